This design comes from an exercise in tuning for small area on the open sky130 flow, not from production work.
In this exercise RTL edits were held to simulation tests only and were not proved equivalent to the original.
The runs stand in the order in which they began. Some may have run side by side, so a run need not build on the results above it, and the first need not be the original design.
Not every run is shown, and edits may drop behaviour that the tests do not exercise.
Power figures rest on the tool's default switching activity, not on a simulated workload.

--- run.sh ---
#!/bin/bash
# synth_recipe.tcl (not shown) runs the flow's synth.tcl, then flattens the netlist and writes it again
# the make line also repeats each setting of config.mk as NAME=value (left out here)
make -C /OpenROAD-flow-scripts/flow DESIGN_CONFIG=/design/flow/config.mk WORK_HOME=/design/flow/orfs CLKGATE_MAP_FILE= SYNTH_SCRIPT=/design/flow/synth_recipe.tcl finish
--- config.mk ---
export PLATFORM = sky130hd
export DESIGN_NAME = au_top_0
export DESIGN_NICKNAME = au_top_0
export VERILOG_FILES = /design/flow/design.v
export SDC_FILE = /design/flow/constraint.sdc
export NUM_CORES = 4
export LEC_CHECK = 0
export CAP_MARGIN = 20
export CORE_MARGIN = 2
export CORE_UTILIZATION = 40
export SLEW_MARGIN = 20
--- design.v ---
module pipeline_6 (
    input clk,
    input in,
    output reg out
  );
  localparam DEPTH = 2'h2;
  reg [1:0] M_pipe_d, M_pipe_q;
  always @* begin
    M_pipe_d = M_pipe_q;
    M_pipe_d[0+0-:1] = in;
    out = M_pipe_q[1+0-:1];
    M_pipe_d[1] = M_pipe_q[0];
  end
  always @(posedge clk) begin
    M_pipe_q <= M_pipe_d;
  end
endmodule
module button_conditioner_2 (
    input clk,
    input in,
    output reg out
  );
  localparam CLK_FREQ = 26'h2faf080;
  localparam MIN_DELAY = 5'h14;
  localparam NUM_SYNC = 2'h2;
  wire [1-1:0] M_sync_out;
  reg [1-1:0] M_sync_in;
  pipeline_6 sync (
    .clk(clk),
    .in(M_sync_in),
    .out(M_sync_out)
  );
  reg [7:0] M_ctr_d, M_ctr_q;  
  always @* begin
    M_ctr_d = M_ctr_q;
    M_sync_in = in;
    out = (&M_ctr_q);
    if (!(&M_ctr_q)) begin
      M_ctr_d = M_ctr_q + 1'h1;
    end
    if (!M_sync_out) begin
      M_ctr_d = 1'h0;
    end
  end
  always @(posedge clk) begin
    M_ctr_q <= M_ctr_d;
  end
endmodule
module edge_detector_3 (
    input clk,
    input in,
    output reg out
  );
  localparam RISE = 1'h1;
  localparam FALL = 1'h0;
  reg M_last_d, M_last_q;
  always @* begin
    M_last_d = M_last_q;
    out = 1'h0;
    M_last_d = in;
    if (1'h1) begin
      if (in == 1'h1 && M_last_q == 1'h0) begin
        out = 1'h1;
      end
    end
    if (1'h0) begin
      if (in == 1'h0 && M_last_q == 1'h1) begin
        out = 1'h1;
      end
    end
  end
  always @(posedge clk) begin
    M_last_q <= M_last_d;
  end
endmodule
module reset_conditioner_1 (
    input clk,
    input in,
    output reg out
  );
  localparam STAGES = 3'h4;
  reg [3:0] M_stage_d, M_stage_q;
  always @* begin
    M_stage_d = M_stage_q;
    M_stage_d = {M_stage_q[0+2-:3], 1'h0};
    out = M_stage_q[3+0-:1];
  end
  always @(posedge clk) begin
    if (in == 1'b1) begin
      M_stage_q <= 4'hf;
    end else begin
      M_stage_q <= M_stage_d;
    end
  end
endmodule
module counter_11 (
    input clk,
    input rst,
    output reg [0:0] value
  );
  localparam SIZE = 1'h1;
  localparam DIV = 5'h0e;
  localparam TOP = 1'h0;
  localparam UP = 1'h1;
  reg [14:0] M_ctr_d, M_ctr_q;
  localparam MAX_VALUE = 15'h3fff;
  always @* begin
    M_ctr_d = M_ctr_q;
    value = M_ctr_q[14+0-:1];
    if (1'h1) begin
      M_ctr_d = M_ctr_q + 1'h1;
      if (1'h0 && M_ctr_q == 15'h3fff) begin
        M_ctr_d = 1'h0;
      end
    end else begin
      M_ctr_d = M_ctr_q - 1'h1;
      if (1'h0 && M_ctr_q == 1'h0) begin
        M_ctr_d = 15'h3fff;
      end
    end
  end
  always @(posedge clk) begin
    if (rst == 1'b1) begin
      M_ctr_q <= 1'h0;
    end else begin
      M_ctr_q <= M_ctr_d;
    end
  end
endmodule
module counter_12 (
    input clk,
    input rst,
    output reg [1:0] value
  );
  localparam SIZE = 2'h2;
  localparam DIV = 5'h10;
  localparam TOP = 4'h3;
  localparam UP = 1'h1;
  reg [17:0] M_ctr_d, M_ctr_q;
  localparam MAX_VALUE = 20'h3ffff;
  always @* begin
    M_ctr_d = M_ctr_q;
    value = M_ctr_q[16+1-:2];
    if (1'h1) begin
      M_ctr_d = M_ctr_q + 1'h1;
      if (1'h1 && M_ctr_q == 20'h3ffff) begin
        M_ctr_d = 1'h0;
      end
    end else begin
      M_ctr_d = M_ctr_q - 1'h1;
      if (1'h1 && M_ctr_q == 1'h0) begin
        M_ctr_d = 20'h3ffff;
      end
    end
  end
  always @(posedge clk) begin
    if (rst == 1'b1) begin
      M_ctr_q <= 1'h0;
    end else begin
      M_ctr_q <= M_ctr_d;
    end
  end
endmodule
module decoder_14 (
    input [1:0] in,
    output reg [3:0] out
  );
  localparam WIDTH = 2'h2;
  always @* begin
    out = 1'h0;
    out[(in)*1+0-:1] = 1'h1;
  end
endmodule
module seven_seg_13 (
    input [4:0] char,
    output reg [6:0] segs
  );
  always @* begin
    case (char)
      1'h0: begin
        segs = 7'h3f;
      end
      1'h1: begin
        segs = 7'h06;
      end
      2'h2: begin
        segs = 7'h5b;
      end
      2'h3: begin
        segs = 7'h4f;
      end
      3'h4: begin
        segs = 7'h66;
      end
      3'h5: begin
        segs = 7'h6d;
      end
      3'h6: begin
        segs = 7'h7d;
      end
      3'h7: begin
        segs = 7'h07;
      end
      4'h8: begin
        segs = 7'h7f;
      end
      4'h9: begin
        segs = 7'h67;
      end
      4'ha: begin
        segs = 7'h77;
      end
      4'hb: begin
        segs = 7'h7c;
      end
      4'hc: begin
        segs = 7'h39;
      end
      4'hd: begin
        segs = 7'h79;
      end
      4'he: begin
        segs = 7'h76;
      end
      4'hf: begin
        segs = 7'h5e;
      end
      5'h10: begin
        segs = 7'h38;
      end
      5'h11: begin
        segs = 7'h71;
      end
      5'h12: begin
        segs = 7'h6d;
      end
      5'h13: begin
        segs = 7'h73;
      end
      5'h14: begin
        segs = 7'h77;
      end
      5'h15: begin
        segs = 7'h3e;
      end
      default: begin
        segs = 7'h00;
      end
    endcase
  end
endmodule
module multi_seven_seg_5 (
    input clk,
    input rst,
    input [19:0] values,
    output reg [6:0] seg,
    output reg [3:0] sel
  );
  localparam DIGITS = 3'h4;
  localparam DIV = 5'h10;
  localparam DIGIT_BITS = 2'h2;
  wire [2-1:0] M_ctr_value;
  counter_12 ctr (
    .clk(clk),
    .rst(rst),
    .value(M_ctr_value)
  );
  wire [7-1:0] M_seg_dec_segs;
  reg [5-1:0] M_seg_dec_char;
  seven_seg_13 seg_dec (
    .char(M_seg_dec_char),
    .segs(M_seg_dec_segs)
  );
  wire [4-1:0] M_digit_dec_out;
  reg [2-1:0] M_digit_dec_in;
  decoder_14 digit_dec (
    .in(M_digit_dec_in),
    .out(M_digit_dec_out)
  );
  always @* begin
    M_seg_dec_char = values[(M_ctr_value)*5+4-:5];
    seg = M_seg_dec_segs;
    M_digit_dec_in = M_ctr_value;
    sel = M_digit_dec_out;
  end
endmodule
module adder_16 (
    input rst,
    input [15:0] a,
    input [15:0] b,
    input [5:0] alufn,
    output reg [2:0] zvn,
    output reg [15:0] out
  );
  reg [15:0] s;
  always @* begin
    s = 16'h0000;
    if (alufn[0+0-:1] == 1'h0) begin
      s = a + b;
    end
    if (alufn[0+0-:1] == 1'h1) begin
      s = a - b;
    end
    zvn[0+0-:1] = s[15+0-:1];
    zvn[1+0-:1] = (a[15+0-:1] & (b[15+0-:1] ^ alufn[0+0-:1]) & !s[15+0-:1]) | (!a[15+0-:1] & !(b[15+0-:1] ^ alufn[0+0-:1]) & s[15+0-:1]);
    zvn[2+0-:1] = 1'h0;
    if (s == 16'h0000) begin
      zvn[2+0-:1] = 1'h1;
    end
    out = s;
  end
endmodule
module boolean_18 (
    input rst,
    input [15:0] a,
    input [15:0] b,
    input [5:0] alufn_op,
    output reg [15:0] out
  );
  always @* begin
    case (alufn_op[0+3-:4])
      4'h8: begin
        out = a & b;
      end
      4'he: begin
        out = a | b;
      end
      4'h6: begin
        out = a ^ b;
      end
      4'ha: begin
        out = a;
      end
      default: begin
        out = 16'h0000;
      end
    endcase
  end
endmodule
module comparator_15 (
    input rst,
    input z,
    input v,
    input n,
    input [5:0] alufn_op,
    output reg [15:0] out
  );
  always @* begin
    case (alufn_op[1+1-:2])
      default: begin
        out[0+0-:1] = 1'h0;
      end
      2'h2: begin
        out[0+0-:1] = n ^ v;
      end
      2'h1: begin
        out[0+0-:1] = z;
      end
      2'h3: begin
        out[0+0-:1] = z | n ^ v;
      end
    endcase
    out[1+14-:15] = 1'h0;
  end
endmodule
module multiplier_19 (
    input rst,
    input [15:0] a,
    input [15:0] b,
    input [5:0] alufn_op,
    output reg [15:0] out
  );
  always @* begin
    case (alufn_op)
      default: begin
        out = 16'h0000;
      end
      6'h02: begin
        out = a * b;
      end
    endcase
  end
endmodule
module shifter_17 (
    input rst,
    input [15:0] a,
    input [3:0] b,
    input [5:0] alufn_op,
    output reg [15:0] out
  );
  always @* begin
    case (alufn_op[0+2-:3])
      default: begin
        out = a;
      end
      2'h0: begin
        out = a << b;
      end
      2'h1: begin
        out = a >> b;
      end
      2'h2: begin
        out = $signed(a) >>> b;
      end
      2'h3: begin
        out = (a << b) | (a >> (5'h10 - b));
      end
      3'h4: begin
        out = (a >> b) | (a << (5'h10 - b));
      end
    endcase
  end
endmodule
module alu_7 (
    input rst,
    input [5:0] alufn_signal,
    input [15:0] a,
    input [15:0] b,
    output reg [15:0] out,
    output reg [0:0] div_err,
    output reg [2:0] zvn,
    output reg [15:0] a_data,
    output reg [15:0] b_data,
    output reg [5:0] aluop_signal
  );
  wire [16-1:0] M_cmp_out;
  reg [1-1:0] M_cmp_z;
  reg [1-1:0] M_cmp_v;
  reg [1-1:0] M_cmp_n;
  reg [6-1:0] M_cmp_alufn_op;
  comparator_15 cmp (
    .rst(rst),
    .z(M_cmp_z),
    .v(M_cmp_v),
    .n(M_cmp_n),
    .alufn_op(M_cmp_alufn_op),
    .out(M_cmp_out)
  );
  wire [3-1:0] M_add_zvn;
  wire [16-1:0] M_add_out;
  reg [16-1:0] M_add_a;
  reg [16-1:0] M_add_b;
  reg [6-1:0] M_add_alufn;
  adder_16 add (
    .rst(rst),
    .a(M_add_a),
    .b(M_add_b),
    .alufn(M_add_alufn),
    .zvn(M_add_zvn),
    .out(M_add_out)
  );
  wire [16-1:0] M_shift_out;
  reg [16-1:0] M_shift_a;
  reg [4-1:0] M_shift_b;
  reg [6-1:0] M_shift_alufn_op;
  shifter_17 shift (
    .rst(rst),
    .a(M_shift_a),
    .b(M_shift_b),
    .alufn_op(M_shift_alufn_op),
    .out(M_shift_out)
  );
  wire [16-1:0] M_bool_out;
  reg [16-1:0] M_bool_a;
  reg [16-1:0] M_bool_b;
  reg [6-1:0] M_bool_alufn_op;
  boolean_18 bool (
    .rst(rst),
    .a(M_bool_a),
    .b(M_bool_b),
    .alufn_op(M_bool_alufn_op),
    .out(M_bool_out)
  );
  wire [16-1:0] M_mult_out;
  reg [16-1:0] M_mult_a;
  reg [16-1:0] M_mult_b;
  reg [6-1:0] M_mult_alufn_op;
  multiplier_19 mult (
    .rst(rst),
    .a(M_mult_a),
    .b(M_mult_b),
    .alufn_op(M_mult_alufn_op),
    .out(M_mult_out)
  );
  always @* begin
    zvn = 3'h0;
    M_add_a = a;
    M_add_b = b;
    M_add_alufn = alufn_signal;
    M_bool_a = a;
    M_bool_b = b;
    M_bool_alufn_op = alufn_signal;
    M_mult_a = a;
    M_mult_b = b;
    M_mult_alufn_op = alufn_signal;
    M_shift_a = a;
    M_shift_b = b;
    M_shift_alufn_op = alufn_signal;
    M_cmp_z = 1'h0;
    M_cmp_v = 1'h0;
    M_cmp_n = 1'h0;
    M_cmp_alufn_op = alufn_signal;
    div_err = 1'h0;
    out = 16'h0000;
    a_data = a;
    b_data = b;
    aluop_signal = alufn_signal;
    case (alufn_signal[4+1-:2])
      2'h0: begin
        case (alufn_signal[1+0-:1])
          1'h0: begin
            out = M_add_out;
            zvn[2+0-:1] = M_add_zvn[2+0-:1];
            zvn[1+0-:1] = M_add_zvn[1+0-:1];
            zvn[0+0-:1] = M_add_zvn[0+0-:1];
          end
          1'h1: begin
            out = M_mult_out;
          end
        endcase
      end
      2'h1: begin
        out = M_bool_out;
      end
      2'h2: begin
        out = M_shift_out;
      end
      2'h3: begin
        M_cmp_z = M_add_zvn[2+0-:1];
        M_cmp_v = M_add_zvn[1+0-:1];
        M_cmp_n = M_add_zvn[0+0-:1];
        out = M_cmp_out;
      end
    endcase
  end
endmodule
module regfile_8 (
    input clk,
    input rst,
    input [4:0] ra,
    input [4:0] rb,
    input [4:0] rc,
    input we,
    input [15:0] wr_data,
    output reg [15:0] ra_data,
    output reg [15:0] rb_data
  );
  reg [15:0] M_reg_current_position_d, M_reg_current_position_q;
  reg [15:0] M_reg_current_colour_d, M_reg_current_colour_q;
  reg [15:0] M_reg_current_guess_count_d, M_reg_current_guess_count_q;
  reg [15:0] M_reg_game_mode_d, M_reg_game_mode_q;
  reg [15:0] M_reg_code_d, M_reg_code_q;
  reg [15:0] M_reg_code_helper_d, M_reg_code_helper_q;
  reg [15:0] M_reg_guess_d, M_reg_guess_q;
  reg [15:0] M_reg_guess_helper_d, M_reg_guess_helper_q;
  reg [15:0] M_reg_hint_d, M_reg_hint_q;
  reg [15:0] M_reg_temp_code_d, M_reg_temp_code_q;
  reg [15:0] M_reg_temp_guess_d, M_reg_temp_guess_q;
  reg [15:0] M_reg_temp_counter_d, M_reg_temp_counter_q;
  reg [15:0] M_reg_xor_d, M_reg_xor_q;
  reg [15:0] M_reg_led_colour_d, M_reg_led_colour_q;
  reg [15:0] M_reg_temp_d, M_reg_temp_q;
  always @* begin
    M_reg_current_guess_count_d = M_reg_current_guess_count_q;
    M_reg_led_colour_d = M_reg_led_colour_q;
    M_reg_guess_helper_d = M_reg_guess_helper_q;
    M_reg_xor_d = M_reg_xor_q;
    M_reg_code_helper_d = M_reg_code_helper_q;
    M_reg_temp_counter_d = M_reg_temp_counter_q;
    M_reg_temp_d = M_reg_temp_q;
    M_reg_temp_code_d = M_reg_temp_code_q;
    M_reg_current_position_d = M_reg_current_position_q;
    M_reg_current_colour_d = M_reg_current_colour_q;
    M_reg_game_mode_d = M_reg_game_mode_q;
    M_reg_hint_d = M_reg_hint_q;
    M_reg_temp_guess_d = M_reg_temp_guess_q;
    M_reg_guess_d = M_reg_guess_q;
    M_reg_code_d = M_reg_code_q;
    ra_data = 16'h0000;
    rb_data = 16'h0000;
    if (we) begin
      case (rc)
        4'h1: begin
          M_reg_current_position_d = wr_data;
        end
        4'h2: begin
          M_reg_current_colour_d = wr_data;
        end
        4'h3: begin
          M_reg_current_guess_count_d = wr_data;
        end
        4'h4: begin
          M_reg_game_mode_d = wr_data;
        end
        4'h5: begin
          M_reg_code_d = wr_data;
        end
        4'h6: begin
          M_reg_code_helper_d = wr_data;
        end
        4'h7: begin
          M_reg_guess_d = wr_data;
        end
        4'h8: begin
          M_reg_guess_helper_d = wr_data;
        end
        4'h9: begin
          M_reg_hint_d = wr_data;
        end
        4'ha: begin
          M_reg_temp_code_d = wr_data;
        end
        4'hb: begin
          M_reg_temp_guess_d = wr_data;
        end
        4'hc: begin
          M_reg_temp_counter_d = wr_data;
        end
        4'hd: begin
          M_reg_xor_d = wr_data;
        end
        4'he: begin
          M_reg_led_colour_d = wr_data;
        end
        4'hf: begin
          M_reg_temp_d = wr_data;
        end
      endcase
    end
    case (ra)
      4'h1: begin
        ra_data = M_reg_current_position_q;
      end
      4'h2: begin
        ra_data = M_reg_current_colour_q;
      end
      4'h3: begin
        ra_data = M_reg_current_guess_count_q;
      end
      4'h4: begin
        ra_data = M_reg_game_mode_q;
      end
      4'h5: begin
        ra_data = M_reg_code_q;
      end
      4'h6: begin
        ra_data = M_reg_code_helper_q;
      end
      4'h7: begin
        ra_data = M_reg_guess_q;
      end
      4'h8: begin
        ra_data = M_reg_guess_helper_q;
      end
      4'h9: begin
        ra_data = M_reg_hint_q;
      end
      4'ha: begin
        ra_data = M_reg_temp_code_q;
      end
      4'hb: begin
        ra_data = M_reg_temp_guess_q;
      end
      4'hc: begin
        ra_data = M_reg_temp_counter_q;
      end
      4'hd: begin
        ra_data = M_reg_xor_q;
      end
      4'he: begin
        ra_data = M_reg_led_colour_q;
      end
      4'hf: begin
        ra_data = M_reg_temp_q;
      end
      default: begin
        ra_data = 16'h0000;
      end
    endcase
    case (rb)
      4'h1: begin
        rb_data = M_reg_current_position_q;
      end
      4'h2: begin
        rb_data = M_reg_current_colour_q;
      end
      4'h3: begin
        rb_data = M_reg_current_guess_count_q;
      end
      4'h4: begin
        rb_data = M_reg_game_mode_q;
      end
      4'h5: begin
        rb_data = M_reg_code_q;
      end
      4'h6: begin
        rb_data = M_reg_code_helper_q;
      end
      4'h7: begin
        rb_data = M_reg_guess_q;
      end
      4'h8: begin
        rb_data = M_reg_guess_helper_q;
      end
      4'h9: begin
        rb_data = M_reg_hint_q;
      end
      4'ha: begin
        rb_data = M_reg_temp_code_q;
      end
      4'hb: begin
        rb_data = M_reg_temp_guess_q;
      end
      4'hc: begin
        rb_data = M_reg_temp_counter_q;
      end
      4'hd: begin
        rb_data = M_reg_xor_q;
      end
      4'he: begin
        rb_data = M_reg_led_colour_q;
      end
      4'hf: begin
        rb_data = M_reg_temp_q;
      end
      default: begin
        rb_data = 16'h0000;
      end
    endcase
  end
  always @(posedge clk) begin
    if (rst == 1'b1) begin
      M_reg_hint_q <= 1'h0;
    end else begin
      M_reg_hint_q <= M_reg_hint_d;
    end
  end
  always @(posedge clk) begin
    if (rst == 1'b1) begin
      M_reg_temp_guess_q <= 1'h0;
    end else begin
      M_reg_temp_guess_q <= M_reg_temp_guess_d;
    end
  end
  always @(posedge clk) begin
    if (rst == 1'b1) begin
      M_reg_led_colour_q <= 16'h2222;
    end else begin
      M_reg_led_colour_q <= M_reg_led_colour_d;
    end
  end
  always @(posedge clk) begin
    if (rst == 1'b1) begin
      M_reg_game_mode_q <= 1'h0;
    end else begin
      M_reg_game_mode_q <= M_reg_game_mode_d;
    end
  end
  always @(posedge clk) begin
    if (rst == 1'b1) begin
      M_reg_temp_code_q <= 1'h0;
    end else begin
      M_reg_temp_code_q <= M_reg_temp_code_d;
    end
  end
  always @(posedge clk) begin
    if (rst == 1'b1) begin
      M_reg_temp_q <= 1'h0;
    end else begin
      M_reg_temp_q <= M_reg_temp_d;
    end
  end
  always @(posedge clk) begin
    if (rst == 1'b1) begin
      M_reg_current_guess_count_q <= 16'h8000;
    end else begin
      M_reg_current_guess_count_q <= M_reg_current_guess_count_d;
    end
  end
  always @(posedge clk) begin
    if (rst == 1'b1) begin
      M_reg_code_helper_q <= 16'hf000;
    end else begin
      M_reg_code_helper_q <= M_reg_code_helper_d;
    end
  end
  always @(posedge clk) begin
    if (rst == 1'b1) begin
      M_reg_current_position_q <= 1'h0;
    end else begin
      M_reg_current_position_q <= M_reg_current_position_d;
    end
  end
  always @(posedge clk) begin
    if (rst == 1'b1) begin
      M_reg_temp_counter_q <= 1'h1;
    end else begin
      M_reg_temp_counter_q <= M_reg_temp_counter_d;
    end
  end
  always @(posedge clk) begin
    if (rst == 1'b1) begin
      M_reg_guess_helper_q <= 16'hf000;
    end else begin
      M_reg_guess_helper_q <= M_reg_guess_helper_d;
    end
  end
  always @(posedge clk) begin
    if (rst == 1'b1) begin
      M_reg_guess_q <= 16'h2222;
    end else begin
      M_reg_guess_q <= M_reg_guess_d;
    end
  end
  always @(posedge clk) begin
    if (rst == 1'b1) begin
      M_reg_current_colour_q <= 2'h2;
    end else begin
      M_reg_current_colour_q <= M_reg_current_colour_d;
    end
  end
  always @(posedge clk) begin
    if (rst == 1'b1) begin
      M_reg_code_q <= 15'h4627;
    end else begin
      M_reg_code_q <= M_reg_code_d;
    end
  end
  always @(posedge clk) begin
    if (rst == 1'b1) begin
      M_reg_xor_q <= 16'hf000;
    end else begin
      M_reg_xor_q <= M_reg_xor_d;
    end
  end
endmodule
module sel_mux_9 (
    input [15:0] ra_data,
    input [15:0] rb_data,
    input [15:0] alu_data,
    input [2:0] asel_signal,
    input [3:0] bsel_signal,
    input [1:0] wdsel_signal,
    output reg [15:0] asel_out,
    output reg [15:0] bsel_out,
    output reg [15:0] wdsel_out
  );
  always @* begin
    asel_out = 16'h0000;
    bsel_out = 16'h0000;
    wdsel_out = 16'h0000;
    case (asel_signal)
      2'h0: begin
        asel_out = ra_data;
      end
      2'h1: begin
        asel_out = 16'h0001;
      end
      2'h2: begin
        asel_out = 16'h0000;
      end
      2'h3: begin
        asel_out = 16'h0002;
      end
      3'h4: begin
        asel_out = 16'h0008;
      end
      3'h5: begin
        asel_out = 16'h2222;
      end
      3'h6: begin
        asel_out = 16'hf000;
      end
      3'h7: begin
        asel_out = 16'h8000;
      end
      default: begin
        asel_out = ra_data;
      end
    endcase
    case (bsel_signal)
      3'h0: begin
        bsel_out = rb_data;
      end
      3'h1: begin
        bsel_out = 16'h0000;
      end
      3'h2: begin
        bsel_out = 16'h0001;
      end
      3'h3: begin
        bsel_out = 16'h0003;
      end
      3'h4: begin
        bsel_out = 16'h0004;
      end
      3'h5: begin
        bsel_out = 16'h0005;
      end
      3'h6: begin
        bsel_out = 16'h0006;
      end
      3'h7: begin
        bsel_out = 16'h0007;
      end
      4'h8: begin
        bsel_out = 16'h0008;
      end
      4'hc: begin
        bsel_out = 16'h000c;
      end
      4'he: begin
        bsel_out = 16'hffff;
      end
      default: begin
        bsel_out = rb_data;
      end
    endcase
    case (wdsel_signal)
      2'h0: begin
        wdsel_out = alu_data;
      end
      2'h1: begin
        wdsel_out = 16'h0fff;
      end
      2'h2: begin
        wdsel_out = 16'h0000;
      end
    endcase
  end
endmodule
module ws2812b_writer_20 (
    input clk,
    input rst,
    input update,
    input [23:0] color,
    output reg [1:0] pixel_address,
    output reg led,
    output reg reset
  );
  localparam PIXEL_COUNT = 3'h4;
  localparam SEND_PIXEL_state = 1'd0;
  localparam RESET_state = 1'd1;
  reg M_state_d, M_state_q;
  reg [1:0] M_pixel_address_ctr_d, M_pixel_address_ctr_q;
  reg [4:0] M_bit_ctr_d, M_bit_ctr_q;
  reg [6:0] M_ctr_d, M_ctr_q;
  reg [12:0] M_rst_ctr_d, M_rst_ctr_q;
  always @* begin
    M_state_d = M_state_q;
    M_ctr_d = M_ctr_q;
    M_bit_ctr_d = M_bit_ctr_q;
    M_pixel_address_ctr_d = M_pixel_address_ctr_q;
    M_rst_ctr_d = M_rst_ctr_q;
    led = 1'h0;
    reset = 1'h0;
    pixel_address = M_pixel_address_ctr_q;
    case (M_state_q)
      SEND_PIXEL_state: begin
        if (color[(M_bit_ctr_q)*1+0-:1]) begin
          led = M_ctr_q < 7'h50;
        end else begin
          led = M_ctr_q < 6'h28;
        end
        M_ctr_d = M_ctr_q + 1'h1;
        if (M_ctr_q == 7'h7d) begin
          M_ctr_d = 1'h0;
          M_bit_ctr_d = M_bit_ctr_q + 1'h1;
          if (M_bit_ctr_q == 5'h17) begin
            M_bit_ctr_d = 1'h0;
            M_pixel_address_ctr_d = M_pixel_address_ctr_q + 1'h1;
            if (M_pixel_address_ctr_q == 4'h3) begin
              M_pixel_address_ctr_d = 1'h0;
              M_state_d = RESET_state;
            end
          end
        end
      end
      RESET_state: begin
        reset = 1'h1;
        if ((&M_rst_ctr_q)) begin
          if (update) begin
            M_rst_ctr_d = 1'h0;
            M_state_d = SEND_PIXEL_state;
          end
        end else begin
          M_rst_ctr_d = M_rst_ctr_q + 1'h1;
        end
      end
    endcase
  end
  always @(posedge clk) begin
    if (rst == 1'b1) begin
      M_pixel_address_ctr_q <= 1'h0;
      M_bit_ctr_q <= 1'h0;
      M_ctr_q <= 1'h0;
      M_rst_ctr_q <= 1'h0;
      M_state_q <= 1'h0;
    end else begin
      M_pixel_address_ctr_q <= M_pixel_address_ctr_d;
      M_bit_ctr_q <= M_bit_ctr_d;
      M_ctr_q <= M_ctr_d;
      M_rst_ctr_q <= M_rst_ctr_d;
      M_state_q <= M_state_d;
    end
  end
endmodule
module led_out_10 (
    input clk,
    input rst,
    input update,
    input [15:0] encode,
    output reg led
  );
  localparam PIXEL_COUNT = 3'h4;
  localparam ENCODING_AMOUNT = 4'h8;
  reg [3:0] transformed_pixel_address;
  reg [3:0] current_color_encoding;
  localparam LEDCOLOR = 192'h00333366ff664c9900330000003300000033606060000000;
  reg [15:0] M_led_encoding_d, M_led_encoding_q;
  reg [15:0] M_temp_encoding_d, M_temp_encoding_q;
  wire [2-1:0] M_led_strip_pixel_address;
  wire [1-1:0] M_led_strip_led;
  wire [1-1:0] M_led_strip_reset;
  reg [1-1:0] M_led_strip_update;
  reg [24-1:0] M_led_strip_color;
  ws2812b_writer_20 led_strip (
    .clk(clk),
    .rst(rst),
    .update(M_led_strip_update),
    .color(M_led_strip_color),
    .pixel_address(M_led_strip_pixel_address),
    .led(M_led_strip_led),
    .reset(M_led_strip_reset)
  );
  localparam IDLE_state = 1'd0;
  localparam LOAD_state = 1'd1;
  reg M_state_d, M_state_q;
  always @* begin
    M_state_d = M_state_q;
    M_temp_encoding_d = M_temp_encoding_q;
    M_led_encoding_d = M_led_encoding_q;
    case (M_state_q)
      IDLE_state: begin
        if (update) begin
          M_temp_encoding_d = encode;
          M_state_d = LOAD_state;
        end
      end
      LOAD_state: begin
        if (M_led_strip_reset) begin
          M_led_encoding_d = M_temp_encoding_q;
          M_state_d = IDLE_state;
        end
      end
    endcase
    M_led_strip_update = 1'h1;
    transformed_pixel_address = M_led_strip_pixel_address * 3'h4;
    current_color_encoding[0] = M_led_encoding_q[transformed_pixel_address];
    current_color_encoding[1] = M_led_encoding_q[transformed_pixel_address + 4'h1];
    current_color_encoding[2] = M_led_encoding_q[transformed_pixel_address + 4'h2];
    current_color_encoding[3] = 1'b0;
    M_led_strip_color = LEDCOLOR[(current_color_encoding)*24+23-:24];
    led = M_led_strip_led;
  end
  always @(posedge clk) begin
    if (rst == 1'b1) begin
      M_state_q <= 1'h0;
    end else begin
      M_state_q <= M_state_d;
    end
  end
  always @(posedge clk) begin
    if (rst == 1'b1) begin
      M_temp_encoding_q <= 1'h0;
    end else begin
      M_temp_encoding_q <= M_temp_encoding_d;
    end
  end
  always @(posedge clk) begin
    if (rst == 1'b1) begin
      M_led_encoding_q <= 1'h0;
    end else begin
      M_led_encoding_q <= M_led_encoding_d;
    end
  end
endmodule
module control_fsm_4 (
    input clk,
    input rst,
    input colour_button,
    input confirm_button,
    output reg [15:0] out,
    output reg [19:0] seg_out,
    output reg [15:0] outled
  );
  wire [16-1:0] M_alu16_out;
  wire [1-1:0] M_alu16_div_err;
  wire [3-1:0] M_alu16_zvn;
  wire [16-1:0] M_alu16_a_data;
  wire [16-1:0] M_alu16_b_data;
  wire [6-1:0] M_alu16_aluop_signal;
  reg [6-1:0] M_alu16_alufn_signal;
  reg [16-1:0] M_alu16_a;
  reg [16-1:0] M_alu16_b;
  alu_7 alu16 (
    .rst(rst),
    .alufn_signal(M_alu16_alufn_signal),
    .a(M_alu16_a),
    .b(M_alu16_b),
    .out(M_alu16_out),
    .div_err(M_alu16_div_err),
    .zvn(M_alu16_zvn),
    .a_data(M_alu16_a_data),
    .b_data(M_alu16_b_data),
    .aluop_signal(M_alu16_aluop_signal)
  );
  wire [16-1:0] M_regfile_ra_data;
  wire [16-1:0] M_regfile_rb_data;
  reg [5-1:0] M_regfile_ra;
  reg [5-1:0] M_regfile_rb;
  reg [5-1:0] M_regfile_rc;
  reg [1-1:0] M_regfile_we;
  reg [16-1:0] M_regfile_wr_data;
  regfile_8 regfile (
    .clk(clk),
    .rst(rst),
    .ra(M_regfile_ra),
    .rb(M_regfile_rb),
    .rc(M_regfile_rc),
    .we(M_regfile_we),
    .wr_data(M_regfile_wr_data),
    .ra_data(M_regfile_ra_data),
    .rb_data(M_regfile_rb_data)
  );
  wire [16-1:0] M_sel_mux_asel_out;
  wire [16-1:0] M_sel_mux_bsel_out;
  wire [16-1:0] M_sel_mux_wdsel_out;
  reg [16-1:0] M_sel_mux_ra_data;
  reg [16-1:0] M_sel_mux_rb_data;
  reg [16-1:0] M_sel_mux_alu_data;
  reg [3-1:0] M_sel_mux_asel_signal;
  reg [4-1:0] M_sel_mux_bsel_signal;
  reg [2-1:0] M_sel_mux_wdsel_signal;
  sel_mux_9 sel_mux (
    .ra_data(M_sel_mux_ra_data),
    .rb_data(M_sel_mux_rb_data),
    .alu_data(M_sel_mux_alu_data),
    .asel_signal(M_sel_mux_asel_signal),
    .bsel_signal(M_sel_mux_bsel_signal),
    .wdsel_signal(M_sel_mux_wdsel_signal),
    .asel_out(M_sel_mux_asel_out),
    .bsel_out(M_sel_mux_bsel_out),
    .wdsel_out(M_sel_mux_wdsel_out)
  );
  wire [(5'h10+0)-1:0] M_led_out_led;
  reg [(5'h10+0)-1:0] M_led_out_update;
  reg [(5'h10+0)*16-1:0] M_led_out_encode;
  genvar GEN_led_out0;
  generate
  for (GEN_led_out0=0;GEN_led_out0<5'h10;GEN_led_out0=GEN_led_out0+1) begin: led_out_gen_0
    led_out_10 led_out (
      .clk(clk),
      .rst(rst),
      .update(M_led_out_update[GEN_led_out0*(1)+(1)-1-:(1)]),
      .encode(M_led_out_encode[GEN_led_out0*(5'h10)+(5'h10)-1-:(5'h10)]),
      .led(M_led_out_led[GEN_led_out0*(1)+(1)-1-:(1)])
    );
  end
  endgenerate
  wire [1-1:0] M_slow_clock_value;
  counter_11 slow_clock (
    .clk(clk),
    .rst(rst),
    .value(M_slow_clock_value)
  );
  wire [1-1:0] M_slow_edge_out;
  reg [1-1:0] M_slow_edge_in;
  edge_detector_3 slow_edge (
    .clk(clk),
    .in(M_slow_edge_in),
    .out(M_slow_edge_out)
  );
  localparam IDLE_phase = 7'd0;
  localparam NORMALMODE_phase = 7'd1;
  localparam IMPOSTERMODE_phase = 7'd2;
  localparam ADDGAMEMODE_phase = 7'd3;
  localparam SUBGAMEMODE_phase = 7'd4;
  localparam UPDATEGAMEMODEADD_phase = 7'd5;
  localparam UPDATEGAMEMODESUB_phase = 7'd6;
  localparam POSITION_phase = 7'd7;
  localparam BRANCHCOLOURINDEX_phase = 7'd8;
  localparam INCREASECOLOURINDEX_phase = 7'd9;
  localparam UPDATECOLOURINDEX_phase = 7'd10;
  localparam BACKTOFIRSTCOLOURINDEX_phase = 7'd11;
  localparam UPDATECOLOURPOS0_phase = 7'd12;
  localparam ADDTOGUESSINDEX_phase = 7'd13;
  localparam UPDATEGUESSINDEX_phase = 7'd14;
  localparam SHIFTLEFTGUESSINDEX_phase = 7'd15;
  localparam UPDATESHIFTEDGUESSINDEX_phase = 7'd16;
  localparam BRANCHCHECKPOSITIONINDEX_phase = 7'd17;
  localparam INCREASEPOSITIONINDEX_phase = 7'd18;
  localparam UPDATEPOSITIONINDEX_phase = 7'd19;
  localparam FINISH_phase = 7'd20;
  localparam ANDLEDSTRIP_phase = 7'd21;
  localparam SHIFTCOLOUR_phase = 7'd22;
  localparam UPDATELEDCOLOUR_phase = 7'd23;
  localparam UPDATEPHASETWOLED_phase = 7'd24;
  localparam SHIFTXORHELPER_phase = 7'd25;
  localparam UPDATEXORHELPER_phase = 7'd26;
  localparam XOR_phase = 7'd27;
  localparam BRANCHSHIFTCOLOURPOSITION_phase = 7'd28;
  localparam SHIFTCOLOUR0_phase = 7'd29;
  localparam SHIFTCOLOUR1_phase = 7'd30;
  localparam SHIFTCOLOUR2_phase = 7'd31;
  localparam SHIFTCOLOUR3_phase = 7'd32;
  localparam SHIFTGUESSATTEMPTCOUNT_phase = 7'd33;
  localparam UPDATEGUESSATTEMPTCOUNT_phase = 7'd34;
  localparam GETGUESS_phase = 7'd35;
  localparam GETCODE_phase = 7'd36;
  localparam CHECKGUESS_CORRCODE_phase = 7'd37;
  localparam SHIFTHINTRED_phase = 7'd38;
  localparam UPDATEHINTRED_phase = 7'd39;
  localparam SHIFTGUESSHELPERDEFAULT_phase = 7'd40;
  localparam UPDATEGUESSHELPERDEFAULT_phase = 7'd41;
  localparam SHIFTCODEHELPER_phase = 7'd42;
  localparam UPDATECODEHELPER_phase = 7'd43;
  localparam CHECKCODEHELPER_phase = 7'd44;
  localparam SHIFTNOHINT_phase = 7'd45;
  localparam UPDATENOHINT_phase = 7'd46;
  localparam GETNEXTCODE_phase = 7'd47;
  localparam SHIFTTEMPGUESS_phase = 7'd48;
  localparam UPDATETEMPGUESS_phase = 7'd49;
  localparam CHECKTEMPGUESS_TEMPCODE_phase = 7'd50;
  localparam SHIFTHINTWHITE_phase = 7'd51;
  localparam UPDATEHINTWHITE_phase = 7'd52;
  localparam SHIFTCODEHELPERDEFAULT_phase = 7'd53;
  localparam UPDATECODEHELPERDEFAULT_phase = 7'd54;
  localparam COMPARETEMPCOUNTER_phase = 7'd55;
  localparam ADDTEMPCOUNTER_phase = 7'd56;
  localparam UPDATETEMPCOUNTER_phase = 7'd57;
  localparam CHECKGAMEMODE_phase = 7'd58;
  localparam ADDIMPOSTER_phase = 7'd59;
  localparam UPDATEIMPOSTER_phase = 7'd60;
  localparam COMPARECODE_GUESS_phase = 7'd61;
  localparam SHIFTATTEMPTCOUNT_phase = 7'd62;
  localparam UPDATEATTEMPTCOUNT_phase = 7'd63;
  localparam BRANCHATTEMPTCOUNT_phase = 7'd64;
  localparam UPDATEHINTLED_phase = 7'd65;
  localparam RESETPOSITION_phase = 7'd66;
  localparam RESETCOLOUR_phase = 7'd67;
  localparam RESETHINT_phase = 7'd68;
  localparam RESETCOUNTER_phase = 7'd69;
  localparam RESETATTEMPT_phase = 7'd70;
  localparam RESETLEDCOLOUR_phase = 7'd71;
  localparam RESETXORHELPER_phase = 7'd72;
  localparam RESETALLLED_phase = 7'd73;
  localparam RESETGAMEMODE_phase = 7'd74;
  localparam RESETGUESS_phase = 7'd75;
  localparam RESETPOSITIONFINAL_phase = 7'd76;
  localparam RESETCOLOURFINAL_phase = 7'd77;
  localparam RESETHINTFINAL_phase = 7'd78;
  localparam RESETCOUNTERFINAL_phase = 7'd79;
  localparam RESETATTEMPTFINAL_phase = 7'd80;
  localparam RESETLEDCOLOURFINAL_phase = 7'd81;
  localparam RESETXORHELPERFINAL_phase = 7'd82;
  localparam RESETGUESSFINAL_phase = 7'd83;
  localparam LOSE_phase = 7'd84;
  localparam WIN_phase = 7'd85;
  localparam GAMEOVER_phase = 7'd86;
  reg [6:0] M_phase_d, M_phase_q;
  always @* begin
    M_phase_d = M_phase_q;
    M_regfile_ra = 4'h0;
    M_regfile_rb = 4'h0;
    M_regfile_rc = 4'h0;
    M_regfile_we = 1'h0;
    M_regfile_wr_data = 1'h0;
    M_alu16_alufn_signal = 6'h00;
    M_sel_mux_asel_signal = 2'h0;
    M_sel_mux_bsel_signal = 3'h0;
    M_sel_mux_wdsel_signal = 2'h0;
    M_sel_mux_ra_data = M_regfile_ra_data;
    M_sel_mux_rb_data = M_regfile_rb_data;
    M_alu16_a = M_sel_mux_asel_out;
    M_alu16_b = M_sel_mux_bsel_out;
    M_sel_mux_alu_data = M_alu16_out;
    M_regfile_wr_data = M_sel_mux_wdsel_out;
    out = 16'h0000;
    seg_out = 20'h00000;
    M_slow_edge_in = M_slow_clock_value;
    M_led_out_update = 16'h0000;
    M_led_out_encode = 256'h0000000000000000000000000000000000000000000000000000000000000000;
    outled = M_led_out_led;
    case (M_phase_q)
      IDLE_phase: begin
        seg_out = 20'h0be0d;
        if (confirm_button) begin
          M_phase_d = NORMALMODE_phase;
        end
      end
      NORMALMODE_phase: begin
        seg_out = 20'hb59c1;
        if (colour_button) begin
          M_phase_d = ADDGAMEMODE_phase;
        end else begin
          if (confirm_button) begin
            M_phase_d = POSITION_phase;
          end
        end
      end
      ADDGAMEMODE_phase: begin
        seg_out = 20'h519c0;
        M_regfile_ra = 4'h4;
        M_regfile_rb = 4'h0;
        M_sel_mux_asel_signal = 1'h0;
        M_sel_mux_bsel_signal = 2'h2;
        M_sel_mux_wdsel_signal = 2'h0;
        M_alu16_a = M_sel_mux_asel_out;
        M_alu16_b = M_sel_mux_bsel_out;
        M_alu16_alufn_signal = 6'h00;
        M_regfile_rc = 4'hf;
        M_regfile_we = 1'h1;
        M_phase_d = UPDATEGAMEMODEADD_phase;
      end
      UPDATEGAMEMODEADD_phase: begin
        seg_out = 20'h554ce;
        M_regfile_ra = 4'hf;
        M_regfile_rb = 4'h0;
        M_sel_mux_asel_signal = 1'h0;
        M_sel_mux_bsel_signal = 1'h0;
        M_sel_mux_wdsel_signal = 2'h0;
        M_alu16_a = M_sel_mux_asel_out;
        M_alu16_b = M_sel_mux_bsel_out;
        M_alu16_alufn_signal = 6'h1a;
        M_regfile_rc = 4'h4;
        M_regfile_we = 1'h1;
        out = M_sel_mux_asel_out;
        M_phase_d = IMPOSTERMODE_phase;
      end
      IMPOSTERMODE_phase: begin
        seg_out = 20'hb59c2;
        if (colour_button) begin
          M_phase_d = SUBGAMEMODE_phase;
        end else begin
          if (confirm_button) begin
            M_phase_d = POSITION_phase;
          end
        end
      end
      SUBGAMEMODE_phase: begin
        seg_out = 20'h519c0;
        M_regfile_ra = 4'h4;
        M_regfile_rb = 4'h0;
        M_sel_mux_asel_signal = 1'h0;
        M_sel_mux_bsel_signal = 2'h2;
        M_sel_mux_wdsel_signal = 2'h0;
        M_alu16_a = M_sel_mux_asel_out;
        M_alu16_b = M_sel_mux_bsel_out;
        M_alu16_alufn_signal = 6'h01;
        M_regfile_rc = 4'hf;
        M_regfile_we = 1'h1;
        M_phase_d = UPDATEGAMEMODESUB_phase;
      end
      UPDATEGAMEMODESUB_phase: begin
        seg_out = 20'h954ce;
        M_regfile_ra = 4'hf;
        M_regfile_rb = 4'h0;
        M_sel_mux_asel_signal = 1'h0;
        M_sel_mux_bsel_signal = 1'h0;
        M_sel_mux_wdsel_signal = 2'h0;
        M_alu16_a = M_sel_mux_asel_out;
        M_alu16_b = M_sel_mux_bsel_out;
        M_alu16_alufn_signal = 6'h1a;
        M_regfile_rc = 4'h4;
        M_regfile_we = 1'h1;
        out = M_sel_mux_asel_out;
        M_phase_d = NORMALMODE_phase;
      end
      POSITION_phase: begin
        seg_out = 20'h055d0;
        M_regfile_ra = 4'he;
        M_regfile_rb = 4'h3;
        M_sel_mux_asel_signal = 2'h0;
        M_sel_mux_bsel_signal = 3'h0;
        M_sel_mux_wdsel_signal = 2'h0;
        M_alu16_alufn_signal = 6'h1a;
        M_regfile_rc = 4'h0;
        M_regfile_we = 1'h0;
        M_led_out_encode = {5'h10{{M_sel_mux_asel_out}}};
        out = M_sel_mux_asel_out;
        M_led_out_update = M_sel_mux_bsel_out;
        M_phase_d = BACKTOFIRSTCOLOURINDEX_phase;
      end
      BRANCHCOLOURINDEX_phase: begin
        seg_out = 20'h02d81;
        M_regfile_ra = 4'h2;
        M_sel_mux_asel_signal = 1'h0;
        M_sel_mux_bsel_signal = 3'h7;
        M_sel_mux_wdsel_signal = 2'h0;
        M_alu16_a = M_sel_mux_asel_out;
        M_alu16_b = M_sel_mux_bsel_out;
        M_alu16_alufn_signal = 6'h35;
        if (M_sel_mux_wdsel_out) begin
          M_phase_d = INCREASECOLOURINDEX_phase;
        end else begin
          M_phase_d = BACKTOFIRSTCOLOURINDEX_phase;
        end
      end
      INCREASECOLOURINDEX_phase: begin
        seg_out = 20'h00581;
        M_regfile_ra = 4'h2;
        M_regfile_rb = 4'h0;
        M_sel_mux_asel_signal = 1'h0;
        M_sel_mux_bsel_signal = 3'h2;
        M_sel_mux_wdsel_signal = 2'h0;
        M_alu16_a = M_sel_mux_asel_out;
        M_alu16_b = M_sel_mux_bsel_out;
        M_alu16_alufn_signal = 6'h00;
        M_regfile_rc = 4'hf;
        M_regfile_we = 1'h1;
        M_phase_d = UPDATECOLOURINDEX_phase;
      end
      UPDATECOLOURINDEX_phase: begin
        seg_out = 20'h05581;
        M_regfile_ra = 4'hf;
        M_regfile_rb = 4'h0;
        M_sel_mux_asel_signal = 1'h0;
        M_sel_mux_bsel_signal = 1'h0;
        M_sel_mux_wdsel_signal = 2'h0;
        M_alu16_a = M_sel_mux_asel_out;
        M_alu16_b = M_sel_mux_bsel_out;
        M_alu16_alufn_signal = 6'h1a;
        M_regfile_rc = 4'h2;
        M_regfile_we = 1'h1;
        out = M_sel_mux_asel_out;
        M_phase_d = XOR_phase;
      end
      XOR_phase: begin
        seg_out = 20'h05014;
        M_regfile_ra = 4'hd;
        M_regfile_rb = 4'h0;
        M_sel_mux_asel_signal = 1'h0;
        M_sel_mux_bsel_signal = 4'he;
        M_sel_mux_wdsel_signal = 2'h0;
        M_alu16_a = M_sel_mux_asel_out;
        M_alu16_b = M_sel_mux_bsel_out;
        M_alu16_alufn_signal = 6'h16;
        M_regfile_rc = 4'hf;
        M_regfile_we = 1'h1;
        out = M_sel_mux_wdsel_out;
        M_phase_d = ANDLEDSTRIP_phase;
      end
      ANDLEDSTRIP_phase: begin
        seg_out = 20'h02a12;
        M_regfile_ra = 4'h7;
        M_regfile_rb = 4'hf;
        M_sel_mux_asel_signal = 1'h0;
        M_sel_mux_bsel_signal = 1'h0;
        M_sel_mux_wdsel_signal = 2'h0;
        M_alu16_a = M_sel_mux_asel_out;
        M_alu16_b = M_sel_mux_bsel_out;
        M_alu16_alufn_signal = 6'h18;
        M_regfile_rc = 4'he;
        M_regfile_we = 1'h1;
        out = M_sel_mux_wdsel_out;
        M_phase_d = BRANCHSHIFTCOLOURPOSITION_phase;
      end
      BRANCHSHIFTCOLOURPOSITION_phase: begin
        seg_out = 20'h5c993;
        M_regfile_ra = 4'h1;
        M_regfile_rb = 4'h0;
        M_sel_mux_asel_signal = 1'h0;
        M_sel_mux_bsel_signal = 1'h0;
        M_sel_mux_wdsel_signal = 2'h0;
        M_alu16_a = M_sel_mux_asel_out;
        M_alu16_b = M_sel_mux_bsel_out;
        M_alu16_alufn_signal = 6'h1a;
        M_regfile_rc = 4'hf;
        M_regfile_we = 1'h0;
        out = M_sel_mux_wdsel_out;
        if (M_sel_mux_wdsel_out == 1'h0) begin
          M_phase_d = SHIFTCOLOUR0_phase;
        end else begin
          if (M_sel_mux_wdsel_out == 1'h1) begin
            M_phase_d = SHIFTCOLOUR1_phase;
          end else begin
            if (M_sel_mux_wdsel_out == 2'h2) begin
              M_phase_d = SHIFTCOLOUR2_phase;
            end else begin
              if (M_sel_mux_wdsel_out == 2'h3) begin
                M_phase_d = SHIFTCOLOUR3_phase;
              end
            end
          end
        end
      end
      SHIFTCOLOUR0_phase: begin
        seg_out = 20'h93a00;
        M_regfile_ra = 4'h2;
        M_regfile_rb = 4'h0;
        M_sel_mux_asel_signal = 1'h0;
        M_sel_mux_bsel_signal = 4'hc;
        M_sel_mux_wdsel_signal = 2'h0;
        M_alu16_a = M_sel_mux_asel_out;
        M_alu16_b = M_sel_mux_bsel_out;
        M_alu16_alufn_signal = 6'h20;
        M_regfile_rc = 4'hf;
        M_regfile_we = 1'h1;
        out = M_sel_mux_wdsel_out;
        M_phase_d = UPDATELEDCOLOUR_phase;
      end
      SHIFTCOLOUR1_phase: begin
        seg_out = 20'h93a01;
        M_regfile_ra = 4'h2;
        M_regfile_rb = 4'h0;
        M_sel_mux_asel_signal = 1'h0;
        M_sel_mux_bsel_signal = 4'h8;
        M_sel_mux_wdsel_signal = 2'h0;
        M_alu16_a = M_sel_mux_asel_out;
        M_alu16_b = M_sel_mux_bsel_out;
        M_alu16_alufn_signal = 6'h20;
        M_regfile_rc = 4'hf;
        M_regfile_we = 1'h1;
        out = M_sel_mux_wdsel_out;
        M_phase_d = UPDATELEDCOLOUR_phase;
      end
      SHIFTCOLOUR2_phase: begin
        seg_out = 20'h93a02;
        M_regfile_ra = 4'h2;
        M_regfile_rb = 4'h0;
        M_sel_mux_asel_signal = 1'h0;
        M_sel_mux_bsel_signal = 3'h4;
        M_sel_mux_wdsel_signal = 2'h0;
        M_alu16_a = M_sel_mux_asel_out;
        M_alu16_b = M_sel_mux_bsel_out;
        M_alu16_alufn_signal = 6'h20;
        M_regfile_rc = 4'hf;
        M_regfile_we = 1'h1;
        out = M_sel_mux_wdsel_out;
        M_phase_d = UPDATELEDCOLOUR_phase;
      end
      SHIFTCOLOUR3_phase: begin
        seg_out = 20'h93a03;
        M_regfile_ra = 4'h2;
        M_regfile_rb = 4'h0;
        M_sel_mux_asel_signal = 1'h0;
        M_sel_mux_bsel_signal = 1'h0;
        M_sel_mux_wdsel_signal = 2'h0;
        M_alu16_a = M_sel_mux_asel_out;
        M_alu16_b = M_sel_mux_bsel_out;
        M_alu16_alufn_signal = 6'h1a;
        M_regfile_rc = 4'hf;
        M_regfile_we = 1'h1;
        out = M_sel_mux_wdsel_out;
        M_phase_d = UPDATELEDCOLOUR_phase;
      end
      UPDATELEDCOLOUR_phase: begin
        seg_out = 20'hac260;
        M_regfile_ra = 4'hf;
        M_regfile_rb = 4'he;
        M_sel_mux_asel_signal = 2'h0;
        M_sel_mux_bsel_signal = 3'h0;
        M_sel_mux_wdsel_signal = 2'h0;
        M_alu16_alufn_signal = 6'h00;
        M_regfile_rc = 4'h7;
        M_regfile_we = 1'h1;
        M_phase_d = UPDATEPHASETWOLED_phase;
      end
      UPDATEPHASETWOLED_phase: begin
        seg_out = 20'h05590;
        M_regfile_ra = 4'h7;
        M_regfile_rb = 4'h3;
        M_sel_mux_asel_signal = 2'h0;
        M_sel_mux_bsel_signal = 3'h0;
        M_sel_mux_wdsel_signal = 2'h0;
        M_alu16_alufn_signal = 6'h00;
        M_regfile_rc = 4'h0;
        M_regfile_we = 1'h0;
        M_led_out_encode = {5'h10{{M_sel_mux_asel_out}}};
        out = M_sel_mux_asel_out;
        M_led_out_update = M_sel_mux_bsel_out;
        if (confirm_button) begin
          M_phase_d = BRANCHCHECKPOSITIONINDEX_phase;
        end else begin
          if (colour_button) begin
            M_phase_d = BRANCHCOLOURINDEX_phase;
          end
        end
      end
      BACKTOFIRSTCOLOURINDEX_phase: begin
        seg_out = 20'h5c581;
        M_regfile_ra = 4'h0;
        M_regfile_rb = 4'h0;
        M_sel_mux_asel_signal = 2'h3;
        M_sel_mux_bsel_signal = 1'h0;
        M_sel_mux_wdsel_signal = 2'h0;
        M_alu16_a = M_sel_mux_asel_out;
        M_alu16_b = M_sel_mux_bsel_out;
        M_alu16_alufn_signal = 6'h1a;
        M_regfile_rc = 4'hf;
        M_regfile_we = 1'h1;
        M_phase_d = UPDATECOLOURINDEX_phase;
      end
      BRANCHCHECKPOSITIONINDEX_phase: begin
        seg_out = 20'h5b261;
        M_regfile_ra = 4'h1;
        M_regfile_rb = 4'h0;
        M_sel_mux_asel_signal = 1'h0;
        M_sel_mux_bsel_signal = 3'h3;
        M_sel_mux_wdsel_signal = 2'h0;
        M_alu16_a = M_sel_mux_asel_out;
        M_alu16_b = M_sel_mux_bsel_out;
        M_alu16_alufn_signal = 6'h35;
        M_regfile_rc = 4'h0;
        M_regfile_we = 1'h0;
        if (M_sel_mux_wdsel_out) begin
          M_phase_d = INCREASEPOSITIONINDEX_phase;
        end else begin
          M_phase_d = SHIFTGUESSATTEMPTCOUNT_phase;
        end
      end
      INCREASEPOSITIONINDEX_phase: begin
        seg_out = 20'h00661;
        M_regfile_ra = 4'h1;
        M_regfile_rb = 4'h0;
        M_sel_mux_asel_signal = 1'h0;
        M_sel_mux_bsel_signal = 3'h2;
        M_sel_mux_wdsel_signal = 2'h0;
        M_alu16_a = M_sel_mux_asel_out;
        M_alu16_b = M_sel_mux_bsel_out;
        M_alu16_alufn_signal = 6'h00;
        M_regfile_rc = 4'hf;
        M_regfile_we = 1'h1;
        M_phase_d = UPDATEPOSITIONINDEX_phase;
      end
      UPDATEPOSITIONINDEX_phase: begin
        seg_out = 20'h05661;
        M_regfile_ra = 4'hf;
        M_regfile_rb = 4'h0;
        M_sel_mux_asel_signal = 1'h0;
        M_sel_mux_bsel_signal = 1'h0;
        M_sel_mux_wdsel_signal = 2'h0;
        M_alu16_a = M_sel_mux_asel_out;
        M_alu16_b = M_sel_mux_bsel_out;
        M_alu16_alufn_signal = 6'h1a;
        M_regfile_rc = 4'h1;
        M_regfile_we = 1'h1;
        M_phase_d = SHIFTXORHELPER_phase;
      end
      SHIFTXORHELPER_phase: begin
        seg_out = 20'h049d4;
        M_regfile_ra = 4'hd;
        M_regfile_rb = 4'h0;
        M_sel_mux_asel_signal = 1'h0;
        M_sel_mux_bsel_signal = 3'h4;
        M_sel_mux_wdsel_signal = 2'h0;
        M_alu16_a = M_sel_mux_asel_out;
        M_alu16_b = M_sel_mux_bsel_out;
        M_alu16_alufn_signal = 6'h21;
        M_regfile_rc = 4'hf;
        M_regfile_we = 1'h1;
        out = M_sel_mux_wdsel_out;
        M_phase_d = UPDATEXORHELPER_phase;
      end
      UPDATEXORHELPER_phase: begin
        seg_out = 20'hac9d4;
        M_regfile_ra = 4'hf;
        M_regfile_rb = 4'h0;
        M_sel_mux_asel_signal = 1'h0;
        M_sel_mux_bsel_signal = 3'h4;
        M_sel_mux_wdsel_signal = 2'h0;
        M_alu16_a = M_sel_mux_asel_out;
        M_alu16_b = M_sel_mux_bsel_out;
        M_alu16_alufn_signal = 6'h1a;
        M_regfile_rc = 4'hd;
        M_regfile_we = 1'h1;
        out = M_sel_mux_wdsel_out;
        M_phase_d = BACKTOFIRSTCOLOURINDEX_phase;
      end
      SHIFTGUESSATTEMPTCOUNT_phase: begin
        seg_out = 20'h9194c;
        M_regfile_ra = 4'h3;
        M_regfile_rb = 4'h0;
        M_sel_mux_asel_signal = 2'h0;
        M_sel_mux_bsel_signal = 4'h2;
        M_sel_mux_wdsel_signal = 2'h0;
        M_alu16_alufn_signal = 6'h21;
        M_regfile_rc = 4'hf;
        M_regfile_we = 1'h1;
        out = M_sel_mux_wdsel_out;
        M_phase_d = UPDATEGUESSATTEMPTCOUNT_phase;
      end
      UPDATEGUESSATTEMPTCOUNT_phase: begin
        seg_out = 20'ha994c;
        M_regfile_ra = 4'hf;
        M_regfile_rb = 4'h0;
        M_sel_mux_asel_signal = 2'h0;
        M_sel_mux_bsel_signal = 4'h0;
        M_sel_mux_wdsel_signal = 2'h0;
        M_alu16_alufn_signal = 6'h1a;
        M_regfile_rc = 4'h3;
        M_regfile_we = 1'h1;
        out = M_sel_mux_wdsel_out;
        M_phase_d = FINISH_phase;
      end
      FINISH_phase: begin
        seg_out = 20'h8864e;
        M_regfile_ra = 4'h7;
        M_regfile_rb = 4'h0;
        M_sel_mux_asel_signal = 1'h0;
        M_sel_mux_bsel_signal = 3'h4;
        M_sel_mux_wdsel_signal = 2'h0;
        M_alu16_a = M_sel_mux_asel_out;
        M_alu16_b = M_sel_mux_bsel_out;
        M_alu16_alufn_signal = 6'h1a;
        M_regfile_rc = 4'h0;
        M_regfile_we = 1'h0;
        out = M_sel_mux_wdsel_out;
        M_phase_d = GETGUESS_phase;
      end
      GETGUESS_phase: begin
        seg_out = 20'h00001;
        M_regfile_ra = 4'h7;
        M_regfile_rb = 4'h8;
        M_sel_mux_asel_signal = 2'h0;
        M_sel_mux_bsel_signal = 4'h0;
        M_sel_mux_wdsel_signal = 2'h0;
        M_alu16_alufn_signal = 6'h18;
        M_regfile_rc = 4'hb;
        M_regfile_we = 1'h1;
        out = M_sel_mux_asel_out;
        M_phase_d = GETCODE_phase;
      end
      GETCODE_phase: begin
        seg_out = 20'h00002;
        M_regfile_ra = 4'h5;
        M_regfile_rb = 4'h6;
        M_sel_mux_asel_signal = 2'h0;
        M_sel_mux_bsel_signal = 4'h0;
        M_sel_mux_wdsel_signal = 2'h0;
        M_alu16_alufn_signal = 6'h18;
        M_regfile_rc = 4'ha;
        M_regfile_we = 1'h1;
        M_phase_d = CHECKGUESS_CORRCODE_phase;
      end
      CHECKGUESS_CORRCODE_phase: begin
        seg_out = 20'h6318c;
        M_regfile_ra = 4'ha;
        M_regfile_rb = 4'hb;
        M_sel_mux_asel_signal = 2'h0;
        M_sel_mux_bsel_signal = 4'h0;
        M_sel_mux_wdsel_signal = 2'h0;
        M_alu16_alufn_signal = 6'h33;
        M_regfile_rc = 4'h0;
        M_regfile_we = 1'h0;
        if (M_sel_mux_wdsel_out == 16'h0001) begin
          M_phase_d = SHIFTHINTRED_phase;
        end else begin
          M_phase_d = SHIFTCODEHELPER_phase;
        end
      end
      SHIFTHINTRED_phase: begin
        seg_out = 20'h049d4;
        M_regfile_ra = 4'h9;
        M_regfile_rb = 4'h0;
        M_sel_mux_asel_signal = 2'h0;
        M_sel_mux_bsel_signal = 4'h4;
        M_sel_mux_wdsel_signal = 2'h0;
        M_alu16_alufn_signal = 6'h23;
        M_regfile_rc = 4'hf;
        M_regfile_we = 1'h1;
        M_phase_d = UPDATEHINTRED_phase;
      end
      UPDATEHINTRED_phase: begin
        seg_out = 20'h049d4;
        M_regfile_ra = 4'hf;
        M_regfile_rb = 4'h0;
        M_sel_mux_asel_signal = 2'h0;
        M_sel_mux_bsel_signal = 4'h3;
        M_sel_mux_wdsel_signal = 2'h0;
        M_alu16_alufn_signal = 6'h00;
        M_regfile_rc = 4'h9;
        M_regfile_we = 1'h1;
        M_phase_d = SHIFTGUESSHELPERDEFAULT_phase;
      end
      SHIFTCODEHELPER_phase: begin
        seg_out = 20'h0498e;
        M_regfile_ra = 4'h6;
        M_regfile_rb = 4'h0;
        M_sel_mux_asel_signal = 2'h0;
        M_sel_mux_bsel_signal = 4'h4;
        M_sel_mux_wdsel_signal = 2'h0;
        M_alu16_alufn_signal = 6'h23;
        M_regfile_rc = 4'hf;
        M_regfile_we = 1'h1;
        M_phase_d = UPDATECODEHELPER_phase;
      end
      UPDATECODEHELPER_phase: begin
        seg_out = 20'h0558e;
        M_regfile_ra = 4'hf;
        M_regfile_rb = 4'h0;
        M_sel_mux_asel_signal = 2'h0;
        M_sel_mux_bsel_signal = 4'h0;
        M_sel_mux_wdsel_signal = 2'h0;
        M_alu16_alufn_signal = 6'h1a;
        M_regfile_rc = 4'h6;
        M_regfile_we = 1'h1;
        M_phase_d = CHECKCODEHELPER_phase;
      end
      CHECKCODEHELPER_phase: begin
        seg_out = 20'h0318e;
        M_regfile_ra = 4'h6;
        M_regfile_rb = 4'h8;
        M_sel_mux_asel_signal = 2'h0;
        M_sel_mux_bsel_signal = 4'h0;
        M_sel_mux_wdsel_signal = 2'h0;
        M_alu16_alufn_signal = 6'h33;
        M_regfile_rc = 4'h0;
        M_regfile_we = 1'h0;
        if (M_sel_mux_wdsel_out == 16'h0001) begin
          M_phase_d = SHIFTNOHINT_phase;
        end else begin
          M_phase_d = GETNEXTCODE_phase;
        end
      end
      SHIFTNOHINT_phase: begin
        seg_out = 20'h0000e;
        M_regfile_ra = 4'h9;
        M_regfile_rb = 4'h0;
        M_sel_mux_asel_signal = 2'h0;
        M_sel_mux_bsel_signal = 4'h4;
        M_sel_mux_wdsel_signal = 2'h0;
        M_alu16_alufn_signal = 6'h23;
        M_regfile_rc = 4'hf;
        M_regfile_we = 1'h1;
        M_phase_d = UPDATENOHINT_phase;
      end
      UPDATENOHINT_phase: begin
        seg_out = 20'ha800e;
        M_regfile_ra = 4'hf;
        M_regfile_rb = 4'h0;
        M_sel_mux_asel_signal = 2'h0;
        M_sel_mux_bsel_signal = 4'h0;
        M_sel_mux_wdsel_signal = 2'h0;
        M_alu16_alufn_signal = 6'h1a;
        M_regfile_rc = 4'h9;
        M_regfile_we = 1'h1;
        M_phase_d = SHIFTGUESSHELPERDEFAULT_phase;
      end
      GETNEXTCODE_phase: begin
        seg_out = 20'h00003;
        M_regfile_ra = 4'h5;
        M_regfile_rb = 4'h6;
        M_sel_mux_asel_signal = 2'h0;
        M_sel_mux_bsel_signal = 4'h0;
        M_sel_mux_wdsel_signal = 2'h0;
        M_alu16_alufn_signal = 6'h18;
        M_regfile_rc = 4'ha;
        M_regfile_we = 1'h1;
        M_phase_d = SHIFTTEMPGUESS_phase;
      end
      SHIFTTEMPGUESS_phase: begin
        seg_out = 20'h00012;
        M_regfile_ra = 4'hb;
        M_regfile_rb = 4'h0;
        M_sel_mux_asel_signal = 2'h0;
        M_sel_mux_bsel_signal = 4'h4;
        M_sel_mux_wdsel_signal = 2'h0;
        M_alu16_alufn_signal = 6'h23;
        M_regfile_rc = 4'hf;
        M_regfile_we = 1'h1;
        M_phase_d = UPDATETEMPGUESS_phase;
      end
      UPDATETEMPGUESS_phase: begin
        seg_out = 20'h0540c;
        M_regfile_ra = 4'hf;
        M_regfile_rb = 4'h0;
        M_sel_mux_asel_signal = 2'h0;
        M_sel_mux_bsel_signal = 4'h0;
        M_sel_mux_wdsel_signal = 2'h0;
        M_alu16_alufn_signal = 16'h001a;
        M_regfile_rc = 4'hb;
        M_regfile_we = 1'h1;
        M_phase_d = CHECKTEMPGUESS_TEMPCODE_phase;
      end
      CHECKTEMPGUESS_TEMPCODE_phase: begin
        seg_out = 20'h0300c;
        M_regfile_ra = 4'ha;
        M_regfile_rb = 4'hb;
        M_sel_mux_asel_signal = 2'h0;
        M_sel_mux_bsel_signal = 4'h0;
        M_sel_mux_wdsel_signal = 2'h0;
        M_alu16_alufn_signal = 6'h33;
        M_regfile_rc = 4'h0;
        M_regfile_we = 1'h0;
        if (M_sel_mux_wdsel_out == 16'h0001) begin
          M_phase_d = SHIFTHINTWHITE_phase;
        end else begin
          M_phase_d = SHIFTCODEHELPER_phase;
        end
      end
      SHIFTHINTWHITE_phase: begin
        seg_out = 20'h049ce;
        M_regfile_ra = 4'h9;
        M_regfile_rb = 4'h0;
        M_sel_mux_asel_signal = 2'h0;
        M_sel_mux_bsel_signal = 4'h4;
        M_sel_mux_wdsel_signal = 2'h0;
        M_alu16_alufn_signal = 6'h23;
        M_regfile_rc = 4'hf;
        M_regfile_we = 1'h1;
        M_phase_d = UPDATEHINTWHITE_phase;
      end
      UPDATEHINTWHITE_phase: begin
        seg_out = 20'h029ce;
        M_regfile_ra = 4'hf;
        M_regfile_rb = 4'h0;
        M_sel_mux_asel_signal = 2'h0;
        M_sel_mux_bsel_signal = 4'h2;
        M_sel_mux_wdsel_signal = 2'h0;
        M_alu16_alufn_signal = 6'h00;
        M_regfile_rc = 4'h9;
        M_regfile_we = 1'h1;
        M_phase_d = SHIFTGUESSHELPERDEFAULT_phase;
      end
      SHIFTGUESSHELPERDEFAULT_phase: begin
        seg_out = 20'h031cf;
        M_regfile_ra = 4'h8;
        M_regfile_rb = 4'h0;
        M_sel_mux_asel_signal = 2'h0;
        M_sel_mux_bsel_signal = 4'h4;
        M_sel_mux_wdsel_signal = 2'h0;
        M_alu16_alufn_signal = 6'h24;
        M_regfile_rc = 4'hf;
        M_regfile_we = 1'h1;
        M_phase_d = UPDATEGUESSHELPERDEFAULT_phase;
      end
      UPDATEGUESSHELPERDEFAULT_phase: begin
        seg_out = 20'h055cf;
        M_regfile_ra = 4'hf;
        M_regfile_rb = 4'h0;
        M_sel_mux_asel_signal = 2'h0;
        M_sel_mux_bsel_signal = 4'h0;
        M_sel_mux_wdsel_signal = 2'h0;
        M_alu16_alufn_signal = 6'h1a;
        M_regfile_rc = 4'h8;
        M_regfile_we = 1'h1;
        M_phase_d = UPDATECODEHELPERDEFAULT_phase;
      end
      UPDATECODEHELPERDEFAULT_phase: begin
        seg_out = 20'h0318f;
        M_regfile_ra = 4'h8;
        M_regfile_rb = 4'h0;
        M_sel_mux_asel_signal = 2'h0;
        M_sel_mux_bsel_signal = 4'h0;
        M_sel_mux_wdsel_signal = 2'h0;
        M_alu16_alufn_signal = 6'h1a;
        M_regfile_rc = 4'h6;
        M_regfile_we = 1'h1;
        M_phase_d = COMPARETEMPCOUNTER_phase;
      end
      COMPARETEMPCOUNTER_phase: begin
        seg_out = 20'h6302c;
        M_regfile_ra = 4'hc;
        M_regfile_rb = 4'h0;
        M_sel_mux_asel_signal = 2'h0;
        M_sel_mux_bsel_signal = 4'h4;
        M_sel_mux_wdsel_signal = 2'h0;
        M_alu16_alufn_signal = 6'h33;
        M_regfile_rc = 4'h0;
        M_regfile_we = 1'h0;
        if (M_sel_mux_wdsel_out == 16'h0001) begin
          M_phase_d = CHECKGAMEMODE_phase;
        end else begin
          M_phase_d = ADDTEMPCOUNTER_phase;
        end
      end
      ADDTEMPCOUNTER_phase: begin
        seg_out = 20'h53180;
        M_regfile_ra = 4'hc;
        M_regfile_rb = 4'h0;
        M_sel_mux_asel_signal = 2'h0;
        M_sel_mux_bsel_signal = 4'h2;
        M_sel_mux_wdsel_signal = 2'h0;
        M_alu16_alufn_signal = 6'h00;
        M_regfile_rc = 4'hf;
        M_regfile_we = 1'h1;
        M_phase_d = UPDATETEMPCOUNTER_phase;
      end
      UPDATETEMPCOUNTER_phase: begin
        seg_out = 20'hab18c;
        M_regfile_ra = 4'hf;
        M_regfile_rb = 4'h0;
        M_sel_mux_asel_signal = 2'h0;
        M_sel_mux_bsel_signal = 4'h0;
        M_sel_mux_wdsel_signal = 2'h0;
        M_alu16_alufn_signal = 6'h1a;
        M_regfile_rc = 4'hc;
        M_regfile_we = 1'h1;
        M_phase_d = GETGUESS_phase;
      end
      CHECKGAMEMODE_phase: begin
        seg_out = 20'h630ce;
        M_regfile_ra = 4'h4;
        M_regfile_rb = 4'h0;
        M_sel_mux_asel_signal = 2'h0;
        M_sel_mux_bsel_signal = 4'h2;
        M_sel_mux_wdsel_signal = 2'h0;
        M_alu16_alufn_signal = 6'h33;
        M_regfile_rc = 4'h0;
        M_regfile_we = 1'h0;
        if (M_sel_mux_wdsel_out == 16'h0001) begin
          M_phase_d = ADDIMPOSTER_phase;
        end else begin
          M_phase_d = UPDATEHINTLED_phase;
        end
      end
      ADDIMPOSTER_phase: begin
        seg_out = 20'h52821;
        M_regfile_ra = 4'h9;
        M_regfile_rb = 4'h0;
        M_sel_mux_asel_signal = 2'h0;
        M_sel_mux_bsel_signal = 4'h3;
        M_sel_mux_wdsel_signal = 2'h0;
        M_alu16_alufn_signal = 6'h1e;
        M_regfile_rc = 4'hf;
        M_regfile_we = 1'h1;
        out = M_sel_mux_asel_out;
        M_phase_d = UPDATEIMPOSTER_phase;
      end
      UPDATEIMPOSTER_phase: begin
        seg_out = 20'ha8421;
        M_regfile_ra = 4'hf;
        M_regfile_rb = 4'h0;
        M_sel_mux_asel_signal = 2'h0;
        M_sel_mux_bsel_signal = 4'h0;
        M_sel_mux_wdsel_signal = 2'h0;
        M_alu16_alufn_signal = 6'h1a;
        M_regfile_rc = 4'h9;
        M_regfile_we = 1'h1;
        out = M_sel_mux_asel_out;
        M_phase_d = UPDATEHINTLED_phase;
      end
      UPDATEHINTLED_phase: begin
        seg_out = 20'hab82d;
        M_regfile_ra = 4'h9;
        M_regfile_rb = 4'h3;
        M_sel_mux_asel_signal = 2'h0;
        M_sel_mux_bsel_signal = 4'h0;
        M_sel_mux_wdsel_signal = 2'h0;
        M_alu16_alufn_signal = 6'h1a;
        M_regfile_rc = 4'h0;
        M_regfile_we = 1'h0;
        M_led_out_encode = {5'h10{{M_sel_mux_asel_out}}};
        out = M_sel_mux_asel_out;
        M_led_out_update = M_sel_mux_bsel_out;
        M_phase_d = COMPARECODE_GUESS_phase;
      end
      COMPARECODE_GUESS_phase: begin
        seg_out = 20'h6318c;
        M_regfile_ra = 4'h5;
        M_regfile_rb = 4'h7;
        M_sel_mux_asel_signal = 2'h0;
        M_sel_mux_bsel_signal = 4'h0;
        M_sel_mux_wdsel_signal = 2'h0;
        M_alu16_alufn_signal = 6'h33;
        M_regfile_rc = 4'h0;
        M_regfile_we = 1'h0;
        if (M_sel_mux_wdsel_out == 16'h0001) begin
          M_phase_d = WIN_phase;
        end else begin
          M_phase_d = SHIFTATTEMPTCOUNT_phase;
        end
      end
      SHIFTATTEMPTCOUNT_phase: begin
        seg_out = 20'h5298c;
        M_regfile_ra = 4'h3;
        M_regfile_rb = 4'h0;
        M_sel_mux_asel_signal = 2'h0;
        M_sel_mux_bsel_signal = 4'h2;
        M_sel_mux_wdsel_signal = 2'h0;
        M_alu16_alufn_signal = 6'h21;
        M_regfile_rc = 4'hf;
        M_regfile_we = 1'h1;
        out = M_sel_mux_wdsel_out;
        M_phase_d = UPDATEATTEMPTCOUNT_phase;
      end
      UPDATEATTEMPTCOUNT_phase: begin
        seg_out = 20'haa98c;
        M_regfile_ra = 4'hf;
        M_regfile_rb = 4'h0;
        M_sel_mux_asel_signal = 2'h0;
        M_sel_mux_bsel_signal = 4'h0;
        M_sel_mux_wdsel_signal = 2'h0;
        M_alu16_alufn_signal = 6'h1a;
        M_regfile_rc = 4'h3;
        M_regfile_we = 1'h1;
        out = M_sel_mux_wdsel_out;
        M_phase_d = BRANCHATTEMPTCOUNT_phase;
      end
      BRANCHATTEMPTCOUNT_phase: begin
        seg_out = 20'h5314c;
        M_regfile_ra = 4'h3;
        M_regfile_rb = 4'h0;
        M_sel_mux_asel_signal = 2'h0;
        M_sel_mux_bsel_signal = 4'h1;
        M_sel_mux_wdsel_signal = 2'h0;
        M_alu16_alufn_signal = 6'h33;
        M_regfile_rc = 4'h0;
        M_regfile_we = 1'h0;
        if (M_sel_mux_wdsel_out == 16'h0001) begin
          M_phase_d = LOSE_phase;
        end else begin
          M_phase_d = RESETPOSITION_phase;
        end
      end
      RESETPOSITION_phase: begin
        seg_out = 20'ha5281;
        M_regfile_ra = 4'h0;
        M_regfile_rb = 4'h0;
        M_sel_mux_asel_signal = 2'h2;
        M_sel_mux_bsel_signal = 4'h0;
        M_sel_mux_wdsel_signal = 2'h0;
        M_alu16_alufn_signal = 6'h1a;
        M_regfile_rc = 4'h1;
        M_regfile_we = 1'h1;
        out = M_sel_mux_wdsel_out;
        M_phase_d = RESETCOLOUR_phase;
      end
      RESETCOLOUR_phase: begin
        seg_out = 20'ha5282;
        M_regfile_ra = 4'h0;
        M_regfile_rb = 4'h0;
        M_sel_mux_asel_signal = 2'h3;
        M_sel_mux_bsel_signal = 4'h0;
        M_sel_mux_wdsel_signal = 2'h0;
        M_alu16_alufn_signal = 6'h1a;
        M_regfile_rc = 4'h2;
        M_regfile_we = 1'h1;
        out = M_sel_mux_wdsel_out;
        M_phase_d = RESETHINT_phase;
      end
      RESETHINT_phase: begin
        seg_out = 20'ha5283;
        M_regfile_ra = 4'h0;
        M_regfile_rb = 4'h0;
        M_sel_mux_asel_signal = 2'h2;
        M_sel_mux_bsel_signal = 4'h0;
        M_sel_mux_wdsel_signal = 2'h0;
        M_alu16_alufn_signal = 6'h1a;
        M_regfile_rc = 4'h9;
        M_regfile_we = 1'h1;
        out = M_sel_mux_wdsel_out;
        M_phase_d = RESETCOUNTER_phase;
      end
      RESETCOUNTER_phase: begin
        seg_out = 20'ha5281;
        M_regfile_ra = 4'h0;
        M_regfile_rb = 4'h0;
        M_sel_mux_asel_signal = 2'h1;
        M_sel_mux_bsel_signal = 4'h0;
        M_sel_mux_wdsel_signal = 2'h0;
        M_alu16_alufn_signal = 6'h1a;
        M_regfile_rc = 4'hc;
        M_regfile_we = 1'h1;
        out = M_sel_mux_wdsel_out;
        M_phase_d = RESETLEDCOLOUR_phase;
      end
      RESETLEDCOLOUR_phase: begin
        seg_out = 20'h0520c;
        M_regfile_ra = 4'h0;
        M_regfile_rb = 4'h0;
        M_sel_mux_asel_signal = 3'h5;
        M_sel_mux_bsel_signal = 4'h0;
        M_sel_mux_wdsel_signal = 2'h0;
        M_alu16_alufn_signal = 6'h1a;
        M_regfile_rc = 4'he;
        M_regfile_we = 1'h1;
        out = M_sel_mux_wdsel_out;
        M_phase_d = RESETXORHELPER_phase;
      end
      RESETXORHELPER_phase: begin
        seg_out = 20'h5294e;
        M_regfile_ra = 4'h0;
        M_regfile_rb = 4'h0;
        M_sel_mux_asel_signal = 3'h6;
        M_sel_mux_bsel_signal = 4'h0;
        M_sel_mux_wdsel_signal = 2'h0;
        M_alu16_alufn_signal = 6'h1a;
        M_regfile_rc = 4'hd;
        M_regfile_we = 1'h1;
        out = M_sel_mux_wdsel_out;
        M_phase_d = RESETGUESS_phase;
      end
      RESETGUESS_phase: begin
        seg_out = 20'h52946;
        M_regfile_ra = 4'h0;
        M_regfile_rb = 4'h0;
        M_sel_mux_asel_signal = 3'h5;
        M_sel_mux_bsel_signal = 4'h0;
        M_sel_mux_wdsel_signal = 2'h0;
        M_alu16_alufn_signal = 6'h1a;
        M_regfile_rc = 4'h7;
        M_regfile_we = 1'h1;
        out = M_sel_mux_wdsel_out;
        M_phase_d = POSITION_phase;
      end
      LOSE_phase: begin
        seg_out = 20'h8024d;
        if (M_slow_edge_out) begin
          M_phase_d = GAMEOVER_phase;
        end
      end
      WIN_phase: begin
        seg_out = 20'h9aa52;
        if (M_slow_edge_out) begin
          M_phase_d = GAMEOVER_phase;
        end
      end
      GAMEOVER_phase: begin
        seg_out = 20'h8864e;
        if (M_slow_edge_out) begin
          M_phase_d = RESETATTEMPT_phase;
        end
      end
      RESETATTEMPT_phase: begin
        seg_out = 20'h5294a;
        M_regfile_ra = 4'h0;
        M_regfile_rb = 4'h0;
        M_sel_mux_asel_signal = 3'h7;
        M_sel_mux_bsel_signal = 3'h0;
        M_sel_mux_wdsel_signal = 2'h0;
        M_alu16_alufn_signal = 6'h1a;
        M_regfile_rc = 4'h3;
        M_regfile_we = 1'h1;
        out = M_sel_mux_wdsel_out;
        M_phase_d = RESETALLLED_phase;
      end
      RESETALLLED_phase: begin
        seg_out = 20'h52950;
        M_regfile_ra = 4'h0;
        M_regfile_rb = 4'h0;
        M_sel_mux_asel_signal = 3'h2;
        M_sel_mux_bsel_signal = 4'he;
        M_sel_mux_wdsel_signal = 2'h0;
        M_alu16_alufn_signal = 6'h1a;
        M_regfile_rc = 4'h0;
        M_regfile_we = 1'h0;
        M_led_out_encode = {5'h10{{M_sel_mux_asel_out}}};
        out = M_sel_mux_wdsel_out;
        M_led_out_update = M_sel_mux_bsel_out;
        M_phase_d = RESETGAMEMODE_phase;
      end
      RESETGAMEMODE_phase: begin
        seg_out = 20'h528ce;
        M_regfile_ra = 4'h0;
        M_regfile_rb = 4'h0;
        M_sel_mux_asel_signal = 3'h2;
        M_sel_mux_bsel_signal = 4'he;
        M_sel_mux_wdsel_signal = 2'h0;
        M_alu16_alufn_signal = 6'h1a;
        M_regfile_rc = 4'h4;
        M_regfile_we = 1'h1;
        M_led_out_encode = {5'h10{{M_sel_mux_asel_out}}};
        out = M_sel_mux_wdsel_out;
        M_led_out_update = M_sel_mux_bsel_out;
        M_phase_d = RESETPOSITIONFINAL_phase;
      end
      RESETPOSITIONFINAL_phase: begin
        seg_out = 20'ha5281;
        M_regfile_ra = 4'h0;
        M_regfile_rb = 4'h0;
        M_sel_mux_asel_signal = 2'h2;
        M_sel_mux_bsel_signal = 4'h0;
        M_sel_mux_wdsel_signal = 2'h0;
        M_alu16_alufn_signal = 6'h1a;
        M_regfile_rc = 4'h1;
        M_regfile_we = 1'h1;
        out = M_sel_mux_wdsel_out;
        M_phase_d = RESETCOLOURFINAL_phase;
      end
      RESETCOLOURFINAL_phase: begin
        seg_out = 20'ha5282;
        M_regfile_ra = 4'h0;
        M_regfile_rb = 4'h0;
        M_sel_mux_asel_signal = 2'h3;
        M_sel_mux_bsel_signal = 4'h0;
        M_sel_mux_wdsel_signal = 2'h0;
        M_alu16_alufn_signal = 6'h1a;
        M_regfile_rc = 4'h2;
        M_regfile_we = 1'h1;
        out = M_sel_mux_wdsel_out;
        M_phase_d = RESETHINTFINAL_phase;
      end
      RESETHINTFINAL_phase: begin
        seg_out = 20'ha5283;
        M_regfile_ra = 4'h0;
        M_regfile_rb = 4'h0;
        M_sel_mux_asel_signal = 2'h2;
        M_sel_mux_bsel_signal = 4'h0;
        M_sel_mux_wdsel_signal = 2'h0;
        M_alu16_alufn_signal = 6'h1a;
        M_regfile_rc = 4'h9;
        M_regfile_we = 1'h1;
        out = M_sel_mux_wdsel_out;
        M_phase_d = RESETCOUNTERFINAL_phase;
      end
      RESETCOUNTERFINAL_phase: begin
        seg_out = 20'ha5281;
        M_regfile_ra = 4'h0;
        M_regfile_rb = 4'h0;
        M_sel_mux_asel_signal = 2'h1;
        M_sel_mux_bsel_signal = 4'h0;
        M_sel_mux_wdsel_signal = 2'h0;
        M_alu16_alufn_signal = 6'h1a;
        M_regfile_rc = 4'hc;
        M_regfile_we = 1'h1;
        out = M_sel_mux_wdsel_out;
        M_phase_d = RESETLEDCOLOURFINAL_phase;
      end
      RESETLEDCOLOURFINAL_phase: begin
        seg_out = 20'h0520c;
        M_regfile_ra = 4'h0;
        M_regfile_rb = 4'h0;
        M_sel_mux_asel_signal = 3'h5;
        M_sel_mux_bsel_signal = 4'h0;
        M_sel_mux_wdsel_signal = 2'h0;
        M_alu16_alufn_signal = 6'h1a;
        M_regfile_rc = 4'he;
        M_regfile_we = 1'h1;
        out = M_sel_mux_wdsel_out;
        M_phase_d = RESETXORHELPERFINAL_phase;
      end
      RESETXORHELPERFINAL_phase: begin
        seg_out = 20'h5294e;
        M_regfile_ra = 4'h0;
        M_regfile_rb = 4'h0;
        M_sel_mux_asel_signal = 3'h6;
        M_sel_mux_bsel_signal = 4'h0;
        M_sel_mux_wdsel_signal = 2'h0;
        M_alu16_alufn_signal = 6'h1a;
        M_regfile_rc = 4'hd;
        M_regfile_we = 1'h1;
        out = M_sel_mux_wdsel_out;
        M_phase_d = RESETGUESSFINAL_phase;
      end
      RESETGUESSFINAL_phase: begin
        seg_out = 20'h52946;
        M_regfile_ra = 4'h0;
        M_regfile_rb = 4'h0;
        M_sel_mux_asel_signal = 3'h5;
        M_sel_mux_bsel_signal = 4'h0;
        M_sel_mux_wdsel_signal = 2'h0;
        M_alu16_alufn_signal = 6'h1a;
        M_regfile_rc = 4'h7;
        M_regfile_we = 1'h1;
        out = M_sel_mux_wdsel_out;
        M_phase_d = IDLE_phase;
      end
    endcase
  end
  always @(posedge clk) begin
    if (rst == 1'b1) begin
      M_phase_q <= 1'h0;
    end else begin
      M_phase_q <= M_phase_d;
    end
  end
endmodule
module au_top_0 (
    input clk,
    input rst_n,
    output reg [7:0] led,
    input usb_rx,
    output reg usb_tx,
    output reg [7:0] io_seg,
    output reg [3:0] io_sel,
    input [1:0] inbutton,
    output reg [15:0] outled,
    output reg [7:0] outseg,
    output reg [3:0] outsel
  );
  reg rst;
  wire [1-1:0] M_reset_cond_out;
  reg [1-1:0] M_reset_cond_in;
  reset_conditioner_1 reset_cond (
    .clk(clk),
    .in(M_reset_cond_in),
    .out(M_reset_cond_out)
  );
  wire [(2'h2+0)-1:0] M_buttoncond_out;
  reg [(2'h2+0)-1:0] M_buttoncond_in;
  genvar GEN_buttoncond0;
  generate
  for (GEN_buttoncond0=0;GEN_buttoncond0<2'h2;GEN_buttoncond0=GEN_buttoncond0+1) begin: buttoncond_gen_0
    button_conditioner_2 buttoncond (
      .clk(clk),
      .in(M_buttoncond_in[GEN_buttoncond0*(1)+(1)-1-:(1)]),
      .out(M_buttoncond_out[GEN_buttoncond0*(1)+(1)-1-:(1)])
    );
  end
  endgenerate
  wire [(2'h2+0)-1:0] M_buttondetector_out;
  reg [(2'h2+0)-1:0] M_buttondetector_in;
  genvar GEN_buttondetector0;
  generate
  for (GEN_buttondetector0=0;GEN_buttondetector0<2'h2;GEN_buttondetector0=GEN_buttondetector0+1) begin: buttondetector_gen_0
    edge_detector_3 buttondetector (
      .clk(clk),
      .in(M_buttondetector_in[GEN_buttondetector0*(1)+(1)-1-:(1)]),
      .out(M_buttondetector_out[GEN_buttondetector0*(1)+(1)-1-:(1)])
    );
  end
  endgenerate
  wire [16-1:0] M_man_out;
  wire [20-1:0] M_man_seg_out;
  wire [16-1:0] M_man_outled;
  reg [1-1:0] M_man_colour_button;
  reg [1-1:0] M_man_confirm_button;
  control_fsm_4 man (
    .clk(clk),
    .rst(rst),
    .colour_button(M_man_colour_button),
    .confirm_button(M_man_confirm_button),
    .out(M_man_out),
    .seg_out(M_man_seg_out),
    .outled(M_man_outled)
  );
  wire [7-1:0] M_seg_seg;
  wire [4-1:0] M_seg_sel;
  reg [20-1:0] M_seg_values;
  multi_seven_seg_5 seg (
    .clk(clk),
    .rst(rst),
    .values(M_seg_values),
    .seg(M_seg_seg),
    .sel(M_seg_sel)
  );
  always @* begin
    M_reset_cond_in = ~rst_n;
    rst = M_reset_cond_out;
    usb_tx = usb_rx;
    led = 8'h00;
    io_seg = 8'hff;
    io_sel = 4'hf;
    M_buttoncond_in = inbutton;
    M_buttondetector_in = M_buttoncond_out;
    outseg = M_seg_seg;
    outsel = M_seg_sel;
    M_man_confirm_button = 1'h0;
    M_man_colour_button = 1'h0;
    M_man_confirm_button = M_buttondetector_out[0+0-:1];
    M_man_colour_button = M_buttondetector_out[1+0-:1];
    outled = M_man_outled;
    M_seg_values = M_man_seg_out;
    io_seg = ~M_seg_seg;
    io_sel = ~M_seg_sel;
  end
endmodule
--- constraint.sdc ---
create_clock -name core_clock -period 12.0 [get_ports {clk}]
set_input_delay 2.4000 -clock core_clock [delete_from_list [all_inputs] [get_ports {clk}]]
set_output_delay 2.4000 -clock core_clock [all_outputs]
set_load 0.01 [all_outputs]
==> results.yml, run 1 <==
outcome:
  status: "timing/DRC/antenna clean"
die:
  die_y_um: 425
  initial_utilization: 0.402
  coreArea_sq_mm: 0.176
  die-area_sq_mm: 0.180
  die_x_um: 425
  io_pins: 54
  rows: 154
critical_path:
  crit_top_cell: "nor2_1"
  critPathLaunchType: "flip-flop"
  path_class: "flip-flop to flip-flop"
  required_ps: 12700
  critPathSlowestCell: "a211oi_4"
  cp-end-kind: "flip-flop"
  worst_path_largest_cell_delay_ps: 860
  r2r_cells: 29
  cp_top_family: "simple AND/OR/NAND/NOR gates"
  startpoint: "man.M_phase_q[2]"
  reg2reg_slack_ps: 2420
  timing.rr.end: "man.M_phase_q[6]"
  path_buf_inv: 2
  worstSetupPathDepth: 29
  cp_max_fo: 48
  worstPathArrival_ps: 10280
  cp-endpoint: "man.M_phase_q[6]"
  worstReg2RegStart: "man.M_phase_q[2]"
placement:
  place.gp.congestion: 1.05
  dpl.hpwl_um: 174000
  io_buffers: 41
sta:
  setup_viol: 0
  drv_slew: 0
  relSlewSlack: 0.152
  finalCriticalPeriod_ps: 9580
  fin_tns_setup_ps: 0
  finalCritPeriodShare: 0.798
  finalHoldViolations: 0
  rsz0062_at_grt: "no"
  fin_skew_ps: 51.9
  timing.fmax_mhz: 104
  worst_pin_slew_ps: 1260
synthesis:
  syn_area_sq_mm: 0.0707
  synth_ff_type: "dfxtp_1"
  synth_async_sr_flop_share: 0
  synthSimpleGateAreaFrac: 0.237
  syn_area_per_cell_sq_um: 7.75
  postSynthCellCount: 9132
  synth.top_cell.area_share: 0.327
  ys_top_cells_by_area: "dfxtp_1 (33%), nor2_1 (7.1%), nand2_1 (6.5%), ha_1 (5.6%), a21oi_1 (5.2%)"
  synth_seq_cells: 1155
  synthAdderAreaFrac: 0.0605
  yosysWarnings: 21
  synth_compound_area_frac: 0.216
  synth_cell_type_count: 126
  synth_area_leader_cell: "dfxtp_1"
  seq_area_frac_synth: 0.327
  synthMuxAreaShare: 0.0499
  synth-edff-count: 0
  synthXorXnorAreaFrac: 0.0553
  synth_top_family_by_area: "simple AND/OR/NAND/NOR gates"
clock_network:
  worstSkewPairLatency_ps: 820
  post_cts_buffers: 0
  ctsHoldBuffers: 0
  clockRootBuffer: "clkbuf_16"
  cts.sinks: 1155
  numCtsBuffers: 136
  htree_levels: 4
  cts-resized-gates: 0
  cts_tree: "yes"
  cts_max_path_buffers: 3
  clk_pin_slew_ps: 70
cells_and_area:
  fillers: 17400
  area_delta_synth_final_pct: 9.51
  final_nets: 9148
  drive_above_1_share: 0.0715
route:
  wl_per_cell_um: 22.2
  routed_wl_um: 251000
  firstDrtPassIters: 8
  vias: 67600
  drc_errors: 0
  ant_nets: 0
  via_per_inst: 6.00
  first_iter_violations: 7662
flow_run:
  cap_viol_max_count: 0
global_routing:
  grt_pass1_wl_um: 381000
  grt_pass1_vias: 62300
  grt_max_degree: 162
  grt_util_all_layers: 0.268
  grt_antenna_before_repair: 9
  grt_overflow_total: 0
hold_path:
  min_path_type: "flip-flop to flip-flop"
  worstHoldStart: "buttoncond_gen_0[0].buttoncond.sync.M_pipe_q[0]"
## per-layer routing
| metal | global-route usage | up-vias | part of all wire |
|---|---|---|---|
| met5 | 0 | - | 0.00030 |
| li1 | - | 31800 | - |
| met4 | 0.139 | 10 | 0.056 |
| met1 | 0.353 | 31900 | 0.42 |
| met3 | 0.0685 | 789 | 0.094 |
| met2 | 0.402 | 3099 | 0.42 |
## metrics by stage
stage	cell area, sq um	hold slack, ps	utilization	setup slack, ps	instances
floorplan	70800	310	-	4300	9140
global placement	72600	313	0.413	2890	11000
detailed placement	72600	315	0.413	2910	11000
CTS	77400	328	0.440	2580	11300
global route	77400	330	0.440	2000	11300
finish	77500	326	0.440	2420	11300
## layout make-up
cell class,instances,area [sq um],area share
multi-input cells,7078,44000,0.568
flip-flops and latches,1155,23100,0.299
clock buffers,182,3830,0.0494
well taps,2340,2930,0.0378
repair buffers,207,1690,0.0218
clock inverters,66,935,0.0121
inverters,233,881,0.0114
diodes,7,17.5,0.000226
## cell usage in the layout, fill, tap and decap left out, types with 138 or more instances in the layout
master / instances
nand3_1: 270
buf_4: 163
nor3_1: 157
xnor2_1: 205
mux2i_1: 188
a21oi_1: 728
inv_1: 207
nand2_1: 1229
a211oi_1: 331
nor2_1: 1333
dfxtp_1: 1147
ha_1: 315
xor2_1: 239
clkbuf_16: 138
o21ai_0: 384
## synthesized netlist by cell type, types with 31 or more instances
library cell,n
nor2_1,1336
nor3b_1,40
nand2b_1,45
a31oi_1,97
inv_1,208
o21ai_0,384
a21oi_1,732
nand3_1,270
buf_4,51
a211oi_1,331
nand4_1,113
xnor2_1,206
xor2_1,239
clkbuf_1,490
dfxtp_1,1155
buf_2,62
mux2i_1,188
a221oi_1,37
or3_1,49
nor3_1,177
and3_1,101
nor4_1,39
a22o_1,33
nand2_1,1229
ha_1,315
a22oi_1,97
and2_1,39
mux4_2,68
a21o_1,34
o2111ai_1,31
o211ai_1,72
a32oi_1,42
nor2b_1,66
o21ai_1,32
o22ai_1,84
buf_1,43
## worst min-delay path by stage
stage                     cells past startpoint                                               to
final                                         0  buttoncond_gen_0[0].buttoncond.sync.M_pipe_q[1]
after global routing                          0  buttoncond_gen_0[0].buttoncond.sync.M_pipe_q[1]
after CTS                                     0  buttoncond_gen_0[0].buttoncond.sync.M_pipe_q[1]
after detailed placement                      0  buttoncond_gen_0[0].buttoncond.sync.M_pipe_q[1]
after global placement                        0  buttoncond_gen_0[0].buttoncond.sync.M_pipe_q[1]
after floorplan                               0  buttoncond_gen_0[0].buttoncond.sync.M_pipe_q[1]
## worst reg2reg max path: cells and delay by family (launching register included)
kind | cells | cell delay [ps]
buffers and inverters | 2 | 670
and+or+nand+nor | 15 | 4700
AOI/OAI and AO/OA | 8 | 1990
adders and majority gates | 2 | 1010
DFF | 1 | 730
xor gates and xnor gates | 2 | 380
## sequential cells by signal (all words and copies together) (netlist names), 18 cells and up
register                                                   flops
man.led_out_gen_0.led_out.led_strip.M_rst_ctr_q              208
man.led_out_gen_0.led_out.M_led_encoding_q                   192
man.led_out_gen_0.led_out.M_temp_encoding_q                  192
man.led_out_gen_0.led_out.led_strip.M_ctr_q                  112
man.led_out_gen_0.led_out.led_strip.M_bit_ctr_q               80
man.led_out_gen_0.led_out.led_strip.M_pixel_address_ctr_q     32
seg.ctr.M_ctr_q                                               18
## logic make-up after synthesis
family,count (synthesis)
AOI/OAI and AO/OA,2329
xor gates and xnor gates,446
adders and majority gates,332
buffers and inverters,907
DFF,1155
muxes,265
other,2
and+or+nand+nor,3696
Power of run 1 is not shown: the default activity estimate is doubtful for this run.
==> run 2, diff against run 1 <==
==> design.v (replaced) <==
module button_conditioner_2 (
    input clk,
    input in,
    output press
  );
  reg [1:0] sync;
  reg [7:0] ctr;
  reg last;
  wire full = &ctr;
  always @(posedge clk) begin
    sync <= {sync[0], in};
    if (!sync[1])
      ctr <= 8'h00;
    else if (!full)
      ctr <= ctr + 8'h01;
    last <= full;
  end
  assign press = full & ~last;
endmodule
module reset_conditioner_1 (
    input clk,
    input in,
    output out
  );
  reg [3:0] stage;
  always @(posedge clk) begin
    if (in)
      stage <= 4'hf;
    else
      stage <= {stage[2:0], 1'b0};
  end
  assign out = stage[3];
endmodule
module multi_seven_seg_5 (
    input clk,
    input rst,
    input [19:0] values,
    output reg [6:0] seg,
    output [3:0] sel,
    output slow_edge
  );
  reg [17:0] ctr;
  always @(posedge clk) begin
    if (rst)
      ctr <= 18'h00000;
    else
      ctr <= ctr + 18'h00001;
  end
  assign slow_edge = ctr[14] & ~|ctr[13:0];
  wire [1:0] digit = ctr[17:16];
  assign sel = 4'b0001 << digit;
  wire [4:0] ch = values[digit*5 +: 5];
  always @* begin
    case (ch)
      5'h00: seg = 7'h3f;
      5'h01: seg = 7'h06;
      5'h02: seg = 7'h5b;
      5'h03: seg = 7'h4f;
      5'h04: seg = 7'h66;
      5'h05: seg = 7'h6d;
      5'h06: seg = 7'h7d;
      5'h07: seg = 7'h07;
      5'h08: seg = 7'h7f;
      5'h09: seg = 7'h67;
      5'h0a: seg = 7'h77;
      5'h0b: seg = 7'h7c;
      5'h0c: seg = 7'h39;
      5'h0d: seg = 7'h79;
      5'h0e: seg = 7'h76;
      5'h0f: seg = 7'h5e;
      5'h10: seg = 7'h38;
      5'h11: seg = 7'h71;
      5'h12: seg = 7'h6d;
      5'h13: seg = 7'h73;
      5'h14: seg = 7'h77;
      5'h15: seg = 7'h3e;
      default: seg = 7'h00;
    endcase
  end
endmodule
module ws2812b_writer_20 (
    input clk,
    input rst,
    output reg in_reset,
    output reg [1:0] pixel,
    output [7:0] wave
  );
  localparam LEDCOLOR = 192'h00333366ff664c9900330000003300000033606060000000;
  reg [6:0] ctr;
  reg [4:0] bit_ctr;
  wire c1 = in_reset ? &ctr : (ctr == 7'd125);
  wire c2 = c1 & (in_reset ? &bit_ctr : (bit_ctr == 5'd23));
  wire c3 = c2 & (in_reset ? pixel[0] : &pixel);
  always @(posedge clk) begin
    if (rst) begin
      in_reset <= 1'b0;
      pixel <= 2'd0;
      bit_ctr <= 5'd0;
      ctr <= 7'd0;
    end else begin
      ctr <= c1 ? 7'd0 : ctr + 7'd1;
      if (c2)
        bit_ctr <= 5'd0;
      else if (c1)
        bit_ctr <= bit_ctr + 5'd1;
      if (c3)
        pixel <= 2'd0;
      else if (c2)
        pixel <= pixel + 2'd1;
      if (c3)
        in_reset <= ~in_reset;
    end
  end
  wire lt40 = ctr < 7'd40;
  wire lt80 = ctr < 7'd80;
  genvar c;
  generate
    for (c = 0; c < 8; c = c + 1) begin : wv
      assign wave[c] = ~in_reset & (LEDCOLOR[c*24 + bit_ctr] ? lt80 : lt40);
    end
  endgenerate
endmodule
module led_out_10 (
    input clk,
    input rst,
    input upd_guess,           
    input upd_hint,            
    input upd_all,             
    input [3:0] attempt,
    input [11:0] guess,
    input [7:0] hint,
    output [15:0] outled
  );
  wire in_reset;
  wire [1:0] pixel;
  wire [7:0] wave;
  ws2812b_writer_20 writer (.clk(clk), .rst(rst), .in_reset(in_reset), .pixel(pixel), .wave(wave));
  wire [11:0] genc = upd_all ? 12'h000 : guess;
  wire [7:0] henc = upd_all ? 8'h00 : hint;
  genvar k;
  generate
    for (k = 0; k < 8; k = k + 1) begin : line
      reg gst;
      reg [11:0] gpend, gdisp;
      wire gupd = upd_all | (upd_guess & (attempt == k));
      always @(posedge clk) begin
        if (rst) begin
          gst <= 1'b0;
          gdisp <= 12'h000;
        end else if (gst) begin
          if (in_reset) begin
            gst <= 1'b0;
            gdisp <= gpend;
          end
        end else if (gupd) begin
          gst <= 1'b1;
        end
        if (!gst && gupd)
          gpend <= genc;
      end
      wire [2:0] gcol = gdisp[pixel*3 +: 3];
      assign outled[15-2*k] = wave[gcol];
      reg hst;
      reg [7:0] hpend, hdisp;
      wire hupd = upd_all | (upd_hint & (attempt == k));
      always @(posedge clk) begin
        if (rst) begin
          hst <= 1'b0;
          hdisp <= 8'h00;
        end else if (hst) begin
          if (in_reset) begin
            hst <= 1'b0;
            hdisp <= hpend;
          end
        end else if (hupd) begin
          hst <= 1'b1;
        end
        if (!hst && hupd)
          hpend <= henc;
      end
      wire [1:0] hcol = hdisp[pixel*2 +: 2];
      assign outled[14-2*k] = hcol[1] ? wave[3] : hcol[0] ? wave[1] : wave[0];
    end
  endgenerate
endmodule
module control_fsm_4 (
    input clk,
    input rst,
    input colour_button,
    input confirm_button,
    input slow_edge,
    output reg [19:0] seg_out,
    output upd_guess,
    output upd_hint,
    output upd_all,
    output [3:0] attempt,
    output [11:0] guess,
    output [7:0] hint
  );
  localparam IDLE = 7'd0;
  localparam NORMALMODE = 7'd1;
  localparam IMPOSTERMODE = 7'd2;
  localparam ADDGAMEMODE = 7'd3;
  localparam SUBGAMEMODE = 7'd4;
  localparam UPDATEGAMEMODEADD = 7'd5;
  localparam UPDATEGAMEMODESUB = 7'd6;
  localparam POSITION = 7'd7;
  localparam BRANCHCOLOURINDEX = 7'd8;
  localparam INCREASECOLOURINDEX = 7'd9;
  localparam UPDATECOLOURINDEX = 7'd10;
  localparam BACKTOFIRSTCOLOURINDEX = 7'd11;
  localparam BRANCHCHECKPOSITIONINDEX = 7'd17;
  localparam INCREASEPOSITIONINDEX = 7'd18;
  localparam UPDATEPOSITIONINDEX = 7'd19;
  localparam FINISH = 7'd20;
  localparam ANDLEDSTRIP = 7'd21;
  localparam UPDATELEDCOLOUR = 7'd23;
  localparam UPDATEPHASETWOLED = 7'd24;
  localparam SHIFTXORHELPER = 7'd25;
  localparam UPDATEXORHELPER = 7'd26;
  localparam XOR = 7'd27;
  localparam BRANCHSHIFTCOLOURPOSITION = 7'd28;
  localparam SHIFTCOLOUR0 = 7'd29;
  localparam SHIFTCOLOUR1 = 7'd30;
  localparam SHIFTCOLOUR2 = 7'd31;
  localparam SHIFTCOLOUR3 = 7'd32;
  localparam SHIFTGUESSATTEMPTCOUNT = 7'd33;
  localparam UPDATEGUESSATTEMPTCOUNT = 7'd34;
  localparam GETGUESS = 7'd35;
  localparam GETCODE = 7'd36;
  localparam CHECKGUESS_CORRCODE = 7'd37;
  localparam SHIFTHINTRED = 7'd38;
  localparam UPDATEHINTRED = 7'd39;
  localparam SHIFTGUESSHELPERDEFAULT = 7'd40;
  localparam UPDATEGUESSHELPERDEFAULT = 7'd41;
  localparam SHIFTCODEHELPER = 7'd42;
  localparam UPDATECODEHELPER = 7'd43;
  localparam CHECKCODEHELPER = 7'd44;
  localparam SHIFTNOHINT = 7'd45;
  localparam UPDATENOHINT = 7'd46;
  localparam GETNEXTCODE = 7'd47;
  localparam SHIFTTEMPGUESS = 7'd48;
  localparam UPDATETEMPGUESS = 7'd49;
  localparam CHECKTEMPGUESS_TEMPCODE = 7'd50;
  localparam SHIFTHINTWHITE = 7'd51;
  localparam UPDATEHINTWHITE = 7'd52;
  localparam UPDATECODEHELPERDEFAULT = 7'd54;
  localparam COMPARETEMPCOUNTER = 7'd55;
  localparam ADDTEMPCOUNTER = 7'd56;
  localparam UPDATETEMPCOUNTER = 7'd57;
  localparam CHECKGAMEMODE = 7'd58;
  localparam ADDIMPOSTER = 7'd59;
  localparam UPDATEIMPOSTER = 7'd60;
  localparam COMPARECODE_GUESS = 7'd61;
  localparam SHIFTATTEMPTCOUNT = 7'd62;
  localparam UPDATEATTEMPTCOUNT = 7'd63;
  localparam BRANCHATTEMPTCOUNT = 7'd64;
  localparam UPDATEHINTLED = 7'd65;
  localparam RESETPOSITION = 7'd66;
  localparam RESETCOLOUR = 7'd67;
  localparam RESETHINT = 7'd68;
  localparam RESETCOUNTER = 7'd69;
  localparam RESETATTEMPT = 7'd70;
  localparam RESETLEDCOLOUR = 7'd71;
  localparam RESETXORHELPER = 7'd72;
  localparam RESETALLLED = 7'd73;
  localparam RESETGAMEMODE = 7'd74;
  localparam RESETGUESS = 7'd75;
  localparam LOSE = 7'd84;
  localparam WIN = 7'd85;
  localparam GAMEOVER = 7'd86;
  localparam [11:0] CODE = {3'd4, 3'd6, 3'd2, 3'd7};
  reg [6:0] ph, ph_d;
  reg [1:0] pos;
  reg [2:0] col;
  reg [3:0] att;
  reg mode;
  reg [11:0] g;
  reg [7:0] h;
  reg [1:0] tc, j;
  assign attempt = att;
  assign guess = g;
  assign hint = h;
  assign upd_guess = (ph == POSITION) | (ph == UPDATEPHASETWOLED);
  assign upd_hint = (ph == UPDATEHINTLED);
  assign upd_all = (ph == RESETALLLED) | (ph == RESETGAMEMODE);
  wire [1:0] q0 = ~tc;                
  wire [1:0] q1 = q0 + j;             
  wire [2:0] gq = g[q0*3 +: 3];
  wire red = gq == CODE[q0*3 +: 3];
  wire white = gq == CODE[q1*3 +: 3];
  always @* begin
    ph_d = ph;
    seg_out = 20'h00000;
    case (ph)
      IDLE: begin
        seg_out = 20'h0be0d;
        if (confirm_button) ph_d = NORMALMODE;
      end
      NORMALMODE: begin
        seg_out = 20'hb59c1;
        if (colour_button) ph_d = ADDGAMEMODE;
        else if (confirm_button) ph_d = POSITION;
      end
      ADDGAMEMODE: begin
        seg_out = 20'h519c0;
        ph_d = UPDATEGAMEMODEADD;
      end
      UPDATEGAMEMODEADD: begin
        seg_out = 20'h554ce;
        ph_d = IMPOSTERMODE;
      end
      IMPOSTERMODE: begin
        seg_out = 20'hb59c2;
        if (colour_button) ph_d = SUBGAMEMODE;
        else if (confirm_button) ph_d = POSITION;
      end
      SUBGAMEMODE: begin
        seg_out = 20'h519c0;
        ph_d = UPDATEGAMEMODESUB;
      end
      UPDATEGAMEMODESUB: begin
        seg_out = 20'h954ce;
        ph_d = NORMALMODE;
      end
      POSITION: begin
        seg_out = 20'h055d0;
        ph_d = BACKTOFIRSTCOLOURINDEX;
      end
      BRANCHCOLOURINDEX: begin
        seg_out = 20'h02d81;
        ph_d = (col != 3'd7) ? INCREASECOLOURINDEX : BACKTOFIRSTCOLOURINDEX;
      end
      INCREASECOLOURINDEX: begin
        seg_out = 20'h00581;
        ph_d = UPDATECOLOURINDEX;
      end
      UPDATECOLOURINDEX: begin
        seg_out = 20'h05581;
        ph_d = XOR;
      end
      XOR: begin
        seg_out = 20'h05014;
        ph_d = ANDLEDSTRIP;
      end
      ANDLEDSTRIP: begin
        seg_out = 20'h02a12;
        ph_d = BRANCHSHIFTCOLOURPOSITION;
      end
      BRANCHSHIFTCOLOURPOSITION: begin
        seg_out = 20'h5c993;
        case (pos)
          2'd0: ph_d = SHIFTCOLOUR0;
          2'd1: ph_d = SHIFTCOLOUR1;
          2'd2: ph_d = SHIFTCOLOUR2;
          default: ph_d = SHIFTCOLOUR3;
        endcase
      end
      SHIFTCOLOUR0: begin
        seg_out = 20'h93a00;
        ph_d = UPDATELEDCOLOUR;
      end
      SHIFTCOLOUR1: begin
        seg_out = 20'h93a01;
        ph_d = UPDATELEDCOLOUR;
      end
      SHIFTCOLOUR2: begin
        seg_out = 20'h93a02;
        ph_d = UPDATELEDCOLOUR;
      end
      SHIFTCOLOUR3: begin
        seg_out = 20'h93a03;
        ph_d = UPDATELEDCOLOUR;
      end
      UPDATELEDCOLOUR: begin
        seg_out = 20'hac260;
        ph_d = UPDATEPHASETWOLED;
      end
      UPDATEPHASETWOLED: begin
        seg_out = 20'h05590;
        if (confirm_button) ph_d = BRANCHCHECKPOSITIONINDEX;
        else if (colour_button) ph_d = BRANCHCOLOURINDEX;
      end
      BACKTOFIRSTCOLOURINDEX: begin
        seg_out = 20'h5c581;
        ph_d = UPDATECOLOURINDEX;
      end
      BRANCHCHECKPOSITIONINDEX: begin
        seg_out = 20'h5b261;
        ph_d = (pos != 2'd3) ? INCREASEPOSITIONINDEX : SHIFTGUESSATTEMPTCOUNT;
      end
      INCREASEPOSITIONINDEX: begin
        seg_out = 20'h00661;
        ph_d = UPDATEPOSITIONINDEX;
      end
      UPDATEPOSITIONINDEX: begin
        seg_out = 20'h05661;
        ph_d = SHIFTXORHELPER;
      end
      SHIFTXORHELPER: begin
        seg_out = 20'h049d4;
        ph_d = UPDATEXORHELPER;
      end
      UPDATEXORHELPER: begin
        seg_out = 20'hac9d4;
        ph_d = BACKTOFIRSTCOLOURINDEX;
      end
      SHIFTGUESSATTEMPTCOUNT: begin
        seg_out = 20'h9194c;
        ph_d = UPDATEGUESSATTEMPTCOUNT;
      end
      UPDATEGUESSATTEMPTCOUNT: begin
        seg_out = 20'ha994c;
        ph_d = FINISH;
      end
      FINISH: begin
        seg_out = 20'h8864e;
        ph_d = GETGUESS;
      end
      GETGUESS: begin
        seg_out = 20'h00001;
        ph_d = GETCODE;
      end
      GETCODE: begin
        seg_out = 20'h00002;
        ph_d = CHECKGUESS_CORRCODE;
      end
      CHECKGUESS_CORRCODE: begin
        seg_out = 20'h6318c;
        ph_d = red ? SHIFTHINTRED : SHIFTCODEHELPER;
      end
      SHIFTHINTRED: begin
        seg_out = 20'h049d4;
        ph_d = UPDATEHINTRED;
      end
      UPDATEHINTRED: begin
        seg_out = 20'h049d4;
        ph_d = SHIFTGUESSHELPERDEFAULT;
      end
      SHIFTCODEHELPER: begin
        seg_out = 20'h0498e;
        ph_d = UPDATECODEHELPER;
      end
      UPDATECODEHELPER: begin
        seg_out = 20'h0558e;
        ph_d = CHECKCODEHELPER;
      end
      CHECKCODEHELPER: begin
        seg_out = 20'h0318e;
        ph_d = (j == 2'd0) ? SHIFTNOHINT : GETNEXTCODE;
      end
      SHIFTNOHINT: begin
        seg_out = 20'h0000e;
        ph_d = UPDATENOHINT;
      end
      UPDATENOHINT: begin
        seg_out = 20'ha800e;
        ph_d = SHIFTGUESSHELPERDEFAULT;
      end
      GETNEXTCODE: begin
        seg_out = 20'h00003;
        ph_d = SHIFTTEMPGUESS;
      end
      SHIFTTEMPGUESS: begin
        seg_out = 20'h00012;
        ph_d = UPDATETEMPGUESS;
      end
      UPDATETEMPGUESS: begin
        seg_out = 20'h0540c;
        ph_d = CHECKTEMPGUESS_TEMPCODE;
      end
      CHECKTEMPGUESS_TEMPCODE: begin
        seg_out = 20'h0300c;
        ph_d = white ? SHIFTHINTWHITE : SHIFTCODEHELPER;
      end
      SHIFTHINTWHITE: begin
        seg_out = 20'h049ce;
        ph_d = UPDATEHINTWHITE;
      end
      UPDATEHINTWHITE: begin
        seg_out = 20'h029ce;
        ph_d = SHIFTGUESSHELPERDEFAULT;
      end
      SHIFTGUESSHELPERDEFAULT: begin
        seg_out = 20'h031cf;
        ph_d = UPDATEGUESSHELPERDEFAULT;
      end
      UPDATEGUESSHELPERDEFAULT: begin
        seg_out = 20'h055cf;
        ph_d = UPDATECODEHELPERDEFAULT;
      end
      UPDATECODEHELPERDEFAULT: begin
        seg_out = 20'h0318f;
        ph_d = COMPARETEMPCOUNTER;
      end
      COMPARETEMPCOUNTER: begin
        seg_out = 20'h6302c;
        ph_d = (tc == 2'd3) ? CHECKGAMEMODE : ADDTEMPCOUNTER;
      end
      ADDTEMPCOUNTER: begin
        seg_out = 20'h53180;
        ph_d = UPDATETEMPCOUNTER;
      end
      UPDATETEMPCOUNTER: begin
        seg_out = 20'hab18c;
        ph_d = GETGUESS;
      end
      CHECKGAMEMODE: begin
        seg_out = 20'h630ce;
        ph_d = mode ? ADDIMPOSTER : UPDATEHINTLED;
      end
      ADDIMPOSTER: begin
        seg_out = 20'h52821;
        ph_d = UPDATEIMPOSTER;
      end
      UPDATEIMPOSTER: begin
        seg_out = 20'ha8421;
        ph_d = UPDATEHINTLED;
      end
      UPDATEHINTLED: begin
        seg_out = 20'hab82d;
        ph_d = COMPARECODE_GUESS;
      end
      COMPARECODE_GUESS: begin
        seg_out = 20'h6318c;
        ph_d = (g == CODE) ? WIN : SHIFTATTEMPTCOUNT;
      end
      SHIFTATTEMPTCOUNT: begin
        seg_out = 20'h5298c;
        ph_d = UPDATEATTEMPTCOUNT;
      end
      UPDATEATTEMPTCOUNT: begin
        seg_out = 20'haa98c;
        ph_d = BRANCHATTEMPTCOUNT;
      end
      BRANCHATTEMPTCOUNT: begin
        seg_out = 20'h5314c;
        ph_d = att[3] ? LOSE : RESETPOSITION;
      end
      RESETPOSITION: begin
        seg_out = 20'ha5281;
        ph_d = RESETCOLOUR;
      end
      RESETCOLOUR: begin
        seg_out = 20'ha5282;
        ph_d = RESETHINT;
      end
      RESETHINT: begin
        seg_out = 20'ha5283;
        ph_d = RESETCOUNTER;
      end
      RESETCOUNTER: begin
        seg_out = 20'ha5281;
        ph_d = RESETLEDCOLOUR;
      end
      RESETLEDCOLOUR: begin
        seg_out = 20'h0520c;
        ph_d = RESETXORHELPER;
      end
      RESETXORHELPER: begin
        seg_out = 20'h5294e;
        ph_d = RESETGUESS;
      end
      RESETGUESS: begin
        seg_out = 20'h52946;
        ph_d = (att == 4'd0) ? IDLE : POSITION;
      end
      LOSE: begin
        seg_out = 20'h8024d;
        if (slow_edge) ph_d = GAMEOVER;
      end
      WIN: begin
        seg_out = 20'h9aa52;
        if (slow_edge) ph_d = GAMEOVER;
      end
      GAMEOVER: begin
        seg_out = 20'h8864e;
        if (slow_edge) ph_d = RESETATTEMPT;
      end
      RESETATTEMPT: begin
        seg_out = 20'h5294a;
        ph_d = RESETALLLED;
      end
      RESETALLLED: begin
        seg_out = 20'h52950;
        ph_d = RESETGAMEMODE;
      end
      RESETGAMEMODE: begin
        seg_out = 20'h528ce;
        ph_d = RESETPOSITION;
      end
      default: begin
        seg_out = 20'h00000;
        ph_d = ph;
      end
    endcase
  end
  always @(posedge clk) begin
    if (rst)
      ph <= IDLE;
    else
      ph <= ph_d;
    if (ph == BACKTOFIRSTCOLOURINDEX)
      col <= 3'd2;
    else if (ph == INCREASECOLOURINDEX)
      col <= col + 3'd1;
    if (ph == POSITION)
      pos <= 2'd0;
    else if (ph == INCREASEPOSITIONINDEX)
      pos <= pos + 2'd1;
    if (rst || ph == RESETATTEMPT)
      att <= 4'd0;
    else if (ph == SHIFTATTEMPTCOUNT)
      att <= att + 4'd1;
    if (ph == IDLE)
      mode <= 1'b0;
    else if (ph == ADDGAMEMODE)
      mode <= 1'b1;
    else if (ph == SUBGAMEMODE)
      mode <= 1'b0;
    if (rst || ph == RESETGUESS)
      g <= {4{3'd2}};
    else if (ph == UPDATELEDCOLOUR)
      case (pos)
        2'd0: g[11:9] <= col;
        2'd1: g[8:6] <= col;
        2'd2: g[5:3] <= col;
        default: g[2:0] <= col;
      endcase
    if (ph == UPDATEHINTRED)
      h <= {h[5:0], 2'b11};
    else if (ph == UPDATEHINTWHITE)
      h <= {h[5:0], 2'b01};
    else if (ph == UPDATENOHINT)
      h <= {h[5:0], 2'b00};
    else if (ph == UPDATEIMPOSTER)
      h[1:0] <= 2'b11;
    if (ph == POSITION)
      tc <= 2'd0;
    else if (ph == ADDTEMPCOUNTER)
      tc <= tc + 2'd1;
    if (ph == GETGUESS)
      j <= 2'd0;
    else if (ph == SHIFTCODEHELPER)
      j <= j + 2'd1;
  end
endmodule
module au_top_0 (
    input clk,
    input rst_n,
    output [7:0] led,
    input usb_rx,
    output usb_tx,
    output [7:0] io_seg,
    output [3:0] io_sel,
    input [1:0] inbutton,
    output [15:0] outled,
    output [7:0] outseg,
    output [3:0] outsel
  );
  wire rst;
  reset_conditioner_1 reset_cond (.clk(clk), .in(~rst_n), .out(rst));
  wire confirm_button, colour_button;
  button_conditioner_2 confirm_cond (.clk(clk), .in(inbutton[0]), .press(confirm_button));
  button_conditioner_2 colour_cond  (.clk(clk), .in(inbutton[1]), .press(colour_button));
  wire [19:0] seg_values;
  wire slow_edge;
  wire [6:0] seg;
  wire [3:0] sel;
  multi_seven_seg_5 display (.clk(clk), .rst(rst), .values(seg_values), .seg(seg), .sel(sel),
                             .slow_edge(slow_edge));
  wire upd_guess, upd_hint, upd_all;
  wire [3:0] attempt;
  wire [11:0] guess;
  wire [7:0] hint;
  control_fsm_4 man (
    .clk(clk), .rst(rst),
    .colour_button(colour_button), .confirm_button(confirm_button),
    .slow_edge(slow_edge),
    .seg_out(seg_values),
    .upd_guess(upd_guess), .upd_hint(upd_hint), .upd_all(upd_all),
    .attempt(attempt), .guess(guess), .hint(hint)
  );
  led_out_10 leds (
    .clk(clk), .rst(rst),
    .upd_guess(upd_guess), .upd_hint(upd_hint), .upd_all(upd_all),
    .attempt(attempt), .guess(guess), .hint(hint),
    .outled(outled)
  );
  assign usb_tx = usb_rx;
  assign led = 8'h00;
  assign outseg = {1'b0, seg};
  assign outsel = sel;
  assign io_seg = ~{1'b0, seg};
  assign io_sel = ~sel;
endmodule
==> run 2 against run 1 <==
Register-to-register slack better by 5300 ps. Maximum frequency increased by 18%. Clock skew shrank 30 ps. Area after synthesis shrank 70%. Count of clock-buffer cells in the layout down 119. Design area decreased by 70%. Core utilization is 0.51 points higher. Routed wire length decreased by 74%. Critical path type is now flip-flop to output pin. Largest cell class is now sequential cells. Highest routed layer is now met4.
==> results.yml, run 2 <==
critical_path:
  startpoint: "man.ph[6]"
  path_class: "flip-flop to output pin"
  worstReg2RegStart: "man.ph[3]"
  cp-end-kind: "output pin"
  required_ps: 9600
  cp_max_fo: 46
  critPathSlowestCell: "nand3b_1"
  path_buf_inv: 2
  cp_top_family: "simple AND/OR/NAND/NOR gates"
  critPathLaunchType: "flip-flop"
  worstPathArrival_ps: 5740
  worst_path_largest_cell_delay_ps: 720
  crit_chain: "buf_4 > nand3b_1 > nor2_1 > a211oi_1 > o2111ai_1 > nor4_1 > or3_1 > mux2_2 > o22ai_1 > o21bai_1 > clkdlybuf4s50_1"
clock_network:
  cts_tree: "yes"
  clockRootBuffer: "clkbuf_16"
  ctsHoldBuffers: 0
  htree_levels: 2
  worstSkewPairLatency_ps: 570
  cts.sinks: 436
  cts_max_path_buffers: 3
  clk_pin_slew_ps: 60
  cts-resized-gates: 0
  numCtsBuffers: 45
  post_cts_buffers: 0
cells_and_area:
  design_area_sq_mm: 0.0235
  fillers: 5036
  antenna_cells: 0
  multi_input_area_sq_mm: 0.0101
  final_cell_mix: "nand2_1 (380), dfxtp_1 (262), a21oi_1 (250), edfxtp_1 (166), nor2_1 (141)"
  regArea_sq_mm: 0.0104
  top_regs: "leds.line.gdisp (96), leds.line.gpend (96)"
  drive_above_1_share: 0.0965
  final_nets: 2231
  final_common_cell: "nand2_1"
  area_delta_synth_final_pct: 9.84
global_routing:
  grt_util_all_layers: 0.234
  grt_overflow_total: 0
  grt_antenna_before_repair: 0
  grt_pass1_wl_um: 100000
  grt_pass1_vias: 16300
  grt_max_degree: 90
route:
  wl_per_cell_um: 22.7
  firstDrtPassIters: 6
  routed_wl_um: 66100
  drc_errors: 0
  via_per_inst: 5.87
  vias: 17100
  ant_nets: 0
  first_iter_violations: 1638
sta:
  rsz0062_at_grt: "no"
  drv_slew: 0
  whs_ps: 330
  finalCriticalPeriod_ps: 8140
  timing.fmax_mhz: 123
  relSlewSlack: 0.231
  finalHoldViolations: 0
  fin_tns_setup_ps: 0
  fin_skew_ps: 22.4
  setup_viol: 0
  finalCritPeriodShare: 0.679
  worst_pin_slew_ps: 1150
synthesis:
  synth-edff-count: 166
  yosysWarnings: 6
  synth.top_cell.area_share: 0.253
  yosysMostFrequentCell: "nand2_1"
  postSynthCellCount: 2238
  synth_cell_type_count: 95
  ys_top_cells_by_area: "dfxtp_1 (25%), edfxtp_1 (23%), nand2_1 (6.7%), mux4_2 (6.2%), a21oi_1 (5.9%)"
  synth_seq_cells: 436
  seq_area_frac_synth: 0.486
  synth_area_leader_cell: "dfxtp_1"
  synth_ff_type: "dfxtp_1"
  syn_area_sq_mm: 0.0214
  synth_async_sr_flop_share: 0
  synth_common_cells: "nand2_1 (380), dfxtp_1 (270), a21oi_1 (251)"
  syn_area_per_cell_sq_um: 9.56
hold_path:
  min_path_type: "flip-flop to flip-flop"
  worstHoldStart: "confirm_cond.sync[0]"
die:
  coreArea_sq_mm: 0.0528
  io_pins: 54
  initial_utilization: 0.405
  die_x_um: 235
  rows: 84
  die-area_sq_mm: 0.0553
  die_y_um: 235
flow_run:
  cap_viol_max_count: 0
placement:
  io_buffers: 41
  dpl.hpwl_um: 44400
  place_area_sq_mm: 0.0221
  place.gp.congestion: 1.05
outcome:
  status: "timing/DRC/antenna clean"
## run 2: changes by cell type after synthesis, sizes merged, moves of 172 or more
cell	previous run	this run
xor2	239	34
clkbuf	493	90
xnor2	207	18
nand2	1229	380
a211oi	335	31
a21oi	735	251
inv	217	43
ha	315	34
o21ai	418	69
dfxtp	1155	270
mux2i	189	17
nor2	1336	144
## run 2: path summary, 6_finish.rpt
path / cells after the start / end / slack (ps)
worst max-delay path: 11 / io_seg[4] / 3860
worst min-delay path: 0 / confirm_cond.sync[1] / 330
worst max register to register: 9 / man.ph[0] / 7680
worst min register to register: 0 / confirm_cond.sync[1] / 330
## run 2: cell families (layout without fill, tap and decap cells)
group | count (synthesis) | after routing | share of synthesized area
AND/OR/NAND/NOR | 929 | 929 | 0.211
AO/OA/AOI/OAI | 487 | 487 | 0.139
flip-flops | 436 | 436 | 0.486
buffers and inverters | 209 | 191 | 0.0457
multiplexers | 89 | 89 | 0.0769
XOR/XNOR | 52 | 52 | 0.0213
adder cells (fa/ha/maj) | 34 | 34 | 0.0199
other | 2 | 10 | 0.000351
## run 2: layout make-up
cell class                      count  area share
Tap cell                          688      0.0366
Multi-Input combinational cell   1601       0.429
Sequential cell                   436       0.443
Inverter                           43     0.00687
Clock buffer                       63      0.0538
Clock inverter                     20     0.00591
Timing Repair Buffer               65      0.0253
## run 2: through the flow
step | util | setup slack (ps) | std cells
global route | 0.445 | 3530 | 2916
floorplan | - | 6340 | 2246
CTS | 0.445 | 3960 | 2915
detailed placement | 0.419 | 4590 | 2832
global placement | 0.418 | 4580 | 2831
finish | 0.445 | 3860 | 2916
## run 2: metal layers
layer	vias up	GRT usage	part of all wire
li1	7996	-	-
met1	8270	0.315	0.43
met2	683	0.374	0.45
met3	168	0.0331	0.063
met4	0	0.108	0.048
met5	-	0	0
Power of run 2 is not shown: the default activity estimate is doubtful for this run.
==> run 3, diff against run 2 <==
==> design.v (replaced) <==
module button_conditioner_2 (
    input clk,
    input in,
    output press
  );
  reg [1:0] sync;
  reg [7:0] ctr;
  reg last;
  wire full = &ctr;
  always @(posedge clk) begin
    sync <= {sync[0], in};
    if (!sync[1])
      ctr <= 8'h00;
    else if (!full)
      ctr <= ctr + 8'h01;
    last <= full;
  end
  assign press = full & ~last;
endmodule
module reset_conditioner_1 (
    input clk,
    input in,
    output out
  );
  reg [3:0] stage;
  always @(posedge clk) begin
    if (in)
      stage <= 4'hf;
    else
      stage <= {stage[2:0], 1'b0};
  end
  assign out = stage[3];
endmodule
module multi_seven_seg_5 (
    input clk,
    input rst,
    input [19:0] values,
    output reg [6:0] seg,
    output [3:0] sel,
    output slow_edge,
    output [1:0] phase
  );
  reg [17:0] ctr;
  always @(posedge clk) begin
    if (rst)
      ctr <= 18'h00000;
    else
      ctr <= ctr + 18'h00001;
  end
  assign slow_edge = ctr[14] & ~|ctr[13:0];
  assign phase = ctr[1:0];
  wire [1:0] digit = ctr[17:16];
  assign sel = 4'b0001 << digit;
  wire [4:0] ch = values[digit*5 +: 5];
  always @* begin
    case (ch)
      5'h00: seg = 7'h3f;
      5'h01: seg = 7'h06;
      5'h02: seg = 7'h5b;
      5'h03: seg = 7'h4f;
      5'h04: seg = 7'h66;
      5'h05: seg = 7'h6d;
      5'h06: seg = 7'h7d;
      5'h07: seg = 7'h07;
      5'h08: seg = 7'h7f;
      5'h09: seg = 7'h67;
      5'h0a: seg = 7'h77;
      5'h0b: seg = 7'h7c;
      5'h0c: seg = 7'h39;
      5'h0d: seg = 7'h79;
      5'h0e: seg = 7'h76;
      5'h0f: seg = 7'h5e;
      5'h10: seg = 7'h38;
      5'h11: seg = 7'h71;
      5'h12: seg = 7'h6d;
      5'h13: seg = 7'h73;
      5'h14: seg = 7'h77;
      5'h15: seg = 7'h3e;
      default: seg = 7'h00;
    endcase
  end
endmodule
module ws2812b_writer_20 (
    input clk,
    input rst,
    output reg in_reset,       
    output reg [1:0] pixel,    
    output [7:0] colbit,       
    output hi_all,             
    output hi_one,             
    output sample,             
    output gap_start           
  );
  localparam LEDCOLOR = 192'h00333366ff664c9900330000003300000033606060000000;
  reg [6:0] ctr;
  reg [4:0] bit_ctr;
  wire c1 = in_reset ? &ctr : (ctr == 7'd125);
  wire c2 = c1 & (in_reset ? &bit_ctr : (bit_ctr == 5'd23));
  wire c3 = c2 & (in_reset ? pixel[0] : &pixel);
  always @(posedge clk) begin
    if (rst) begin
      in_reset <= 1'b0;
      pixel <= 2'd0;
      bit_ctr <= 5'd0;
      ctr <= 7'd0;
    end else begin
      ctr <= c1 ? 7'd0 : ctr + 7'd1;
      if (c2)
        bit_ctr <= 5'd0;
      else if (c1)
        bit_ctr <= bit_ctr + 5'd1;
      if (c3)
        pixel <= 2'd0;
      else if (c2)
        pixel <= pixel + 2'd1;
      if (c3)
        in_reset <= ~in_reset;
    end
  end
  assign hi_all = ~in_reset & (ctr < 7'd40);
  assign hi_one = ~in_reset & (ctr < 7'd80);
  assign sample = ~in_reset & (ctr[6:2] == 5'd9);
  assign gap_start = in_reset & (ctr[6:2] == 5'd0) & (bit_ctr == 5'd0) & ~pixel[0];
  genvar c;
  generate
    for (c = 0; c < 8; c = c + 1) begin : cb
      assign colbit[c] = LEDCOLOR[c*24 + bit_ctr];
    end
  endgenerate
endmodule
module led_out_10 (
    input clk,
    input rst,
    input upd_guess,           
    input upd_hint,            
    input upd_all,             
    input [3:0] attempt,
    input [11:0] guess,
    input [7:0] hint,
    input [1:0] phase,
    output [15:0] outled
  );
  wire in_reset, hi_all, hi_one, sample, gap_start;
  wire [1:0] pixel;
  wire [7:0] colbit;
  ws2812b_writer_20 writer (.clk(clk), .rst(rst), .in_reset(in_reset), .pixel(pixel),
                            .colbit(colbit), .hi_all(hi_all), .hi_one(hi_one),
                            .sample(sample), .gap_start(gap_start));
  wire [1:0] lpix = ~phase;
  wire take = sample & (lpix == pixel);
  wire [7:0] gcap, hcap;       
  wire ev = |{gcap, hcap};
  reg ev1, ev2, ev3, cev1, cev2, cev3;
  reg tg, th, tz;              
  wire cev = ev1 & in_reset;
  wire lwin = ev1 | ev2 | ev3;
  wire cwin = cev | cev1 | cev2 | cev3;
  wire zero = rst | (ev ? upd_all : tz);
  wire lall = rst | lwin;
  wire zall = rst | tz;
  wire call = rst | gap_start;
  always @(posedge clk) begin
    if (rst) begin
      {ev1, ev2, ev3, cev1, cev2, cev3} <= 6'b0;
      {tg, th, tz} <= 3'b0;
    end else begin
      ev1 <= ev; ev2 <= ev1; ev3 <= ev2;
      cev1 <= cev; cev2 <= cev1; cev3 <= cev2;
      if (ev) begin
        tg <= upd_guess;
        th <= upd_hint;
        tz <= upd_all;
      end
    end
  end
  wire [2:0] gsrc = zero ? 3'b000 : guess[lpix*3 +: 3];
  wire [1:0] hsrc = zero ? 2'b00 : hint[lpix*2 +: 2];
  genvar k, b;
  generate
    for (k = 0; k < 8; k = k + 1) begin : line
      wire mine = (attempt == k);
      reg gst, gcur;
      wire gupd = upd_all | (upd_guess & mine);
      assign gcap[k] = ~gst & gupd;
      wire gsel = zall | (tg & mine);
      wire gload = gcap[k] | (lall & gsel);
      wire gcopy = call | (cwin & gsel);
      wire [2:0] gtap;
      always @(posedge clk) begin
        if (rst)
          gst <= 1'b0;
        else if (gst)
          gst <= ~in_reset;
        else
          gst <= gupd;
      end
      for (b = 0; b < 3; b = b + 1) begin : gbit
        reg [3:0] pend, disp;
        wire pin = gload ? gsrc[b] : pend[3];
        wire din = gcopy ? pin : disp[3];
        always @(posedge clk) begin
          pend <= {pend[2:0], pin};
          disp <= {disp[2:0], din};
        end
        assign gtap[b] = disp[3];
      end
      always @(posedge clk)
        if (take) gcur <= colbit[gtap];
      assign outled[15-2*k] = hi_all | (hi_one & gcur);
      reg hst, hcur;
      wire hupd = upd_all | (upd_hint & mine);
      assign hcap[k] = ~hst & hupd;
      wire hsel = zall | (th & mine);
      wire hload = hcap[k] | (lall & hsel);
      wire hcopy = call | (cwin & hsel);
      wire [1:0] htap;
      always @(posedge clk) begin
        if (rst)
          hst <= 1'b0;
        else if (hst)
          hst <= ~in_reset;
        else
          hst <= hupd;
      end
      for (b = 0; b < 2; b = b + 1) begin : hbit
        reg [3:0] pend, disp;
        wire pin = hload ? hsrc[b] : pend[3];
        wire din = hcopy ? pin : disp[3];
        always @(posedge clk) begin
          pend <= {pend[2:0], pin};
          disp <= {disp[2:0], din};
        end
        assign htap[b] = disp[3];
      end
      always @(posedge clk)
        if (take) hcur <= htap[1] ? colbit[3] : htap[0] ? colbit[1] : colbit[0];
      assign outled[14-2*k] = hi_all | (hi_one & hcur);
    end
  endgenerate
endmodule
module control_fsm_4 (
    input clk,
    input rst,
    input colour_button,
    input confirm_button,
    input slow_edge,
    output reg [20-1:0] seg_out,
    output upd_guess,
    output upd_hint,
    output upd_all,
    output [3:0] attempt,
    output [11:0] guess,
    output [7:0] hint
  );
  localparam [6:0] IDLE = 7'd0;
  localparam [6:0] NORMALMODE = 7'd1;
  localparam [6:0] ADDGAMEMODE = 7'd2;
  localparam [6:0] UPDATEGAMEMODEADD = 7'd3;
  localparam [6:0] IMPOSTERMODE = 7'd4;
  localparam [6:0] SUBGAMEMODE = 7'd5;
  localparam [6:0] UPDATEGAMEMODESUB = 7'd6;
  localparam [6:0] RESETGUESS = 7'd7;
  localparam [6:0] POSITION = 7'd8;
  localparam [6:0] BACKTOFIRSTCOLOURINDEX = 7'd9;
  localparam [6:0] UPDATECOLOURINDEX = 7'd10;
  localparam [6:0] XOR = 7'd11;
  localparam [6:0] ANDLEDSTRIP = 7'd12;
  localparam [6:0] BRANCHSHIFTCOLOURPOSITION = 7'd13;
  localparam [6:0] UPDATELEDCOLOUR = 7'd14;
  localparam [6:0] UPDATEPHASETWOLED = 7'd15;
  localparam [6:0] BRANCHCOLOURINDEX = 7'd16;
  localparam [6:0] INCREASECOLOURINDEX = 7'd17;
  localparam [6:0] BRANCHCHECKPOSITIONINDEX = 7'd18;
  localparam [6:0] INCREASEPOSITIONINDEX = 7'd19;
  localparam [6:0] UPDATEPOSITIONINDEX = 7'd20;
  localparam [6:0] SHIFTXORHELPER = 7'd21;
  localparam [6:0] UPDATEXORHELPER = 7'd22;
  localparam [6:0] SHIFTCOLOUR0 = 7'd23;
  localparam [6:0] SHIFTCOLOUR1 = 7'd24;
  localparam [6:0] SHIFTCOLOUR2 = 7'd25;
  localparam [6:0] SHIFTCOLOUR3 = 7'd26;
  localparam [6:0] SHIFTGUESSATTEMPTCOUNT = 7'd27;
  localparam [6:0] UPDATEGUESSATTEMPTCOUNT = 7'd28;
  localparam [6:0] FINISH = 7'd29;
  localparam [6:0] GETGUESS = 7'd30;
  localparam [6:0] GETCODE = 7'd31;
  localparam [6:0] CHECKGUESS_CORRCODE = 7'd32;
  localparam [6:0] SHIFTCODEHELPER = 7'd33;
  localparam [6:0] UPDATECODEHELPER = 7'd34;
  localparam [6:0] CHECKCODEHELPER = 7'd35;
  localparam [6:0] GETNEXTCODE = 7'd36;
  localparam [6:0] SHIFTTEMPGUESS = 7'd37;
  localparam [6:0] UPDATETEMPGUESS = 7'd38;
  localparam [6:0] CHECKTEMPGUESS_TEMPCODE = 7'd39;
  localparam [6:0] SHIFTHINTWHITE = 7'd40;
  localparam [6:0] UPDATEHINTWHITE = 7'd41;
  localparam [6:0] SHIFTNOHINT = 7'd42;
  localparam [6:0] UPDATENOHINT = 7'd43;
  localparam [6:0] SHIFTHINTRED = 7'd44;
  localparam [6:0] UPDATEHINTRED = 7'd45;
  localparam [6:0] SHIFTGUESSHELPERDEFAULT = 7'd46;
  localparam [6:0] UPDATEGUESSHELPERDEFAULT = 7'd47;
  localparam [6:0] UPDATECODEHELPERDEFAULT = 7'd48;
  localparam [6:0] COMPARETEMPCOUNTER = 7'd49;
  localparam [6:0] ADDTEMPCOUNTER = 7'd50;
  localparam [6:0] UPDATETEMPCOUNTER = 7'd51;
  localparam [6:0] CHECKGAMEMODE = 7'd52;
  localparam [6:0] ADDIMPOSTER = 7'd53;
  localparam [6:0] UPDATEIMPOSTER = 7'd54;
  localparam [6:0] UPDATEHINTLED = 7'd55;
  localparam [6:0] COMPARECODE_GUESS = 7'd56;
  localparam [6:0] SHIFTATTEMPTCOUNT = 7'd57;
  localparam [6:0] UPDATEATTEMPTCOUNT = 7'd58;
  localparam [6:0] BRANCHATTEMPTCOUNT = 7'd59;
  localparam [6:0] RESETPOSITION = 7'd60;
  localparam [6:0] RESETCOLOUR = 7'd61;
  localparam [6:0] RESETHINT = 7'd62;
  localparam [6:0] RESETCOUNTER = 7'd63;
  localparam [6:0] RESETLEDCOLOUR = 7'd64;
  localparam [6:0] RESETXORHELPER = 7'd65;
  localparam [6:0] WIN = 7'd66;
  localparam [6:0] LOSE = 7'd67;
  localparam [6:0] GAMEOVER = 7'd68;
  localparam [6:0] RESETATTEMPT = 7'd69;
  localparam [6:0] RESETALLLED = 7'd70;
  localparam [6:0] RESETGAMEMODE = 7'd71;
  localparam [11:0] CODE = {3'd4, 3'd6, 3'd2, 3'd7};
  reg [7-1:0] ph, ph_d;
  reg [1:0] pos;
  reg [2:0] col;
  reg [3:0] att;
  reg mode;
  reg [11:0] g;
  reg [7:0] h;
  reg [1:0] tc, j;
  assign attempt = att;
  assign guess = g;
  assign hint = h;
  assign upd_guess = (ph == POSITION) | (ph == UPDATEPHASETWOLED);
  assign upd_hint = (ph == UPDATEHINTLED);
  assign upd_all = (ph == RESETALLLED) | (ph == RESETGAMEMODE);
  wire [1:0] q0 = ~tc;                
  wire [1:0] q1 = q0 + j;             
  wire [2:0] gq = g[q0*3 +: 3];
  wire red = gq == CODE[q0*3 +: 3];
  wire white = gq == CODE[q1*3 +: 3];
  always @* begin
    ph_d = ph + 1'b1;
    seg_out = 0;
    case (ph)
      IDLE: begin seg_out = 20'h0be0d; if (confirm_button) ph_d = NORMALMODE; else ph_d = IDLE; end
      NORMALMODE: begin seg_out = 20'hb59c1; if (colour_button) ph_d = ADDGAMEMODE; else if (confirm_button) ph_d = POSITION; else ph_d = NORMALMODE; end
      ADDGAMEMODE: begin seg_out = 20'h519c0; end
      UPDATEGAMEMODEADD: begin seg_out = 20'h554ce; end
      IMPOSTERMODE: begin seg_out = 20'hb59c2; if (colour_button) ph_d = SUBGAMEMODE; else if (confirm_button) ph_d = POSITION; else ph_d = IMPOSTERMODE; end
      SUBGAMEMODE: begin seg_out = 20'h519c0; end
      UPDATEGAMEMODESUB: begin seg_out = 20'h954ce; ph_d = NORMALMODE; end
      RESETGUESS: begin seg_out = 20'h52946; if (att == 4'd0) ph_d = IDLE; else ph_d = ph + 1'b1; end
      POSITION: begin seg_out = 20'h055d0; end
      BACKTOFIRSTCOLOURINDEX: begin seg_out = 20'h5c581; end
      UPDATECOLOURINDEX: begin seg_out = 20'h05581; end
      XOR: begin seg_out = 20'h05014; end
      ANDLEDSTRIP: begin seg_out = 20'h02a12; end
      BRANCHSHIFTCOLOURPOSITION: begin seg_out = 20'h5c993; if (pos == 2'd0) ph_d = SHIFTCOLOUR0; else if (pos == 2'd1) ph_d = SHIFTCOLOUR1; else if (pos == 2'd2) ph_d = SHIFTCOLOUR2; else ph_d = SHIFTCOLOUR3; end
      UPDATELEDCOLOUR: begin seg_out = 20'hac260; end
      UPDATEPHASETWOLED: begin seg_out = 20'h05590; if (confirm_button) ph_d = BRANCHCHECKPOSITIONINDEX; else if (colour_button) ph_d = BRANCHCOLOURINDEX; else ph_d = UPDATEPHASETWOLED; end
      BRANCHCOLOURINDEX: begin seg_out = 20'h02d81; if (col == 3'd7) ph_d = BACKTOFIRSTCOLOURINDEX; else ph_d = ph + 1'b1; end
      INCREASECOLOURINDEX: begin seg_out = 20'h00581; ph_d = UPDATECOLOURINDEX; end
      BRANCHCHECKPOSITIONINDEX: begin seg_out = 20'h5b261; if (pos == 2'd3) ph_d = SHIFTGUESSATTEMPTCOUNT; else ph_d = ph + 1'b1; end
      INCREASEPOSITIONINDEX: begin seg_out = 20'h00661; end
      UPDATEPOSITIONINDEX: begin seg_out = 20'h05661; end
      SHIFTXORHELPER: begin seg_out = 20'h049d4; end
      UPDATEXORHELPER: begin seg_out = 20'hac9d4; ph_d = BACKTOFIRSTCOLOURINDEX; end
      SHIFTCOLOUR0: begin seg_out = 20'h93a00; ph_d = UPDATELEDCOLOUR; end
      SHIFTCOLOUR1: begin seg_out = 20'h93a01; ph_d = UPDATELEDCOLOUR; end
      SHIFTCOLOUR2: begin seg_out = 20'h93a02; ph_d = UPDATELEDCOLOUR; end
      SHIFTCOLOUR3: begin seg_out = 20'h93a03; ph_d = UPDATELEDCOLOUR; end
      SHIFTGUESSATTEMPTCOUNT: begin seg_out = 20'h9194c; end
      UPDATEGUESSATTEMPTCOUNT: begin seg_out = 20'ha994c; end
      FINISH: begin seg_out = 20'h8864e; end
      GETGUESS: begin seg_out = 20'h00001; end
      GETCODE: begin seg_out = 20'h00002; end
      CHECKGUESS_CORRCODE: begin seg_out = 20'h6318c; if (red) ph_d = SHIFTHINTRED; else ph_d = ph + 1'b1; end
      SHIFTCODEHELPER: begin seg_out = 20'h0498e; end
      UPDATECODEHELPER: begin seg_out = 20'h0558e; end
      CHECKCODEHELPER: begin seg_out = 20'h0318e; if (j == 2'd0) ph_d = SHIFTNOHINT; else ph_d = ph + 1'b1; end
      GETNEXTCODE: begin seg_out = 20'h00003; end
      SHIFTTEMPGUESS: begin seg_out = 20'h00012; end
      UPDATETEMPGUESS: begin seg_out = 20'h0540c; end
      CHECKTEMPGUESS_TEMPCODE: begin seg_out = 20'h0300c; if (white) ph_d = SHIFTHINTWHITE; else ph_d = SHIFTCODEHELPER; end
      SHIFTHINTWHITE: begin seg_out = 20'h049ce; end
      UPDATEHINTWHITE: begin seg_out = 20'h029ce; ph_d = SHIFTGUESSHELPERDEFAULT; end
      SHIFTNOHINT: begin seg_out = 20'h0000e; end
      UPDATENOHINT: begin seg_out = 20'ha800e; ph_d = SHIFTGUESSHELPERDEFAULT; end
      SHIFTHINTRED: begin seg_out = 20'h049d4; end
      UPDATEHINTRED: begin seg_out = 20'h049d4; end
      SHIFTGUESSHELPERDEFAULT: begin seg_out = 20'h031cf; end
      UPDATEGUESSHELPERDEFAULT: begin seg_out = 20'h055cf; end
      UPDATECODEHELPERDEFAULT: begin seg_out = 20'h0318f; end
      COMPARETEMPCOUNTER: begin seg_out = 20'h6302c; if (tc == 2'd3) ph_d = CHECKGAMEMODE; else ph_d = ph + 1'b1; end
      ADDTEMPCOUNTER: begin seg_out = 20'h53180; end
      UPDATETEMPCOUNTER: begin seg_out = 20'hab18c; ph_d = GETGUESS; end
      CHECKGAMEMODE: begin seg_out = 20'h630ce; if (mode) ph_d = ADDIMPOSTER; else ph_d = UPDATEHINTLED; end
      ADDIMPOSTER: begin seg_out = 20'h52821; end
      UPDATEIMPOSTER: begin seg_out = 20'ha8421; end
      UPDATEHINTLED: begin seg_out = 20'hab82d; end
      COMPARECODE_GUESS: begin seg_out = 20'h6318c; if (g == CODE) ph_d = WIN; else ph_d = ph + 1'b1; end
      SHIFTATTEMPTCOUNT: begin seg_out = 20'h5298c; end
      UPDATEATTEMPTCOUNT: begin seg_out = 20'haa98c; end
      BRANCHATTEMPTCOUNT: begin seg_out = 20'h5314c; if (att == 4'd7) ph_d = LOSE; else ph_d = ph + 1'b1; end
      RESETPOSITION: begin seg_out = 20'ha5281; end
      RESETCOLOUR: begin seg_out = 20'ha5282; end
      RESETHINT: begin seg_out = 20'ha5283; end
      RESETCOUNTER: begin seg_out = 20'ha5281; end
      RESETLEDCOLOUR: begin seg_out = 20'h0520c; end
      RESETXORHELPER: begin seg_out = 20'h5294e; ph_d = RESETGUESS; end
      WIN: begin seg_out = 20'h9aa52; if (slow_edge) ph_d = GAMEOVER; else ph_d = WIN; end
      LOSE: begin seg_out = 20'h8024d; if (slow_edge) ph_d = GAMEOVER; else ph_d = LOSE; end
      GAMEOVER: begin seg_out = 20'h8864e; if (slow_edge) ph_d = RESETATTEMPT; else ph_d = GAMEOVER; end
      RESETATTEMPT: begin seg_out = 20'h5294a; end
      RESETALLLED: begin seg_out = 20'h52950; end
      RESETGAMEMODE: begin seg_out = 20'h528ce; ph_d = RESETPOSITION; end
      default: ;
    endcase
  end
  always @(posedge clk) begin
    if (rst)
      ph <= IDLE;
    else
      ph <= ph_d;
    if (ph == BACKTOFIRSTCOLOURINDEX)
      col <= 3'd2;
    else if (ph == INCREASECOLOURINDEX)
      col <= col + 3'd1;
    if (ph == POSITION)
      pos <= 2'd0;
    else if (ph == INCREASEPOSITIONINDEX)
      pos <= pos + 2'd1;
    if (rst || ph == RESETATTEMPT)
      att <= 4'd0;
    else if (ph == BRANCHATTEMPTCOUNT)
      att <= att + 4'd1;
    if (ph == IDLE)
      mode <= 1'b0;
    else if (ph == ADDGAMEMODE)
      mode <= 1'b1;
    else if (ph == SUBGAMEMODE)
      mode <= 1'b0;
    if (rst || ph == RESETGUESS)
      g <= {4{3'd2}};
    else if (ph == UPDATELEDCOLOUR)
      case (pos)
        2'd0: g[11:9] <= col;
        2'd1: g[8:6] <= col;
        2'd2: g[5:3] <= col;
        default: g[2:0] <= col;
      endcase
    if (ph == UPDATEHINTRED)
      h <= {h[5:0], 2'b11};
    else if (ph == UPDATEHINTWHITE)
      h <= {h[5:0], 2'b01};
    else if (ph == UPDATENOHINT)
      h <= {h[5:0], 2'b00};
    else if (ph == UPDATEIMPOSTER)
      h[1:0] <= 2'b11;
    if (ph == POSITION)
      tc <= 2'd0;
    else if (ph == ADDTEMPCOUNTER)
      tc <= tc + 2'd1;
    if (ph == GETGUESS)
      j <= 2'd0;
    else if (ph == SHIFTCODEHELPER)
      j <= j + 2'd1;
  end
endmodule
module au_top_0 (
    input clk,
    input rst_n,
    output [7:0] led,
    input usb_rx,
    output usb_tx,
    output [7:0] io_seg,
    output [3:0] io_sel,
    input [1:0] inbutton,
    output [15:0] outled,
    output [7:0] outseg,
    output [3:0] outsel
  );
  wire rst;
  reset_conditioner_1 reset_cond (.clk(clk), .in(~rst_n), .out(rst));
  wire confirm_button, colour_button;
  button_conditioner_2 confirm_cond (.clk(clk), .in(inbutton[0]), .press(confirm_button));
  button_conditioner_2 colour_cond  (.clk(clk), .in(inbutton[1]), .press(colour_button));
  wire [19:0] seg_values;
  wire slow_edge;
  wire [1:0] phase;
  wire [6:0] seg;
  wire [3:0] sel;
  multi_seven_seg_5 display (.clk(clk), .rst(rst), .values(seg_values), .seg(seg), .sel(sel),
                             .slow_edge(slow_edge), .phase(phase));
  wire upd_guess, upd_hint, upd_all;
  wire [3:0] attempt;
  wire [11:0] guess;
  wire [7:0] hint;
  control_fsm_4 man (
    .clk(clk), .rst(rst),
    .colour_button(colour_button), .confirm_button(confirm_button),
    .slow_edge(slow_edge),
    .seg_out(seg_values),
    .upd_guess(upd_guess), .upd_hint(upd_hint), .upd_all(upd_all),
    .attempt(attempt), .guess(guess), .hint(hint)
  );
  led_out_10 leds (
    .clk(clk), .rst(rst),
    .upd_guess(upd_guess), .upd_hint(upd_hint), .upd_all(upd_all),
    .attempt(attempt), .guess(guess), .hint(hint), .phase(phase),
    .outled(outled)
  );
  assign usb_tx = usb_rx;
  assign led = 8'h00;
  assign outseg = {1'b0, seg};
  assign outsel = sel;
  assign io_seg = ~{1'b0, seg};
  assign io_sel = ~sel;
endmodule
==> run 3 against run 2 <==
Critical path depth is 2 higher. Die area is 13% lower. Design area is 11% lower. Global-route usage is 3.2 points lower. Clock skew is 21 ps higher. Via count is 17% lower. Sequential cell count is 25 higher. Setup slack better by 390 ps. First-iteration DRC count is 35% lower. Cell count is 12% lower. Register-to-register slack hardly changed. Sequential share of layout area is 0.94 points higher. Critical endpoint is now outseg[3].
==> results.yml, run 3 <==
sta:
  finalCriticalPeriod_ps: 7750
  drv_slew: 0
  finalHoldViolations: 0
  rsz0062_at_grt: "no"
  setup_viol: 0
  whs_ps: 286
  fin_tns_setup_ps: 0
  fin_skew_ps: 43.2
  finalCritPeriodShare: 0.646
  worst_pin_slew_ps: 1120
  relSlewSlack: 0.254
  timing.fmax_mhz: 129
route:
  ant_nets: 0
  drc_errors: 0
  routed_wl_um: 48900
  firstDrtPassIters: 5
  via_per_inst: 5.52
  first_iter_violations: 1057
  vias: 14100
  wl_per_cell_um: 19.1
power_and_ir_drop:
  p_leak_nw: 7.97
  peakVddDrop_uv: 108
  internal_power_w: 0.00242
  switchingPower_w: 0.000626
  p_per_area_mw_per_mm2: 146
  swShare: 0.206
  pwr-share-clk: 0.470
  power_frac_comb: 0.014
  finalPower_w: 0.00304
  seqPwrFrac: 0.516
die:
  io_pins: 54
  rows: 79
  die_x_um: 220
  die_y_um: 220
  coreArea_sq_mm: 0.0463
  die-area_sq_mm: 0.0483
  initial_utilization: 0.403
flow_run:
  cap_viol_max_count: 0
clock_network:
  cts.sinks: 461
  numCtsBuffers: 46
  post_cts_buffers: 0
  cts_max_path_buffers: 3
  htree_levels: 2
  clk_pin_slew_ps: 60
  worstSkewPairLatency_ps: 580
  ctsHoldBuffers: 0
  cts_tree: "yes"
  cts-resized-gates: 0
  clockRootBuffer: "clkbuf_16"
critical_path:
  path_class: "flip-flop to output pin"
  worstPathArrival_ps: 5350
  required_ps: 9600
  critPathLaunchType: "flip-flop"
  cp-end-kind: "output pin"
  cp_max_fo: 29
  critPathSlowestCell: "nor3_1"
  worst_path_largest_cell_delay_ps: 700
  crit_chain: "inv_1 > ha_1 > buf_4 > or2_2 > o21ai_0 > a21oi_1 > nor3_1 > a41o_1 > and2_1 > nand2_1 > a31o_2 > o31a_1 > clkdlybuf4s50_1"
placement:
  dp_cells: 2475
  dpl.hpwl_um: 33900
  io_buffers: 41
  place.gp.congestion: 0.983
synthesis:
  syn_area_per_cell_sq_um: 9.65
  yosysWarnings: 6
  synth-edff-count: 22
  syn_area_sq_mm: 0.0186
  synth_seq_cells: 461
  seq_area_frac_synth: 0.507
  synth_cell_type_count: 86
  synth.top_cell.area_share: 0.472
  synth_area_leader_cell: "dfxtp_1"
  yosysMostFrequentCell: "dfxtp_1"
  postSynthCellCount: 1930
  synth_common_cells: "dfxtp_1 (439), nand2_1 (182), a21oi_1 (163)"
  synth_ff_type: "dfxtp_1"
  ys_top_cells_by_area: "dfxtp_1 (47%), a21oi_1 (4.4%), nand2_1 (3.7%), edfxtp_1 (3.5%), nor2_1 (3.2%)"
  synth_async_sr_flop_share: 0
cells_and_area:
  area_delta_synth_final_pct: 12.1
  antenna_cells: 0
  finalNonFillerCells: 2558
  fin_util: 0.452
  top_regs: "leds.line.gbit.disp (96), leds.line.gbit.pend (96)"
  drive_above_1_share: 0.0912
  final_common_cell: "dfxtp_1"
  final_nets: 1961
  fillers: 4367
  final_cell_mix: "dfxtp_1 (438), nand2_1 (182), a21oi_1 (163), nor2_1 (160), nand3_1 (65)"
global_routing:
  grt_antenna_before_repair: 0
  grt_overflow_total: 0
  grt_util_all_layers: 0.202
  grt_pass1_wl_um: 76300
  grt_max_degree: 82
  grt_pass1_vias: 13400
outcome:
  status: "timing/DRC/antenna clean"
hold_path:
  min_path_type: "flip-flop to flip-flop"
## run 3: cell types whose count changed after synthesis, moves of 26 or more
cell      before  now
dfxtp_1      270  439
nand3_1      126   65
mux4_2        59   22
clkbuf_1      90   64
o31ai_2        0   27
o31ai_1        7   64
a21oi_1      251  163
nand2_1      380  182
and3_1        16   55
edfxtp_1     166   22
## run 3: worst paths after layout
path	start	to	slack, ps	cells past startpoint
max	man.ph[0]	outseg[3]	4250	13
min	leds.line[4].hbit[0].pend[2]	leds.line[4].hbit[0].pend[3]	290	0
max reg2reg	man.ph[6]	leds.line[0].hbit[0].disp[0]	7670	9
min reg2reg	leds.line[4].hbit[0].pend[2]	leds.line[4].hbit[0].pend[3]	290	0
## run 3: area by class of cell
class / count / area (sq um) / area share
Sequential cell: 461 / 9450 / 0.452
Multi-Input combinational cell: 1313 / 8450 / 0.405
Clock buffer: 63 / 1320 / 0.0629
Tap cell: 607 / 759 / 0.0363
Timing Repair Buffer: 59 / 546 / 0.0261
Clock inverter: 19 / 236 / 0.0113
Inverter: 36 / 135 / 0.00647
## run 3: critical path, delay by kind of cell, from the launching register on
kind            cells  cell delay [ps]
compound gates      5             1520
fa+ha+maj           1              220
simple gates        4             1710
buf+inv             3              850
flops               1              460
## run 3: kinds of logic (layout without fill, tap and decap cells)
kind of cell | after synthesis | in the layout | synth area share
adders and majority gates | 39 | 39 | 0.0262
AOI/OAI and AO/OA | 477 | 477 | 0.173
DFF | 461 | 461 | 0.507
other | 2 | 10 | 0.000403
buffers and inverters | 164 | 177 | 0.0424
muxes | 40 | 40 | 0.0366
and+or+nand+nor | 692 | 692 | 0.188
xor gates and xnor gates | 55 | 55 | 0.0259
## run 3: metrics by stage
stage	worst slack, ps	area, sq um
2_1_floorplan	6110	18700
3_3_place_gp	4950	19300
3_5_place_dp	5020	19300
4_1_cts	4370	20900
5_1_grt	4070	20900
6_report	4250	20900
## run 3: metal layers
layer	track usage	wire, um	up-vias
met5	0	0	-
met3	0.0346	2680	110
met1	0.262	21500	6700
met4	0.0796	1750	0
li1	-	-	6868
met2	0.335	23000	444
## run 3: power by group through the flow
stage | logic (W) | clock network [W] | registers, W
finish | 0.0000435 | 0.00143 | 0.00157
detailed placement | 0.0000439 | 0 | 0.00160
global route | 0.0000490 | 0.00153 | 0.00157
global placement | 0.0000431 | 0 | 0.00160
floorplan | 0.0000358 | 0 | 0.00160
CTS | 0.0000441 | 0.00147 | 0.00157
==> run 4, diff against run 3 <==
--- a/config.mk
+++ b/config.mk
@@ -8,4 +8,5 @@
 export CAP_MARGIN = 20
 export CORE_MARGIN = 2
-export CORE_UTILIZATION = 40
+export CORE_UTILIZATION = 70
+export PLACE_DENSITY = 0.8
 export SLEW_MARGIN = 20
==> run 4 against run 3 <==
Die area down 42%. Cell count down 11%. Hold slack better by 27 ps. Total power up 0.53%. Routed wire length up 28%. Combinational power up 14%. Largest power group unchanged. Maximum frequency up 0.21%.
==> results.yml, run 4 <==
clock_network:
  ctsHoldBuffers: 0
  numCtsBuffers: 43
  post_cts_buffers: 0
  cts.sinks: 461
  cts_max_path_buffers: 3
  cts-resized-gates: 0
  worstSkewPairLatency_ps: 560
  cts_tree: "yes"
  clk_pin_slew_ps: 70
  clockRootBuffer: "clkbuf_16"
  htree_levels: 2
route:
  routed_wl_um: 62400
  drc_errors: 0
  wl_per_cell_um: 27.3
  vias: 16400
  first_iter_violations: 2765
  ant_nets: 0
  firstDrtPassIters: 31
  via_per_inst: 7.20
synthesis:
  synth_area_leader_cell: "dfxtp_1"
  synth_ff_type: "dfxtp_1"
  synthXorXnorAreaFrac: 0.0259
  yosysMostFrequentCell: "dfxtp_1"
  postSynthCellCount: 1930
  yosysWarnings: 6
  synth_compound_area_frac: 0.173
  synthSimpleGateAreaFrac: 0.188
  synth_cell_type_count: 86
  synth_seq_cells: 461
  synthAdderAreaFrac: 0.0262
  syn_area_per_cell_sq_um: 9.65
  seq_area_frac_synth: 0.507
  ys_top_cells_by_area: "dfxtp_1 (47%), a21oi_1 (4.4%), nand2_1 (3.7%), edfxtp_1 (3.5%), nor2_1 (3.2%)"
  synth_common_cells: "dfxtp_1 (439), nand2_1 (182), a21oi_1 (163)"
  syn_area_sq_mm: 0.0186
  synth_top_family_by_area: "simple AND/OR/NAND/NOR gates"
  synth.top_cell.area_share: 0.472
  synth-edff-count: 22
  synthMuxAreaShare: 0.0366
  synth_async_sr_flop_share: 0
sta:
  setup_viol: 0
  fin_tns_setup_ps: 0
  finalCritPeriodShare: 0.644
  timing.fmax_mhz: 129
  drv_slew: 0
  fin_ws_ps: 4270
  worst_pin_slew_ps: 1150
  whs_ps: 313
  finalHoldViolations: 0
  relSlewSlack: 0.236
  finalCriticalPeriod_ps: 7730
  fin_skew_ps: 23.3
  rsz0062_at_grt: "no"
cells_and_area:
  area_delta_synth_final_pct: 9.84
  finalNonFillerCells: 2282
  top_regs: "leds.line.gbit.disp (96), leds.line.gbit.pend (96)"
  final_common_cell: "dfxtp_1"
  final_cell_mix: "dfxtp_1 (438), nand2_1 (182), a21oi_1 (163), nor2_1 (160), nand3_1 (65)"
  drive_above_1_share: 0.0895
  final_nets: 1955
  fin_util: 0.783
placement:
  io_buffers: 41
  place.gp.congestion: 1.05
  dp_slack_ps: 5020
  dpl.hpwl_um: 35100
  dp_cells: 2200
critical_path:
  worstPathArrival_ps: 5330
  cp-end-kind: "output pin"
  critPathSlowestCell: "nor2b_1"
  worstReg2RegStart: "man.ph[3]"
  worst_path_largest_cell_delay_ps: 680
  cp_top_family: "compound AO/OA/AOI/OAI gates"
  required_ps: 9600
  timing.rr.end: "leds.line[1].hbit[0].pend[0]"
  path_buf_inv: 4
  crit_chain: "buf_4 > nor2b_1 > nand2_1 > a21oi_1 > nor2_1 > o211ai_1 > o211a_1 > inv_1 > ha_1 > inv_1 > a21oi_1 > o21bai_1 > a211oi_1 > a2bb2oi_1 > clkdlybuf4s50_1"
  reg2reg_slack_ps: 7400
  critPathLaunchType: "flip-flop"
  r2r_cells: 10
  path_class: "flip-flop to output pin"
  cp_max_fo: 52
power_and_ir_drop:
  swShare: 0.218
  internal_power_w: 0.00239
  peakVddDrop_uv: 110
  seqPwrFrac: 0.514
  switchingPower_w: 0.000667
  power_frac_comb: 0.016
  pwr-share-clk: 0.470
  p_leak_nw: 7.92
  p_per_area_mw_per_mm2: 150
die:
  coreArea_sq_mm: 0.0261
  rows: 59
  die-area_sq_mm: 0.0279
  die_x_um: 167
  io_pins: 54
  initial_utilization: 0.713
  die_y_um: 167
hold_path:
  min_path_type: "flip-flop to flip-flop"
  worstHoldStart: "leds.line[0].gbit[1].pend[2]"
  hold_end: "leds.line[0].gbit[1].pend[3]"
  whs_path_depth: 0
global_routing:
  grt_util_all_layers: 0.436
  grt_max_degree: 82
  grt_pass1_wl_um: 95000
  grt_pass1_vias: 16400
  grt_antenna_before_repair: 4
  grt_overflow_total: 0
outcome:
  status: "timing/DRC/antenna clean"
flow_run:
  cap_viol_max_count: 0
run 4: changes by cell type in the layout (fill, tap and decap cells not counted), sizes merged:
| cell | previous run | this run |
|---|---|---|
| bufinv | 3 | 4 |
| clkinv | 11 | 12 |
| clkbuf | 63 | 58 |
| diode | 0 | 2 |
| buf | 18 | 15 |
run 4: how the worst max path moves through the flow:
stage,depth (start not counted),to,slack (ps),from
after floorplan,15,io_seg[3],6110,man.ph[0]
after global placement,15,io_seg[3],5080,man.ph[0]
after detailed placement,15,io_seg[0],5020,man.ph[2]
after CTS,15,io_seg[3],4440,man.ph[0]
after global routing,15,io_seg[0],4010,man.ph[2]
final,15,io_seg[0],4270,man.ph[2]
run 4: through the flow:
step	power [W]	cell area, sq um
3_3_place_gp	0.00164	19000
3_5_place_dp	0.00165	19000
5_1_grt	0.00311	20500
2_1_floorplan	0.00164	18700
6_report	0.00306	20500
4_1_cts	0.00304	20400
run 4: cell type report:
cell class | count | area [sq um]
clock buffers | 58 | 1230
flip-flops and latches | 461 | 9450
well taps | 335 | 419
multi-input cells | 1313 | 8460
clock inverters | 21 | 239
diodes | 2 | 5.00
fillers | 1400 | 5670
repair buffers | 56 | 523
inverters | 36 | 135
run 4: cell families after synthesis:
logic type / after synthesis
simple gates: 692
buf+inv: 164
mux: 40
other cells: 2
compound gates: 477
fa+ha+maj: 39
flops: 461
xor+xnor: 55
run 4: power by group through the flow:
stage          Combinational (W)  Sequential, W  Clock, W
3_3_place_gp           0.0000408        0.00160         0
5_1_grt                0.0000522        0.00157   0.00148
6_report               0.0000494        0.00157   0.00144
4_1_cts                0.0000469        0.00157   0.00142
2_1_floorplan          0.0000358        0.00160         0
3_5_place_dp           0.0000439        0.00160         0
run 4: layer usage:
layer  vias up  track usage  part of all wire  routed length, um
li1       6842            -                 -                  -
met1      7611        0.507              0.34              21400
met2      1508        0.701              0.45              28200
met3       464        0.116              0.12               7420
met4         4        0.310             0.086               5360
met5         -       0.0226           0.00043                 27
==> run 5, diff against run 4 <==
--- a/design.v
+++ b/design.v
@@ -85,4 +85,5 @@
     input rst,
     output reg in_reset,       
+    output last_gap,           
     output reg [1:0] pixel,    
     output [7:0] colbit,       
@@ -118,4 +119,5 @@
     end
   end
+  assign last_gap = in_reset & c3;
   assign hi_all = ~in_reset & (ctr < 7'd40);
   assign hi_one = ~in_reset & (ctr < 7'd80);
@@ -135,4 +137,5 @@
     input upd_hint,            
     input upd_all,             
+    input guess_shown,         
     input [3:0] attempt,
     input [11:0] guess,
@@ -141,9 +144,9 @@
     output [15:0] outled
   );
-  wire in_reset, hi_all, hi_one, sample, gap_start;
+  wire in_reset, last_gap, hi_all, hi_one, sample, gap_start;
   wire [1:0] pixel;
   wire [7:0] colbit;
-  ws2812b_writer_20 writer (.clk(clk), .rst(rst), .in_reset(in_reset), .pixel(pixel),
-                            .colbit(colbit), .hi_all(hi_all), .hi_one(hi_one),
+  ws2812b_writer_20 writer (.clk(clk), .rst(rst), .in_reset(in_reset), .last_gap(last_gap),
+                            .pixel(pixel), .colbit(colbit), .hi_all(hi_all), .hi_one(hi_one),
                             .sample(sample), .gap_start(gap_start));
   wire [1:0] lpix = ~phase;
@@ -156,8 +159,4 @@
   wire lwin = ev1 | ev2 | ev3;
   wire cwin = cev | cev1 | cev2 | cev3;
-  wire zero = rst | (ev ? upd_all : tz);
-  wire lall = rst | lwin;
-  wire zall = rst | tz;
-  wire call = rst | gap_start;
   always @(posedge clk) begin
     if (rst) begin
@@ -174,16 +173,35 @@
     end
   end
-  wire [2:0] gsrc = zero ? 3'b000 : guess[lpix*3 +: 3];
-  wire [1:0] hsrc = zero ? 2'b00 : hint[lpix*2 +: 2];
+  reg [11:0] snap;
+  reg [2:0] snap_line;
+  wire gcap_cur = |gcap & upd_guess;
+  always @(posedge clk)
+    if (gcap_cur & (~in_reset | last_gap) & (guess_shown | (snap_line == attempt[2:0]))) begin
+      snap <= guess;
+      snap_line <= attempt[2:0];
+    end
+  reg zc;
+  always @(posedge clk)
+    if (!gap_start) zc <= ev ? upd_all : tz;
+  wire zero = rst | tz;
+  wire zgap = rst | zc;
+  wire [2:0] live = zero ? 3'b000 : guess[lpix*3 +: 3];      
+  wire [2:0] kept = zgap ? 3'b000 : snap[lpix*3 +: 3];
+  wire [2:0] start = zgap ? 3'b000 : 3'b010;                  
+  wire zero_h = rst | (ev ? upd_all : tz);
+  wire [1:0] hsrc = zero_h ? 2'b00 : hint[lpix*2 +: 2];
+  wire lall = rst | lwin;
+  wire zall = rst | tz;
+  wire call = rst | gap_start;
   genvar k, b;
   generate
     for (k = 0; k < 8; k = k + 1) begin : line
       wire mine = (attempt == k);
-      reg gst, gcur;
+      reg gst, gcm, gcur;
       wire gupd = upd_all | (upd_guess & mine);
       assign gcap[k] = ~gst & gupd;
-      wire gsel = zall | (tg & mine);
-      wire gload = gcap[k] | (lall & gsel);
-      wire gcopy = call | (cwin & gsel);
+      wire gcommit = rst | (gap_start & (gst | gcm));          
+      wire gnow = cwin & (tz | (tg & mine));                   
+      wire [2:0] gval = (snap_line == k) ? kept : start;
       wire [2:0] gtap;
       always @(posedge clk) begin
@@ -194,13 +212,11 @@
         else
           gst <= gupd;
+        gcm <= gap_start & (gst | gcm);
       end
       for (b = 0; b < 3; b = b + 1) begin : gbit
-        reg [3:0] pend, disp;
-        wire pin = gload ? gsrc[b] : pend[3];
-        wire din = gcopy ? pin : disp[3];
-        always @(posedge clk) begin
-          pend <= {pend[2:0], pin};
+        reg [3:0] disp;
+        wire din = gnow ? live[b] : gcommit ? gval[b] : disp[3];
+        always @(posedge clk)
           disp <= {disp[2:0], din};
-        end
         assign gtap[b] = disp[3];
       end
@@ -249,4 +265,5 @@
     output upd_hint,
     output upd_all,
+    output guess_shown,
     output [3:0] attempt,
     output [11:0] guess,
@@ -333,5 +350,4 @@
   reg [11:0] g;
   reg [7:0] h;
-  reg [1:0] tc, j;
   assign attempt = att;
   assign guess = g;
@@ -340,6 +356,7 @@
   assign upd_hint = (ph == UPDATEHINTLED);
   assign upd_all = (ph == RESETALLLED) | (ph == RESETGAMEMODE);
-  wire [1:0] q0 = ~tc;                
-  wire [1:0] q1 = q0 + j;             
+  assign guess_shown = (ph == UPDATEPHASETWOLED);
+  wire [1:0] q0 = 2'd2 - pos;         
+  wire [1:0] q1 = q0 + col[1:0];      
   wire [2:0] gq = g[q0*3 +: 3];
   wire red = gq == CODE[q0*3 +: 3];
@@ -384,5 +401,5 @@
       SHIFTCODEHELPER: begin seg_out = 20'h0498e; end
       UPDATECODEHELPER: begin seg_out = 20'h0558e; end
-      CHECKCODEHELPER: begin seg_out = 20'h0318e; if (j == 2'd0) ph_d = SHIFTNOHINT; else ph_d = ph + 1'b1; end
+      CHECKCODEHELPER: begin seg_out = 20'h0318e; if (col[1:0] == 2'd0) ph_d = SHIFTNOHINT; else ph_d = ph + 1'b1; end
       GETNEXTCODE: begin seg_out = 20'h00003; end
       SHIFTTEMPGUESS: begin seg_out = 20'h00012; end
@@ -398,5 +415,5 @@
       UPDATEGUESSHELPERDEFAULT: begin seg_out = 20'h055cf; end
       UPDATECODEHELPERDEFAULT: begin seg_out = 20'h0318f; end
-      COMPARETEMPCOUNTER: begin seg_out = 20'h6302c; if (tc == 2'd3) ph_d = CHECKGAMEMODE; else ph_d = ph + 1'b1; end
+      COMPARETEMPCOUNTER: begin seg_out = 20'h6302c; if (pos == 2'd2) ph_d = CHECKGAMEMODE; else ph_d = ph + 1'b1; end
       ADDTEMPCOUNTER: begin seg_out = 20'h53180; end
       UPDATETEMPCOUNTER: begin seg_out = 20'hab18c; ph_d = GETGUESS; end
@@ -431,9 +448,11 @@
     if (ph == BACKTOFIRSTCOLOURINDEX)
       col <= 3'd2;
-    else if (ph == INCREASECOLOURINDEX)
+    else if (ph == GETGUESS)
+      col <= 3'd0;
+    else if (ph == INCREASECOLOURINDEX || ph == SHIFTCODEHELPER)
       col <= col + 3'd1;
     if (ph == POSITION)
       pos <= 2'd0;
-    else if (ph == INCREASEPOSITIONINDEX)
+    else if (ph == INCREASEPOSITIONINDEX || ph == ADDTEMPCOUNTER)
       pos <= pos + 2'd1;
     if (rst || ph == RESETATTEMPT)
@@ -464,12 +483,4 @@
     else if (ph == UPDATEIMPOSTER)
       h[1:0] <= 2'b11;
-    if (ph == POSITION)
-      tc <= 2'd0;
-    else if (ph == ADDTEMPCOUNTER)
-      tc <= tc + 2'd1;
-    if (ph == GETGUESS)
-      j <= 2'd0;
-    else if (ph == SHIFTCODEHELPER)
-      j <= j + 2'd1;
   end
 endmodule
@@ -499,5 +510,5 @@
   multi_seven_seg_5 display (.clk(clk), .rst(rst), .values(seg_values), .seg(seg), .sel(sel),
                              .slow_edge(slow_edge), .phase(phase));
-  wire upd_guess, upd_hint, upd_all;
+  wire upd_guess, upd_hint, upd_all, guess_shown;
   wire [3:0] attempt;
   wire [11:0] guess;
@@ -509,10 +520,10 @@
     .seg_out(seg_values),
     .upd_guess(upd_guess), .upd_hint(upd_hint), .upd_all(upd_all),
-    .attempt(attempt), .guess(guess), .hint(hint)
+    .guess_shown(guess_shown), .attempt(attempt), .guess(guess), .hint(hint)
   );
   led_out_10 leds (
     .clk(clk), .rst(rst),
     .upd_guess(upd_guess), .upd_hint(upd_hint), .upd_all(upd_all),
-    .attempt(attempt), .guess(guess), .hint(hint), .phase(phase),
+    .guess_shown(guess_shown), .attempt(attempt), .guess(guess), .hint(hint), .phase(phase),
     .outled(outled)
   );
==> flow/run.sh (new file) <==
#!/bin/bash
# Layout flow: the standard synthesis, then its combinational logic mapped
# again for area with ABC (every register kept as it is: same instance, name and
# cell), then the standard layout from floorplan to finish.
# Each tool writes its full output to a log file in this folder.
set -euo pipefail

bash standard.sh synth > synth.log 2>&1

R=orfs/results/$FLOW_PLATFORM/au_top_0/base
L=orfs/logs/$FLOW_PLATFORM/au_top_0/base
YOSYS=$(command -v yosys || echo "$FLOW_HOME/../tools/install/yosys/bin/yosys")
LIB=$(grep -o -- '-liberty [^ ]*' $L/1_2_yosys.log | head -1 | cut -d' ' -f2)
DONT_USE=$(grep -o -- '-dont_use [^ ]*' $L/1_2_yosys.log | sort -u | tr '\n' ' ')
# the register cells the standard synthesis used
SEQ=$(grep -o '^ *sky130_fd_sc_hd__[a-z0-9_]*' $R/1_2_yosys.v | sort -u | grep -E '__(df|edf|sdf|dl)' | tr '\n' ' ')

cp $R/1_2_yosys.v standard_netlist.v
cat > remap.ys <<EOS
read_liberty -ignore_miss_func $LIB
read_verilog standard_netlist.v
hierarchy -top $FLOW_TOP
setattr -mod -set keep_hierarchy 1 $SEQ
flatten
delete t:\$scopeinfo
opt_clean -purge
abc -liberty $LIB $DONT_USE -script "+strash;dc2;&get,-n;&deepsyn,-T,60;&put;dch,-f;amap;topo"
setundef -zero
splitnets
opt_clean -purge
hilomap -singleton -hicell sky130_fd_sc_hd__conb_1 HI -locell sky130_fd_sc_hd__conb_1 LO
insbuf -buf sky130_fd_sc_hd__buf_4 A X
blackbox $SEQ
stat -liberty $LIB
write_verilog -noattr -nohex -nodec remapped_netlist.v
EOS
"$YOSYS" -s remap.ys > remap.log 2>&1

# keep the standard netlist if the new one lost or changed any register
if [ "$(grep -cE '^ *sky130_fd_sc_hd__(df|edf|sdf|dl)' standard_netlist.v)" = "$(grep -cE '^ *sky130_fd_sc_hd__(df|edf|sdf|dl)' remapped_netlist.v)" ] &&
   diff <(grep -E '^ *sky130_fd_sc_hd__(df|edf|sdf|dl)' standard_netlist.v | sort) \
        <(grep -E '^ *sky130_fd_sc_hd__(df|edf|sdf|dl)' remapped_netlist.v | sort) > /dev/null; then
  cp remapped_netlist.v $R/1_2_yosys.v
  echo "using the remapped netlist" > netlist_choice.log
else
  echo "remapped netlist differs in its registers; using the standard one" > netlist_choice.log
fi

bash standard.sh > layout.log 2>&1
==> standard.sh (new file) <==
#!/bin/bash
# synth_recipe.tcl (not shown) runs the flow's synth.tcl, then flattens the netlist and writes it again
# the make line also repeats each setting of config.mk as NAME=value (left out here)
make -C /OpenROAD-flow-scripts/flow DESIGN_CONFIG=/design/flow/config.mk WORK_HOME=/design/flow/orfs CLKGATE_MAP_FILE= SYNTH_SCRIPT=/design/flow/synth_recipe.tcl "${@:-finish}"
--- a/config.mk
+++ b/config.mk
@@ -8,5 +8,5 @@
 export CAP_MARGIN = 20
 export CORE_MARGIN = 2
-export CORE_UTILIZATION = 70
-export PLACE_DENSITY = 0.8
+export CORE_UTILIZATION = 40
+export CTS_BUF_LIST = sky130_fd_sc_hd__clkbuf_4
 export SLEW_MARGIN = 20
removed: run.sh
==> run 5 against run 4 <==
Hold slack lost 13 ps. Design area shrank 20%. Highest routed layer is now met4. Sequential power shrank 13%. Via count shrank 25%.
==> results.yml, run 5 <==
outcome:
  status: "timing/DRC/antenna clean"
clock_network:
  htree_levels: 3
  cts-resized-gates: 0
  post_cts_buffers: 0
  numCtsBuffers: 95
  ctsHoldBuffers: 0
  clockRootBuffer: "clkbuf_4"
  worstSkewPairLatency_ps: 790
  clk_pin_slew_ps: 60
  cts_max_path_buffers: 3
  cts_tree: "yes"
  cts.sinks: 385
sta:
  drv_slew: 0
  worst_pin_slew_ps: 1180
  finalCriticalPeriod_ps: 8710
  fin_skew_ps: 51.6
  finalHoldViolations: 0
  finalCritPeriodShare: 0.726
  rsz0062_at_grt: "no"
  timing.fmax_mhz: 115
  relSlewSlack: 0.204
  setup_viol: 0
  fin_tns_setup_ps: 0
critical_path:
  reg2reg_slack_ps: 6860
  critPathLaunchType: "flip-flop"
  worstPathArrival_ps: 6310
  required_ps: 9600
  timing.rr.end: "leds.line[7].hbit[0].disp[0]"
  startpoint: "man.ph[1]"
  cp-endpoint: "outseg[0]"
  r2r_cells: 18
  worstReg2RegStart: "man.ph[1]"
  cp_max_fo: 13
  cp-end-kind: "output pin"
  path_class: "flip-flop to output pin"
die:
  initial_utilization: 0.407
  rows: 68
  die_y_um: 192
  io_pins: 54
  die_x_um: 192
  die-area_sq_mm: 0.0369
  coreArea_sq_mm: 0.0347
global_routing:
  grt_antenna_before_repair: 2
  grt_max_degree: 41
  grt_util_all_layers: 0.240
  grt_overflow_total: 0
  grt_pass1_wl_um: 67000
  grt_pass1_vias: 11900
power_and_ir_drop:
  swShare: 0.221
  peakVddDrop_uv: 89.2
  switchingPower_w: 0.000548
  p_leak_nw: 5.90
  power_frac_comb: 0.020
  pwr-share-clk: 0.430
  internal_power_w: 0.00193
  finalPower_w: 0.00248
  p_per_area_mw_per_mm2: 151
  seqPwrFrac: 0.550
cells_and_area:
  fin_util: 0.473
  drive_above_1_share: 0.0926
  regArea_sq_mm: 0.00809
  final_common_cell: "dfxtp_1"
  multi_input_area_sq_mm: 0.00524
  largest_reg_flops: 96
  regMostFlops: "leds.line.gbit.disp"
  final_cell_mix: "dfxtp_1 (346), nor2_1 (292), clkinv_1 (226), clkbuf_4 (144), o21ai_0 (106)"
  final_nets: 1736
  area_delta_synth_final_pct: 16.1
  top_regs: "leds.line.gbit.disp (96), leds.line.hbit.disp (64), leds.line.hbit.pend (64)"
  fillers: 3404
synthesis:
  yosysWarnings: 6
  syn_area_sq_mm: 0.0141
  syn_area_per_cell_sq_um: 8.95
  postSynthCellCount: 1580
route:
  drc_errors: 0
  routed_wl_um: 43500
  wl_per_cell_um: 19.2
  vias: 12300
  firstDrtPassIters: 5
  first_iter_violations: 769
  via_per_inst: 5.45
  ant_nets: 0
placement:
  io_buffers: 41
  dpl.hpwl_um: 31700
  place.gp.congestion: 1.01
flow_run:
  cap_viol_max_count: 0
hold_path:
  min_path_type: "flip-flop to flip-flop"
[run 5: routing by layer]
layer,vias up,share of wire,track usage,wire (um)
li1,5956,-,-,-
met1,5780,0.43,0.290,18500
met2,457,0.47,0.393,20300
met3,133,0.056,0.0530,2440
met4,0,0.051,0.140,2220
met5,-,0,0,0
[run 5: critical path: stages, from the launching register on]
cell	delay [ps]
dfxtp_1	570
clkinv_1	490
nor2_1	400
clkinv_1	260
nor2_1	400
clkinv_1	230
o21ai_0	410
nor2_1	140
a31oi_1	180
nor3_1	80
o21a_1	200
o221ai_1	190
o21ai_0	130
a31oi_1	420
clkinv_1	180
nor2_1	180
nor2_1	90
o21ai_0	100
o31ai_1	140
a21oi_1	210
clkdlybuf4s50_1	570
[run 5: how the worst min path moves through the flow]
stage | start | cells past startpoint | to
after floorplan | colour_cond.sync[0] | 0 | colour_cond.sync[1]
after global placement | leds.line[1].hbit[1].disp[1] | 0 | leds.line[1].hbit[1].disp[2]
after detailed placement | leds.line[0].hbit[0].disp[2] | 0 | leds.line[0].hbit[0].disp[3]
after CTS | leds.line[4].hbit[0].disp[1] | 0 | leds.line[4].hbit[0].disp[2]
after global routing | leds.line[4].gbit[0].disp[2] | 0 | leds.line[4].gbit[0].disp[3]
final | leds.line[4].hbit[0].disp[1] | 0 | leds.line[4].hbit[0].disp[2]
[run 5: power groups by stage]
stage | registers [W] | logic [W] | clock network [W]
final | 0.00136 | 0.0000492 | 0.00107
after floorplan | 0.00139 | 0.0000374 | 0
after CTS | 0.00136 | 0.0000494 | 0.00110
after detailed placement | 0.00139 | 0.0000491 | 0
after global routing | 0.00137 | 0.0000562 | 0.00118
after global placement | 0.00139 | 0.0000488 | 0
[run 5: per-stage QoR]
step	setup slack, ps	area, sq um	instances	hold WS (ps)
finish	3290	16400	2262	300
global route	2700	16400	2261	313
CTS	3250	16400	2258	303
detailed placement	4170	15200	2089	312
global placement	4100	15200	2089	310
floorplan	5690	14200	1588	310
[run 5: layout make-up]
cell class                 instances  area share
sequential                       385       0.493
multi-input combinational        986       0.319
clock buffer                     144      0.0658
inverter                         206      0.0471
tap                              455      0.0347
timing repair buffer              57      0.0323
clock inverter                    25     0.00755
antenna                            4    0.000610
==> run 6, diff against run 5 <==
--- a/design.v
+++ b/design.v
@@ -5,16 +5,13 @@
   );
   reg [1:0] sync;
-  reg [7:0] ctr;
-  reg last;
-  wire full = &ctr;
+  reg [7:0] lfsr;
+  reg done, last;
   always @(posedge clk) begin
     sync <= {sync[0], in};
-    if (!sync[1])
-      ctr <= 8'h00;
-    else if (!full)
-      ctr <= ctr + 8'h01;
-    last <= full;
+    lfsr <= sync[1] ? {lfsr[6:0], ~(lfsr[7] ^ lfsr[5] ^ lfsr[4] ^ lfsr[3])} : 8'h00;
+    done <= sync[1] & (done | (lfsr == 8'h80));
+    last <= done;
   end
-  assign press = full & ~last;
+  assign press = done & ~last;
 endmodule
 module reset_conditioner_1 (
@@ -284,62 +281,59 @@
   localparam [6:0] ANDLEDSTRIP = 7'd12;
   localparam [6:0] BRANCHSHIFTCOLOURPOSITION = 7'd13;
-  localparam [6:0] UPDATELEDCOLOUR = 7'd14;
-  localparam [6:0] UPDATEPHASETWOLED = 7'd15;
-  localparam [6:0] BRANCHCOLOURINDEX = 7'd16;
-  localparam [6:0] INCREASECOLOURINDEX = 7'd17;
-  localparam [6:0] BRANCHCHECKPOSITIONINDEX = 7'd18;
-  localparam [6:0] INCREASEPOSITIONINDEX = 7'd19;
-  localparam [6:0] UPDATEPOSITIONINDEX = 7'd20;
-  localparam [6:0] SHIFTXORHELPER = 7'd21;
-  localparam [6:0] UPDATEXORHELPER = 7'd22;
-  localparam [6:0] SHIFTCOLOUR0 = 7'd23;
-  localparam [6:0] SHIFTCOLOUR1 = 7'd24;
-  localparam [6:0] SHIFTCOLOUR2 = 7'd25;
-  localparam [6:0] SHIFTCOLOUR3 = 7'd26;
-  localparam [6:0] SHIFTGUESSATTEMPTCOUNT = 7'd27;
-  localparam [6:0] UPDATEGUESSATTEMPTCOUNT = 7'd28;
-  localparam [6:0] FINISH = 7'd29;
-  localparam [6:0] GETGUESS = 7'd30;
-  localparam [6:0] GETCODE = 7'd31;
-  localparam [6:0] CHECKGUESS_CORRCODE = 7'd32;
-  localparam [6:0] SHIFTCODEHELPER = 7'd33;
-  localparam [6:0] UPDATECODEHELPER = 7'd34;
-  localparam [6:0] CHECKCODEHELPER = 7'd35;
-  localparam [6:0] GETNEXTCODE = 7'd36;
-  localparam [6:0] SHIFTTEMPGUESS = 7'd37;
-  localparam [6:0] UPDATETEMPGUESS = 7'd38;
-  localparam [6:0] CHECKTEMPGUESS_TEMPCODE = 7'd39;
-  localparam [6:0] SHIFTHINTWHITE = 7'd40;
-  localparam [6:0] UPDATEHINTWHITE = 7'd41;
-  localparam [6:0] SHIFTNOHINT = 7'd42;
-  localparam [6:0] UPDATENOHINT = 7'd43;
-  localparam [6:0] SHIFTHINTRED = 7'd44;
-  localparam [6:0] UPDATEHINTRED = 7'd45;
-  localparam [6:0] SHIFTGUESSHELPERDEFAULT = 7'd46;
-  localparam [6:0] UPDATEGUESSHELPERDEFAULT = 7'd47;
-  localparam [6:0] UPDATECODEHELPERDEFAULT = 7'd48;
-  localparam [6:0] COMPARETEMPCOUNTER = 7'd49;
-  localparam [6:0] ADDTEMPCOUNTER = 7'd50;
-  localparam [6:0] UPDATETEMPCOUNTER = 7'd51;
-  localparam [6:0] CHECKGAMEMODE = 7'd52;
-  localparam [6:0] ADDIMPOSTER = 7'd53;
-  localparam [6:0] UPDATEIMPOSTER = 7'd54;
-  localparam [6:0] UPDATEHINTLED = 7'd55;
-  localparam [6:0] COMPARECODE_GUESS = 7'd56;
-  localparam [6:0] SHIFTATTEMPTCOUNT = 7'd57;
-  localparam [6:0] UPDATEATTEMPTCOUNT = 7'd58;
-  localparam [6:0] BRANCHATTEMPTCOUNT = 7'd59;
-  localparam [6:0] RESETPOSITION = 7'd60;
-  localparam [6:0] RESETCOLOUR = 7'd61;
-  localparam [6:0] RESETHINT = 7'd62;
-  localparam [6:0] RESETCOUNTER = 7'd63;
-  localparam [6:0] RESETLEDCOLOUR = 7'd64;
-  localparam [6:0] RESETXORHELPER = 7'd65;
-  localparam [6:0] WIN = 7'd66;
-  localparam [6:0] LOSE = 7'd67;
-  localparam [6:0] GAMEOVER = 7'd68;
-  localparam [6:0] RESETATTEMPT = 7'd69;
-  localparam [6:0] RESETALLLED = 7'd70;
-  localparam [6:0] RESETGAMEMODE = 7'd71;
+  localparam [6:0] SHIFTCOLOUR = 7'd14;
+  localparam [6:0] UPDATELEDCOLOUR = 7'd15;
+  localparam [6:0] UPDATEPHASETWOLED = 7'd16;
+  localparam [6:0] BRANCHCOLOURINDEX = 7'd17;
+  localparam [6:0] INCREASECOLOURINDEX = 7'd18;
+  localparam [6:0] BRANCHCHECKPOSITIONINDEX = 7'd19;
+  localparam [6:0] INCREASEPOSITIONINDEX = 7'd20;
+  localparam [6:0] UPDATEPOSITIONINDEX = 7'd21;
+  localparam [6:0] SHIFTXORHELPER = 7'd22;
+  localparam [6:0] UPDATEXORHELPER = 7'd23;
+  localparam [6:0] SHIFTGUESSATTEMPTCOUNT = 7'd24;
+  localparam [6:0] UPDATEGUESSATTEMPTCOUNT = 7'd25;
+  localparam [6:0] FINISH = 7'd26;
+  localparam [6:0] GETGUESS = 7'd27;
+  localparam [6:0] GETCODE = 7'd28;
+  localparam [6:0] CHECKGUESS_CORRCODE = 7'd29;
+  localparam [6:0] SHIFTCODEHELPER = 7'd30;
+  localparam [6:0] UPDATECODEHELPER = 7'd31;
+  localparam [6:0] CHECKCODEHELPER = 7'd32;
+  localparam [6:0] GETNEXTCODE = 7'd33;
+  localparam [6:0] SHIFTTEMPGUESS = 7'd34;
+  localparam [6:0] UPDATETEMPGUESS = 7'd35;
+  localparam [6:0] CHECKTEMPGUESS_TEMPCODE = 7'd36;
+  localparam [6:0] SHIFTHINTWHITE = 7'd37;
+  localparam [6:0] UPDATEHINTWHITE = 7'd38;
+  localparam [6:0] SHIFTNOHINT = 7'd39;
+  localparam [6:0] UPDATENOHINT = 7'd40;
+  localparam [6:0] SHIFTHINTRED = 7'd41;
+  localparam [6:0] UPDATEHINTRED = 7'd42;
+  localparam [6:0] SHIFTGUESSHELPERDEFAULT = 7'd43;
+  localparam [6:0] UPDATEGUESSHELPERDEFAULT = 7'd44;
+  localparam [6:0] UPDATECODEHELPERDEFAULT = 7'd45;
+  localparam [6:0] COMPARETEMPCOUNTER = 7'd46;
+  localparam [6:0] ADDTEMPCOUNTER = 7'd47;
+  localparam [6:0] UPDATETEMPCOUNTER = 7'd48;
+  localparam [6:0] CHECKGAMEMODE = 7'd49;
+  localparam [6:0] ADDIMPOSTER = 7'd50;
+  localparam [6:0] UPDATEIMPOSTER = 7'd51;
+  localparam [6:0] UPDATEHINTLED = 7'd52;
+  localparam [6:0] COMPARECODE_GUESS = 7'd53;
+  localparam [6:0] SHIFTATTEMPTCOUNT = 7'd54;
+  localparam [6:0] UPDATEATTEMPTCOUNT = 7'd55;
+  localparam [6:0] BRANCHATTEMPTCOUNT = 7'd56;
+  localparam [6:0] RESETPOSITION = 7'd57;
+  localparam [6:0] RESETCOLOUR = 7'd58;
+  localparam [6:0] RESETHINT = 7'd59;
+  localparam [6:0] RESETCOUNTER = 7'd60;
+  localparam [6:0] RESETLEDCOLOUR = 7'd61;
+  localparam [6:0] RESETXORHELPER = 7'd62;
+  localparam [6:0] WIN = 7'd63;
+  localparam [6:0] LOSE = 7'd64;
+  localparam [6:0] GAMEOVER = 7'd65;
+  localparam [6:0] RESETATTEMPT = 7'd66;
+  localparam [6:0] RESETALLLED = 7'd67;
+  localparam [6:0] RESETGAMEMODE = 7'd68;
   localparam [11:0] CODE = {3'd4, 3'd6, 3'd2, 3'd7};
   reg [7-1:0] ph, ph_d;
@@ -379,5 +373,6 @@
       XOR: begin seg_out = 20'h05014; end
       ANDLEDSTRIP: begin seg_out = 20'h02a12; end
-      BRANCHSHIFTCOLOURPOSITION: begin seg_out = 20'h5c993; if (pos == 2'd0) ph_d = SHIFTCOLOUR0; else if (pos == 2'd1) ph_d = SHIFTCOLOUR1; else if (pos == 2'd2) ph_d = SHIFTCOLOUR2; else ph_d = SHIFTCOLOUR3; end
+      BRANCHSHIFTCOLOURPOSITION: begin seg_out = 20'h5c993; end
+      SHIFTCOLOUR: begin seg_out = {18'h24e80, pos}; end
       UPDATELEDCOLOUR: begin seg_out = 20'hac260; end
       UPDATEPHASETWOLED: begin seg_out = 20'h05590; if (confirm_button) ph_d = BRANCHCHECKPOSITIONINDEX; else if (colour_button) ph_d = BRANCHCOLOURINDEX; else ph_d = UPDATEPHASETWOLED; end
@@ -389,8 +384,4 @@
       SHIFTXORHELPER: begin seg_out = 20'h049d4; end
       UPDATEXORHELPER: begin seg_out = 20'hac9d4; ph_d = BACKTOFIRSTCOLOURINDEX; end
-      SHIFTCOLOUR0: begin seg_out = 20'h93a00; ph_d = UPDATELEDCOLOUR; end
-      SHIFTCOLOUR1: begin seg_out = 20'h93a01; ph_d = UPDATELEDCOLOUR; end
-      SHIFTCOLOUR2: begin seg_out = 20'h93a02; ph_d = UPDATELEDCOLOUR; end
-      SHIFTCOLOUR3: begin seg_out = 20'h93a03; ph_d = UPDATELEDCOLOUR; end
       SHIFTGUESSATTEMPTCOUNT: begin seg_out = 20'h9194c; end
       UPDATEGUESSATTEMPTCOUNT: begin seg_out = 20'ha994c; end
--- a/flow/run.sh
+++ b/flow/run.sh
@@ -5,4 +5,5 @@
 # Each tool writes its full output to a log file in this folder.
 set -euo pipefail
+DEEPSYN_S=${DEEPSYN_S:-180}
 
 bash standard.sh synth > synth.log 2>&1
@@ -17,5 +18,6 @@
 
 cp $R/1_2_yosys.v standard_netlist.v
-cat > remap.ys <<EOS
+for i in 1 2 3 4; do
+cat > remap_$i.ys <<EOS
 read_liberty -ignore_miss_func $LIB
 read_verilog standard_netlist.v
@@ -25,5 +27,5 @@
 delete t:\$scopeinfo
 opt_clean -purge
-abc -liberty $LIB $DONT_USE -script "+strash;dc2;&get,-n;&deepsyn,-T,60;&put;dch,-f;amap;topo"
+abc -liberty $LIB $DONT_USE -script "+strash;dc2;&get,-n;&deepsyn,-T,$DEEPSYN_S,-S,$i;&put;dch,-f;amap;topo"
 setundef -zero
 splitnets
@@ -32,8 +34,18 @@
 insbuf -buf sky130_fd_sc_hd__buf_4 A X
 blackbox $SEQ
-stat -liberty $LIB
-write_verilog -noattr -nohex -nodec remapped_netlist.v
+tee -o remap_$i.stat stat -liberty $LIB
+write_verilog -noattr -nohex -nodec remapped_$i.v
 EOS
-"$YOSYS" -s remap.ys > remap.log 2>&1
+"$YOSYS" -s remap_$i.ys > remap_$i.log 2>&1 &
+done
+wait
+best=""; best_area=""
+for i in 1 2 3 4; do
+  a=$( (grep -o "Chip area for module '.au_top_0': [0-9.]*" remap_$i.stat 2>/dev/null || true) | awk '{print $NF}')
+  echo "run $i: $a" >> remap_choice.log
+  if [ -n "$a" ] && { [ -z "$best_area" ] || awk "BEGIN{exit !($a < $best_area)}"; }; then best=$i; best_area=$a; fi
+done
+echo "best: $best ($best_area)" >> remap_choice.log
+if [ -n "$best" ]; then cp remapped_$best.v remapped_netlist.v; else cp standard_netlist.v remapped_netlist.v; fi
 
 # keep the standard netlist if the new one lost or changed any register
@@ -47,3 +59,7 @@
 fi
 
-bash standard.sh > layout.log 2>&1
+# every port still gets a buffer, as in the standard flow (the smallest one);
+# the clock tree uses clkbuf_4 and no dummy loads
+bash standard.sh "BUFFER_PORTS_ARGS=-buffer_cell sky130_fd_sc_hd__buf_1" \
+  "CTS_ARGS=-sink_clustering_enable -repair_clock_nets -buf_list sky130_fd_sc_hd__clkbuf_4 -dont_use_dummy_load" \
+  > layout.log 2>&1
==> run 6 against run 5 <==
Setup slack worse by 100 ps. Largest cell class unchanged. Cell count down 3.8%. Critical path depth down 1. Highest routed layer unchanged. Clock power decreased by 24%. Area after synthesis fell by 0.42%. Via count shrank 2.1%. Still clean on timing, DRC and antenna.
==> results.yml, run 6 <==
synthesis:
  syn_area_sq_mm: 0.0141
  postSynthCellCount: 1565
  yosysWarnings: 6
  syn_area_per_cell_sq_um: 9.00
critical_path:
  worstReg2RegStart: "man.ph[0]"
  reg2reg_slack_ps: 6030
  critPathSlowestCell: "dfxtp_1"
  worstPathArrival_ps: 6410
  cp_max_fo: 14
  r2r_cells: 16
  path_class: "flip-flop to output pin"
  crit_top_cell: "clkinv_1"
  critPathLaunchType: "flip-flop"
  worst_path_largest_cell_delay_ps: 680
  crit_chain: "clkinv_1 > nor2_1 > clkinv_1 > nor2_1 > clkinv_1 > o22ai_1 > or2_0 > nor2_1 > nand2_1 > nor3_1 > nor3_1 > clkinv_1 > a21oi_1 > nor2_1 > a21oi_1 > clkinv_1 > o221ai_1 > clkinv_1 > buf_1"
  timing.rr.end: "leds.line[7].hbit[1].disp[0]"
  cp-end-kind: "output pin"
  required_ps: 9600
clock_network:
  clk_pin_slew_ps: 60
  numCtsBuffers: 99
  clockRootBuffer: "clkbuf_4"
  ctsHoldBuffers: 0
  cts-resized-gates: 0
  cts.sinks: 387
  htree_levels: 3
  cts_tree: "yes"
  worstSkewPairLatency_ps: 780
  cts_max_path_buffers: 3
  post_cts_buffers: 0
global_routing:
  grt_util_all_layers: 0.232
  grt_overflow_total: 0
  grt_pass1_vias: 11600
  grt_max_degree: 48
  grt_antenna_before_repair: 2
  grt_pass1_wl_um: 64400
hold_path:
  whs_path_depth: 0
  hold_end: "leds.line[2].hbit[0].pend[2]"
  worstHoldStart: "leds.line[2].hbit[0].pend[1]"
  min_path_type: "flip-flop to flip-flop"
route:
  drc_errors: 0
  wl_per_cell_um: 19.5
  firstDrtPassIters: 5
  via_per_inst: 5.54
  ant_nets: 0
  first_iter_violations: 836
  vias: 12100
  routed_wl_um: 42300
cells_and_area:
  final_cell_mix: "dfxtp_1 (348), nor2_1 (275), clkinv_1 (206), nand2_1 (113), o21ai_0 (100)"
  final_nets: 1726
  drive_above_1_share: 0.0698
  area_delta_synth_final_pct: 11.1
  largest_reg_flops: 96
  final_common_cell: "dfxtp_1"
  regMostFlops: "leds.line.gbit.disp"
  top_regs: "leds.line.gbit.disp (96), leds.line.hbit.disp (64), leds.line.hbit.pend (64)"
die:
  die_x_um: 192
  die_y_um: 192
  coreArea_sq_mm: 0.0346
  io_pins: 54
  rows: 68
  die-area_sq_mm: 0.0367
  initial_utilization: 0.407
power_and_ir_drop:
  p_leak_nw: 5.47
  peakVddDrop_uv: 83.4
  p_per_area_mw_per_mm2: 142
sta:
  rsz0062_at_grt: "no"
  fin_skew_ps: 119
  timing.fmax_mhz: 113
  relSlewSlack: 0.295
  finalHoldViolations: 0
  finalCriticalPeriod_ps: 8810
  drv_slew: 0
  fin_ws_ps: 3190
  setup_viol: 0
  finalCritPeriodShare: 0.734
  worst_pin_slew_ps: 1050
  fin_tns_setup_ps: 0
placement:
  place.gp.congestion: 1.02
  dp_slack_ps: 4050
  dpl.hpwl_um: 31000
  io_buffers: 41
flow_run:
  cap_viol_max_count: 0
outcome:
  status: "timing/DRC/antenna clean"
## run 6: where the power goes
part	switching (W)	total [W]	internal [W]
logic	0.0000291	0.0000446	0.0000155
clock network	0.000442	0.000814	0.000372
registers	0.0000147	0.00136	0.00135
## run 6: worst max-delay path by stage
stage / start / endpoint / slack [ps] / cells past startpoint
floorplan: man.ph[2] / outseg[0] / 5240 / 19
detailed placement: man.ph[1] / outseg[0] / 4050 / 19
global placement: man.ph[1] / outseg[0] / 3920 / 19
CTS: man.ph[1] / outseg[0] / 3240 / 19
global route: man.ph[1] / outseg[0] / 2800 / 19
finish: man.ph[1] / outseg[0] / 3190 / 19
## run 6: critical path, delay by kind of cell, from the launching register on
family / cells / cell delay (ps)
flops: 1 / 680
buf+inv: 7 / 1930
compound gates: 4 / 910
simple gates: 8 / 2220
## run 6: area by class of cell
class | count | area (sq um)
Clock buffer | 99 | 743
Multi-Input combinational cell | 969 | 5150
Tap cell | 455 | 569
Fill cell | 3435 | 19000
Sequential cell | 387 | 8130
Timing Repair Buffer | 58 | 282
Antenna cell | 2 | 5.00
Inverter | 206 | 773
## run 6: stage by stage
stage	cell area, sq um	utilization	hold WS [ps]	cells	total power, W
after floorplan	14100	-	310	1573	0.00142
after global placement	14900	0.430	310	2075	0.00143
after detailed placement	14900	0.430	312	2075	0.00144
after CTS	15600	0.452	235	2174	0.00226
after global routing	15600	0.452	244	2176	0.00233
final	15600	0.452	251	2176	0.00222
## run 6: routing by layer
layer / vias to the layer above / GRT usage / part of all wire
met2: 427 / 0.375 / 0.46
met4: 0 / 0.139 / 0.055
met1: 5634 / 0.285 / 0.43
li1: 5855 / - / -
met3: 147 / 0.0493 / 0.053
met5: - / 0 / 0
==> run 7, diff against run 6 <==
--- a/flow/run.sh
+++ b/flow/run.sh
@@ -60,6 +60,6 @@
 
 # every port still gets a buffer, as in the standard flow (the smallest one);
-# the clock tree uses clkbuf_4 and no dummy loads
+# the clock tree uses clkbuf_8 leaves of up to 15 registers, and no dummy loads
 bash standard.sh "BUFFER_PORTS_ARGS=-buffer_cell sky130_fd_sc_hd__buf_1" \
-  "CTS_ARGS=-sink_clustering_enable -repair_clock_nets -buf_list sky130_fd_sc_hd__clkbuf_4 -dont_use_dummy_load" \
+  "CTS_ARGS=-sink_clustering_enable -repair_clock_nets -buf_list sky130_fd_sc_hd__clkbuf_8 -dont_use_dummy_load -sink_clustering_size 15 -sink_clustering_max_diameter 80" \
   > layout.log 2>&1
--- a/config.mk
+++ b/config.mk
@@ -8,5 +8,6 @@
 export CAP_MARGIN = 20
 export CORE_MARGIN = 2
-export CORE_UTILIZATION = 40
-export CTS_BUF_LIST = sky130_fd_sc_hd__clkbuf_4
+export CORE_UTILIZATION = 55
+export CTS_BUF_LIST = sky130_fd_sc_hd__clkbuf_8
+export PLACE_DENSITY = 0.65
 export SLEW_MARGIN = 20
==> run 7 against run 6 <==
Still clean on timing, DRC and antenna. Sequential power barely moved. Register-to-register slack barely moved. Clock power shrank 26%. Critical path depth decreased by 2. Sequential cell count unchanged. Total power decreased by 9.3%. Via count decreased by 2.6%. Cell count fell by 10%.
==> results.yml, run 7 <==
cells_and_area:
  area_delta_synth_final_pct: 7.47
  final_common_cell: "dfxtp_1"
  antenna_cells: 0
  multi_input_area_sq_mm: 0.00510
  top_regs: "leds.line.gbit.disp (96), leds.line.hbit.disp (64), leds.line.hbit.pend (64)"
  largest_reg_flops: 96
  fillers: 2130
  drive_above_1_share: 0.0295
  design_area_sq_mm: 0.0151
  regMostFlops: "leds.line.gbit.disp"
  final_cell_mix: "dfxtp_1 (348), nor2_1 (274), clkinv_1 (219), o21ai_0 (91), a21oi_1 (77)"
  final_nets: 1636
  regArea_sq_mm: 0.00813
clock_network:
  htree_levels: 1
  worstSkewPairLatency_ps: 620
  cts.sinks: 387
  clk_pin_slew_ps: 90
  cts_tree: "yes"
  cts_max_path_buffers: 3
  cts-resized-gates: 0
  numCtsBuffers: 30
  post_cts_buffers: 0
  ctsHoldBuffers: 0
  clockRootBuffer: "clkbuf_8"
synthesis:
  syn_area_per_cell_sq_um: 9.12
  postSynthCellCount: 1546
  yosysWarnings: 6
  syn_area_sq_mm: 0.0141
global_routing:
  grt_max_degree: 48
  grt_antenna_before_repair: 0
  grt_pass1_vias: 10900
  grt_util_all_layers: 0.293
  grt_pass1_wl_um: 61000
  grt_overflow_total: 0
die:
  initial_utilization: 0.560
  rows: 58
  die_y_um: 164
  coreArea_sq_mm: 0.0252
  io_pins: 54
  die-area_sq_mm: 0.0269
  die_x_um: 164
critical_path:
  crit_top_cell: "clkinv_1"
  crit_chain: "clkinv_1 > nor3_1 > clkinv_1 > nor2_1 > a2111oi_0 > o21ai_0 > o41a_1 > nor3_1 > a311oi_1 > clkinv_1 > nor2_1 > o22ai_1 > a31oi_1 > clkinv_1 > o22ai_1 > clkinv_1 > buf_1"
  worst_path_largest_cell_delay_ps: 810
  critPathLaunchType: "flip-flop"
  cp-end-kind: "output pin"
  critPathSlowestCell: "dfxtp_1"
  path_class: "flip-flop to output pin"
  cp_max_fo: 18
  required_ps: 9600
  worstPathArrival_ps: 6040
sta:
  worst_pin_slew_ps: 974
  finalCritPeriodShare: 0.703
  finalHoldViolations: 0
  rsz0062_at_grt: "no"
  finalCriticalPeriod_ps: 8440
  fin_tns_setup_ps: 0
  drv_slew: 0
  fin_ws_ps: 3560
  fin_skew_ps: 86.2
  timing.fmax_mhz: 119
  setup_viol: 0
  relSlewSlack: 0.348
route:
  routed_wl_um: 39600
  firstDrtPassIters: 6
  via_per_inst: 6.00
  drc_errors: 0
  vias: 11700
  ant_nets: 0
  wl_per_cell_um: 20.2
  first_iter_violations: 1463
placement:
  dpl.hpwl_um: 29200
  place.gp.congestion: 1.04
  place_area_sq_mm: 0.0147
  dp_slack_ps: 4440
  io_buffers: 41
hold_path:
  min_path_type: "flip-flop to flip-flop"
power_and_ir_drop:
  finalPower_w: 0.00202
  peakVddDrop_uv: 160
  p_per_area_mw_per_mm2: 133
  p_leak_nw: 5.21
flow_run:
  cap_viol_max_count: 0
outcome:
  status: "timing/DRC/antenna clean"
## run 7: layout make-up
type                    count  area share
flip-flops and latches    387       0.537
multi-input cells         937       0.337
inverters                 219      0.0543
clock buffers              30      0.0273
well taps                 330      0.0273
repair buffers             56      0.0176
## run 7: metal layers
layer | wire [um] | part of all wire | track usage | vias to the layer above
li1 | - | - | - | 5615
met1 | 16600 | 0.42 | 0.377 | 5472
met2 | 18600 | 0.47 | 0.496 | 517
met3 | 2520 | 0.064 | 0.0429 | 142
met4 | 1940 | 0.049 | 0.114 | 0
met5 | 0 | 0 | 0 | -
## run 7: where the power goes
part	total, W	switching [W]	internal [W]
clock	0.000605	0.000383	0.000222
combinational	0.0000477	0.0000305	0.0000172
sequential	0.00136	0.0000156	0.00135
## run 7: path summary, 6_finish.rpt
check	from	depth (start not counted)	end	slack [ps]
max reg2reg	man.ph[2]	17	leds.line[3].hbit[0].disp[0]	6030
min	leds.line[4].hbit[1].disp[0]	0	leds.line[4].hbit[1].disp[1]	290
max	man.ph[3]	17	outseg[0]	3560
min reg2reg	leds.line[4].hbit[1].disp[0]	0	leds.line[4].hbit[1].disp[1]	290
## run 7: through the flow
step	hold WS [ps]	cells	utilization
after detailed placement	312	1929	0.585
final	287	1959	0.602
after floorplan	310	1554	-
after global routing	291	1959	0.602
after CTS	284	1959	0.602
after global placement	310	1929	0.585
## run 7: worst max-delay path, delay by kind of cell, from the launching register on
| family | cells | cell delay (ps) |
|---|---|---|
| AOI/OAI and AO/OA | 7 | 1530 |
| DFF | 1 | 810 |
| and+or+nand+nor | 4 | 1440 |
| buffers and inverters | 6 | 1660 |
==> run 8, diff against run 7 <==
--- a/flow/run.sh
+++ b/flow/run.sh
@@ -5,5 +5,5 @@
 # Each tool writes its full output to a log file in this folder.
 set -euo pipefail
-DEEPSYN_S=${DEEPSYN_S:-180}
+DEEPSYN_S=${DEEPSYN_S:-60}
 
 bash standard.sh synth > synth.log 2>&1
@@ -18,5 +18,8 @@
 
 cp $R/1_2_yosys.v standard_netlist.v
+SEEDS=("4 5 6" "1 2 3" "7 8 9" "10 11")
 for i in 1 2 3 4; do
+DS=""
+for s in ${SEEDS[$((i-1))]}; do DS="$DS;dc2;&get,-n;&deepsyn,-T,$DEEPSYN_S,-S,$s;&put"; done
 cat > remap_$i.ys <<EOS
 read_liberty -ignore_miss_func $LIB
@@ -27,5 +30,5 @@
 delete t:\$scopeinfo
 opt_clean -purge
-abc -liberty $LIB $DONT_USE -script "+strash;dc2;&get,-n;&deepsyn,-T,$DEEPSYN_S,-S,$i;&put;dch,-f;amap;topo"
+abc -liberty $LIB $DONT_USE -script "+strash$DS;dch,-f;amap;topo"
 setundef -zero
 splitnets
==> run 8 against run 7 <==
Routed wire length increased by 0.65%. Still clean on timing, DRC and antenna. Sequential cell count is the same. Non-clock buffer count shrank 3. Critical endpoint is now io_seg[1]. Critical path depth up 5. Combinational power increased by 6.7%. Largest cell class unchanged.
==> results.yml, run 8 <==
power_and_ir_drop:
  p_per_area_mw_per_mm2: 133
  p_leak_nw: 5.14
  peakVddDrop_uv: 135
die:
  io_pins: 54
  die-area_sq_mm: 0.0267
  initial_utilization: 0.558
  coreArea_sq_mm: 0.0250
  die_x_um: 163
  rows: 58
  die_y_um: 163
placement:
  place.gp.congestion: 1.08
  dp_slack_ps: 4430
  dpl.hpwl_um: 30300
  dp_cells: 1931
  io_buffers: 41
critical_path:
  required_ps: 9600
  worstPathArrival_ps: 6000
  reg2reg_slack_ps: 6800
  cp_top_family: "compound AO/OA/AOI/OAI gates"
  path_buf_inv: 7
  worst_path_largest_cell_delay_ps: 630
  cp_max_fo: 13
  critPathLaunchType: "flip-flop"
  critPathSlowestCell: "a311oi_1"
  timing.rr.end: "leds.line[5].hbit[1].disp[0]"
  crit_chain: "clkinv_1 > nor2_1 > clkinv_1 > nor2_1 > clkinv_1 > o21ai_0 > o21ai_0 > o21ai_0 > o21ai_0 > nand2_1 > nor4_1 > a311oi_1 > clkinv_1 > nor2_1 > nor2_1 > o21ai_0 > clkinv_1 > nor2_1 > nor2_1 > o22ai_1 > clkinv_1 > buf_1"
  worstReg2RegStart: "man.ph[1]"
  r2r_cells: 18
  path_class: "flip-flop to output pin"
  cp-end-kind: "output pin"
sta:
  timing.fmax_mhz: 119
  setup_viol: 0
  relSlewSlack: 0.380
  rsz0062_at_grt: "no"
  worst_pin_slew_ps: 920
  finalHoldViolations: 0
  fin_skew_ps: 41.4
  finalCritPeriodShare: 0.700
  drv_slew: 0
  fin_tns_setup_ps: 0
  finalCriticalPeriod_ps: 8400
  fin_ws_ps: 3600
synthesis:
  syn_area_sq_mm: 0.0140
  yosysWarnings: 6
  syn_area_per_cell_sq_um: 9.01
  postSynthCellCount: 1551
route:
  vias: 11700
  wl_per_cell_um: 20.3
  firstDrtPassIters: 6
  via_per_inst: 5.98
  ant_nets: 0
  routed_wl_um: 39900
  first_iter_violations: 1226
  drc_errors: 0
flow_run:
  cap_viol_max_count: 0
global_routing:
  grt_util_all_layers: 0.299
  grt_pass1_wl_um: 61600
  grt_max_degree: 39
  grt_pass1_vias: 11300
  grt_antenna_before_repair: 0
  grt_overflow_total: 0
cells_and_area:
  antenna_cells: 0
  top_regs: "leds.line.gbit.disp (96), leds.line.hbit.disp (64), leds.line.hbit.pend (64)"
  fillers: 2181
  finalNonFillerCells: 1960
  drive_above_1_share: 0.0270
  area_delta_synth_final_pct: 7.28
  final_nets: 1637
  largest_reg_flops: 96
  final_cell_mix: "dfxtp_1 (348), nor2_1 (253), clkinv_1 (221), o21ai_0 (126), nand2_1 (96)"
  final_common_cell: "dfxtp_1"
  regMostFlops: "leds.line.gbit.disp"
  regArea_sq_mm: 0.00813
  multi_input_area_sq_mm: 0.00497
clock_network:
  clockRootBuffer: "clkbuf_8"
  numCtsBuffers: 29
  cts_max_path_buffers: 3
  worstSkewPairLatency_ps: 610
  ctsHoldBuffers: 0
  cts_tree: "yes"
  cts.sinks: 387
  clk_pin_slew_ps: 100
  htree_levels: 1
  cts-resized-gates: 0
  post_cts_buffers: 0
hold_path:
  whs_path_depth: 0
  worstHoldStart: "leds.line[7].hbit[0].pend[1]"
  hold_end: "leds.line[7].hbit[0].pend[2]"
  min_path_type: "flip-flop to flip-flop"
outcome:
  status: "timing/DRC/antenna clean"
run 8: cell count changes in the layout (fill, tap and decap cells not counted), sizes merged, moves of 12 or more:
cell | previous run | this run
o21a | 33 | 17
nand3 | 15 | 27
o22a | 25 | 8
o22ai | 55 | 69
o21ai | 91 | 126
nor2 | 274 | 253
nand2 | 64 | 96
o211ai | 1 | 13
run 8: how the worst max path moves through the flow:
| stage | cells past startpoint | from | slack (ps) | end |
|---|---|---|---|---|
| detailed placement | 22 | man.ph[1] | 4430 | io_seg[1] |
| floorplan | 21 | man.ph[1] | 5380 | io_seg[1] |
| global route | 22 | man.ph[1] | 3190 | outseg[5] |
| CTS | 22 | man.ph[1] | 3760 | io_seg[1] |
| finish | 22 | man.ph[1] | 3600 | io_seg[1] |
| global placement | 23 | man.ph[2] | 4450 | outseg[3] |
run 8: layout make-up:
type,instances,share of cell area
multi-input combinational,940,0.332
timing repair buffer,53,0.0163
tap,330,0.0276
inverter,221,0.0554
clock buffer,29,0.0266
sequential,387,0.542
run 8: report_power, final:
part	leakage [nW]	internal [W]	switching, W
combinational	1.72	0.0000169	0.0000339
sequential	3.22	0.00134	0.0000141
clock	0.209	0.000215	0.000375
run 8: stage by stage:
| step | hold WS, ps | total power, W | instance area, sq um | util |
|---|---|---|---|---|
| after floorplan | 310 | 0.00142 | 14000 | - |
| after global placement | 310 | 0.00143 | 14600 | 0.583 |
| after detailed placement | 312 | 0.00144 | 14600 | 0.583 |
| after CTS | 297 | 0.00202 | 15000 | 0.599 |
| after global routing | 316 | 0.00207 | 15000 | 0.599 |
| final | 297 | 0.00200 | 15000 | 0.599 |
run 8: per-layer routing:
| layer | GRT usage | vias up | wire [um] |
|---|---|---|---|
| li1 | - | 5589 | - |
| met1 | 0.359 | 5421 | 15700 |
| met2 | 0.508 | 555 | 18700 |
| met3 | 0.0493 | 162 | 2820 |
| met4 | 0.174 | 0 | 2660 |
| met5 | 0 | - | 0 |
run 8: worst reg2reg max path: stages, from the launching register on:
cell and delay, ps:
dfxtp_1 490, clkinv_1 460, nand2_1 450, nor2_1 250
o21ai_0 270, buf_4 230, clkinv_1 240, a21oi_1 620
a211oi_1 170, nor4_1 370, nand3_1 160, clkinv_1 100
o22ai_1 120, clkinv_1 80, nand2_1 60, or3_1 560
a21oi_1 320, nor2_1 80, a21oi_1 100
==> run 9, diff against run 8 <==
--- a/flow/run.sh
+++ b/flow/run.sh
@@ -18,11 +18,14 @@
 
 cp $R/1_2_yosys.v standard_netlist.v
-SEEDS=("4 5 6" "1 2 3" "7 8 9" "10 11")
-for i in 1 2 3 4; do
-DS=""
-for s in ${SEEDS[$((i-1))]}; do DS="$DS;dc2;&get,-n;&deepsyn,-T,$DEEPSYN_S,-S,$s;&put"; done
-cat > remap_$i.ys <<EOS
+remap_batch() {  # remap_batch BATCH INPUT "seeds of run 1" ... "seeds of run 4"
+  local b=$1 in=$2; shift 2
+  local i=0
+  for seeds in "$@"; do
+    i=$((i+1))
+    local DS=""
+    for s in $seeds; do DS="$DS;dc2;&get,-n;&deepsyn,-T,$DEEPSYN_S,-S,$s;&put"; done
+    cat > remap_${b}_$i.ys <<EOS
 read_liberty -ignore_miss_func $LIB
-read_verilog standard_netlist.v
+read_verilog $in
 hierarchy -top $FLOW_TOP
 setattr -mod -set keep_hierarchy 1 $SEQ
@@ -37,18 +40,28 @@
 insbuf -buf sky130_fd_sc_hd__buf_4 A X
 blackbox $SEQ
-tee -o remap_$i.stat stat -liberty $LIB
-write_verilog -noattr -nohex -nodec remapped_$i.v
+tee -o remap_${b}_$i.stat stat -liberty $LIB
+write_verilog -noattr -nohex -nodec remapped_${b}_$i.v
 EOS
-"$YOSYS" -s remap_$i.ys > remap_$i.log 2>&1 &
-done
-wait
+    "$YOSYS" -s remap_${b}_$i.ys > remap_${b}_$i.log 2>&1 &
+  done
+  wait
+}
 best=""; best_area=""
-for i in 1 2 3 4; do
-  a=$( (grep -o "Chip area for module '.au_top_0': [0-9.]*" remap_$i.stat 2>/dev/null || true) | awk '{print $NF}')
-  echo "run $i: $a" >> remap_choice.log
-  if [ -n "$a" ] && { [ -z "$best_area" ] || awk "BEGIN{exit !($a < $best_area)}"; }; then best=$i; best_area=$a; fi
-done
-echo "best: $best ($best_area)" >> remap_choice.log
-if [ -n "$best" ]; then cp remapped_$best.v remapped_netlist.v; else cp standard_netlist.v remapped_netlist.v; fi
+pick() {  # pick BATCH: keep the smallest netlist so far in best/best_area
+  local b=$1 i a
+  for i in 1 2 3 4; do
+    a=$( (grep -o "Chip area for module '.au_top_0': [0-9.]*" remap_${b}_$i.stat 2>/dev/null || true) | awk '{print $NF}')
+    echo "batch $b run $i: $a" >> remap_choice.log
+    if [ -n "$a" ] && { [ -z "$best_area" ] || awk "BEGIN{exit !($a < $best_area)}"; }; then best=remapped_${b}_$i.v; best_area=$a; fi
+  done
+  echo "best so far: $best ($best_area)" >> remap_choice.log
+}
+remap_batch 1 standard_netlist.v "4 5 6" "1 2 3" "7 8 9" "10 11"
+pick 1
+if [ -n "$best" ]; then
+  remap_batch 2 "$best" "12 13" "14 15" "16 17" "18 19"
+  pick 2
+fi
+if [ -n "$best" ]; then cp "$best" remapped_netlist.v; else cp standard_netlist.v remapped_netlist.v; fi
 
 # keep the standard netlist if the new one lost or changed any register
==> run 9 against run 8 <==
Still clean. Register-to-register slack lost 850 ps. Critical path depth shrank 3. Total power grew 0.18%. Area after synthesis grew 0.32%. Synthesized cell count shrank 0.39%. Largest cell class unchanged.
==> results.yml, run 9 <==
outcome:
  status: "timing/DRC/antenna clean"
sta:
  worst_pin_slew_ps: 1070
  finalHoldViolations: 0
  fin_tns_setup_ps: 0
  drv_slew: 0
  setup_viol: 0
  timing.fmax_mhz: 117
  finalCritPeriodShare: 0.712
  finalCriticalPeriod_ps: 8540
  fin_ws_ps: 3460
  fin_skew_ps: 98.4
  rsz0062_at_grt: "no"
  relSlewSlack: 0.287
critical_path:
  crit_top_cell: "clkinv_1"
  path_class: "flip-flop to output pin"
  required_ps: 9600
  worstPathArrival_ps: 6140
  startpoint: "man.ph[2]"
  worstReg2RegStart: "man.ph[2]"
  critPathSlowestCell: "dfxtp_1"
  worst_path_largest_cell_delay_ps: 740
  crit_chain: "clkinv_1 > nor2_1 > clkinv_1 > nor2_1 > nor3_1 > o22ai_1 > or3_1 > nor2_1 > a2111oi_0 > a31oi_1 > o21ai_0 > clkinv_1 > nand2_1 > o21ai_0 > or2_0 > o31ai_1 > o21ai_0 > clkinv_1 > buf_1"
  r2r_cells: 18
  timing.rr.end: "leds.line[6].hbit[1].disp[0]"
  reg2reg_slack_ps: 5950
  cp_max_fo: 19
  cp-end-kind: "output pin"
  critPathLaunchType: "flip-flop"
placement:
  dp_slack_ps: 4340
  place.gp.congestion: 1.08
  io_buffers: 41
  dpl.hpwl_um: 29100
route:
  wl_per_cell_um: 20.3
  routed_wl_um: 39700
  ant_nets: 0
  vias: 11900
  first_iter_violations: 1303
  via_per_inst: 6.05
  firstDrtPassIters: 5
  drc_errors: 0
clock_network:
  cts.sinks: 387
  cts-resized-gates: 0
  ctsHoldBuffers: 0
  cts_tree: "yes"
  clk_pin_slew_ps: 100
  clockRootBuffer: "clkbuf_8"
  htree_levels: 1
  post_cts_buffers: 0
  numCtsBuffers: 30
  worstSkewPairLatency_ps: 600
  cts_max_path_buffers: 3
cells_and_area:
  final_cell_mix: "dfxtp_1 (348), nor2_1 (237), clkinv_1 (214), o21ai_0 (107), nand2_1 (105)"
  area_delta_synth_final_pct: 7.52
  regMostFlops: "leds.line.gbit.disp"
  drive_above_1_share: 0.0295
  final_common_cell: "dfxtp_1"
  top_regs: "leds.line.gbit.disp (96), leds.line.hbit.disp (64), leds.line.hbit.pend (64)"
  largest_reg_flops: 96
  final_nets: 1635
  antenna_cells: 0
global_routing:
  grt_max_degree: 46
  grt_util_all_layers: 0.296
  grt_pass1_wl_um: 61700
  grt_overflow_total: 0
  grt_antenna_before_repair: 0
  grt_pass1_vias: 11400
hold_path:
  hold_end: "leds.line[4].hbit[0].pend[2]"
  min_path_type: "flip-flop to flip-flop"
  worstHoldStart: "leds.line[4].hbit[0].pend[1]"
  whs_path_depth: 0
die:
  rows: 58
  die_y_um: 164
  io_pins: 54
  coreArea_sq_mm: 0.0251
  initial_utilization: 0.558
  die_x_um: 164
  die-area_sq_mm: 0.0268
synthesis:
  postSynthCellCount: 1545
  syn_area_sq_mm: 0.0140
  syn_area_per_cell_sq_um: 9.07
  yosysWarnings: 6
power_and_ir_drop:
  p_per_area_mw_per_mm2: 133
  p_leak_nw: 5.10
  finalPower_w: 0.00200
  peakVddDrop_uv: 120
flow_run:
  cap_viol_max_count: 0
## run 9: cell types whose count changed in the layout (fill, tap and decap cells not counted), sizes merged, moves of 7 or more
cell,previous run,this run
o22ai,69,62
nor4,8,19
o211ai,13,6
clkinv,221,214
a21oi,69,78
nand3,27,20
nand4,24,17
nand2,96,105
nor2b,5,12
nor2,253,237
o21ai,126,108
## run 9: metrics by stage
| stage | instance area, sq um | std cells | utilization | hold slack [ps] |
|---|---|---|---|---|
| 3_3_place_gp | 14700 | 1928 | 0.584 | 310 |
| 3_5_place_dp | 14700 | 1928 | 0.584 | 312 |
| 6_report | 15100 | 1958 | 0.600 | 323 |
| 2_1_floorplan | 14000 | 1553 | - | 310 |
| 5_1_grt | 15100 | 1958 | 0.600 | 332 |
| 4_1_cts | 15100 | 1958 | 0.600 | 327 |
## run 9: power by group
part           switching [W]  internal [W]  total (W)
sequential         0.0000134       0.00134    0.00136
combinational      0.0000320     0.0000162  0.0000482
clock               0.000376      0.000222   0.000598
total               0.000421       0.00158    0.00200
## run 9: layout make-up
class | count | area [sq um]
Clock buffer | 30 | 413
Fill cell | 2211 | 10000
Inverter | 214 | 803
Multi-Input combinational cell | 941 | 5040
Sequential cell | 387 | 8130
Tap cell | 330 | 413
Timing Repair Buffer | 56 | 267
## run 9: metal layers
layer | GRT usage | share of wire | vias up
met5 | 0 | 0 | -
met4 | 0.148 | 0.052 | 0
met3 | 0.0427 | 0.069 | 185
met2 | 0.493 | 0.46 | 642
met1 | 0.378 | 0.42 | 5436
li1 | - | - | 5592
## run 9: critical path: cells and delay by family (launching register included)
kind	cells	cell delay, ps
AO/OA/AOI/OAI	7	1820
buffers and inverters	5	1370
flip-flops	1	740
AND/OR/NAND/NOR	7	1590
## run 9: worst max path at each step
stage / slack (ps) / end
finish: 3460 / io_seg[0]
global route: 2910 / io_seg[0]
CTS: 3650 / io_seg[0]
detailed placement: 4340 / io_seg[0]
global placement: 4410 / io_seg[0]
floorplan: 5430 / io_seg[2]

-- port drivers added, routing unchanged --
How much do the figures lean on ideal ports? The routed layouts below were timed once more, with nothing changed but the port constraints. Step 1 assumes that a clkbuf_16 drives the clock port and a buf_2 every other input. Step 2, shift: input delay + t, output delay - t, t = (earliest + latest rising clock arrival at the registers) / 2. This alone moves slack from input paths to output paths. Three values: ideal ports, drivers, drivers and shift; two values: the first two.
run	t, ns	setup slack, ns	worst hold slack (ns)	slew at the worst register clock pin (ns)	worst data-port slew with drivers (ns)
run 1	0.871	2.423 / 2.423 / 2.423	0.326 / 0.326 / 0.326	0.07 / 0.07	0.06
run 2	0.614	3.858 / 3.801 / 4.415	0.330 / 0.330 / 0.330	0.06 / 0.06	0.06
run 3	0.614	4.250 / 4.195 / 4.809	0.286 / 0.286 / 0.286	0.06 / 0.06	0.06
run 4	0.601	4.266 / 4.210 / 4.812	0.313 / 0.313 / 0.313	0.08 / 0.08	0.06
run 5	0.815	3.288 / 3.235 / 4.050	0.300 / 0.300 / 0.300	0.08 / 0.08	0.06
run 6	0.765	3.187 / 3.137 / 3.903	0.251 / 0.251 / 0.251	0.07 / 0.07	0.06
run 7	0.629	3.564 / 3.514 / 4.144	0.287 / 0.287 / 0.287	0.09 / 0.09	0.06
run 8	0.637	3.598 / 3.551 / 4.187	0.297 / 0.297 / 0.297	0.10 / 0.10	0.06
run 9	0.597	3.461 / 3.418 / 4.015	0.323 / 0.323 / 0.323	0.10 / 0.10	0.06
After both steps every run listed still meets setup and hold.
